What follows belongs to an exercise in optimizing a design on an open flow for small area; a production flow would make more cautious choices.
Where RTL was checked, it was by simulation tests only, not by an equivalence proof against the original.
Runs are listed by start time; runs that overlapped did not see each other's results, and the first one shown may already differ from the original design.
Not every run is shown, and edits may drop behaviour that the tests do not exercise.
For runs 5, 7 and 8, only the layout was checked, not whether the RTL still works.
Power is estimated from default activity; no workload was simulated.

===== design/flow/run.sh =====
#!/bin/bash
# synth_recipe.tcl (not shown) runs the flow's synth.tcl, then flattens the netlist and writes it again
# the make line also repeats each setting of config.mk as NAME=value (left out here)
make -C /OpenROAD-flow-scripts/flow DESIGN_CONFIG=/design/flow/config.mk WORK_HOME=/design/flow/orfs CLKGATE_MAP_FILE= SYNTH_SCRIPT=/design/flow/synth_recipe.tcl finish

===== design/flow/config.mk =====
export PLATFORM = sky130hd
export DESIGN_NAME = sync_fifo
export DESIGN_NICKNAME = sync_fifo
export VERILOG_FILES = /design/flow/design.v
export SDC_FILE = /design/flow/constraint.sdc
export NUM_CORES = 4
export LEC_CHECK = 0
export CAP_MARGIN = 20
export CORE_MARGIN = 2
export CORE_UTILIZATION = 40
export SLEW_MARGIN = 20

===== design/flow/constraint.sdc =====
create_clock -name core_clock -period 6.5 [get_ports {clk}]
set_input_delay 1.3000 -clock core_clock [delete_from_list [all_inputs] [get_ports {clk}]]
set_output_delay 1.3000 -clock core_clock [all_outputs]
set_load 0.01 [all_outputs]

===== design/flow/design.v =====
`timescale 1ns / 1ps
module sync_fifo #(
    parameter DATA_WIDTH = 8,
    parameter DEPTH = 32,
    parameter ALMOST_COUNT = 2
) (
    input wire clk,
    input wire reset,
    input wire wr_en,
    input wire rd_en,
    input wire [DATA_WIDTH-1:0] wr_data,
    output reg [DATA_WIDTH-1:0] rd_data,
    output wire empty,
    output wire full,
    output wire almost_empty,
    output wire almost_full,
    output wire valid,
    output wire overflow,
    output wire underflow,
    output wire [DEPTH:0] count
);
reg [DEPTH:0] wr_ptr;
reg [DEPTH:0] rd_ptr;
reg [DATA_WIDTH-1:0] memory [0:DEPTH-1];
    always @(posedge clk or posedge reset) begin
    if(reset) begin
        wr_ptr <= 0;
        rd_ptr <= 0;
    end else begin
        if(wr_en && !full) begin
            memory[wr_ptr[$clog2(DEPTH)-1:0]] <= wr_data;
            wr_ptr <= wr_ptr + 1;
        end
        if(rd_en && !empty) begin
            rd_data <= memory[rd_ptr[$clog2(DEPTH)-1:0]];
            rd_ptr <= rd_ptr + 1;
        end
    end
end
assign empty = (wr_ptr == rd_ptr);
assign full = (wr_ptr == rd_ptr + 32);
assign almost_empty = (wr_ptr - rd_ptr <= ALMOST_COUNT && rd_ptr != wr_ptr);
assign almost_full = (wr_ptr - rd_ptr >= DEPTH - ALMOST_COUNT && !full);
assign valid = (rd_en && !empty);
assign overflow = (wr_en && full);
assign underflow = (rd_en && empty);
assign count = wr_ptr - rd_ptr;
endmodule

==> results of run 1 <==
-- power by group through the flow --
stage,clock network (µW),logic [µW],registers [µW]
after floorplan,0,995,2550
after global placement,0,1690,2570
after detailed placement,0,1700,2570
after CTS,2100,1710,2530
after global routing,2190,1850,2550
final,2080,1720,2530
-- layer usage --
layer / up-vias / global-route usage
li1: 5022 / -
met1: 5487 / 0.327
met2: 512 / 0.336
met3: 92 / 0.0395
met4: 0 / 0.0706
met5: - / 0
-- area by class of cell --
type                       instances  share of cell area
tap                              518              0.0357
multi-input combinational        847               0.314
clock inverter                    19              0.0141
timing repair buffer              89              0.0452
clock buffer                      45              0.0521
sequential                       330               0.528
inverter                          50              0.0103
-- kinds of logic (layout without fill, tap and decap cells) --
family / after synthesis / after routing
AND/OR/NAND/NOR: 411 / 411
flip-flops: 330 / 330
AO/OA/AOI/OAI: 262 / 262
XOR/XNOR: 126 / 126
buffers and inverters: 83 / 203
adder cells (fa/ha/maj): 46 / 46
multiplexers: 2 / 2
-- sequential cells by signal, indices dropped and copies added, names as in the netlist --
| signal | count |
|---|---|
| rd_ptr | 33 |
| rd_data | 8 |
| memory | 256 |
| wr_ptr | 33 |
-- worst paths after layout --
check,from,to,depth (start not counted)
setup reg to reg,rd_ptr[6],memory[4][4],11
max in group asynchronous,reset,rd_ptr[29],3
hold reg to reg,wr_ptr[5],wr_ptr[5],1
min in group asynchronous,reset,wr_ptr[4],2
setup / recovery,wr_ptr[0],almost_empty,13
hold / removal,wr_ptr[5],wr_ptr[5],1
-- critical path: stages, from the launching register on --
cell,delay (ns)
dfrtp_1,0.42
inv_1,0.12
ha_1,0.17
inv_1,0.05
fa_1,0.40
a21o_1,0.22
a221oi_4,0.36
xnor2_1,0.13
or4_1,0.56
or4_1,0.46
or4_1,0.43
nor4_2,0.29
and4_1,0.22
clkdlybuf4s50_1,0.53
-- through the flow --
step	instances	worst slack, ns
2_1_floorplan	1260	1.62
3_3_place_gp	1833	0.923
3_5_place_dp	1834	0.861
4_1_cts	1898	0.292
5_1_grt	1898	0.0123
6_report	1898	0.294
-- synthesized netlist by cell type (all sizes together), types with 2 or more instances --
| master | n |
|---|---|
| a211oi | 13 |
| nor3 | 26 |
| a31oi | 2 |
| nor3b | 4 |
| and4 | 9 |
| or4b | 2 |
| inv | 50 |
| edfxtp | 264 |
| nand2b | 5 |
| o2111ai | 2 |
| a222oi | 8 |
| nor2 | 136 |
| or3 | 15 |
| a2111oi | 3 |
| nand4 | 35 |
| ha | 45 |
| a221oi | 40 |
| a22o | 33 |
| o31ai | 3 |
| and2 | 8 |
| nand3 | 39 |
| a211o | 3 |
| o22a | 2 |
| clkbuf | 20 |
| a21o | 5 |
| a221o | 2 |
| buf | 13 |
| o31a | 2 |
| xor2 | 38 |
| nor4b | 2 |
| a22oi | 46 |
| mux2 | 2 |
| o2111a | 4 |
| o21ai | 31 |
| a21oi | 44 |
| dfrtp | 66 |
| nand2 | 90 |
| and3 | 17 |
| a41oi | 3 |
| nor4 | 12 |
| xnor2 | 88 |
| o21a | 7 |
| or4 | 6 |
-- what timing repair did --
item | 4_1_cts | 5_1_grt
endpoints found under the setup margin | 0 | 1
buffers inserted | 0 | 0
resized for setup | 0 | 2
==> flow_metrics.py, run 1 <==
metrics = {
    "run_status": {
        "status": "no timing/DRC/antenna violations",
    },
    "cts": {
        "clock_latency_ns": 0.53,
        "clk_path_buf_depth": 3,
        "cts_tree": "built",
        "hold_buffers": 0,
        "cts_buffers": 36,
        "cts_sinks": 330,
        "cts_htree_levels": 2,
        "clk_pin_slew_ns": 0.06,
        "root_buffer": "clkbuf_16",
    },
    "floorplanning": {
        "core_um2": 38600,
        "fp.dieW_um": 202,
        "dieArea_um2": 40600,
        "die_y_um": 202,
        "io_pins": 60,
        "initial_core_util": 0.405,
        "std_cell_rows": 72,
    },
    "timing": {
        "final_max_slew_viol_count": 0,
        "timing.slew.headroom": 0.201,
        "max_freq_mhz": 161,
        "clock_skew_ns": 0.0191,
        "fin_tns_setup_ns": 0,
        "hold_violations": 0,
        "finalCritPeriodShare": 0.955,
        "whs_ns": 0.515,
        "tightest_slew_ns": 1.19,
        "finalSetupViolCount": 0,
        "grt_setup_unrepaired": "false",
        "fin_crit_ns": 6.21,
    },
    "logic_synthesis": {
        "ys_warn_count": 2,
        "syn-cell-area_um2": 15600,
        "synth-seq-cells": 330,
        "synthAdderAreaFrac": 0.0373,
        "synth_top_area_frac": 0.508,
        "synthFlopType": "edfxtp_1",
        "yosys.area_share.xor_xnor": 0.0707,
        "synth_mux_area_frac": 0.00144,
        "ys_seq_area_frac": 0.614,
        "synth-simple-area-share": 0.128,
        "synth_top_family_by_area": "simple AND/OR/NAND/NOR gates",
        "avgSynthCellArea_um2": 12.4,
        "ys_types": 68,
        "synth_edf_count": 264,
        "synth_compound_area_frac": 0.127,
        "synth_area_leaders": "edfxtp_1 (51%), dfrtp_1 (11%), xnor2_1 (4.9%), ha_1 (3.6%), nor2_1 (3.3%)",
        "synth_largest_area_cell": "edfxtp_1",
        "syn_inst": 1260,
        "async_reset_ff_frac": 0.200,
    },
    "global_route": {
        "track_usage": 0.223,
        "overflow": 0,
        "grt_max_degree": 59,
        "grt_pass1_vias": 10600,
        "grt_pass1_wl_um": 68100,
        "antenna_found_initial": 0,
    },
    "finish": {
        "syn_to_final_growth_pct": 16.2,
        "layout_commonest_cell": "edfxtp_1",
        "seq_area_um2": 9580,
        "final_area_um2": 18100,
        "multi_input_area_um2": 5700,
        "mostFrequentLayoutCells": "edfxtp_1 (264), nor2_1 (135), nand2_1 (90)",
        "postLayoutCoreUtil": 0.470,
        "fill_cells": 3511,
        "drive_above_1_share": 0.0703,
        "antenna_cells": 0,
        "nets": 1412,
    },
    "routing": {
        "vias_per_cell": 5.86,
        "dr.pass1.iters": 6,
        "wl_um": 45700,
        "route.met3.wl_um": 3920,
        "wire_per_inst_um": 24.1,
        "drc": 0,
        "wl_met2_um": 20100,
        "vias": 11100,
        "drt_iter0_drc": 1317,
        "top_layer": "met4",
        "drtAntennaViolNets": 0,
        "m1WireLength_um": 20200,
    },
    "power": {
        "ir_drop_v": 0.000199,
        "switching_share": 0.316,
        "p_int_uw": 4340,
        "p_leak_uw": 0.00649,
        "p_seq_frac": 0.399,
        "total_power_uw": 6340,
        "pwr-share-clk": 0.329,
        "switchingPower_uw": 2010,
        "power.density_nw_per_um2": 350,
        "combPwrFrac": 0.272,
    },
    "placed_design": {
        "place_congestion": 0.921,
        "hpwl_um": 32100,
        "placed_area_um2": 16900,
        "port_buffers": 59,
    },
    "worst_setup_path": {
        "crit_type": "reg2out",
        "rrSetupSlack_ns": 1.52,
        "crit_required_ns": 5.20,
        "arrival_ns": 4.91,
        "cp_max_fo": 5,
        "cp-start-kind": "flop",
        "end_kind": "output pin",
    },
    "job": {
        "maxCapViolCount": 0,
    },
    "worst_hold_path": {
        "hold_path_class": "reg2reg",
    },
}
==> run 2: changes to the inputs <==
==> design/flow/design.v (replaced) <==
module sync_fifo #(
    parameter DATA_WIDTH = 8,
    parameter DEPTH = 32,
    parameter ALMOST_COUNT = 2
) (
    input wire clk,
    input wire reset,
    input wire wr_en,
    input wire rd_en,
    input wire [DATA_WIDTH-1:0] wr_data,
    output reg [DATA_WIDTH-1:0] rd_data,
    output wire empty,
    output wire full,
    output wire almost_empty,
    output wire almost_full,
    output wire valid,
    output wire overflow,
    output wire underflow,
    output wire [DEPTH:0] count
);
localparam AW = $clog2(DEPTH);
reg [AW:0] n;                           
reg [DATA_WIDTH-1:0] mem [0:DEPTH-1];   
assign empty        = (n == 0);
assign full         = n[AW];
assign almost_empty = (n != 0) && (n <= ALMOST_COUNT);
assign almost_full  = !n[AW] && (n >= DEPTH - ALMOST_COUNT);
assign valid        = rd_en && !empty;
assign overflow     = wr_en && full;
assign underflow    = rd_en && empty;
assign count        = {{(DEPTH-AW){1'b0}}, n};
wire do_wr = wr_en && !full;
wire do_rd = valid;
always @(posedge clk or posedge reset) begin
    if (reset)
        n <= 0;
    else if (do_wr != do_rd)
        n <= do_wr ? n + 1'b1 : n - 1'b1;
end
integer i;
always @(posedge clk) begin
    if (do_wr) begin
        mem[0] <= wr_data;
        for (i = 1; i < DEPTH; i = i + 1)
            mem[i] <= mem[i-1];
    end
end
wire [AW-1:0] ra = n[AW-1:0] - 1'b1;
always @(posedge clk) begin
    if (do_rd)
        rd_data <= mem[ra];
end
endmodule
==> flow_metrics.py, run 2 <==
metrics = {
    "timing": {
        "tightest_slew_ns": 1.15,
        "fin_tns_setup_ns": 0,
        "hold_violations": 0,
        "max_freq_mhz": 224,
        "clock_skew_ns": 0.00961,
        "finalSetupViolCount": 0,
        "fin_crit_ns": 4.46,
        "final_max_slew_viol_count": 0,
        "finalCritPeriodShare": 0.686,
        "grt_setup_unrepaired": "false",
        "timing.slew.headroom": 0.228,
        "whs_ns": 0.445,
    },
    "placed_design": {
        "hpwl_um": 18400,
        "port_buffers": 32,
        "place_congestion": 0.914,
        "place_inst": 1096,
        "placed_area_um2": 11700,
    },
    "job": {
        "maxCapViolCount": 0,
    },
    "floorplanning": {
        "initial_core_util": 0.409,
        "fp.dieW_um": 170,
        "io_pins": 60,
        "dieArea_um2": 29100,
        "die_y_um": 170,
        "core_um2": 27100,
        "std_cell_rows": 60,
    },
    "logic_synthesis": {
        "synth_area_leaders": "edfxtp_1 (71%), nand3_1 (2.9%), buf_4 (2.0%), a22oi_1 (1.8%), and3_1 (1.5%)",
        "synth_largest_area_cell": "edfxtp_1",
        "synth_top_area_frac": 0.715,
        "synthTopCellsByCount": "edfxtp_1 (264), nand3_1 (64), buf_4 (29), a22oi_1 (27), and3_1 (26)",
        "syn_inst": 717,
        "async_reset_ff_frac": 0.0222,
        "synth-seq-cells": 270,
        "yosysMostFrequentCell": "edfxtp_1",
        "synth_edf_count": 264,
        "syn-cell-area_um2": 11100,
        "synthFlopType": "edfxtp_1",
        "ys_seq_area_frac": 0.729,
        "ys_types": 63,
        "ys_warn_count": 2,
        "avgSynthCellArea_um2": 15.5,
    },
    "worst_hold_path": {
        "hold_path_class": "reg2reg",
    },
    "cts": {
        "cts_tree": "built",
        "cts_htree_levels": 1,
        "clk_pin_slew_ns": 0.06,
        "cts_sinks": 270,
        "root_buffer": "clkbuf_16",
        "hold_buffers": 0,
        "clock_latency_ns": 0.54,
        "post_cts_buffers": 0,
        "cts_buffers": 28,
        "cts_resized": 0,
        "clk_path_buf_depth": 3,
    },
    "routing": {
        "drt_iter0_drc": 1057,
        "drtAntennaViolNets": 0,
        "wl_met2_um": 13400,
        "drc": 0,
        "wl_um": 29800,
        "m1WireLength_um": 12100,
        "vias": 6890,
        "wire_per_inst_um": 26.0,
        "vias_per_cell": 6.00,
        "top_layer": "met4",
        "route.met3.wl_um": 3020,
        "dr.pass1.iters": 6,
    },
    "global_route": {
        "grt_pass1_vias": 6877,
        "antenna_found_initial": 0,
        "overflow": 0,
        "grt_pass1_wl_um": 44000,
        "grt_max_degree": 154,
        "track_usage": 0.205,
    },
    "finish": {
        "drive_above_1_share": 0.108,
        "mostFrequentLayoutCells": "edfxtp_1 (264), nand3_1 (64), clkdlybuf4s50_1 (32)",
        "layout_commonest_cell": "edfxtp_1",
        "final_area_um2": 12600,
        "syn_to_final_growth_pct": 14.0,
        "largest_reg_flops": 256,
        "final_cells": 1148,
        "nets": 771,
    },
    "power": {
        "ir_drop_v": 0.000250,
        "power.density_nw_per_um2": 497,
        "total_power_uw": 6280,
        "p_leak_uw": 0.00426,
    },
    "worst_setup_path": {
        "end_kind": "output pin",
        "crit_required_ns": 5.20,
        "cp-start-kind": "flop",
        "crit_type": "reg2out",
        "cp_max_fo": 39,
        "arrival_ns": 3.16,
    },
    "run_status": {
        "status": "no timing/DRC/antenna violations",
    },
}
-- run 2: changes by cell type after synthesis, sizes merged, moves of 28 or more --
| cell | delta |
|---|---|
| nor2 | -120 |
| xnor2 | -83 |
| nand2 | -75 |
| dfrtp | -60 |
| inv | -42 |
| buf | +41 |
| ha | -41 |
| a221oi | -39 |
| xor2 | -37 |
| a21oi | -30 |
| a22o | -28 |
-- run 2: metrics by stage --
step,util,worst slack [ns]
final,0.467,2.04
after CTS,0.466,2.05
after global routing,0.466,1.94
after detailed placement,0.433,2.53
after floorplan,-,0.529
after global placement,0.433,2.65
-- run 2: final timing paths --
| path | from | endpoint | slack, ns | cells after the start |
|---|---|---|---|---|
| min in group asynchronous | reset | n[5] | 0.99 | 2 |
| min reg2reg | mem[14][7] | mem[15][7] | 0.44 | 0 |
| max reg2reg | n[3] | rd_data[4] | 3.22 | 6 |
| min | mem[14][7] | mem[15][7] | 0.44 | 0 |
| max | n[4] | underflow | 2.04 | 6 |
| max in group asynchronous | reset | n[0] | 5.28 | 2 |
-- run 2: power breakdown --
group	total (µW)	internal [µW]	switching [µW]
sequential	2760	2510	250
clock	1580	928	657
combinational	1940	637	1300
total	6280	4070	2210
-- run 2: cell type report --
type	count	area [µm²]
clock buffers	34	744
diodes	1	2.50
repair buffers	52	483
inverters	8	33.8
well taps	372	465
multi-input cells	394	2680
flip-flops and latches	270	8080
clock inverters	17	155
fillers	2314	14500
-- run 2: kinds of logic (layout without fill, tap and decap cells) --
kind of cell / count (synthesis) / after routing / share of synthesized area
buffers and inverters: 79 / 111 / 0.0402
AOI/OAI and AO/OA: 123 / 123 / 0.0850
adders and majority gates: 5 / 5 / 0.00632
muxes: 27 / 27 / 0.0257
xor gates and xnor gates: 6 / 6 / 0.00643
DFF: 270 / 270 / 0.729
other: 1 / 28 / 0.000338
and+or+nand+nor: 206 / 206 / 0.108
-- run 2: metal layers --
layer / GRT usage / vias up
li1: - / 2906
met1: 0.290 / 3436
met2: 0.305 / 448
met3: 0.0430 / 100
met4: 0.0918 / 0
met5: 0 / -
-- run 2: critical path, cell delays in order, from the launching register on --
cell and delay (ns):
dfrtp_1 0.36, buf_4 0.28, nor3_2 0.88, nand2_1 0.23, nor2_1 0.18, and2_1 0.15, clkdlybuf4s50_1 0.53
==> run 3: changes to the inputs <==
--- a/design/flow/design.v
+++ b/design/flow/design.v
@@ -46,8 +46,16 @@
     end
 end
 wire [AW-1:0] ra = n[AW-1:0] - 1'b1;
+wire [DEPTH-1:0] rsel = {{(DEPTH-1){1'b0}}, 1'b1} << ra;
+reg [DATA_WIDTH-1:0] rword;
+integer j;
+always @(*) begin
+    rword = 0;
+    for (j = 0; j < DEPTH; j = j + 1)
+        rword = rword | (mem[j] & {DATA_WIDTH{rsel[j]}});
+end
 always @(posedge clk) begin
     if (do_rd)
-        rd_data <= mem[ra];
+        rd_data <= rword;
 end
 endmodule
--- a/design/flow/config.mk
+++ b/design/flow/config.mk
@@ -7,5 +7,6 @@
 export LEC_CHECK = 0
 export CAP_MARGIN = 20
 export CORE_MARGIN = 2
-export CORE_UTILIZATION = 40
+export CORE_UTILIZATION = 70
+export CTS_BUF_LIST = sky130_fd_sc_hd__clkbuf_4 sky130_fd_sc_hd__clkbuf_2
 export SLEW_MARGIN = 20
==> flow_metrics.py, run 3 <==
metrics = {
    "run_status": {
        "status": "no timing/DRC/antenna violations",
    },
    "cts": {
        "cts_htree_levels": 3,
        "clk_path_buf_depth": 3,
        "cts_resized": 0,
        "cts_buffers": 69,
        "cts_tree": "built",
        "hold_buffers": 0,
        "root_buffer": "clkbuf_4",
        "cts_sinks": 270,
        "post_cts_buffers": 0,
        "clock_latency_ns": 0.67,
        "clk_pin_slew_ns": 0.07,
    },
    "routing": {
        "dr.pass1.iters": 5,
        "vias": 7015,
        "drc": 0,
        "route.met3.wl_um": 3240,
        "drt_iter0_drc": 907,
        "wl_met2_um": 11700,
        "drtAntennaViolNets": 0,
        "m1WireLength_um": 9960,
        "vias_per_cell": 6.95,
        "top_layer": "met4",
        "wl_um": 25900,
        "wire_per_inst_um": 25.7,
    },
    "floorplanning": {
        "core_um2": 15100,
        "std_cell_rows": 45,
        "fp.dieW_um": 128,
        "initial_core_util": 0.714,
        "io_pins": 60,
        "dieArea_um2": 16500,
        "die_y_um": 128,
    },
    "timing": {
        "clock_skew_ns": 0.0401,
        "finalSetupViolCount": 0,
        "hold_violations": 0,
        "tightest_slew_ns": 1.13,
        "fin_tns_setup_ns": 0,
        "whs_ns": 0.424,
        "max_freq_mhz": 213,
        "fin_crit_ns": 4.70,
        "setup_ws_ns": 1.80,
        "grt_setup_unrepaired": "false",
        "final_max_slew_viol_count": 0,
        "finalCritPeriodShare": 0.723,
        "timing.slew.headroom": 0.242,
    },
    "worst_setup_path": {
        "arrival_ns": 3.40,
        "cp_max_fo": 39,
        "crit_required_ns": 5.20,
        "end_kind": "output pin",
        "cp-start-kind": "flop",
        "crit_type": "reg2out",
    },
    "logic_synthesis": {
        "synth_edf_count": 264,
        "avgSynthCellArea_um2": 15.5,
        "synth-seq-cells": 270,
        "async_reset_ff_frac": 0.0222,
        "yosys.area_share.xor_xnor": 0.00555,
        "synth_top_family_by_area": "simple AND/OR/NAND/NOR gates",
        "synthTopCellsByCount": "edfxtp_1 (264), nand3_1 (138), buf_4 (31), clkbuf_1 (30), a32oi_1 (29)",
        "ys_types": 58,
        "yosysMostFrequentCell": "edfxtp_1",
        "synth_compound_area_frac": 0.0539,
        "synthAdderAreaFrac": 0.00648,
        "synth_largest_area_cell": "edfxtp_1",
        "synth_top_area_frac": 0.733,
        "synth_area_leaders": "edfxtp_1 (73%), nand3_1 (6.4%), a32oi_1 (2.3%), buf_4 (2.2%), nand4_1 (1.6%)",
        "synth_mux_area_frac": 0.0164,
        "syn_inst": 700,
        "ys_warn_count": 2,
        "ys_seq_area_frac": 0.747,
        "syn-cell-area_um2": 10800,
        "synthFlopType": "edfxtp_1",
        "synth-simple-area-share": 0.130,
    },
    "job": {
        "maxCapViolCount": 0,
    },
    "global_route": {
        "track_usage": 0.327,
        "grt_pass1_vias": 6890,
        "antenna_found_initial": 1,
        "overflow": 0,
        "grt_max_degree": 109,
        "grt_pass1_wl_um": 39100,
    },
    "power": {
        "combPwrFrac": 0.284,
        "switchingPower_uw": 1970,
        "switching_share": 0.351,
        "p_int_uw": 3630,
        "power.density_nw_per_um2": 465,
        "p_seq_frac": 0.478,
        "pwr-share-clk": 0.239,
        "p_leak_uw": 0.00411,
        "ir_drop_v": 0.000381,
    },
    "finish": {
        "postLayoutCoreUtil": 0.795,
        "drive_above_1_share": 0.180,
        "final_cells": 1009,
        "nets": 792,
        "layout_commonest_cell": "edfxtp_1",
        "syn_to_final_growth_pct": 11.3,
        "largest_reg_flops": 256,
        "mostFrequentLayoutCells": "edfxtp_1 (264), nand3_1 (138), clkbuf_4 (94)",
    },
    "placed_design": {
        "place_inst": 892,
        "hpwl_um": 15000,
        "port_buffers": 32,
        "pre_cts_ws_ns": 2.32,
        "place_congestion": 0.896,
    },
    "worst_hold_path": {
        "hold_path_class": "reg2reg",
    },
}
## run 3: changes by cell type after synthesis, moves of 13 or more
cell / before / now
nand3_1: 64 / 138
a22oi_1: 27 / 8
and3_1: 26 / 7
a32oi_1: 11 / 29
nand4_1: 14 / 28
buf_2: 20 / 7
clkbuf_1: 17 / 30
mux2i_1: 15 / 2
## run 3: metrics by stage
step / total power, µW / area (µm²)
after floorplan: 3660 / 10900
after global placement: 4200 / 11300
after detailed placement: 4250 / 11300
after CTS: 5590 / 12000
after global routing: 5840 / 12000
final: 5600 / 12000
## run 3: power by group through the flow
| stage | Clock (µW) | Sequential (µW) | Combinational (µW) |
|---|---|---|---|
| floorplan | 0 | 2680 | 986 |
| global placement | 0 | 2690 | 1510 |
| detailed placement | 0 | 2700 | 1550 |
| CTS | 1370 | 2670 | 1560 |
| global route | 1450 | 2710 | 1680 |
| finish | 1340 | 2680 | 1590 |
## run 3: worst paths after layout
check / cells after the start / slack (ns) / from / end
setup / recovery: 6 / 1.80 / n[2] / valid
hold / removal: 0 / 0.42 / mem[6][4] / mem[7][4]
setup reg to reg: 6 / 3.08 / n[2] / rd_data[2]
hold reg to reg: 0 / 0.42 / mem[6][4] / mem[7][4]
max in group asynchronous: 2 / 5.42 / reset / n[4]
min in group asynchronous: 2 / 0.88 / reset / n[5]
## run 3: logic make-up (layout without fill, tap and decap cells)
| logic type | after synthesis | in the layout |
|---|---|---|
| XOR/XNOR | 6 | 6 |
| AO/OA/AOI/OAI | 72 | 72 |
| AND/OR/NAND/NOR | 252 | 252 |
| other | 1 | 28 |
| adder cells (fa/ha/maj) | 5 | 5 |
| flip-flops | 270 | 270 |
| buffers and inverters | 79 | 173 |
| multiplexers | 15 | 15 |
## run 3: worst max-delay path, cell delays in order (launching register included)
cell and delay (ns):
dfrtp_1 0.94, nor2_2 0.03, buf_4 0.32, and2_1 0.36, a21boi_1 0.21, buf_4 0.30
clkdlybuf4s50_1 0.59
## run 3: final cells by class
cell class / instances / area (µm²)
Clock buffer: 94 / 706
Tap cell: 188 / 235
Sequential cell: 270 / 8080
Timing Repair Buffer: 54 / 498
Inverter: 3 / 15.0
Antenna cell: 1 / 2.50
Multi-Input combinational cell: 377 / 2420
Clock inverter: 22 / 83.8
Fill cell: 891 / 3100
## run 3: routing by layer
layer,GRT usage,vias to the layer above
li1,-,2950
met4,0.165,0
met3,0.105,81
met5,0,-
met1,0.456,3434
met2,0.475,550
==> run 4: changes to the inputs <==
==> design/flow/flow/run.sh (new file) <==
#!/bin/bash
# Own layout flow: the standard flow (standard.sh), with
#  - synthesis identical except for the ABC script used for the
#    combinational mapping (flow/abc_area.script, an area-oriented
#    mapping); registers are mapped exactly as in the standard synthesis;
#  - smaller port buffers, one shared tie cell, and a clock tree of small
#    buffers without dummy loads.
# Each tool's full output goes to the ORFS logs under orfs/logs and to
# standard.log in this folder.
set -euo pipefail
HERE=$(pwd)
mkdir -p mysynth
sed "s#log_cmd abc {\*}\$abc_args#log_cmd abc {*}[lreplace \$abc_args 1 1 $HERE/flow/abc_area.script]#" \
    "$FLOW_HOME/scripts/synth.tcl" > mysynth/synth.tcl
grep -q "flow/abc_area.script" mysynth/synth.tcl
sed "s#\$::env(SCRIPTS_DIR)/synth.tcl#$HERE/mysynth/synth.tcl#" synth_recipe.tcl > mysynth/synth_recipe.tcl
grep -q "mysynth/synth.tcl" mysynth/synth_recipe.tcl

source "$HERE/flow/settings.sh"

bash standard.sh \
    SYNTH_SCRIPT="$HERE/mysynth/synth_recipe.tcl" \
    "${EXTRA[@]}" \
    finish > standard.log 2>&1
==> design/flow/flow/abc_area.script (new file) <==
strash
&get -n
&st
&syn2
&dch
&nf -R 1000
&put
==> design/flow/flow/settings.sh (new file) <==
EXTRA=(
    CORE_UTILIZATION=70
    SKIP_REPAIR_TIE_FANOUT=1
    "BUFFER_PORTS_ARGS=-buffer_cell sky130_fd_sc_hd__buf_1"
    "CTS_ARGS=-sink_clustering_enable -repair_clock_nets -dont_use_dummy_load -buf_list {sky130_fd_sc_hd__clkbuf_4 sky130_fd_sc_hd__clkbuf_8} -sink_clustering_size 16 -sink_clustering_max_diameter 60"
)
==> design/flow/standard.sh (new file) <==
#!/bin/bash
# synth_recipe.tcl (not shown) runs the flow's synth.tcl, then flattens the netlist and writes it again
# the make line also repeats each setting of config.mk as NAME=value (left out here)
make -C /OpenROAD-flow-scripts/flow DESIGN_CONFIG=/design/flow/config.mk WORK_HOME=/design/flow/orfs CLKGATE_MAP_FILE= SYNTH_SCRIPT=/design/flow/synth_recipe.tcl "${@:-finish}"
--- a/design/flow/config.mk
+++ b/design/flow/config.mk
@@ -7,6 +7,5 @@
 export LEC_CHECK = 0
 export CAP_MARGIN = 20
 export CORE_MARGIN = 2
-export CORE_UTILIZATION = 70
-export CTS_BUF_LIST = sky130_fd_sc_hd__clkbuf_4 sky130_fd_sc_hd__clkbuf_2
+export CORE_UTILIZATION = 40
 export SLEW_MARGIN = 20
removed: design/flow/run.sh
==> flow_metrics.py, run 4 <==
metrics = {
    "timing": {
        "finalSetupViolCount": 0,
        "whs_ns": 0.433,
        "max_freq_mhz": 238,
        "clock_skew_ns": 0.0410,
        "grt_setup_unrepaired": "false",
        "hold_violations": 0,
        "fin_tns_setup_ns": 0,
        "finalCritPeriodShare": 0.647,
        "fin_crit_ns": 4.20,
        "tightest_slew_ns": 0.941,
        "final_max_slew_viol_count": 0,
        "timing.slew.headroom": 0.373,
    },
    "routing": {
        "drtAntennaViolNets": 0,
        "drt_iter0_drc": 1182,
        "wl_um": 19500,
        "wire_per_inst_um": 26.0,
        "dr.pass1.iters": 8,
        "drc": 0,
        "vias": 5311,
        "vias_per_cell": 7.10,
    },
    "worst_hold_path": {
        "hold_path_class": "reg2reg",
    },
    "power": {
        "ir_drop_v": 0.000309,
        "switching_share": 0.304,
        "p_int_uw": 3060,
        "combPwrFrac": 0.205,
        "p_leak_uw": 0.00330,
        "power.density_nw_per_um2": 422,
        "p_seq_frac": 0.624,
        "pwr-share-clk": 0.171,
        "switchingPower_uw": 1330,
    },
    "logic_synthesis": {
        "ys_seq_area_frac": 0.812,
        "avgSynthCellArea_um2": 18.4,
        "synthTopCellsByCount": "edfxtp_1 (264), a222oi_1 (46), nor2_1 (39), buf_4 (28), nand2_1 (26)",
        "synth_top_area_frac": 0.797,
        "synth_largest_area_cell": "edfxtp_1",
        "yosysMostFrequentCell": "edfxtp_1",
        "synthFlopType": "edfxtp_1",
        "async_reset_ff_frac": 0.0222,
        "synth-seq-cells": 270,
        "synth_area_leaders": "edfxtp_1 (80%), a222oi_1 (4.6%), buf_4 (2.1%), a22oi_1 (1.7%), dfrtp_1 (1.5%)",
        "syn-cell-area_um2": 9950,
        "ys_types": 32,
        "syn_inst": 540,
        "synth_edf_count": 264,
        "ys_warn_count": 2,
    },
    "worst_setup_path": {
        "cp-start-kind": "flop",
        "arrival_ns": 2.90,
        "cp_max_fo": 11,
        "end_kind": "output pin",
        "crit_required_ns": 5.20,
        "crit_type": "reg2out",
    },
    "floorplanning": {
        "std_cell_rows": 43,
        "io_pins": 60,
        "dieArea_um2": 15200,
        "core_um2": 13900,
        "fp.dieW_um": 123,
        "initial_core_util": 0.717,
        "die_y_um": 123,
    },
    "finish": {
        "multi_input_area_um2": 1650,
        "antenna_cells": 0,
        "mostFrequentLayoutCells": "edfxtp_1 (264), a222oi_1 (46), nor2_1 (39)",
        "syn_to_final_growth_pct": 4.55,
        "largest_reg_flops": 256,
        "nets": 587,
        "drive_above_1_share": 0.0440,
        "seq_area_um2": 8080,
        "layout_commonest_cell": "edfxtp_1",
        "fill_cells": 815,
    },
    "placed_design": {
        "place_congestion": 0.865,
        "port_buffers": 32,
        "hpwl_um": 13000,
    },
    "job": {
        "maxCapViolCount": 0,
    },
    "global_route": {
        "grt_pass1_vias": 4962,
        "grt_max_degree": 176,
        "antenna_found_initial": 0,
        "grt_pass1_wl_um": 29300,
        "overflow": 0,
        "track_usage": 0.264,
    },
    "cts": {
        "clk_path_buf_depth": 3,
        "clk_pin_slew_ns": 0.10,
        "root_buffer": "clkbuf_8",
        "cts_buffers": 20,
        "hold_buffers": 0,
        "cts_sinks": 270,
        "cts_resized": 0,
        "cts_htree_levels": 1,
        "post_cts_buffers": 0,
        "clock_latency_ns": 0.52,
        "cts_tree": "built",
    },
    "run_status": {
        "status": "no timing/DRC/antenna violations",
    },
}
run 4: cell types whose count changed after synthesis, sizes merged, moves of 9 or more:
cell / previous run / this run
a32o: 9 / 0
nand3: 138 / 22
a22oi: 8 / 22
clkbuf: 30 / 0
nand2: 16 / 26
mux2: 12 / 1
buf: 46 / 28
nor2: 9 / 39
a222oi: 0 / 46
a32oi: 29 / 0
a22o: 1 / 14
a221oi: 2 / 14
nand4: 28 / 8
run 4: cell families after synthesis:
| kind of cell | count (synthesis) | synth area share |
|---|---|---|
| simple gates | 120 | 0.0584 |
| mux | 1 | 0.00113 |
| xor+xnor | 6 | 0.00528 |
| flops | 270 | 0.812 |
| other cells | 1 | 0.000377 |
| compound gates | 106 | 0.0935 |
| fa+ha+maj | 5 | 0.00704 |
| buf+inv | 31 | 0.0223 |
run 4: path summary, 6_finish.rpt:
path / from / end / slack, ns / cells past startpoint
max: n[3] / valid / 2.30 / 5
min: mem[19][4] / mem[20][4] / 0.43 / 0
max reg2reg: n[5] / n[1] / 3.30 / 4
min reg2reg: mem[19][4] / mem[20][4] / 0.43 / 0
max in group asynchronous: reset / n[2] / 5.66 / 2
min in group asynchronous: reset / n[5] / 0.63 / 2
run 4: critical path, cell delays in order, from the launching register on:
cell and delay (ns):
dfrtp_1 0.49, or3_1 0.49, or2_0 0.25, o21ai_0 0.42, clkinv_1 0.48, buf_1 0.24
run 4: metal layers:
metal,part of all wire,vias up,GRT usage
li1,-,2297,-
met1,0.43,2643,0.422
met2,0.46,341,0.395
met3,0.091,30,0.0401
met4,0.018,0,0.0618
met5,0,-,0
run 4: cell type report:
type | instances | share of cell area
flip-flops and latches | 270 | 0.777
repair buffers | 36 | 0.0144
inverters | 3 | 0.00229
multi-input cells | 239 | 0.158
clock buffers | 20 | 0.0265
well taps | 180 | 0.0217
run 4: power groups by stage:
stage	clock, µW	sequential [µW]	combinational [µW]
finish	752	2740	899
global route	823	2780	976
CTS	765	2730	890
detailed placement	0	2760	888
global placement	0	2730	860
floorplan	0	2730	599
run 4: per-stage QoR:
stage	power, µW	cells	area (µm²)	utilization	worst slack (ns)
floorplan	3330	540	9950	-	0.565
global placement	3590	728	10100	0.729	2.93
detailed placement	3650	728	10100	0.729	2.83
CTS	4390	748	10400	0.749	2.30
global route	4580	748	10400	0.749	2.09
finish	4390	748	10400	0.749	2.30
==> run 5: changes to the inputs <==
--- a/design/flow/design.v
+++ b/design/flow/design.v
@@ -47,15 +47,49 @@
 end
 wire [AW-1:0] ra = n[AW-1:0] - 1'b1;
 wire [DEPTH-1:0] rsel = {{(DEPTH-1){1'b0}}, 1'b1} << ra;
+localparam NG = (DEPTH + 2) / 3;             
+wire [DATA_WIDTH-1:0] grp_n [0:NG-1];        
+genvar g, b;
+generate
+    for (g = 0; g < NG; g = g + 1) begin : grp
+        for (b = 0; b < DATA_WIDTH; b = b + 1) begin : bit_
+            if (3*g + 2 < DEPTH) begin : full3
+                sync_fifo_aoi222 u (
+                    .a1(rsel[3*g]),   .a2(mem[3*g][b]),
+                    .b1(rsel[3*g+1]), .b2(mem[3*g+1][b]),
+                    .c1(rsel[3*g+2]), .c2(mem[3*g+2][b]),
+                    .y(grp_n[g][b]));
+            end else begin : part2
+                sync_fifo_aoi22 u (
+                    .a1(rsel[3*g]),   .a2(mem[3*g][b]),
+                    .b1(rsel[3*g+1]), .b2(mem[3*g+1][b]),
+                    .y(grp_n[g][b]));
+            end
+        end
+    end
+endgenerate
 reg [DATA_WIDTH-1:0] rword;
 integer j;
 always @(*) begin
-    rword = 0;
-    for (j = 0; j < DEPTH; j = j + 1)
-        rword = rword | (mem[j] & {DATA_WIDTH{rsel[j]}});
+    rword = {DATA_WIDTH{1'b1}};
+    for (j = 0; j < NG; j = j + 1)
+        rword = rword & grp_n[j];
+    rword = ~rword;
 end
 always @(posedge clk) begin
     if (do_rd)
         rd_data <= rword;
 end
 endmodule
+module sync_fifo_aoi222 (
+    input wire a1, a2, b1, b2, c1, c2,
+    output wire y
+);
+assign y = ~((a1 & a2) | (b1 & b2) | (c1 & c2));
+endmodule
+module sync_fifo_aoi22 (
+    input wire a1, a2, b1, b2,
+    output wire y
+);
+assign y = ~((a1 & a2) | (b1 & b2));
+endmodule
==> design/flow/flow/settings.sh (replaced) <==
EXTRA=(
    CORE_UTILIZATION=70
    SKIP_REPAIR_TIE_FANOUT=1
    "SYNTH_KEEP_MODULES=sync_fifo_aoi222 sync_fifo_aoi22"
    "BUFFER_PORTS_ARGS=-buffer_cell sky130_fd_sc_hd__buf_1"
    "CTS_ARGS=-sink_clustering_enable -repair_clock_nets -dont_use_dummy_load -buf_list {sky130_fd_sc_hd__clkbuf_4 sky130_fd_sc_hd__clkbuf_8} -sink_clustering_size 16 -sink_clustering_max_diameter 60"
)
==> flow_metrics.py, run 5 <==
metrics = {
    "finish": {
        "layout_commonest_cell": "edfxtp_1",
        "final_cells": 721,
        "drive_above_1_share": 0.0425,
        "syn_to_final_growth_pct": 4.40,
        "mostFrequentLayoutCells": "edfxtp_1 (264), a222oi_1 (80), nor2_1 (46)",
        "nets": 560,
        "antenna_cells": 0,
        "postLayoutCoreUtil": 0.743,
        "largest_reg_flops": 256,
    },
    "floorplanning": {
        "std_cell_rows": 43,
        "core_um2": 13800,
        "initial_core_util": 0.712,
        "dieArea_um2": 15000,
        "io_pins": 60,
        "die_y_um": 123,
        "fp.dieW_um": 123,
    },
    "cts": {
        "hold_buffers": 0,
        "clk_path_buf_depth": 3,
        "cts_tree": "built",
        "cts_htree_levels": 1,
        "clock_latency_ns": 0.50,
        "root_buffer": "clkbuf_8",
        "cts_sinks": 270,
        "post_cts_buffers": 0,
        "cts_buffers": 20,
        "cts_resized": 0,
        "clk_pin_slew_ns": 0.09,
    },
    "timing": {
        "tightest_slew_ns": 1.07,
        "timing.slew.headroom": 0.285,
        "finalSetupViolCount": 0,
        "final_max_slew_viol_count": 0,
        "clock_skew_ns": 0.0244,
        "fin_crit_ns": 3.89,
        "whs_ns": 0.444,
        "hold_violations": 0,
        "grt_setup_unrepaired": "false",
        "finalCritPeriodShare": 0.598,
        "max_freq_mhz": 257,
        "fin_tns_setup_ns": 0,
    },
    "global_route": {
        "grt_max_degree": 90,
        "antenna_found_initial": 0,
        "overflow": 0,
        "grt_pass1_wl_um": 27400,
        "grt_pass1_vias": 4853,
        "track_usage": 0.245,
    },
    "worst_setup_path": {
        "crit_required_ns": 5.20,
        "path_common_cell": "clkinv_1",
        "cp_max_fo": 9,
        "cp-start-kind": "flop",
        "cpPeakStageDelay_ns": 0.49,
        "critPathSlowestCell": "dfrtp_1",
        "cp_cell_sequence": "clkinv_1 > nand2_1 > or3_1 > nor3_1 > nand2b_1 > clkinv_1 > buf_1",
        "arrival_ns": 2.59,
        "crit_type": "reg2out",
        "end_kind": "output pin",
    },
    "logic_synthesis": {
        "synth-seq-cells": 270,
        "async_reset_ff_frac": 0.0222,
        "synth_area_leaders": "edfxtp_1 (81%), a222oi_1 (8.1%), buf_4 (2.1%), nor2_1 (1.8%), dfrtp_1 (1.5%)",
        "ys_seq_area_frac": 0.821,
        "synthTopCellsByCount": "edfxtp_1 (264), a222oi_1 (80), nor2_1 (46), buf_4 (28), nand4_1 (24)",
        "synth_edf_count": 264,
        "synth_top_area_frac": 0.805,
        "synth_largest_area_cell": "edfxtp_1",
        "avgSynthCellArea_um2": 19.1,
        "syn-cell-area_um2": 9840,
        "ys_types": 27,
        "ys_warn_count": 3,
        "yosysMostFrequentCell": "edfxtp_1",
        "synthFlopType": "edfxtp_1",
        "syn_inst": 515,
    },
    "run_status": {
        "status": "no timing/DRC/antenna violations",
    },
    "routing": {
        "dr.pass1.iters": 8,
        "drt_iter0_drc": 949,
        "wire_per_inst_um": 24.9,
        "drc": 0,
        "wl_um": 18000,
        "vias_per_cell": 7.20,
        "vias": 5189,
        "drtAntennaViolNets": 0,
    },
    "placed_design": {
        "port_buffers": 32,
        "place_inst": 701,
        "hpwl_um": 11700,
        "place_congestion": 0.781,
    },
    "power": {
        "ir_drop_v": 0.000226,
        "pwr-share-clk": 0.169,
        "p_int_uw": 3000,
        "switching_share": 0.310,
        "switchingPower_uw": 1350,
        "p_seq_frac": 0.601,
        "power.density_nw_per_um2": 423,
        "total_power_uw": 4340,
        "combPwrFrac": 0.230,
        "p_leak_uw": 0.00315,
    },
    "job": {
        "maxCapViolCount": 0,
    },
    "worst_hold_path": {
        "hold_path_class": "reg2reg",
    },
}
-- run 5: cell types whose count changed after synthesis, sizes merged, moves of 14 or more --
cell / change
a221oi: -14
a222oi: +34
a22o: -14
a22oi: -14
nand2: -22
nand3: -15
nand4: +16
-- run 5: path summary, 6_finish.rpt --
check	from	endpoint	slack, ns	cells after the start
setup reg to reg	n[1]	rd_data[4]	3.06	8
min in group asynchronous	reset	n[5]	0.66	2
hold reg to reg	mem[16][0]	mem[17][0]	0.44	0
max in group asynchronous	reset	n[1]	5.69	2
hold / removal	mem[16][0]	mem[17][0]	0.44	0
setup / recovery	n[0]	valid	2.61	7
-- run 5: logic make-up (layout without fill, tap and decap cells) --
group	Yosys count	count (layout)	share of synthesized area
AO/OA/AOI/OAI	103	103	0.0958
other	1	1	0.000381
adder cells (fa/ha/maj)	5	5	0.00712
buffers and inverters	35	61	0.0240
XOR/XNOR	7	7	0.00623
flip-flops	270	270	0.821
AND/OR/NAND/NOR	94	94	0.0458
-- run 5: power groups by stage --
stage / registers (µW) / clock network, µW / logic (µW)
detailed placement: 2640 / 0 / 995
floorplan: 2630 / 0 / 664
CTS: 2610 / 759 / 995
finish: 2610 / 736 / 998
global placement: 2620 / 0 / 967
global route: 2650 / 821 / 1100
-- run 5: layout make-up --
cell class                      count  area [µm²]
Inverter                            7        33.8
Clock buffer                       20         275
Timing Repair Buffer               34         135
Sequential cell                   270        8080
Tap cell                          180         225
Multi-Input combinational cell    210        1530
Fill cell                         813        3550
-- run 5: worst max-delay path: cells and delay by family, from the launching register on --
family,cells,cell delay [ns]
flip-flops,1,0.49
buffers and inverters,3,0.73
AND/OR/NAND/NOR,4,0.87
-- run 5: per-module statistics from Yosys (local to each module, per instance) --
module            area [µm²]  flip-flops and latches  copies in the design  cells
sync_fifo_aoi222        10.0                       0                    80      1
sync_fifo_aoi22         7.51                       0                     8      1
sync_fifo               8980                     270                     1    427
-- run 5: per-layer routing --
| metal | part of all wire | vias to the layer above | global-route usage |
|---|---|---|---|
| met5 | 0 | - | 0 |
| met4 | 0.021 | 0 | 0.0647 |
| met3 | 0.11 | 29 | 0.0432 |
| met2 | 0.46 | 352 | 0.366 |
| met1 | 0.41 | 2559 | 0.387 |
| li1 | - | 2249 | - |
-- run 5: per-stage QoR --
| step | setup slack [ns] | instance area [µm²] |
|---|---|---|
| 6_report | 2.61 | 10300 |
| 5_1_grt | 2.37 | 10300 |
| 4_1_cts | 2.60 | 10300 |
| 3_5_place_dp | 2.97 | 10000 |
| 3_3_place_gp | 3.06 | 10000 |
| 2_1_floorplan | 0.536 | 9840 |
==> run 6: changes to the inputs <==
--- a/design/flow/design.v
+++ b/design/flow/design.v
@@ -47,49 +47,15 @@
 end
 wire [AW-1:0] ra = n[AW-1:0] - 1'b1;
 wire [DEPTH-1:0] rsel = {{(DEPTH-1){1'b0}}, 1'b1} << ra;
-localparam NG = (DEPTH + 2) / 3;             
-wire [DATA_WIDTH-1:0] grp_n [0:NG-1];        
-genvar g, b;
-generate
-    for (g = 0; g < NG; g = g + 1) begin : grp
-        for (b = 0; b < DATA_WIDTH; b = b + 1) begin : bit_
-            if (3*g + 2 < DEPTH) begin : full3
-                sync_fifo_aoi222 u (
-                    .a1(rsel[3*g]),   .a2(mem[3*g][b]),
-                    .b1(rsel[3*g+1]), .b2(mem[3*g+1][b]),
-                    .c1(rsel[3*g+2]), .c2(mem[3*g+2][b]),
-                    .y(grp_n[g][b]));
-            end else begin : part2
-                sync_fifo_aoi22 u (
-                    .a1(rsel[3*g]),   .a2(mem[3*g][b]),
-                    .b1(rsel[3*g+1]), .b2(mem[3*g+1][b]),
-                    .y(grp_n[g][b]));
-            end
-        end
-    end
-endgenerate
 reg [DATA_WIDTH-1:0] rword;
 integer j;
 always @(*) begin
-    rword = {DATA_WIDTH{1'b1}};
-    for (j = 0; j < NG; j = j + 1)
-        rword = rword & grp_n[j];
-    rword = ~rword;
+    rword = 0;
+    for (j = 0; j < DEPTH; j = j + 1)
+        rword = rword | (mem[j] & {DATA_WIDTH{rsel[j]}});
 end
 always @(posedge clk) begin
     if (do_rd)
         rd_data <= rword;
 end
 endmodule
-module sync_fifo_aoi222 (
-    input wire a1, a2, b1, b2, c1, c2,
-    output wire y
-);
-assign y = ~((a1 & a2) | (b1 & b2) | (c1 & c2));
-endmodule
-module sync_fifo_aoi22 (
-    input wire a1, a2, b1, b2,
-    output wire y
-);
-assign y = ~((a1 & a2) | (b1 & b2));
-endmodule
==> design/flow/flow/settings.sh (replaced) <==
EXTRA=(
    CORE_UTILIZATION=70
    SKIP_REPAIR_TIE_FANOUT=1
    "BUFFER_PORTS_ARGS=-buffer_cell sky130_fd_sc_hd__buf_1"
    "CTS_ARGS=-sink_clustering_enable -repair_clock_nets -dont_use_dummy_load -buf_list {sky130_fd_sc_hd__clkbuf_16} -sink_clustering_size 32 -sink_clustering_max_diameter 120"
)
==> flow_metrics.py, run 6 <==
metrics = {
    "worst_setup_path": {
        "end_kind": "output pin",
        "cp-start-kind": "flop",
        "crit_type": "reg2out",
        "cp_max_fo": 11,
        "crit_required_ns": 5.20,
        "arrival_ns": 2.88,
    },
    "logic_synthesis": {
        "ys_types": 32,
        "yosysMostFrequentCell": "edfxtp_1",
        "syn-cell-area_um2": 9950,
        "syn_inst": 540,
        "async_reset_ff_frac": 0.0222,
        "synth_area_leaders": "edfxtp_1 (80%), a222oi_1 (4.6%), buf_4 (2.1%), a22oi_1 (1.7%), dfrtp_1 (1.5%)",
        "ys_seq_area_frac": 0.812,
        "synth_top_area_frac": 0.797,
        "synthFlopType": "edfxtp_1",
        "synth_edf_count": 264,
        "synthTopCellsByCount": "edfxtp_1 (264), a222oi_1 (46), nor2_1 (39), buf_4 (28), nand2_1 (26)",
        "synth-seq-cells": 270,
        "synth_largest_area_cell": "edfxtp_1",
        "avgSynthCellArea_um2": 18.4,
        "ys_warn_count": 2,
    },
    "finish": {
        "postLayoutCoreUtil": 0.751,
        "largest_reg_flops": 256,
        "final_cells": 740,
        "drive_above_1_share": 0.0304,
        "layout_commonest_cell": "edfxtp_1",
        "mostFrequentLayoutCells": "edfxtp_1 (264), a222oi_1 (46), nor2_1 (39)",
        "syn_to_final_growth_pct": 4.81,
        "antenna_cells": 0,
        "nets": 579,
    },
    "timing": {
        "clock_skew_ns": 0.0480,
        "finalSetupViolCount": 0,
        "max_freq_mhz": 239,
        "final_max_slew_viol_count": 0,
        "hold_violations": 0,
        "timing.slew.headroom": 0.370,
        "tightest_slew_ns": 0.945,
        "grt_setup_unrepaired": "false",
        "fin_tns_setup_ns": 0,
        "finalCritPeriodShare": 0.643,
        "fin_crit_ns": 4.18,
    },
    "cts": {
        "clk_path_buf_depth": 3,
        "root_buffer": "clkbuf_16",
        "post_cts_buffers": 0,
        "cts_resized": 0,
        "cts_sinks": 270,
        "clock_latency_ns": 0.47,
        "cts_htree_levels": 1,
        "clk_pin_slew_ns": 0.11,
        "cts_buffers": 12,
        "cts_tree": "built",
        "hold_buffers": 0,
    },
    "placed_design": {
        "place_inst": 728,
        "hpwl_um": 13000,
        "place_congestion": 0.865,
        "port_buffers": 32,
    },
    "global_route": {
        "grt_pass1_vias": 4921,
        "grt_max_degree": 176,
        "track_usage": 0.262,
        "grt_pass1_wl_um": 29300,
        "overflow": 0,
        "antenna_found_initial": 0,
    },
    "routing": {
        "vias_per_cell": 7.22,
        "dr.pass1.iters": 6,
        "drc": 0,
        "drtAntennaViolNets": 0,
        "wl_um": 19500,
        "wire_per_inst_um": 26.4,
        "drt_iter0_drc": 1139,
        "vias": 5341,
    },
    "floorplanning": {
        "die_y_um": 123,
        "fp.dieW_um": 123,
        "initial_core_util": 0.717,
        "std_cell_rows": 43,
        "io_pins": 60,
        "core_um2": 13900,
        "dieArea_um2": 15200,
    },
    "power": {
        "power.density_nw_per_um2": 426,
        "ir_drop_v": 0.000312,
        "p_leak_uw": 0.00330,
    },
    "run_status": {
        "status": "no timing/DRC/antenna violations",
    },
    "job": {
        "maxCapViolCount": 0,
    },
    "worst_hold_path": {
        "hold_path_class": "reg2reg",
    },
}
run 6: changes by cell type after synthesis, moves of 4 or more:
cell | previous run | this run
nor2_1 | 46 | 39
a22o_1 | 0 | 14
a21oi_1 | 9 | 5
nand3_1 | 7 | 22
a221oi_1 | 0 | 14
or4_1 | 0 | 6
clkinv_1 | 7 | 3
a22oi_1 | 8 | 22
nand2_1 | 4 | 26
a222oi_1 | 80 | 46
nand4_1 | 24 | 8
run 6: critical path, cell delays in order, from the launching register on:
cell      delay [ns]
dfrtp_1         0.50
or3_1           0.50
or2_0           0.26
o21ai_0         0.43
clkinv_1        0.48
buf_1           0.24
run 6: per-layer routing:
| layer | vias up | routed length [µm] | track usage |
|---|---|---|---|
| li1 | 2283 | - | - |
| met1 | 2688 | 8350 | 0.420 |
| met2 | 340 | 8940 | 0.393 |
| met3 | 30 | 1840 | 0.0383 |
| met4 | 0 | 386 | 0.0597 |
| met5 | - | 0 | 0 |
run 6: worst paths after layout:
path                            start  cells past startpoint          to  slack, ns
min reg2reg                mem[11][7]                      0  mem[12][7]       0.42
max reg2reg                      n[5]                      4        n[1]       3.34
max                              n[3]                      5       valid       2.32
min in group asynchronous       reset                      2        n[4]       0.68
min                        mem[11][7]                      0  mem[12][7]       0.42
max in group asynchronous       reset                      2        n[1]       5.60
run 6: stage by stage:
step | hold WS [ns] | setup slack, ns | area, µm² | power (µW)
2_1_floorplan | 0.425 | 0.565 | 9950 | 3330
3_3_place_gp | 0.427 | 2.93 | 10100 | 3590
3_5_place_dp | 0.434 | 2.83 | 10100 | 3650
4_1_cts | 0.416 | 2.35 | 10400 | 4440
5_1_grt | 0.429 | 2.16 | 10400 | 4620
6_report | 0.417 | 2.32 | 10400 | 4440
run 6: cells by family (layout without fill, tap and decap cells):
family	count (synthesis)	in the layout	synth area share
AO/OA/AOI/OAI	106	106	0.0935
multiplexers	1	1	0.00113
adder cells (fa/ha/maj)	5	5	0.00704
XOR/XNOR	6	6	0.00528
other	1	1	0.000377
flip-flops	270	270	0.812
buffers and inverters	31	51	0.0223
AND/OR/NAND/NOR	120	120	0.0584
run 6: cell type report:
class / count / area (µm²)
multi-input cells: 239 / 1650
flip-flops and latches: 270 / 8080
fillers: 814 / 3460
well taps: 180 / 225
inverters: 3 / 23.8
repair buffers: 36 / 150
clock buffers: 12 / 300
run 6: where the power goes:
part	switching (µW)	internal [µW]
Combinational	614	288
Clock	466	335
Sequential	249	2490
Total	1330	3110
==> run 7: changes to the inputs <==
--- a/design/flow/design.v
+++ b/design/flow/design.v
@@ -47,15 +47,49 @@
 end
 wire [AW-1:0] ra = n[AW-1:0] - 1'b1;
 wire [DEPTH-1:0] rsel = {{(DEPTH-1){1'b0}}, 1'b1} << ra;
+localparam NG = (DEPTH + 2) / 3;             
+wire [DATA_WIDTH-1:0] grp_n [0:NG-1];        
+genvar g, b;
+generate
+    for (g = 0; g < NG; g = g + 1) begin : grp
+        for (b = 0; b < DATA_WIDTH; b = b + 1) begin : bit_
+            if (3*g + 2 < DEPTH) begin : full3
+                sync_fifo_aoi222 u (
+                    .a1(rsel[3*g]),   .a2(mem[3*g][b]),
+                    .b1(rsel[3*g+1]), .b2(mem[3*g+1][b]),
+                    .c1(rsel[3*g+2]), .c2(mem[3*g+2][b]),
+                    .y(grp_n[g][b]));
+            end else begin : part2
+                sync_fifo_aoi22 u (
+                    .a1(rsel[3*g]),   .a2(mem[3*g][b]),
+                    .b1(rsel[3*g+1]), .b2(mem[3*g+1][b]),
+                    .y(grp_n[g][b]));
+            end
+        end
+    end
+endgenerate
 reg [DATA_WIDTH-1:0] rword;
 integer j;
 always @(*) begin
-    rword = 0;
-    for (j = 0; j < DEPTH; j = j + 1)
-        rword = rword | (mem[j] & {DATA_WIDTH{rsel[j]}});
+    rword = {DATA_WIDTH{1'b1}};
+    for (j = 0; j < NG; j = j + 1)
+        rword = rword & grp_n[j];
+    rword = ~rword;
 end
 always @(posedge clk) begin
     if (do_rd)
         rd_data <= rword;
 end
 endmodule
+module sync_fifo_aoi222 (
+    input wire a1, a2, b1, b2, c1, c2,
+    output wire y
+);
+assign y = ~((a1 & a2) | (b1 & b2) | (c1 & c2));
+endmodule
+module sync_fifo_aoi22 (
+    input wire a1, a2, b1, b2,
+    output wire y
+);
+assign y = ~((a1 & a2) | (b1 & b2));
+endmodule
==> design/flow/flow/settings.sh (replaced) <==
EXTRA=(
    CORE_UTILIZATION=70
    SKIP_REPAIR_TIE_FANOUT=1
    "SYNTH_KEEP_MODULES=sync_fifo_aoi222 sync_fifo_aoi22"
    "BUFFER_PORTS_ARGS=-buffer_cell sky130_fd_sc_hd__buf_1"
    "CTS_ARGS=-sink_clustering_enable -repair_clock_nets -dont_use_dummy_load -buf_list {sky130_fd_sc_hd__clkbuf_4 sky130_fd_sc_hd__clkbuf_16} -root_buf sky130_fd_sc_hd__clkbuf_4 -tree_buf sky130_fd_sc_hd__clkbuf_4 -sink_clustering_buffer sky130_fd_sc_hd__clkbuf_16 -sink_clustering_size 36 -sink_clustering_max_diameter 120"
)
==> flow_metrics.py, run 7 <==
metrics = {
    "timing": {
        "final_max_slew_viol_count": 0,
        "hold_violations": 0,
        "fin_tns_setup_ns": 0,
        "timing.slew.headroom": 0.288,
        "grt_setup_unrepaired": "false",
        "fin_crit_ns": 3.98,
        "finalCritPeriodShare": 0.612,
        "finalSetupViolCount": 0,
        "tightest_slew_ns": 1.07,
        "max_freq_mhz": 251,
        "clock_skew_ns": 0.0455,
    },
    "job": {
        "maxCapViolCount": 0,
    },
    "global_route": {
        "track_usage": 0.240,
        "antenna_found_initial": 1,
        "grt_max_degree": 90,
        "grt_pass1_vias": 4726,
        "overflow": 0,
        "grt_pass1_wl_um": 26900,
    },
    "cts": {
        "cts_tree": "built",
        "cts_resized": 0,
        "cts_buffers": 11,
        "post_cts_buffers": 0,
        "cts_sinks": 270,
        "clock_latency_ns": 0.58,
        "cts_htree_levels": 1,
        "hold_buffers": 0,
        "clk_pin_slew_ns": 0.12,
        "clk_path_buf_depth": 3,
        "root_buffer": "clkbuf_4",
    },
    "floorplanning": {
        "core_um2": 13800,
        "fp.dieW_um": 123,
        "std_cell_rows": 43,
        "io_pins": 60,
        "initial_core_util": 0.712,
        "dieArea_um2": 15000,
        "die_y_um": 123,
    },
    "worst_setup_path": {
        "crit_required_ns": 5.20,
        "arrival_ns": 2.68,
        "path_common_cell": "clkinv_1",
        "crit_type": "reg2out",
        "cp-start-kind": "flop",
        "cpPeakStageDelay_ns": 0.50,
        "cp_max_fo": 9,
        "critPathSlowestCell": "dfrtp_1",
        "cp_cell_sequence": "clkinv_1 > nand2_1 > or3_1 > nor3_1 > nand2b_1 > clkinv_1 > buf_1",
        "end_kind": "output pin",
    },
    "placed_design": {
        "port_buffers": 32,
        "place_congestion": 0.781,
        "placed_area_um2": 10000,
        "hpwl_um": 11700,
    },
    "finish": {
        "largest_reg_flops": 256,
        "mostFrequentLayoutCells": "edfxtp_1 (264), a222oi_1 (80), nor2_1 (46)",
        "nets": 551,
        "fill_cells": 827,
        "postLayoutCoreUtil": 0.740,
        "layout_commonest_cell": "edfxtp_1",
        "syn_to_final_growth_pct": 3.89,
        "final_area_um2": 10200,
        "drive_above_1_share": 0.0263,
    },
    "routing": {
        "drc": 0,
        "dr.pass1.iters": 7,
        "vias": 5158,
        "wl_um": 17600,
        "drtAntennaViolNets": 0,
        "vias_per_cell": 7.23,
        "drt_iter0_drc": 1215,
        "wire_per_inst_um": 24.7,
    },
    "logic_synthesis": {
        "synth_area_leaders": "edfxtp_1 (81%), a222oi_1 (8.1%), buf_4 (2.1%), nor2_1 (1.8%), dfrtp_1 (1.5%)",
        "yosysMostFrequentCell": "edfxtp_1",
        "ys_seq_area_frac": 0.821,
        "ys_types": 27,
        "synth_top_area_frac": 0.805,
        "async_reset_ff_frac": 0.0222,
        "syn-cell-area_um2": 9840,
        "avgSynthCellArea_um2": 19.1,
        "synth-seq-cells": 270,
        "syn_inst": 515,
        "synth_largest_area_cell": "edfxtp_1",
        "synth_edf_count": 264,
        "synthTopCellsByCount": "edfxtp_1 (264), a222oi_1 (80), nor2_1 (46), buf_4 (28), nand4_1 (24)",
        "synthFlopType": "edfxtp_1",
        "ys_warn_count": 3,
    },
    "worst_hold_path": {
        "hold_path_class": "reg2reg",
    },
    "power": {
        "p_leak_uw": 0.00312,
        "ir_drop_v": 0.000310,
        "power.density_nw_per_um2": 420,
    },
    "run_status": {
        "status": "no timing/DRC/antenna violations",
    },
}
-- run 7: area by class of cell --
| class | count | area [µm²] | area share |
|---|---|---|---|
| Clock buffer | 11 | 223 | 0.0218 |
| Multi-Input combinational cell | 210 | 1530 | 0.150 |
| Tap cell | 180 | 225 | 0.0220 |
| Antenna cell | 1 | 2.50 | 0.000245 |
| Timing Repair Buffer | 34 | 135 | 0.0132 |
| Inverter | 7 | 33.8 | 0.00330 |
| Sequential cell | 270 | 8080 | 0.790 |
-- run 7: metrics by stage --
step | setup slack, ns | hold slack (ns) | std cells | total power (µW)
floorplan | 0.536 | 0.425 | 515 | 3290
global placement | 3.06 | 0.429 | 701 | 3590
detailed placement | 2.97 | 0.436 | 701 | 3640
CTS | 2.49 | 0.413 | 712 | 4300
global route | 2.27 | 0.418 | 713 | 4490
finish | 2.52 | 0.404 | 713 | 4290
-- run 7: cell families after synthesis --
kind of cell / share of synthesized area
buffers and inverters: 0.0240
and+or+nand+nor: 0.0458
other: 0.000381
adders and majority gates: 0.00712
AOI/OAI and AO/OA: 0.0958
DFF: 0.821
xor gates and xnor gates: 0.00623
-- run 7: path summary, 6_finish.rpt --
kind                            startpoint         end  slack, ns  depth (start not counted)
worst max register to register        n[1]  rd_data[4]       3.09                          8
worst max-delay path                  n[0]       valid       2.52                          7
worst min-delay path             mem[6][1]   mem[7][1]       0.40                          0
min in group asynchronous            reset        n[5]       0.56                          2
worst min register to register   mem[6][1]   mem[7][1]       0.40                          0
max in group asynchronous            reset        n[0]       5.78                          2
-- run 7: power breakdown --
part           leakage [µW]  total (µW)  internal, µW  switching, µW
logic              0.000487         999           309            690
clock network      0.000112         686           245            441
registers           0.00252        2610          2410            199
total               0.00312        4290          2960           1330
-- run 7: Yosys stat by module (local to each module, per instance) --
module	copies in the design	cells inside	area (µm²)
sync_fifo	1	427	8980
sync_fifo_aoi22	8	1	7.51
sync_fifo_aoi222	80	1	10.0
-- run 7: per-layer routing --
layer,GRT usage,share of wire
met1,0.380,0.42
met2,0.367,0.46
met3,0.0307,0.096
met4,0.0582,0.020
met5,0,0
-- run 7: worst max-delay path, delay by kind of cell, from the launching register on --
family / cells / cell delay, ns
buffers and inverters: 3 / 0.72
flip-flops: 1 / 0.50
AND/OR/NAND/NOR: 4 / 0.88
==> run 8: changes to the inputs <==
==> design/flow/flow/settings.sh (replaced) <==
EXTRA=(
    CORE_UTILIZATION=70
    SKIP_REPAIR_TIE_FANOUT=1
    "SYNTH_KEEP_MODULES=sync_fifo_aoi222 sync_fifo_aoi22"
    "BUFFER_PORTS_ARGS=-buffer_cell sky130_fd_sc_hd__buf_1"
    "CTS_ARGS=-sink_clustering_enable -repair_clock_nets -dont_use_dummy_load -buf_list {sky130_fd_sc_hd__clkbuf_4 sky130_fd_sc_hd__clkbuf_8} -root_buf sky130_fd_sc_hd__clkbuf_4 -tree_buf sky130_fd_sc_hd__clkbuf_4 -sink_clustering_buffer sky130_fd_sc_hd__clkbuf_8 -sink_clustering_size 18 -sink_clustering_max_diameter 70"
)
==> flow_metrics.py, run 8 <==
metrics = {
    "timing": {
        "tightest_slew_ns": 1.08,
        "hold_violations": 0,
        "fin_crit_ns": 3.97,
        "timing.slew.headroom": 0.281,
        "fin_tns_setup_ns": 0,
        "whs_ns": 0.443,
        "grt_setup_unrepaired": "false",
        "finalCritPeriodShare": 0.610,
        "final_max_slew_viol_count": 0,
        "max_freq_mhz": 252,
        "setup_ws_ns": 2.53,
        "finalSetupViolCount": 0,
        "clock_skew_ns": 0.0261,
    },
    "finish": {
        "final_cells": 719,
        "largest_reg_flops": 256,
        "postLayoutCoreUtil": 0.740,
        "syn_to_final_growth_pct": 3.93,
        "layout_commonest_cell": "edfxtp_1",
        "multi_input_area_um2": 1530,
        "seq_area_um2": 8080,
        "drive_above_1_share": 0.0390,
        "nets": 558,
        "fill_cells": 823,
        "antenna_cells": 0,
        "mostFrequentLayoutCells": "edfxtp_1 (264), a222oi_1 (80), nor2_1 (46)",
    },
    "placed_design": {
        "port_buffers": 32,
        "place_inst": 701,
        "hpwl_um": 11700,
        "pre_cts_ws_ns": 2.97,
        "place_congestion": 0.781,
    },
    "logic_synthesis": {
        "synth_area_leaders": "edfxtp_1 (81%), a222oi_1 (8.1%), buf_4 (2.1%), nor2_1 (1.8%), dfrtp_1 (1.5%)",
        "synthFlopType": "edfxtp_1",
        "ys_warn_count": 3,
        "ys_types": 27,
        "async_reset_ff_frac": 0.0222,
        "ys_seq_area_frac": 0.821,
        "yosysMostFrequentCell": "edfxtp_1",
        "synth_top_area_frac": 0.805,
        "avgSynthCellArea_um2": 19.1,
        "synth_edf_count": 264,
        "syn-cell-area_um2": 9840,
        "syn_inst": 515,
        "synth-seq-cells": 270,
        "synthTopCellsByCount": "edfxtp_1 (264), a222oi_1 (80), nor2_1 (46), buf_4 (28), nand4_1 (24)",
        "synth_largest_area_cell": "edfxtp_1",
    },
    "worst_setup_path": {
        "reg2reg_to": "rd_data[5]",
        "end_kind": "output pin",
        "crit_start": "n[0]",
        "crit_required_ns": 5.20,
        "cp_max_fo": 9,
        "worstReg2RegStart": "n[1]",
        "crit_type": "reg2out",
        "reg2regPathDepth": 8,
        "cp-start-kind": "flop",
        "arrival_ns": 2.67,
        "rrSetupSlack_ns": 3.07,
        "endpoint": "valid",
    },
    "floorplanning": {
        "core_um2": 13800,
        "die_y_um": 123,
        "fp.dieW_um": 123,
        "dieArea_um2": 15000,
        "io_pins": 60,
        "std_cell_rows": 43,
        "initial_core_util": 0.712,
    },
    "power": {
        "power.density_nw_per_um2": 419,
        "ir_drop_v": 0.000226,
        "p_leak_uw": 0.00313,
    },
    "cts": {
        "hold_buffers": 0,
        "cts_sinks": 270,
        "clk_pin_slew_ns": 0.10,
        "cts_buffers": 18,
        "clock_latency_ns": 0.60,
        "cts_tree": "built",
        "cts_resized": 0,
        "post_cts_buffers": 0,
        "root_buffer": "clkbuf_4",
        "clk_path_buf_depth": 3,
        "cts_htree_levels": 1,
    },
    "run_status": {
        "status": "no timing/DRC/antenna violations",
    },
    "routing": {
        "dr.pass1.iters": 6,
        "vias": 5146,
        "vias_per_cell": 7.16,
        "drt_iter0_drc": 1017,
        "wl_um": 17800,
        "drtAntennaViolNets": 0,
        "wire_per_inst_um": 24.8,
        "drc": 0,
    },
    "global_route": {
        "grt_pass1_vias": 4818,
        "grt_pass1_wl_um": 27100,
        "antenna_found_initial": 0,
        "overflow": 0,
        "grt_max_degree": 90,
        "track_usage": 0.242,
    },
    "job": {
        "maxCapViolCount": 0,
    },
    "worst_hold_path": {
        "hold_path_class": "reg2reg",
    },
}
[run 8: cell counts after synthesis]
No cell type changed its count.
[run 8: metal layers]
layer	wire length, µm	global-route usage	vias to the layer above
met2	8080	0.363	314
li1	-	-	2246
met3	1820	0.0358	23
met4	331	0.0596	0
met5	0	0	-
met1	7560	0.385	2563
[run 8: kinds of logic (layout without fill, tap and decap cells)]
kind of cell    Yosys count  count (layout)  synth area share
flops                   270             270             0.821
compound gates          103             103            0.0958
other cells               1               1          0.000381
simple gates             94              94            0.0458
buf+inv                  35              59            0.0240
xor+xnor                  7               7           0.00623
fa+ha+maj                 5               5           0.00712
[run 8: modules after synthesis, one instance, submodules excluded]
module	cell area, µm²	copies in the design
sync_fifo	8980	1
sync_fifo_aoi22	7.51	8
sync_fifo_aoi222	10.0	80
[run 8: layout make-up]
| cell class | count | share of cell area |
|---|---|---|
| clock buffers | 18 | 0.0224 |
| multi-input cells | 210 | 0.149 |
| inverters | 7 | 0.00330 |
| flip-flops and latches | 270 | 0.790 |
| well taps | 180 | 0.0220 |
| repair buffers | 34 | 0.0132 |
[run 8: how the worst min path moves through the flow]
stage	start	endpoint	slack [ns]	cells after the start
6_report	mem[16][0]	mem[17][0]	0.44	0
5_1_grt	mem[26][7]	mem[27][7]	0.46	0
4_1_cts	mem[16][0]	mem[17][0]	0.44	0
3_5_place_dp	mem[18][7]	mem[19][7]	0.44	0
3_3_place_gp	mem[17][5]	mem[18][5]	0.43	0
2_1_floorplan	mem[9][0]	mem[10][0]	0.43	0
[run 8: critical path, stage by stage, from the launching register on]
cell and delay [ns]:
dfrtp_1 0.49, clkinv_1 0.17, nand2_1 0.13, or3_1 0.34, nor3_1 0.18, nand2b_1 0.22
clkinv_1 0.33, buf_1 0.23
[run 8: report_power, final]
group / switching (µW) / total, µW / internal [µW]
combinational: 691 / 999 / 309
clock: 456 / 684 / 228
sequential: 198 / 2610 / 2410
total: 1340 / 4290 / 2950
[run 8: stage by stage]
| stage | area [µm²] | power (µW) |
|---|---|---|
| finish | 10200 | 4290 |
| global route | 10200 | 4500 |
| CTS | 10200 | 4300 |
| detailed placement | 10000 | 3640 |
| global placement | 10000 | 3590 |
| floorplan | 9840 | 3290 |
==> run 9: changes to the inputs <==
--- a/design/flow/design.v
+++ b/design/flow/design.v
@@ -31,11 +31,25 @@
 assign count        = {{(DEPTH-AW){1'b0}}, n};
 wire do_wr = wr_en && !full;
 wire do_rd = valid;
+wire up = do_wr && !do_rd;
+wire dn = do_rd && !do_wr;
+reg [AW:0] tgl;
+reg all1, all0;
+integer k;
+always @(*) begin
+    all1 = 1'b1;
+    all0 = 1'b1;
+    for (k = 0; k <= AW; k = k + 1) begin
+        tgl[k] = (up && all1) || (dn && all0);
+        all1 = all1 && n[k];
+        all0 = all0 && !n[k];
+    end
+end
 always @(posedge clk or posedge reset) begin
     if (reset)
         n <= 0;
-    else if (do_wr != do_rd)
-        n <= do_wr ? n + 1'b1 : n - 1'b1;
+    else
+        n <= n ^ tgl;
 end
 integer i;
 always @(posedge clk) begin
@@ -45,8 +59,8 @@
             mem[i] <= mem[i-1];
     end
 end
-wire [AW-1:0] ra = n[AW-1:0] - 1'b1;
-wire [DEPTH-1:0] rsel = {{(DEPTH-1){1'b0}}, 1'b1} << ra;
+wire [DEPTH-1:0] nsel = {{(DEPTH-1){1'b0}}, 1'b1} << n[AW-1:0];
+wire [DEPTH-1:0] rsel = {nsel[0], nsel[DEPTH-1:1]};
 localparam NG = (DEPTH + 2) / 3;             
 wire [DATA_WIDTH-1:0] grp_n [0:NG-1];        
 genvar g, b;
==> design/flow/flow/settings.sh (replaced) <==
EXTRA=(
    CORE_UTILIZATION=70
    SKIP_REPAIR_TIE_FANOUT=1
    "SYNTH_KEEP_MODULES=sync_fifo_aoi222 sync_fifo_aoi22"
    "BUFFER_PORTS_ARGS=-buffer_cell sky130_fd_sc_hd__buf_1"
    "CTS_ARGS=-sink_clustering_enable -repair_clock_nets -dont_use_dummy_load -buf_list {sky130_fd_sc_hd__clkbuf_4 sky130_fd_sc_hd__clkbuf_16} -root_buf sky130_fd_sc_hd__clkbuf_4 -tree_buf sky130_fd_sc_hd__clkbuf_4 -sink_clustering_buffer sky130_fd_sc_hd__clkbuf_16 -sink_clustering_size 32 -sink_clustering_max_diameter 100"
)
==> flow_metrics.py, run 9 <==
metrics = {
    "floorplanning": {
        "initial_core_util": 0.709,
        "core_um2": 13700,
        "fp.dieW_um": 122,
        "dieArea_um2": 14900,
        "die_y_um": 122,
        "std_cell_rows": 43,
        "io_pins": 60,
    },
    "worst_setup_path": {
        "crit_start": "n[1]",
        "worstReg2RegStart": "n[1]",
        "crit_type": "reg2out",
        "end_kind": "output pin",
        "crit_required_ns": 5.20,
        "cp-start-kind": "flop",
        "arrival_ns": 2.72,
        "cp_max_fo": 12,
    },
    "placed_design": {
        "hpwl_um": 11800,
        "pre_cts_ws_ns": 2.97,
        "place_congestion": 0.808,
        "port_buffers": 32,
    },
    "finish": {
        "antenna_cells": 0,
        "nets": 533,
        "largest_reg_flops": 256,
        "mostFrequentLayoutCells": "edfxtp_1 (264), a222oi_1 (80), nor2_1 (41)",
        "syn_to_final_growth_pct": 4.59,
        "drive_above_1_share": 0.0387,
        "postLayoutCoreUtil": 0.742,
        "layout_commonest_cell": "edfxtp_1",
    },
    "run_status": {
        "status": "no timing/DRC/antenna violations",
    },
    "timing": {
        "hold_violations": 0,
        "whs_ns": 0.413,
        "fin_tns_setup_ns": 0,
        "clock_skew_ns": 0.0896,
        "final_max_slew_viol_count": 0,
        "grt_setup_unrepaired": "false",
        "max_freq_mhz": 249,
        "tightest_slew_ns": 0.923,
        "fin_crit_ns": 4.02,
        "finalCritPeriodShare": 0.618,
        "setup_ws_ns": 2.48,
        "timing.slew.headroom": 0.382,
        "finalSetupViolCount": 0,
    },
    "logic_synthesis": {
        "synth-seq-cells": 270,
        "yosysMostFrequentCell": "edfxtp_1",
        "avgSynthCellArea_um2": 19.7,
        "syn_inst": 494,
        "synthTopCellsByCount": "edfxtp_1 (264), a222oi_1 (80), nor2_1 (41), buf_4 (28), nand4_1 (24)",
        "synth_top_area_frac": 0.815,
        "async_reset_ff_frac": 0.0222,
        "syn-cell-area_um2": 9730,
        "synthFlopType": "edfxtp_1",
        "ys_types": 27,
        "ys_seq_area_frac": 0.830,
        "ys_warn_count": 3,
        "synth_edf_count": 264,
        "synth_area_leaders": "edfxtp_1 (82%), a222oi_1 (8.2%), buf_4 (2.2%), nor2_1 (1.6%), dfrtp_1 (1.5%)",
        "synth_largest_area_cell": "edfxtp_1",
    },
    "global_route": {
        "grt_pass1_wl_um": 27500,
        "grt_pass1_vias": 4897,
        "antenna_found_initial": 0,
        "use_met1": 0.364,
        "track_usage": 0.247,
        "grtUsageMet3": 0.0342,
        "grt_max_degree": 98,
        "grt_use_met2": 0.397,
        "overflow": 0,
        "top_usage_layer": "met2",
    },
    "routing": {
        "vias_per_cell": 7.23,
        "drt_iter0_drc": 914,
        "dr.pass1.iters": 8,
        "drtAntennaViolNets": 0,
        "wire_per_inst_um": 25.9,
        "drc": 0,
        "vias": 5040,
        "wl_um": 18100,
    },
    "cts": {
        "root_buffer": "clkbuf_4",
        "cts_htree_levels": 1,
        "cts_sinks": 270,
        "post_cts_buffers": 0,
        "clk_path_buf_depth": 3,
        "cts_resized": 0,
        "clock_latency_ns": 0.61,
        "cts_buffers": 12,
        "cts_tree": "built",
        "hold_buffers": 0,
        "clk_pin_slew_ns": 0.12,
    },
    "power": {
        "p_leak_uw": 0.00318,
        "total_power_uw": 4300,
        "ir_drop_v": 0.000269,
        "power.density_nw_per_um2": 423,
    },
    "worst_hold_path": {
        "hold_path_class": "reg2reg",
        "worstHoldStart": "mem[11][3]",
    },
    "job": {
        "maxCapViolCount": 0,
    },
}
-- run 9: cell count changes in the layout (fill, tap and decap cells not counted), moves of 4 or more --
cell	delta
clkbuf_8	-15
clkbuf_16	+9
a21oi_1	-7
nand3_1	-6
nor2_1	-5
buf_4	+4
-- run 9: routing by layer --
layer  wire length (µm)  share of wire  vias up
li1                   -              -     2182
met1               7270           0.40     2551
met2               9090           0.50      286
met3               1420          0.079       21
met4                282          0.016        0
met5                  0              0        -
-- run 9: kinds of logic (layout without fill, tap and decap cells) --
family,after synthesis,in the layout,share of synthesized area
DFF,270,270,0.830
AOI/OAI and AO/OA,93,93,0.0912
and+or+nand+nor,88,88,0.0454
buffers and inverters,33,56,0.0235
xor gates and xnor gates,6,6,0.00540
adders and majority gates,2,2,0.00257
other,1,1,0.000386
muxes,1,1,0.00103
-- run 9: stage by stage --
stage	area (µm²)	cells
finish	10200	697
global route	10200	697
CTS	10200	697
detailed placement	9920	685
global placement	9920	685
floorplan	9730	494
-- run 9: Yosys stat by module (local to each module, per instance) --
module	times used	cells inside	cell area, µm²
sync_fifo_aoi22	8	1	7.51
sync_fifo_aoi222	80	1	10.0
sync_fifo	1	406	8870
-- run 9: cell type report --
type	count	area, µm²
clock buffer	12	248
fill	814	3550
inverter	5	26.3
multi-input combinational	191	1420
sequential	270	8080
tap	180	225
timing repair buffer	39	176
-- run 9: final timing paths --
kind | to | slack (ns) | depth (start not counted)
max | valid | 2.48 | 5
min | mem[12][3] | 0.41 | 0
max reg2reg | n[4] | 3.63 | 9
min reg2reg | mem[12][3] | 0.41 | 0
max in group asynchronous | n[2] | 5.71 | 2
min in group asynchronous | n[5] | 0.57 | 2
-- run 9: power by group --
part	internal [µW]	switching, µW	total, µW
registers	2490	233	2720
logic	249	600	849
clock network	271	454	725
total	3010	1290	4300
-- run 9: worst max-delay path, cell delays in order (launching register included) --
cell	delay, ns
dfrtp_1	0.52
or3_1	0.52
nor3_1	0.27
nand2b_1	0.18
clkinv_1	0.40
buf_1	0.26
==> run 10: changes to the inputs <==
==> design/flow/flow/settings.sh (replaced) <==
EXTRA=(
    CORE_UTILIZATION=70
    SKIP_REPAIR_TIE_FANOUT=1
    "SYNTH_KEEP_MODULES=sync_fifo_aoi222 sync_fifo_aoi22"
    "BUFFER_PORTS_ARGS=-buffer_cell sky130_fd_sc_hd__buf_1"
    "CTS_ARGS=-sink_clustering_enable -repair_clock_nets -dont_use_dummy_load -buf_list {sky130_fd_sc_hd__clkbuf_4 sky130_fd_sc_hd__clkbuf_8} -root_buf sky130_fd_sc_hd__clkbuf_4 -tree_buf sky130_fd_sc_hd__clkbuf_4 -sink_clustering_buffer sky130_fd_sc_hd__clkbuf_8 -sink_clustering_size 18 -sink_clustering_max_diameter 70"
)
==> flow_metrics.py, run 10 <==
metrics = {
    "worst_setup_path": {
        "cp_max_fo": 13,
        "arrival_ns": 2.75,
        "crit_type": "reg2out",
        "rrSetupSlack_ns": 3.60,
        "crit_required_ns": 5.20,
        "cp-start-kind": "flop",
        "end_kind": "output pin",
    },
    "routing": {
        "wl_um": 18200,
        "top_layer": "met4",
        "drc": 0,
        "vias": 5020,
        "drt_iter0_drc": 926,
        "wl_met2_um": 9110,
        "vias_per_cell": 7.14,
        "drtAntennaViolNets": 0,
        "wire_per_inst_um": 25.9,
        "route.met3.wl_um": 1400,
        "dr.pass1.iters": 6,
        "m1WireLength_um": 7350,
    },
    "global_route": {
        "grt_pass1_vias": 4902,
        "overflow": 0,
        "grt_pass1_wl_um": 27600,
        "grt_max_degree": 98,
        "antenna_found_initial": 0,
        "track_usage": 0.250,
    },
    "cts": {
        "cts_tree": "built",
        "post_cts_buffers": 0,
        "cts_resized": 0,
        "cts_buffers": 18,
        "clk_path_buf_depth": 3,
        "root_buffer": "clkbuf_4",
        "clk_pin_slew_ns": 0.11,
        "hold_buffers": 0,
        "clock_latency_ns": 0.62,
        "cts_sinks": 270,
        "cts_htree_levels": 1,
    },
    "floorplanning": {
        "die_y_um": 122,
        "io_pins": 60,
        "dieArea_um2": 14900,
        "fp.dieW_um": 122,
        "std_cell_rows": 43,
        "core_um2": 13700,
        "initial_core_util": 0.709,
    },
    "power": {
        "p_leak_uw": 0.00317,
        "ir_drop_v": 0.000338,
        "power.density_nw_per_um2": 420,
        "total_power_uw": 4260,
    },
    "placed_design": {
        "placed_area_um2": 9920,
        "place_congestion": 0.808,
        "hpwl_um": 11800,
        "port_buffers": 32,
    },
    "finish": {
        "antenna_cells": 0,
        "largest_reg_flops": 256,
        "nets": 539,
        "layout_commonest_cell": "edfxtp_1",
        "seq_area_um2": 8080,
        "drive_above_1_share": 0.0497,
        "syn_to_final_growth_pct": 4.40,
        "mostFrequentLayoutCells": "edfxtp_1 (264), a222oi_1 (80), nor2_1 (41)",
        "multi_input_area_um2": 1420,
        "fill_cells": 822,
        "final_area_um2": 10200,
    },
    "logic_synthesis": {
        "async_reset_ff_frac": 0.0222,
        "synth-seq-cells": 270,
        "synthFlopType": "edfxtp_1",
        "syn_inst": 494,
        "synth_edf_count": 264,
        "ys_warn_count": 3,
        "yosysMostFrequentCell": "edfxtp_1",
        "ys_types": 27,
        "avgSynthCellArea_um2": 19.7,
        "ys_seq_area_frac": 0.830,
        "synth_area_leaders": "edfxtp_1 (82%), a222oi_1 (8.2%), buf_4 (2.2%), nor2_1 (1.6%), dfrtp_1 (1.5%)",
        "syn-cell-area_um2": 9730,
        "synth_top_area_frac": 0.815,
        "synthTopCellsByCount": "edfxtp_1 (264), a222oi_1 (80), nor2_1 (41), buf_4 (28), nand4_1 (24)",
        "synth_largest_area_cell": "edfxtp_1",
    },
    "run_status": {
        "status": "no timing/DRC/antenna violations",
    },
    "timing": {
        "fin_crit_ns": 4.05,
        "fin_tns_setup_ns": 0,
        "clock_skew_ns": 0.0276,
        "hold_violations": 0,
        "finalCritPeriodShare": 0.623,
        "tightest_slew_ns": 0.908,
        "grt_setup_unrepaired": "false",
        "timing.slew.headroom": 0.392,
        "final_max_slew_viol_count": 0,
        "finalSetupViolCount": 0,
        "max_freq_mhz": 247,
    },
    "job": {
        "maxCapViolCount": 0,
    },
    "worst_hold_path": {
        "hold_path_class": "reg2reg",
    },
}
[run 10: cell families (layout without fill, tap and decap cells)]
kind of cell / count (synthesis) / after routing / synth area share
buffers and inverters: 33 / 62 / 0.0235
other: 1 / 1 / 0.000386
adders and majority gates: 2 / 2 / 0.00257
DFF: 270 / 270 / 0.830
muxes: 1 / 1 / 0.00103
AOI/OAI and AO/OA: 93 / 93 / 0.0912
and+or+nand+nor: 88 / 88 / 0.0454
xor gates and xnor gates: 6 / 6 / 0.00540
[run 10: worst max-delay path, stage by stage (launching register included)]
cell and delay [ns]:
dfrtp_1 0.53, or3_1 0.51, nor3_1 0.27, nand2b_1 0.19, clkinv_1 0.39, buf_1 0.25
[run 10: cell type report]
| type | instances | share of cell area |
|---|---|---|
| Clock buffer | 18 | 0.0225 |
| Multi-Input combinational cell | 191 | 0.140 |
| Inverter | 5 | 0.00259 |
| Tap cell | 180 | 0.0222 |
| Timing Repair Buffer | 39 | 0.0174 |
| Sequential cell | 270 | 0.795 |
[run 10: layer usage]
metal  global-route usage  up-vias
li1                     -     2185
met1                0.360     2515
met2                0.392      294
met3               0.0435       26
met4               0.0977        0
met5                    0        -
[run 10: modules after synthesis, one instance, submodules excluded]
module	times used	cell area, µm²	cells inside
sync_fifo	1	8870	406
sync_fifo_aoi222	80	10.0	1
sync_fifo_aoi22	8	7.51	1
[run 10: worst paths after layout]
check                                start          to  depth (start not counted)
worst max-delay path                  n[0]       valid                          5
worst min-delay path            mem[10][2]  mem[11][2]                          0
worst max register to register        n[0]        n[4]                          9
worst min register to register  mem[10][2]  mem[11][2]                          0
max in group asynchronous            reset        n[2]                          2
min in group asynchronous            reset        n[5]                          2
[run 10: power breakdown]
part	switching [µW]	leakage [µW]	total (µW)	internal [µW]
registers	231	0.00259	2720	2490
logic	599	0.000460	848	249
clock network	462	0.000122	691	229
[run 10: metrics by stage]
stage / setup slack (ns) / instances / util / hold WS [ns]
detailed placement: 2.97 / 685 / 0.723 / 0.432
CTS: 2.41 / 703 / 0.740 / 0.450
floorplan: 1.03 / 494 / - / 0.425
finish: 2.45 / 703 / 0.740 / 0.435
global placement: 3.09 / 685 / 0.723 / 0.429
global route: 2.27 / 703 / 0.740 / 0.460
==> run 11: changes to the inputs <==
--- a/design/flow/flow/settings.sh
+++ b/design/flow/flow/settings.sh
@@ -1,5 +1,7 @@
 EXTRA=(
     CORE_UTILIZATION=70
+    SLEW_MARGIN=0
+    CAP_MARGIN=0
     SKIP_REPAIR_TIE_FANOUT=1
     "SYNTH_KEEP_MODULES=sync_fifo_aoi222 sync_fifo_aoi22"
     "BUFFER_PORTS_ARGS=-buffer_cell sky130_fd_sc_hd__buf_1"
==> flow_metrics.py, run 11 <==
metrics = {
    "finish": {
        "nets": 539,
        "antenna_cells": 0,
        "drive_above_1_share": 0.0497,
        "final_area_um2": 10200,
        "final_cells": 703,
        "mostFrequentLayoutCells": "edfxtp_1 (264), a222oi_1 (80), nor2_1 (41)",
        "syn_to_final_growth_pct": 4.36,
        "layout_commonest_cell": "edfxtp_1",
        "largest_reg_flops": 256,
    },
    "global_route": {
        "grt_pass1_vias": 4902,
        "grt_max_degree": 98,
        "track_usage": 0.250,
        "overflow": 0,
        "grt_pass1_wl_um": 27600,
        "antenna_found_initial": 0,
    },
    "floorplanning": {
        "initial_core_util": 0.709,
        "dieArea_um2": 14900,
        "io_pins": 60,
        "die_y_um": 122,
        "core_um2": 13700,
        "fp.dieW_um": 122,
        "std_cell_rows": 43,
    },
    "timing": {
        "clock_skew_ns": 0.0275,
        "grt_setup_unrepaired": "false",
        "finalSetupViolCount": 0,
        "final_max_slew_viol_count": 0,
        "whs_ns": 0.434,
        "fin_tns_setup_ns": 0,
        "tightest_slew_ns": 1.16,
        "hold_violations": 0,
        "finalCritPeriodShare": 0.624,
        "max_freq_mhz": 246,
        "timing.slew.headroom": 0.223,
        "fin_crit_ns": 4.06,
    },
    "cts": {
        "clk_path_buf_depth": 3,
        "cts_buffers": 18,
        "clk_pin_slew_ns": 0.11,
        "cts_sinks": 270,
        "clock_latency_ns": 0.62,
        "post_cts_buffers": 0,
        "cts_tree": "built",
        "cts_htree_levels": 1,
        "hold_buffers": 0,
        "cts_resized": 0,
        "root_buffer": "clkbuf_4",
    },
    "routing": {
        "drt_iter0_drc": 974,
        "drtAntennaViolNets": 0,
        "wire_per_inst_um": 25.9,
        "vias": 5054,
        "vias_per_cell": 7.19,
        "dr.pass1.iters": 9,
        "wl_um": 18200,
        "drc": 0,
    },
    "logic_synthesis": {
        "syn_inst": 494,
        "syn-cell-area_um2": 9730,
        "avgSynthCellArea_um2": 19.7,
        "synth_top_area_frac": 0.815,
        "yosysMostFrequentCell": "edfxtp_1",
        "synth_area_leaders": "edfxtp_1 (82%), a222oi_1 (8.2%), buf_4 (2.2%), nor2_1 (1.6%), dfrtp_1 (1.5%)",
        "synthFlopType": "edfxtp_1",
        "synth_largest_area_cell": "edfxtp_1",
        "ys_seq_area_frac": 0.830,
        "ys_types": 27,
        "async_reset_ff_frac": 0.0222,
        "ys_warn_count": 3,
        "synth-seq-cells": 270,
        "synth_edf_count": 264,
        "synthTopCellsByCount": "edfxtp_1 (264), a222oi_1 (80), nor2_1 (41), buf_4 (28), nand4_1 (24)",
    },
    "worst_setup_path": {
        "critPathSlowestCell": "dfrtp_1",
        "critPathBufInv": 2,
        "cpPeakStageDelay_ns": 0.53,
        "rrSetupSlack_ns": 3.62,
        "end_kind": "output pin",
        "cp_max_fo": 13,
        "crit_required_ns": 5.20,
        "cp_cell_sequence": "or3_1 > nor3_1 > nand2b_1 > clkinv_1 > buf_1",
        "critical_path.top_delay_family": "simple AND/OR/NAND/NOR gates",
        "arrival_ns": 2.76,
        "cp-start-kind": "flop",
        "crit_type": "reg2out",
    },
    "power": {
        "ir_drop_v": 0.000335,
        "p_leak_uw": 0.00317,
        "power.density_nw_per_um2": 420,
        "total_power_uw": 4270,
    },
    "placed_design": {
        "place_congestion": 0.808,
        "placed_area_um2": 9920,
        "place_inst": 685,
        "port_buffers": 32,
        "hpwl_um": 11800,
    },
    "job": {
        "maxCapViolCount": 0,
    },
    "worst_hold_path": {
        "hold_path_class": "reg2reg",
    },
    "run_status": {
        "status": "no timing/DRC/antenna violations",
    },
}
run 11: cell counts after synthesis:
Identical to the previous run, type by type.
run 11: metrics by stage:
step | utilization | setup WS [ns]
after floorplan | - | 1.03
final | 0.740 | 2.44
after global routing | 0.740 | 2.27
after CTS | 0.740 | 2.41
after detailed placement | 0.723 | 2.97
after global placement | 0.723 | 3.09
run 11: modules after synthesis, one instance, submodules excluded:
module            cell area [µm²]  cells  flip-flops and latches
sync_fifo_aoi222             10.0      1                       0
sync_fifo                    8870    406                     270
sync_fifo_aoi22              7.51      1                       0
run 11: path summary, 6_finish.rpt:
path | start | to | cells after the start
worst min register to register | mem[10][2] | mem[11][2] | 0
worst min-delay path | mem[10][2] | mem[11][2] | 0
worst max-delay path | n[0] | valid | 5
max in group asynchronous | reset | n[2] | 2
worst max register to register | n[0] | n[4] | 9
min in group asynchronous | reset | n[5] | 2
run 11: cell type report:
class | instances | area (µm²)
clock buffers | 18 | 229
flip-flops and latches | 270 | 8080
repair buffers | 39 | 173
fillers | 823 | 3570
inverters | 5 | 26.3
multi-input cells | 191 | 1420
well taps | 180 | 225
run 11: logic make-up after synthesis:
logic type	Yosys count	share of synthesized area
mux	1	0.00103
fa+ha+maj	2	0.00257
other cells	1	0.000386
simple gates	88	0.0454
flops	270	0.830
buf+inv	33	0.0235
xor+xnor	6	0.00540
compound gates	93	0.0912
run 11: metal layers:
layer / routed length, µm / GRT usage / up-vias
li1: - / - / 2181
met2: 9070 / 0.392 / 289
met1: 7330 / 0.360 / 2556
met5: 0 / 0 / -
met3: 1460 / 0.0435 / 28
met4: 373 / 0.0977 / 0
run 11: worst register-to-register path: stages (launching register included):
cell	delay (ns)
dfrtp_1	0.53
or3_1	0.51
nor3_1	0.27
nand2b_1	0.18
clkinv_1	0.40
ha_1	0.44
clkinv_1	0.06
or3_1	0.11
o21ai_0	0.11
xor2_1	0.15
run 11: where the power goes:
part	switching, µW	leakage [µW]	total (µW)	internal, µW
Combinational	600	0.000459	848	248
Sequential	231	0.00259	2720	2490
Clock	464	0.000122	693	229
Total	1300	0.00317	4270	2970
==> run 12: changes to the inputs <==
--- a/design/flow/flow/settings.sh
+++ b/design/flow/flow/settings.sh
@@ -1,7 +1,6 @@
 EXTRA=(
-    CORE_UTILIZATION=70
-    SLEW_MARGIN=0
-    CAP_MARGIN=0
+    CORE_UTILIZATION=88
+    PLACE_DENSITY=0.92
     SKIP_REPAIR_TIE_FANOUT=1
     "SYNTH_KEEP_MODULES=sync_fifo_aoi222 sync_fifo_aoi22"
     "BUFFER_PORTS_ARGS=-buffer_cell sky130_fd_sc_hd__buf_1"
==> flow_metrics.py, run 12 <==
metrics = {
    "run_status": {
        "status": "aborted with a tool error",
        "stop_stage": "detailed placement (3_5_place_dp)",
        "error": "[ERROR DPL-0033] detailed placement checks failed during check placement.",
    },
    "logic_synthesis": {
        "synth-seq-cells": 270,
        "synth_area_leaders": "edfxtp_1 (82%), a222oi_1 (8.2%), buf_4 (2.2%), nor2_1 (1.6%), dfrtp_1 (1.5%)",
        "yosysMostFrequentCell": "edfxtp_1",
        "synthFlopType": "edfxtp_1",
        "syn_inst": 494,
        "ys_seq_area_frac": 0.830,
        "synthTopCellsByCount": "edfxtp_1 (264), a222oi_1 (80), nor2_1 (41), buf_4 (28), nand4_1 (24)",
        "async_reset_ff_frac": 0.0222,
        "synth_largest_area_cell": "edfxtp_1",
        "synth_top_area_frac": 0.815,
        "syn-cell-area_um2": 9730,
        "synth_edf_count": 264,
        "ys_warn_count": 3,
        "ys_types": 27,
        "avgSynthCellArea_um2": 19.7,
    },
    "floorplanning": {
        "io_pins": 60,
        "std_cell_rows": 38,
        "fp.dieW_um": 109,
        "die_y_um": 109,
        "initial_core_util": 0.901,
    },
    "placed_design": {
        "hpwl_um": 17100,
        "port_buffers": 32,
        "place_congestion": 0.813,
    },
}
==> run 12: worst max-delay path by stage <==
stage            endpoint  slack (ns)  cells past startpoint
3_3_place_gp   mem[13][5]        2.86                      4
2_1_floorplan        n[4]        1.03                      7
==> run 12: modules after synthesis (local to each module, per instance) <==
module | cells | flip-flops and latches | cell area [µm²]
sync_fifo | 406 | 270 | 8870
sync_fifo_aoi22 | 1 | 0 | 7.51
sync_fifo_aoi222 | 1 | 0 | 10.0
==> run 12: power groups by stage <==
stage / Sequential, µW / Combinational, µW / Clock, µW
3_3_place_gp: 2720 / 769 / 0
2_1_floorplan: 2730 / 526 / 0
==> run 12: cells by family after synthesis <==
kind of cell	after synthesis	share of synthesized area
AOI/OAI and AO/OA	93	0.0912
xor gates and xnor gates	6	0.00540
adders and majority gates	2	0.00257
buffers and inverters	33	0.0235
DFF	270	0.830
muxes	1	0.00103
other	1	0.000386
and+or+nand+nor	88	0.0454
==> run 12: per-stage QoR <==
stage | hold WS, ns | instance area, µm² | setup WS, ns | total power [µW] | instances
after floorplan | 0.425 | 9730 | 1.03 | 3260 | 494
after global placement | 0.428 | 9830 | 2.86 | 3490 | 639
==> run 13: changes to the inputs <==
--- a/design/flow/flow/settings.sh
+++ b/design/flow/flow/settings.sh
@@ -1,6 +1,6 @@
 EXTRA=(
-    CORE_UTILIZATION=88
-    PLACE_DENSITY=0.92
+    CORE_UTILIZATION=84
+    PLACE_DENSITY=0.9
     SKIP_REPAIR_TIE_FANOUT=1
     "SYNTH_KEEP_MODULES=sync_fifo_aoi222 sync_fifo_aoi22"
     "BUFFER_PORTS_ARGS=-buffer_cell sky130_fd_sc_hd__buf_1"
==> flow_metrics.py, run 13 <==
metrics = {
    "run_status": {
        "status": "no timing/DRC/antenna violations",
    },
    "cts": {
        "post_cts_buffers": 0,
        "clk_path_buf_depth": 3,
        "cts_htree_levels": 1,
        "cts_resized": 0,
        "cts_tree": "built",
        "root_buffer": "clkbuf_4",
        "cts_sinks": 270,
        "cts_buffers": 18,
        "hold_buffers": 0,
        "clock_latency_ns": 0.62,
        "clk_pin_slew_ns": 0.12,
    },
    "timing": {
        "timing.slew.headroom": 0.394,
        "final_max_slew_viol_count": 0,
        "finalSetupViolCount": 0,
        "hold_violations": 0,
        "fin_crit_ns": 4.38,
        "finalCritPeriodShare": 0.673,
        "clock_skew_ns": 0.0410,
        "grt_setup_unrepaired": "false",
        "setup_ws_ns": 2.12,
        "fin_tns_setup_ns": 0,
        "max_freq_mhz": 229,
        "tightest_slew_ns": 0.909,
    },
    "placed_design": {
        "hpwl_um": 12900,
        "pre_cts_ws_ns": 2.74,
        "place_congestion": 0.858,
        "port_buffers": 32,
    },
    "logic_synthesis": {
        "ys_types": 27,
        "synthTopCellsByCount": "edfxtp_1 (264), a222oi_1 (80), nor2_1 (41), buf_4 (28), nand4_1 (24)",
        "syn_inst": 494,
        "ys_warn_count": 3,
        "async_reset_ff_frac": 0.0222,
        "synth_area_leaders": "edfxtp_1 (82%), a222oi_1 (8.2%), buf_4 (2.2%), nor2_1 (1.6%), dfrtp_1 (1.5%)",
        "ys_seq_area_frac": 0.830,
        "avgSynthCellArea_um2": 19.7,
        "synth-seq-cells": 270,
        "yosysMostFrequentCell": "edfxtp_1",
        "syn-cell-area_um2": 9730,
        "synth_top_area_frac": 0.815,
        "synth_edf_count": 264,
        "synthFlopType": "edfxtp_1",
        "synth_largest_area_cell": "edfxtp_1",
    },
    "job": {
        "maxCapViolCount": 0,
    },
    "routing": {
        "dr.pass1.iters": 12,
        "vias": 5545,
        "drc": 0,
        "wl_um": 20500,
        "drt_iter0_drc": 1413,
        "drtAntennaViolNets": 0,
        "vias_per_cell": 8.34,
        "wire_per_inst_um": 30.9,
    },
    "finish": {
        "syn_to_final_growth_pct": 3.86,
        "layout_commonest_cell": "edfxtp_1",
        "drive_above_1_share": 0.0479,
        "mostFrequentLayoutCells": "edfxtp_1 (264), a222oi_1 (80), nor2_1 (41)",
        "antenna_cells": 0,
        "fill_cells": 375,
        "nets": 538,
        "largest_reg_flops": 256,
    },
    "global_route": {
        "grt_pass1_vias": 5216,
        "track_usage": 0.332,
        "overflow": 0,
        "antenna_found_initial": 0,
        "grt_pass1_wl_um": 30900,
        "grt_max_degree": 189,
    },
    "power": {
        "combPwrFrac": 0.201,
        "ir_drop_v": 0.000332,
        "p_leak_uw": 0.00317,
        "switchingPower_uw": 1370,
        "p_seq_frac": 0.639,
        "p_int_uw": 2970,
        "pwr-share-clk": 0.161,
        "switching_share": 0.315,
        "power.density_nw_per_um2": 430,
    },
    "floorplanning": {
        "fp.dieW_um": 112,
        "std_cell_rows": 39,
        "io_pins": 60,
        "core_um2": 11400,
        "initial_core_util": 0.856,
        "die_y_um": 112,
        "dieArea_um2": 12500,
    },
    "worst_hold_path": {
        "hold_path_class": "reg2reg",
        "min_to": "mem[15][5]",
        "worstHoldStart": "mem[14][5]",
        "hold_depth": 0,
    },
    "worst_setup_path": {
        "worstReg2RegStart": "n[0]",
        "crit_type": "reg2out",
        "cp_max_fo": 13,
        "arrival_ns": 3.08,
        "end_kind": "output pin",
        "cp-start-kind": "flop",
        "rrSetupSlack_ns": 3.19,
        "crit_required_ns": 5.20,
        "reg2reg_to": "n[4]",
        "reg2regPathDepth": 9,
    },
}
## run 13: cell counts after synthesis
No cell type changed its count.
## run 13: per-stage QoR
| step | hold WS (ns) | utilization | instance area [µm²] | instances | power [µW] |
|---|---|---|---|---|---|
| 2_1_floorplan | 0.425 | - | 9730 | 494 | 3260 |
| 3_3_place_gp | 0.426 | 0.868 | 9870 | 647 | 3490 |
| 3_5_place_dp | 0.433 | 0.868 | 9870 | 647 | 3610 |
| 4_1_cts | 0.450 | 0.888 | 10100 | 665 | 4290 |
| 5_1_grt | 0.458 | 0.889 | 10100 | 665 | 4470 |
| 6_report | 0.434 | 0.889 | 10100 | 665 | 4340 |
## run 13: final cells by class
type	count	area, µm²	share of cell area
tap	143	179	0.0177
clock buffer	18	229	0.0227
sequential	270	8080	0.800
timing repair buffer	38	165	0.0163
inverter	5	31.3	0.00310
multi-input combinational	191	1420	0.141
## run 13: per-module statistics from Yosys, one instance, submodules excluded
module | cells | flops+latches | area, µm²
sync_fifo | 406 | 270 | 8870
sync_fifo_aoi22 | 1 | 0 | 7.51
sync_fifo_aoi222 | 1 | 0 | 10.0
## run 13: power groups by stage
stage          sequential (µW)  combinational, µW  clock, µW
3_5_place_dp              2780                829          0
5_1_grt                   2800                914        749
2_1_floorplan             2730                526          0
6_report                  2770                872        698
4_1_cts                   2760                839        696
3_3_place_gp              2720                772          0
## run 13: logic make-up (layout without fill, tap and decap cells)
group | count (synthesis) | count (layout) | synth area share
buf+inv | 33 | 61 | 0.0235
simple gates | 88 | 88 | 0.0454
mux | 1 | 1 | 0.00103
flops | 270 | 270 | 0.830
xor+xnor | 6 | 6 | 0.00540
other cells | 1 | 1 | 0.000386
compound gates | 93 | 93 | 0.0912
fa+ha+maj | 2 | 2 | 0.00257
## run 13: worst max-delay path by stage
stage | from | endpoint | slack (ns)
global placement | wr_en | mem[0][2] | 2.91
detailed placement | wr_en | n[4] | 2.74
floorplan | wr_en | n[4] | 1.03
global route | n[4] | valid | 1.98
finish | n[0] | valid | 2.12
CTS | n[0] | valid | 2.24
## run 13: layer usage
| layer | global-route usage | wire length [µm] | vias to the layer above |
|---|---|---|---|
| li1 | - | - | 2188 |
| met1 | 0.450 | 6820 | 2621 |
| met2 | 0.544 | 10200 | 609 |
| met3 | 0.0686 | 2500 | 127 |
| met4 | 0.141 | 1020 | 0 |
| met5 | 0 | 0 | - |
## run 13: worst max-delay path: stages, from the launching register on
cell	delay, ns
dfrtp_1	0.57
or3_1	0.55
nor3_1	0.37
nand2b_1	0.21
clkinv_1	0.48
buf_1	0.29
==> run 14: changes to the inputs <==
==> design/flow/flow/settings.sh (replaced) <==
EXTRA=(
    CORE_UTILIZATION=80
    PLACE_DENSITY=0.85
    SKIP_REPAIR_TIE_FANOUT=1
    "SYNTH_KEEP_MODULES=sync_fifo_aoi222 sync_fifo_aoi22"
    "BUFFER_PORTS_ARGS=-buffer_cell sky130_fd_sc_hd__buf_1"
    "CTS_ARGS=-sink_clustering_enable -repair_clock_nets -dont_use_dummy_load -buf_list {sky130_fd_sc_hd__clkbuf_4 sky130_fd_sc_hd__clkbuf_16} -root_buf sky130_fd_sc_hd__clkbuf_4 -tree_buf sky130_fd_sc_hd__clkbuf_4 -sink_clustering_buffer sky130_fd_sc_hd__clkbuf_16 -sink_clustering_size 34 -sink_clustering_max_diameter 100"
)
==> flow_metrics.py, run 14 <==
metrics = {
    "logic_synthesis": {
        "synthFlopType": "edfxtp_1",
        "avgSynthCellArea_um2": 19.7,
        "ys_seq_area_frac": 0.830,
        "synth_area_leaders": "edfxtp_1 (82%), a222oi_1 (8.2%), buf_4 (2.2%), nor2_1 (1.6%), dfrtp_1 (1.5%)",
        "syn-cell-area_um2": 9730,
        "synth_edf_count": 264,
        "ys_types": 27,
        "synth_top_area_frac": 0.815,
        "synthTopCellsByCount": "edfxtp_1 (264), a222oi_1 (80), nor2_1 (41), buf_4 (28), nand4_1 (24)",
        "async_reset_ff_frac": 0.0222,
        "synth_largest_area_cell": "edfxtp_1",
        "synth-seq-cells": 270,
        "syn_inst": 494,
        "yosysMostFrequentCell": "edfxtp_1",
        "ys_warn_count": 3,
    },
    "worst_setup_path": {
        "arrival_ns": 2.71,
        "critical_path.top_delay_family": "simple AND/OR/NAND/NOR gates",
        "critPathBufInv": 2,
        "cp.depth": 5,
        "cp_cell_sequence": "or3_1 > nor3_1 > nand2b_1 > clkinv_1 > buf_1",
        "cp_max_fo": 12,
        "cpPeakStageDelay_ns": 0.54,
        "critPathSlowestCell": "or3_1",
        "crit_required_ns": 5.20,
        "crit_type": "reg2out",
        "rrSetupSlack_ns": 3.65,
        "end_kind": "output pin",
        "reg2regPathDepth": 9,
        "cp-start-kind": "flop",
    },
    "finish": {
        "layout_commonest_cell": "edfxtp_1",
        "antenna_cells": 0,
        "fill_cells": 551,
        "largest_reg_flops": 256,
        "mostFrequentLayoutCells": "edfxtp_1 (264), a222oi_1 (80), nor2_1 (41)",
        "nets": 526,
        "syn_to_final_growth_pct": 3.46,
        "drive_above_1_share": 0.0255,
    },
    "worst_hold_path": {
        "hold_path_class": "reg2reg",
        "hold_depth": 0,
    },
    "routing": {
        "dr.pass1.iters": 10,
        "wl_um": 17700,
        "vias_per_cell": 7.66,
        "drt_iter0_drc": 1054,
        "wire_per_inst_um": 27.0,
        "drc": 0,
        "vias": 5033,
        "drtAntennaViolNets": 0,
    },
    "power": {
        "p_leak_uw": 0.00313,
        "power.density_nw_per_um2": 422,
        "ir_drop_v": 0.000283,
    },
    "floorplanning": {
        "initial_core_util": 0.813,
        "core_um2": 12000,
        "std_cell_rows": 40,
        "dieArea_um2": 13100,
        "fp.dieW_um": 114,
        "io_pins": 60,
        "die_y_um": 114,
    },
    "cts": {
        "clk_pin_slew_ns": 0.12,
        "post_cts_buffers": 0,
        "root_buffer": "clkbuf_4",
        "cts_resized": 0,
        "clock_latency_ns": 0.58,
        "hold_buffers": 0,
        "cts_tree": "built",
        "cts_htree_levels": 1,
        "cts_sinks": 270,
        "cts_buffers": 11,
        "clk_path_buf_depth": 3,
    },
    "timing": {
        "tightest_slew_ns": 0.961,
        "finalCritPeriodShare": 0.616,
        "timing.slew.headroom": 0.359,
        "fin_tns_setup_ns": 0,
        "clock_skew_ns": 0.0176,
        "fin_crit_ns": 4.01,
        "finalSetupViolCount": 0,
        "grt_setup_unrepaired": "false",
        "max_freq_mhz": 250,
        "final_max_slew_viol_count": 0,
        "whs_ns": 0.444,
        "hold_violations": 0,
    },
    "global_route": {
        "antenna_found_initial": 0,
        "overflow": 0,
        "grtUsageMet3": 0.0424,
        "use_met1": 0.389,
        "top_usage_layer": "met2",
        "grt_max_degree": 191,
        "grt_pass1_vias": 4955,
        "track_usage": 0.275,
        "grt_use_met2": 0.456,
        "grt_pass1_wl_um": 27000,
    },
    "placed_design": {
        "hpwl_um": 11700,
        "port_buffers": 32,
        "place_congestion": 0.801,
    },
    "job": {
        "maxCapViolCount": 0,
    },
    "run_status": {
        "status": "no timing/DRC/antenna violations",
    },
}
-- run 14: cell counts after synthesis --
Identical to the previous run, type by type.
-- run 14: final cells by class --
cell class | instances | area, µm² | share of cell area
multi-input combinational | 191 | 1420 | 0.141
timing repair buffer | 33 | 128 | 0.0127
clock buffer | 11 | 223 | 0.0221
inverter | 5 | 31.3 | 0.00311
tap | 147 | 184 | 0.0183
sequential | 270 | 8080 | 0.803
-- run 14: cells by family after synthesis --
| family | share of synthesized area |
|---|---|
| AO/OA/AOI/OAI | 0.0912 |
| XOR/XNOR | 0.00540 |
| adder cells (fa/ha/maj) | 0.00257 |
| buffers and inverters | 0.0235 |
| flip-flops | 0.830 |
| multiplexers | 0.00103 |
| other | 0.000386 |
| AND/OR/NAND/NOR | 0.0454 |
-- run 14: per-layer routing --
layer | share of wire | vias to the layer above
met4 | 0.027 | 0
li1 | - | 2156
met2 | 0.51 | 327
met5 | 0 | -
met3 | 0.090 | 37
met1 | 0.37 | 2513
-- run 14: final timing paths --
check | start | endpoint
setup / recovery | n[1] | valid
hold / removal | mem[2][2] | mem[3][2]
setup reg to reg | n[1] | n[4]
hold reg to reg | mem[2][2] | mem[3][2]
max in group asynchronous | reset | n[2]
min in group asynchronous | reset | n[4]
-- run 14: through the flow --
stage                      util  power [µW]  setup slack [ns]  std cells  cell area [µm²]
after floorplan               -        3260              1.03        494             9730
after global placement    0.822        3480              2.90        646             9840
after detailed placement  0.822        3570              2.78        646             9840
after CTS                 0.841        4240              2.49        657            10100
after global routing      0.841        4400              2.35        657            10100
final                     0.841        4250              2.49        657            10100
-- run 14: worst reg2reg max path, delay by kind of cell, from the launching register on --
family / cells / cell delay (ns)
AO/OA/AOI/OAI: 1 / 0.11
XOR/XNOR: 1 / 0.16
adder cells (fa/ha/maj): 1 / 0.42
buffers and inverters: 2 / 0.44
flip-flops: 1 / 0.52
AND/OR/NAND/NOR: 4 / 1.10
-- run 14: per-module statistics from Yosys, one instance, submodules excluded --
module | cell area [µm²] | cells inside
sync_fifo_aoi22 | 7.51 | 1
sync_fifo_aoi222 | 10.0 | 1
sync_fifo | 8870 | 406
-- run 14: report_power, final --
part | internal [µW] | switching (µW) | leakage, µW
clock | 245 | 447 | 0.000112
combinational | 240 | 586 | 0.000428
sequential | 2500 | 234 | 0.00259
total | 2980 | 1270 | 0.00313
==> run 15: changes to the inputs <==
==> design/flow/flow/settings.sh (replaced) <==
EXTRA=(
    CORE_UTILIZATION=80
    PLACE_DENSITY=0.85
    SKIP_REPAIR_TIE_FANOUT=1
    "SYNTH_KEEP_MODULES=sync_fifo_aoi222 sync_fifo_aoi22"
    "BUFFER_PORTS_ARGS=-buffer_cell sky130_fd_sc_hd__buf_1"
    "CTS_ARGS=-sink_clustering_enable -repair_clock_nets -dont_use_dummy_load -buf_list {sky130_fd_sc_hd__clkbuf_4 sky130_fd_sc_hd__clkbuf_8} -root_buf sky130_fd_sc_hd__clkbuf_4 -tree_buf sky130_fd_sc_hd__clkbuf_4 -sink_clustering_buffer sky130_fd_sc_hd__clkbuf_8 -sink_clustering_size 18 -sink_clustering_max_diameter 70"
)
==> flow_metrics.py, run 15 <==
metrics = {
    "run_status": {
        "status": "no timing/DRC/antenna violations",
    },
    "floorplanning": {
        "core_um2": 12000,
        "dieArea_um2": 13100,
        "die_y_um": 114,
        "io_pins": 60,
        "fp.dieW_um": 114,
        "std_cell_rows": 40,
        "initial_core_util": 0.813,
    },
    "routing": {
        "vias": 5108,
        "dr.pass1.iters": 7,
        "vias_per_cell": 7.68,
        "drc": 0,
        "drtAntennaViolNets": 0,
        "wl_um": 17800,
        "drt_iter0_drc": 1055,
        "wire_per_inst_um": 26.8,
    },
    "timing": {
        "fin_tns_setup_ns": 0,
        "finalCritPeriodShare": 0.617,
        "clock_skew_ns": 0.0342,
        "tightest_slew_ns": 0.958,
        "grt_setup_unrepaired": "false",
        "finalSetupViolCount": 0,
        "hold_violations": 0,
        "fin_crit_ns": 4.01,
        "timing.slew.headroom": 0.361,
        "final_max_slew_viol_count": 0,
        "max_freq_mhz": 249,
    },
    "power": {
        "power.density_nw_per_um2": 420,
        "p_leak_uw": 0.00314,
        "ir_drop_v": 0.000285,
    },
    "logic_synthesis": {
        "yosysMostFrequentCell": "edfxtp_1",
        "synth_top_family_by_area": "compound AO/OA/AOI/OAI gates",
        "syn-cell-area_um2": 9730,
        "synth-simple-area-share": 0.0454,
        "synth_compound_area_frac": 0.0912,
        "synth-seq-cells": 270,
        "synth_top_area_frac": 0.815,
        "ys_types": 27,
        "avgSynthCellArea_um2": 19.7,
        "synth_edf_count": 264,
        "synth_mux_area_frac": 0.00103,
        "ys_warn_count": 3,
        "synthFlopType": "edfxtp_1",
        "synth_area_leaders": "edfxtp_1 (82%), a222oi_1 (8.2%), buf_4 (2.2%), nor2_1 (1.6%), dfrtp_1 (1.5%)",
        "yosys.area_share.xor_xnor": 0.00540,
        "syn_inst": 494,
        "synthAdderAreaFrac": 0.00257,
        "synth_largest_area_cell": "edfxtp_1",
        "ys_seq_area_frac": 0.830,
        "synthTopCellsByCount": "edfxtp_1 (264), a222oi_1 (80), nor2_1 (41), buf_4 (28), nand4_1 (24)",
        "async_reset_ff_frac": 0.0222,
    },
    "worst_setup_path": {
        "worstReg2RegStart": "n[0]",
        "reg2regPathDepth": 9,
        "crit_type": "reg2out",
        "reg2reg_to": "n[4]",
        "cp-start-kind": "flop",
        "end_kind": "output pin",
        "rrSetupSlack_ns": 3.66,
        "crit_start": "n[0]",
        "endpoint": "valid",
        "crit_required_ns": 5.20,
        "cp_max_fo": 13,
        "arrival_ns": 2.71,
    },
    "worst_hold_path": {
        "hold_path_class": "reg2reg",
    },
    "global_route": {
        "top_usage_layer": "met2",
        "grtUsageMet3": 0.0471,
        "grt_pass1_vias": 5051,
        "grt_use_met2": 0.464,
        "grt_max_degree": 191,
        "grt_pass1_wl_um": 27200,
        "use_met1": 0.385,
        "antenna_found_initial": 1,
        "track_usage": 0.279,
        "overflow": 0,
    },
    "placed_design": {
        "hpwl_um": 11700,
        "place_inst": 646,
        "port_buffers": 32,
        "place_congestion": 0.801,
    },
    "finish": {
        "final_cells": 665,
        "mostFrequentLayoutCells": "edfxtp_1 (264), a222oi_1 (80), nor2_1 (41)",
        "layout_commonest_cell": "edfxtp_1",
        "syn_to_final_growth_pct": 3.55,
        "drive_above_1_share": 0.0387,
        "largest_reg_flops": 256,
        "nets": 533,
    },
    "job": {
        "maxCapViolCount": 0,
    },
    "cts": {
        "hold_buffers": 0,
        "root_buffer": "clkbuf_4",
        "clock_latency_ns": 0.60,
        "cts_resized": 0,
        "cts_htree_levels": 1,
        "clk_pin_slew_ns": 0.11,
        "post_cts_buffers": 0,
        "cts_tree": "built",
        "clk_path_buf_depth": 3,
        "cts_sinks": 270,
        "cts_buffers": 18,
    },
}
-- run 15: worst min-delay path by stage --
| stage | from | end | cells past startpoint |
|---|---|---|---|
| 2_1_floorplan | mem[9][0] | mem[10][0] | 0 |
| 3_3_place_gp | mem[27][0] | mem[28][0] | 0 |
| 3_5_place_dp | mem[22][5] | mem[23][5] | 0 |
| 4_1_cts | mem[19][4] | mem[20][4] | 0 |
| 5_1_grt | mem[21][4] | mem[22][4] | 0 |
| 6_report | mem[19][4] | mem[20][4] | 0 |
-- run 15: cell families (layout without fill, tap and decap cells) --
kind of cell,Yosys count,in the layout
flops,270,270
compound gates,93,93
simple gates,88,88
buf+inv,33,56
xor+xnor,6,6
fa+ha+maj,2,2
other cells,1,2
mux,1,1
-- run 15: cell type report --
| class | count | area [µm²] |
|---|---|---|
| Sequential cell | 270 | 8080 |
| Fill cell | 547 | 1890 |
| Multi-Input combinational cell | 191 | 1420 |
| Clock buffer | 18 | 229 |
| Tap cell | 147 | 184 |
| Timing Repair Buffer | 33 | 128 |
| Inverter | 5 | 31.3 |
| Antenna cell | 1 | 2.50 |
-- run 15: per-module statistics from Yosys, one instance, submodules excluded --
| module | flops+latches | cells inside | times used |
|---|---|---|---|
| sync_fifo | 270 | 406 | 1 |
| sync_fifo_aoi22 | 0 | 1 | 8 |
| sync_fifo_aoi222 | 0 | 1 | 80 |
-- run 15: metal layers --
layer,part of all wire,vias up
li1,-,2180
met1,0.36,2509
met2,0.51,370
met3,0.098,49
met4,0.031,0
met5,0,-
-- run 15: metrics by stage --
stage / area (µm²) / setup WS (ns) / power, µW / hold slack (ns) / utilization
after floorplan: 9730 / 1.03 / 3260 / 0.425 / -
after global placement: 9840 / 2.90 / 3480 / 0.429 / 0.822
after detailed placement: 9840 / 2.78 / 3570 / 0.432 / 0.822
after CTS: 10100 / 2.49 / 4230 / 0.449 / 0.841
after global routing: 10100 / 2.36 / 4400 / 0.467 / 0.842
final: 10100 / 2.49 / 4230 / 0.448 / 0.842
-- run 15: worst max-delay path, cell delays in order (launching register included) --
cell and delay (ns):
dfrtp_1 0.53, or3_1 0.52, nor3_1 0.26, nand2b_1 0.18, clkinv_1 0.38, buf_1 0.26
-- run 15: where the power goes --
group	leakage [µW]	total [µW]	switching, µW	internal (µW)
Combinational	0.000428	823	583	240
Sequential	0.00259	2730	235	2500
Clock	0.000122	678	450	228
==> run 16: changes to the inputs <==
==> design/flow/flow/settings.sh (replaced) <==
EXTRA=(
    CORE_UTILIZATION=80
    PLACE_DENSITY=0.85
    SKIP_REPAIR_TIE_FANOUT=1
    "SYNTH_KEEP_MODULES=sync_fifo_aoi222 sync_fifo_aoi22"
    "BUFFER_PORTS_ARGS=-buffer_cell sky130_fd_sc_hd__buf_1"
    "CTS_ARGS=-sink_clustering_enable -repair_clock_nets -dont_use_dummy_load -buf_list {sky130_fd_sc_hd__clkbuf_2 sky130_fd_sc_hd__clkbuf_8} -root_buf sky130_fd_sc_hd__clkbuf_2 -tree_buf sky130_fd_sc_hd__clkbuf_2 -sink_clustering_buffer sky130_fd_sc_hd__clkbuf_8 -sink_clustering_size 20 -sink_clustering_max_diameter 80"
)
==> flow_metrics.py, run 16 <==
metrics = {
    "logic_synthesis": {
        "ys_warn_count": 3,
        "synthTopCellsByCount": "edfxtp_1 (264), a222oi_1 (80), nor2_1 (41), buf_4 (28), nand4_1 (24)",
        "synthFlopType": "edfxtp_1",
        "synth_area_leaders": "edfxtp_1 (82%), a222oi_1 (8.2%), buf_4 (2.2%), nor2_1 (1.6%), dfrtp_1 (1.5%)",
        "synthAdderAreaFrac": 0.00257,
        "yosysMostFrequentCell": "edfxtp_1",
        "synth_top_area_frac": 0.815,
        "ys_seq_area_frac": 0.830,
        "synth_largest_area_cell": "edfxtp_1",
        "synth_edf_count": 264,
        "synth-simple-area-share": 0.0454,
        "ys_types": 27,
        "synth-seq-cells": 270,
        "synth_mux_area_frac": 0.00103,
        "yosys.area_share.xor_xnor": 0.00540,
        "synth_top_family_by_area": "compound AO/OA/AOI/OAI gates",
        "async_reset_ff_frac": 0.0222,
        "syn-cell-area_um2": 9730,
        "avgSynthCellArea_um2": 19.7,
        "synth_compound_area_frac": 0.0912,
        "syn_inst": 494,
    },
    "routing": {
        "wl_um": 17700,
        "dr.pass1.iters": 8,
        "drt_iter0_drc": 1020,
        "drc": 0,
        "vias_per_cell": 7.62,
        "drtAntennaViolNets": 0,
        "vias": 5062,
        "wire_per_inst_um": 26.6,
    },
    "timing": {
        "grt_setup_unrepaired": "false",
        "tightest_slew_ns": 0.971,
        "hold_violations": 0,
        "clock_skew_ns": 0.0468,
        "max_freq_mhz": 243,
        "fin_crit_ns": 4.11,
        "finalCritPeriodShare": 0.633,
        "fin_tns_setup_ns": 0,
        "timing.slew.headroom": 0.352,
        "finalSetupViolCount": 0,
        "whs_ns": 0.400,
        "final_max_slew_viol_count": 0,
    },
    "job": {
        "maxCapViolCount": 0,
    },
    "worst_setup_path": {
        "critPathSlowestCell": "or2_0",
        "cp_cell_sequence": "or2_0 > nor3_1 > nand2b_1 > clkinv_1 > buf_1",
        "arrival_ns": 2.81,
        "cpPeakStageDelay_ns": 0.48,
        "cp-start-kind": "flop",
        "crit_type": "reg2out",
        "crit_required_ns": 5.20,
        "end_kind": "output pin",
        "cp_max_fo": 10,
    },
    "global_route": {
        "grt_pass1_vias": 4970,
        "grt_max_degree": 191,
        "grt_pass1_wl_um": 27000,
        "overflow": 0,
        "antenna_found_initial": 1,
        "track_usage": 0.276,
    },
    "cts": {
        "post_cts_buffers": 0,
        "cts_sinks": 270,
        "root_buffer": "clkbuf_2",
        "cts_tree": "built",
        "clk_path_buf_depth": 3,
        "cts_htree_levels": 1,
        "clock_latency_ns": 0.69,
        "clk_pin_slew_ns": 0.12,
        "cts_resized": 0,
        "hold_buffers": 0,
        "cts_buffers": 17,
    },
    "finish": {
        "drive_above_1_share": 0.0368,
        "fill_cells": 555,
        "layout_commonest_cell": "edfxtp_1",
        "nets": 532,
        "largest_reg_flops": 256,
        "final_cells": 664,
        "postLayoutCoreUtil": 0.840,
        "syn_to_final_growth_pct": 3.33,
        "mostFrequentLayoutCells": "edfxtp_1 (264), a222oi_1 (80), nor2_1 (41)",
    },
    "placed_design": {
        "place_inst": 646,
        "hpwl_um": 11700,
        "port_buffers": 32,
        "place_congestion": 0.801,
    },
    "worst_hold_path": {
        "hold_path_class": "reg2reg",
    },
    "floorplanning": {
        "initial_core_util": 0.813,
        "core_um2": 12000,
        "std_cell_rows": 40,
        "io_pins": 60,
        "dieArea_um2": 13100,
        "die_y_um": 114,
        "fp.dieW_um": 114,
    },
    "power": {
        "p_leak_uw": 0.00313,
        "power.density_nw_per_um2": 418,
        "ir_drop_v": 0.000287,
        "total_power_uw": 4200,
    },
    "run_status": {
        "status": "no timing/DRC/antenna violations",
    },
}
[run 16: path summary, 6_finish.rpt]
kind	start	endpoint	slack [ns]	cells past startpoint
worst min-delay path	mem[2][2]	mem[3][2]	0.40	0
max in group asynchronous	reset	n[2]	5.85	2
worst max-delay path	n[4]	valid	2.39	5
worst min register to register	mem[2][2]	mem[3][2]	0.40	0
min in group asynchronous	reset	n[4]	0.45	2
worst max register to register	n[4]	n[5]	3.63	9
[run 16: per-module statistics from Yosys (local to each module, per instance)]
| module | area (µm²) | copies in the design | flip-flops and latches | cells inside |
|---|---|---|---|---|
| sync_fifo | 8870 | 1 | 270 | 406 |
| sync_fifo_aoi22 | 7.51 | 8 | 0 | 1 |
| sync_fifo_aoi222 | 10.0 | 80 | 0 | 1 |
[run 16: cell type report]
type / instances / area [µm²] / area share
diodes: 1 / 2.50 / 0.000249
clock buffers: 17 / 208 / 0.0207
inverters: 5 / 31.3 / 0.00311
multi-input cells: 191 / 1420 / 0.141
flip-flops and latches: 270 / 8080 / 0.804
well taps: 147 / 184 / 0.0183
repair buffers: 33 / 128 / 0.0127
[run 16: kinds of logic after synthesis]
family                     Yosys count
DFF                                270
AOI/OAI and AO/OA                   93
and+or+nand+nor                     88
buffers and inverters               33
xor gates and xnor gates             6
adders and majority gates            2
other                                1
muxes                                1
[run 16: routing by layer]
metal  track usage  share of wire
met1         0.400           0.38
met2         0.452           0.50
met3        0.0360          0.090
met4        0.0927          0.025
met5             0              0
[run 16: critical path, delay by kind of cell (launching register included)]
kind	cells	cell delay [ns]
flops	1	0.47
buf+inv	2	0.64
simple gates	3	1.02
[run 16: metrics by stage]
stage                     cell area, µm²  setup slack, ns
after floorplan                     9730             1.03
after global placement              9840             2.90
after detailed placement            9840             2.78
after CTS                          10000             2.39
after global routing               10100             2.25
final                              10100             2.39
[run 16: power by group]
| group | internal, µW | total [µW] | switching, µW | leakage, µW |
|---|---|---|---|---|
| registers | 2500 | 2730 | 234 | 0.00259 |
| clock network | 203 | 651 | 447 | 0.000113 |
| logic | 240 | 820 | 580 | 0.000428 |
==> run 17: changes to the inputs <==
==> design/flow/flow/settings.sh (replaced) <==
EXTRA=(
    CORE_UTILIZATION=80
    PLACE_DENSITY=0.85
    SKIP_REPAIR_TIE_FANOUT=1
    "SYNTH_KEEP_MODULES=sync_fifo_aoi222 sync_fifo_aoi22"
    "BUFFER_PORTS_ARGS=-buffer_cell sky130_fd_sc_hd__buf_1"
    "CTS_ARGS=-sink_clustering_enable -repair_clock_nets -dont_use_dummy_load -buf_list {sky130_fd_sc_hd__clkbuf_2 sky130_fd_sc_hd__clkbuf_8} -root_buf sky130_fd_sc_hd__clkbuf_2 -tree_buf sky130_fd_sc_hd__clkbuf_2 -sink_clustering_buffer sky130_fd_sc_hd__clkbuf_8 -sink_clustering_size 18 -sink_clustering_max_diameter 70"
)
==> flow_metrics.py, run 17 <==
metrics = {
    "logic_synthesis": {
        "synth_area_leaders": "edfxtp_1 (82%), a222oi_1 (8.2%), buf_4 (2.2%), nor2_1 (1.6%), dfrtp_1 (1.5%)",
        "ys_types": 27,
        "synthFlopType": "edfxtp_1",
        "synthTopCellsByCount": "edfxtp_1 (264), a222oi_1 (80), nor2_1 (41), buf_4 (28), nand4_1 (24)",
        "ys_seq_area_frac": 0.830,
        "syn-cell-area_um2": 9730,
        "synth_edf_count": 264,
        "synth_largest_area_cell": "edfxtp_1",
        "avgSynthCellArea_um2": 19.7,
        "synth-seq-cells": 270,
        "yosysMostFrequentCell": "edfxtp_1",
        "syn_inst": 494,
        "async_reset_ff_frac": 0.0222,
        "ys_warn_count": 3,
        "synth_top_area_frac": 0.815,
    },
    "worst_setup_path": {
        "crit_type": "reg2out",
        "cp-start-kind": "flop",
        "arrival_ns": 2.82,
        "end_kind": "output pin",
        "crit_required_ns": 5.20,
        "critPathSlowestCell": "or2_0",
        "cp_max_fo": 10,
        "cpPeakStageDelay_ns": 0.48,
        "cp_cell_sequence": "or2_0 > nor3_1 > nand2b_1 > clkinv_1 > buf_1",
    },
    "timing": {
        "timing.slew.headroom": 0.367,
        "finalCritPeriodShare": 0.634,
        "max_freq_mhz": 243,
        "clock_skew_ns": 0.0549,
        "finalSetupViolCount": 0,
        "fin_tns_setup_ns": 0,
        "hold_violations": 0,
        "final_max_slew_viol_count": 0,
        "fin_crit_ns": 4.12,
        "grt_setup_unrepaired": "false",
        "tightest_slew_ns": 0.949,
    },
    "routing": {
        "vias_per_cell": 7.68,
        "drtAntennaViolNets": 0,
        "vias": 5104,
        "drt_iter0_drc": 1037,
        "drc": 0,
        "wl_um": 17800,
        "wire_per_inst_um": 26.8,
        "dr.pass1.iters": 7,
    },
    "finish": {
        "nets": 533,
        "drive_above_1_share": 0.0387,
        "seq_area_um2": 8080,
        "largest_reg_flops": 256,
        "syn_to_final_growth_pct": 3.47,
        "final_cells": 665,
        "mostFrequentLayoutCells": "edfxtp_1 (264), a222oi_1 (80), nor2_1 (41)",
        "layout_commonest_cell": "edfxtp_1",
        "multi_input_area_um2": 1420,
        "fill_cells": 550,
        "postLayoutCoreUtil": 0.841,
    },
    "floorplanning": {
        "die_y_um": 114,
        "io_pins": 60,
        "core_um2": 12000,
        "fp.dieW_um": 114,
        "dieArea_um2": 13100,
        "std_cell_rows": 40,
        "initial_core_util": 0.813,
    },
    "power": {
        "p_leak_uw": 0.00314,
        "ir_drop_v": 0.000285,
        "power.density_nw_per_um2": 419,
    },
    "global_route": {
        "antenna_found_initial": 1,
        "grt_pass1_vias": 5051,
        "grt_pass1_wl_um": 27200,
        "track_usage": 0.279,
        "grt_max_degree": 191,
        "overflow": 0,
    },
    "cts": {
        "cts_sinks": 270,
        "cts_buffers": 18,
        "cts_htree_levels": 1,
        "cts_tree": "built",
        "root_buffer": "clkbuf_2",
        "hold_buffers": 0,
        "clock_latency_ns": 0.71,
        "cts_resized": 0,
        "post_cts_buffers": 0,
        "clk_path_buf_depth": 3,
        "clk_pin_slew_ns": 0.11,
    },
    "job": {
        "maxCapViolCount": 0,
    },
    "placed_design": {
        "port_buffers": 32,
        "place_congestion": 0.801,
        "place_inst": 646,
        "hpwl_um": 11700,
    },
    "run_status": {
        "status": "no timing/DRC/antenna violations",
    },
    "worst_hold_path": {
        "hold_path_class": "in2async",
    },
}
## run 17: cell counts after synthesis
Identical to the previous run, type by type.
## run 17: metal layers
layer  up-vias  share of wire  wire length (µm)  global-route usage
met1      2544           0.37              6600               0.385
li1       2174              -                 -                   -
met4         0          0.026               461               0.102
met3        38          0.093              1660              0.0471
met5         -              0                 0                   0
met2       348           0.51              9130               0.464
## run 17: final timing paths
| check | end | from | slack, ns | cells after the start |
|---|---|---|---|---|
| worst max-delay path | valid | n[4] | 2.38 | 5 |
| worst min-delay path | n[4] | reset | 0.43 | 2 |
| worst max register to register | n[5] | n[4] | 3.65 | 9 |
| worst min register to register | mem[20][4] | mem[19][4] | 0.43 | 0 |
| max in group asynchronous | n[1] | reset | 5.85 | 2 |
| min in group core_clock | mem[20][4] | mem[19][4] | 0.43 | 0 |
## run 17: worst max-delay path: cells and delay by family, from the launching register on
| family | cells | cell delay [ns] |
|---|---|---|
| buffers and inverters | 2 | 0.63 |
| flip-flops | 1 | 0.46 |
| AND/OR/NAND/NOR | 3 | 1.01 |
## run 17: logic make-up (layout without fill, tap and decap cells)
logic type	count (synthesis)	after routing	synth area share
other	1	2	0.000386
multiplexers	1	1	0.00103
AO/OA/AOI/OAI	93	93	0.0912
flip-flops	270	270	0.830
XOR/XNOR	6	6	0.00540
buffers and inverters	33	56	0.0235
AND/OR/NAND/NOR	88	88	0.0454
adder cells (fa/ha/maj)	2	2	0.00257
## run 17: final cells by class
cell class	count	area share
flip-flops and latches	270	0.803
multi-input cells	191	0.141
clock buffers	18	0.0220
well taps	147	0.0183
repair buffers	33	0.0127
inverters	5	0.00311
diodes	1	0.000249
## run 17: metrics by stage
step / total power [µW] / instance area [µm²] / worst slack (ns) / hold WS [ns]
after floorplan: 3260 / 9730 / 1.03 / 0.425
after global placement: 3480 / 9840 / 2.90 / 0.429
after detailed placement: 3570 / 9840 / 2.78 / 0.432
after CTS: 4220 / 10100 / 2.38 / 0.402
after global routing: 4390 / 10100 / 2.24 / 0.431
final: 4220 / 10100 / 2.38 / 0.431
## run 17: power breakdown
part | total (µW) | internal [µW] | switching (µW) | leakage [µW]
Combinational | 821 | 240 | 581 | 0.000428
Clock | 669 | 216 | 453 | 0.000120
Sequential | 2730 | 2500 | 234 | 0.00259
## run 17: Yosys stat by module, one instance, submodules excluded
module | flops+latches | times used | cells | area [µm²]
sync_fifo_aoi22 | 0 | 8 | 1 | 7.51
sync_fifo_aoi222 | 0 | 80 | 1 | 10.0
sync_fifo | 270 | 1 | 406 | 8870
==> run 18: changes to the inputs <==
==> design/flow/flow/settings.sh (replaced) <==
EXTRA=(
    CORE_UTILIZATION=80
    PLACE_DENSITY=0.85
    SKIP_REPAIR_TIE_FANOUT=1
    "SYNTH_KEEP_MODULES=sync_fifo_aoi222 sync_fifo_aoi22"
    "BUFFER_PORTS_ARGS=-buffer_cell sky130_fd_sc_hd__buf_1"
    "CTS_ARGS=-sink_clustering_enable -repair_clock_nets -dont_use_dummy_load -buf_list {sky130_fd_sc_hd__clkbuf_2 sky130_fd_sc_hd__clkbuf_8} -root_buf sky130_fd_sc_hd__clkbuf_2 -tree_buf sky130_fd_sc_hd__clkbuf_2 -sink_clustering_buffer sky130_fd_sc_hd__clkbuf_8 -sink_clustering_size 19 -sink_clustering_max_diameter 75"
)
==> flow_metrics.py, run 18 <==
metrics = {
    "cts": {
        "cts_htree_levels": 1,
        "hold_buffers": 0,
        "cts_buffers": 18,
        "cts_sinks": 270,
        "root_buffer": "clkbuf_2",
        "cts_resized": 0,
        "post_cts_buffers": 0,
        "clk_pin_slew_ns": 0.11,
        "clock_latency_ns": 0.78,
        "cts_tree": "built",
        "clk_path_buf_depth": 3,
    },
    "power": {
        "ir_drop_v": 0.000288,
        "p_leak_uw": 0.00314,
        "power.density_nw_per_um2": 420,
    },
    "placed_design": {
        "port_buffers": 32,
        "place_congestion": 0.801,
        "place_inst": 646,
        "hpwl_um": 11700,
    },
    "global_route": {
        "antenna_found_initial": 0,
        "overflow": 0,
        "grt_use_met2": 0.458,
        "track_usage": 0.279,
        "top_usage_layer": "met2",
        "use_met1": 0.394,
        "grt_pass1_wl_um": 27300,
        "grtUsageMet3": 0.0413,
        "grt_pass1_vias": 5015,
        "grt_max_degree": 191,
    },
    "timing": {
        "tightest_slew_ns": 0.964,
        "timing.slew.headroom": 0.357,
        "final_max_slew_viol_count": 0,
        "finalCritPeriodShare": 0.646,
        "grt_setup_unrepaired": "false",
        "finalSetupViolCount": 0,
        "clock_skew_ns": 0.110,
        "fin_crit_ns": 4.20,
        "hold_violations": 0,
        "fin_tns_setup_ns": 0,
        "max_freq_mhz": 238,
    },
    "finish": {
        "syn_to_final_growth_pct": 3.45,
        "drive_above_1_share": 0.0387,
        "mostFrequentLayoutCells": "edfxtp_1 (264), a222oi_1 (80), nor2_1 (41)",
        "layout_commonest_cell": "edfxtp_1",
        "largest_reg_flops": 256,
        "nets": 533,
        "fill_cells": 558,
        "final_cells": 664,
        "antenna_cells": 0,
    },
    "worst_setup_path": {
        "reg2reg_to": "n[5]",
        "rrSetupSlack_ns": 3.56,
        "cp_max_fo": 10,
        "cp-start-kind": "flop",
        "crit_type": "reg2out",
        "end_kind": "output pin",
        "arrival_ns": 2.90,
        "worstReg2RegStart": "n[4]",
        "crit_required_ns": 5.20,
        "reg2regPathDepth": 9,
    },
    "logic_synthesis": {
        "avgSynthCellArea_um2": 19.7,
        "syn_inst": 494,
        "synthTopCellsByCount": "edfxtp_1 (264), a222oi_1 (80), nor2_1 (41), buf_4 (28), nand4_1 (24)",
        "ys_types": 27,
        "synth_largest_area_cell": "edfxtp_1",
        "synthFlopType": "edfxtp_1",
        "synth-seq-cells": 270,
        "synth_area_leaders": "edfxtp_1 (82%), a222oi_1 (8.2%), buf_4 (2.2%), nor2_1 (1.6%), dfrtp_1 (1.5%)",
        "ys_seq_area_frac": 0.830,
        "synth_top_area_frac": 0.815,
        "synth_edf_count": 264,
        "ys_warn_count": 3,
        "syn-cell-area_um2": 9730,
        "yosysMostFrequentCell": "edfxtp_1",
        "async_reset_ff_frac": 0.0222,
    },
    "routing": {
        "wire_per_inst_um": 26.9,
        "drt_iter0_drc": 1058,
        "dr.pass1.iters": 8,
        "drc": 0,
        "vias_per_cell": 7.66,
        "vias": 5089,
        "drtAntennaViolNets": 0,
        "wl_um": 17800,
    },
    "floorplanning": {
        "std_cell_rows": 40,
        "core_um2": 12000,
        "initial_core_util": 0.813,
        "fp.dieW_um": 114,
        "dieArea_um2": 13100,
        "die_y_um": 114,
        "io_pins": 60,
    },
    "run_status": {
        "status": "no timing/DRC/antenna violations",
    },
    "job": {
        "maxCapViolCount": 0,
    },
    "worst_hold_path": {
        "hold_path_class": "in2async",
    },
}
==> run 18: area by class of cell <==
class	count	area, µm²	share of cell area
Sequential cell	270	8080	0.803
Timing Repair Buffer	33	128	0.0127
Clock buffer	18	221	0.0220
Multi-Input combinational cell	191	1420	0.141
Tap cell	147	184	0.0183
Inverter	5	31.3	0.00311
==> run 18: worst max-delay path by stage <==
stage	start	to	slack, ns	depth (start not counted)
detailed placement	wr_en	mem[9][1]	2.78	4
global placement	wr_en	mem[10][7]	2.90	4
global route	n[4]	valid	2.16	5
CTS	n[4]	valid	2.30	5
finish	n[4]	valid	2.30	5
floorplan	wr_en	n[4]	1.03	7
==> run 18: power by group <==
| group | switching, µW | internal, µW |
|---|---|---|
| Clock | 459 | 216 |
| Sequential | 236 | 2500 |
| Combinational | 579 | 240 |
| Total | 1270 | 2950 |
==> run 18: modules after synthesis (local to each module, per instance) <==
module | flip-flops and latches | copies in the design
sync_fifo | 270 | 1
sync_fifo_aoi22 | 0 | 8
sync_fifo_aoi222 | 0 | 80
==> run 18: metrics by stage <==
step           utilization  power, µW  cell area [µm²]  setup WS, ns  hold WS, ns
2_1_floorplan            -       3260             9730          1.03        0.425
3_3_place_gp         0.822       3480             9840          2.90        0.429
3_5_place_dp         0.822       3570             9840          2.78        0.432
4_1_cts              0.841       4220            10100          2.30        0.333
5_1_grt              0.841       4400            10100          2.16        0.356
6_report             0.841       4230            10100          2.30        0.364
==> run 18: logic make-up after synthesis <==
kind of cell             share of synthesized area
adder cells (fa/ha/maj)                    0.00257
buffers and inverters                       0.0235
AO/OA/AOI/OAI                               0.0912
flip-flops                                   0.830
multiplexers                               0.00103
other                                     0.000386
AND/OR/NAND/NOR                             0.0454
XOR/XNOR                                   0.00540
==> run 18: critical path, stage by stage, from the launching register on <==
cell	delay (ns)
dfrtp_1	0.47
or2_0	0.47
nor3_1	0.35
nand2b_1	0.18
clkinv_1	0.39
buf_1	0.26
==> run 18: per-layer routing <==
layer  routed length [µm]  part of all wire  vias up
li1                     -                 -     2173
met1                 6770              0.38     2530
met2                 8990              0.50      346
met3                 1590             0.089       40
met4                  485             0.027        0
met5                    0                 0        -
==> run 19: changes to the inputs <==
==> design/flow/flow/settings.sh (replaced) <==
EXTRA=(
    CORE_UTILIZATION=80
    PLACE_DENSITY=0.85
    GPL_TIMING_DRIVEN=0
    SKIP_REPAIR_TIE_FANOUT=1
    "SYNTH_KEEP_MODULES=sync_fifo_aoi222 sync_fifo_aoi22"
    "BUFFER_PORTS_ARGS=-buffer_cell sky130_fd_sc_hd__buf_1"
    "CTS_ARGS=-sink_clustering_enable -repair_clock_nets -dont_use_dummy_load -buf_list {sky130_fd_sc_hd__clkbuf_2 sky130_fd_sc_hd__clkbuf_8} -root_buf sky130_fd_sc_hd__clkbuf_2 -tree_buf sky130_fd_sc_hd__clkbuf_2 -sink_clustering_buffer sky130_fd_sc_hd__clkbuf_8 -sink_clustering_size 18 -sink_clustering_max_diameter 70"
)
==> flow_metrics.py, run 19 <==
metrics = {
    "floorplanning": {
        "fp.dieW_um": 114,
        "io_pins": 60,
        "core_um2": 12000,
        "dieArea_um2": 13100,
        "std_cell_rows": 40,
        "initial_core_util": 0.813,
        "die_y_um": 114,
    },
    "cts": {
        "cts_tree": "built",
        "clock_latency_ns": 0.76,
        "clk_path_buf_depth": 3,
        "root_buffer": "clkbuf_2",
        "cts_buffers": 18,
        "clk_pin_slew_ns": 0.11,
        "cts_sinks": 270,
        "cts_htree_levels": 1,
        "cts_resized": 0,
        "post_cts_buffers": 0,
        "hold_buffers": 0,
    },
    "worst_setup_path": {
        "crit_type": "reg2out",
        "arrival_ns": 2.97,
        "end_kind": "output pin",
        "cp-start-kind": "flop",
        "cpPeakStageDelay_ns": 0.55,
        "worstReg2RegStart": "n[0]",
        "cp_max_fo": 13,
        "cp_cell_sequence": "or3_1 > nor3_1 > nand2b_1 > clkinv_1 > buf_1",
        "crit_start": "n[0]",
        "critPathSlowestCell": "or3_1",
        "crit_required_ns": 5.20,
    },
    "logic_synthesis": {
        "synth_top_family_by_area": "compound AO/OA/AOI/OAI gates",
        "synth-simple-area-share": 0.0454,
        "avgSynthCellArea_um2": 19.7,
        "syn_inst": 494,
        "synth-seq-cells": 270,
        "synthAdderAreaFrac": 0.00257,
        "ys_seq_area_frac": 0.830,
        "synth_area_leaders": "edfxtp_1 (82%), a222oi_1 (8.2%), buf_4 (2.2%), nor2_1 (1.6%), dfrtp_1 (1.5%)",
        "async_reset_ff_frac": 0.0222,
        "syn-cell-area_um2": 9730,
        "ys_warn_count": 3,
        "synthTopCellsByCount": "edfxtp_1 (264), a222oi_1 (80), nor2_1 (41), buf_4 (28), nand4_1 (24)",
        "synth_top_area_frac": 0.815,
        "synth_compound_area_frac": 0.0912,
        "synth_largest_area_cell": "edfxtp_1",
        "yosysMostFrequentCell": "edfxtp_1",
        "yosys.area_share.xor_xnor": 0.00540,
        "ys_types": 27,
        "synth_mux_area_frac": 0.00103,
        "synth_edf_count": 264,
        "synthFlopType": "edfxtp_1",
    },
    "timing": {
        "setup_ws_ns": 2.23,
        "fin_crit_ns": 4.27,
        "grt_setup_unrepaired": "false",
        "hold_violations": 0,
        "final_max_slew_viol_count": 0,
        "finalSetupViolCount": 0,
        "finalCritPeriodShare": 0.657,
        "fin_tns_setup_ns": 0,
        "clock_skew_ns": 0.0822,
        "tightest_slew_ns": 0.840,
        "max_freq_mhz": 234,
        "timing.slew.headroom": 0.440,
    },
    "finish": {
        "postLayoutCoreUtil": 0.860,
        "syn_to_final_growth_pct": 5.81,
        "fill_cells": 503,
        "drive_above_1_share": 0.0881,
        "largest_reg_flops": 256,
        "nets": 561,
        "antenna_cells": 0,
        "final_area_um2": 10300,
        "mostFrequentLayoutCells": "edfxtp_1 (264), a222oi_1 (80), nor2_1 (41)",
        "layout_commonest_cell": "edfxtp_1",
    },
    "global_route": {
        "grt_max_degree": 170,
        "antenna_found_initial": 0,
        "grt_pass1_wl_um": 27400,
        "track_usage": 0.279,
        "overflow": 0,
        "grt_pass1_vias": 5011,
    },
    "routing": {
        "wl_um": 18100,
        "vias": 5227,
        "vias_per_cell": 7.55,
        "wire_per_inst_um": 26.2,
        "dr.pass1.iters": 6,
        "drc": 0,
        "drt_iter0_drc": 1053,
        "drtAntennaViolNets": 0,
    },
    "job": {
        "maxCapViolCount": 0,
    },
    "power": {
        "total_power_uw": 4260,
        "switching_share": 0.303,
        "ir_drop_v": 0.000314,
        "power.density_nw_per_um2": 414,
        "pwr-share-clk": 0.159,
        "combPwrFrac": 0.199,
        "p_seq_frac": 0.641,
        "p_leak_uw": 0.00330,
        "switchingPower_uw": 1290,
        "p_int_uw": 2970,
    },
    "placed_design": {
        "placed_area_um2": 10100,
        "port_buffers": 32,
        "hpwl_um": 12000,
        "place_congestion": 0.839,
        "pre_cts_ws_ns": 3.03,
    },
    "run_status": {
        "status": "no timing/DRC/antenna violations",
    },
    "worst_hold_path": {
        "hold_path_class": "in2async",
    },
}
[run 19: critical path: cells and delay by family, from the launching register on]
family        cells  cell delay [ns]
simple gates      3             1.05
buf+inv           2             0.70
flops             1             0.54
[run 19: Yosys stat by module, one instance, submodules excluded]
module / flops+latches / cells inside
sync_fifo_aoi222: 0 / 1
sync_fifo: 270 / 406
sync_fifo_aoi22: 0 / 1
[run 19: kinds of logic after synthesis]
kind of cell / count (synthesis)
xor gates and xnor gates: 6
adders and majority gates: 2
buffers and inverters: 33
DFF: 270
muxes: 1
and+or+nand+nor: 88
AOI/OAI and AO/OA: 93
other: 1
[run 19: layout make-up]
class                   instances  area [µm²]  area share
plain buffers                  28         210      0.0204
flip-flops and latches        270        8080       0.785
repair buffers                 33         148      0.0143
well taps                     147         184      0.0179
multi-input cells             191        1420       0.138
inverters                       5        31.3     0.00304
clock buffers                  18         221      0.0215
[run 19: routing by layer]
metal,global-route usage,up-vias,share of wire
li1,-,2226,-
met1,0.392,2614,0.37
met2,0.467,347,0.52
met3,0.0492,40,0.087
met4,0.0805,0,0.023
met5,0,-,0
[run 19: through the flow]
step                      cells  hold slack (ns)
after floorplan             494            0.425
after global placement      673            0.429
after detailed placement    674            0.432
after CTS                   692            0.360
after global routing        692            0.405
final                       692            0.391
[run 19: power groups by stage]
stage,registers (µW),clock network [µW],logic (µW)
6_report,2730,679,849
3_5_place_dp,2760,0,836
5_1_grt,2770,745,914
2_1_floorplan,2730,0,526
3_3_place_gp,2760,0,766
4_1_cts,2730,690,833
[run 19: path summary, 6_finish.rpt]
| check | depth (start not counted) | endpoint | slack (ns) |
|---|---|---|---|
| worst min register to register | 0 | mem[17][1] | 0.41 |
| worst min-delay path | 2 | n[3] | 0.39 |
| max in group asynchronous | 2 | n[1] | 5.89 |
| min in group core_clock | 0 | mem[17][1] | 0.41 |
| worst max-delay path | 5 | valid | 2.23 |
| worst max register to register | 9 | n[5] | 3.51 |

[what the ideal ports hide]
How much do the figures lean on ideal ports? The routed layouts below were timed once more, with nothing changed but the port constraints. Step 1 assumes that a clkbuf_16 drives the clock port and a buf_2 every other input. Step 2 times the ports against the registers' clock, not the clock port: input delays grow and output delays shrink by t, the midpoint of the rising clock arrivals with the driver on. a / b / c = no drivers / after step 1 / after step 2; a / b = the first two.
| run | t, ns | setup WS [ns] | slew at the worst register clock pin (ns) |
|---|---|---|---|
| run 1 | 0.574 | 0.294 / 0.243 / 0.817 | 0.06 / 0.06 |
| run 2 | 0.587 | 2.041 / 1.990 / 2.524 | 0.06 / 0.06 |
| run 3 | 0.690 | 1.798 / 1.763 / 2.252 | 0.08 / 0.08 |
| run 4 | 0.539 | 2.295 / 2.256 / 2.486 | 0.10 / 0.10 |
| run 5 | 0.528 | 2.615 / 2.578 / 2.966 | 0.09 / 0.09 |
| run 6 | 0.495 | 2.323 / 2.278 / 2.474 | 0.11 / 0.11 |
| run 7 | 0.590 | 2.521 / 2.489 / 2.967 | 0.12 / 0.12 |
| run 8 | 0.621 | 2.534 / 2.499 / 2.953 | 0.11 / 0.11 |
| run 9 | 0.603 | 2.484 / 2.450 / 3.047 | 0.12 / 0.12 |
| run 10 | 0.638 | 2.448 / 2.414 / 3.052 | 0.11 / 0.11 |
| run 11 | 0.639 | 2.443 / 2.409 / 2.992 | 0.11 / 0.11 |
| run 13 | 0.637 | 2.124 / 2.090 / 2.624 | 0.12 / 0.12 |
| run 14 | 0.605 | 2.494 / 2.462 / 2.994 | 0.12 / 0.12 |
| run 15 | 0.621 | 2.488 / 2.452 / 2.993 | 0.11 / 0.11 |
| run 16 | 0.700 | 2.386 / 2.351 / 2.988 | 0.12 / 0.12 |
| run 17 | 0.720 | 2.382 / 2.346 / 2.959 | 0.11 / 0.11 |
| run 18 | 0.752 | 2.303 / 2.272 / 2.964 | 0.12 / 0.12 |
| run 19 | 0.756 | 2.230 / 2.196 / 2.953 | 0.12 / 0.12 |
After both steps every run listed still meets setup and hold.
